From an optimization exercise on the open Yosys and OpenROAD flow, aimed at small area and a short achievable clock period; shortcuts taken in it are not production practice. At most, simulation tests tie the RTL to the original design; equivalence was not proved. Runs are listed by start time; runs that overlapped did not see each other's results, and the first one shown may already differ from the original design. The series may have gaps, and a smaller design here may also do less where the tests do not look. Only the layout flow was run in runs 5, 16 and 20; the RTL was not checked for function there. No activity file was given, so power comes from the tool's default toggle rates.

===== flow/config.mk =====
export PLATFORM = sky130hd
export DESIGN_NAME = Controller
export DESIGN_NICKNAME = Controller
export VERILOG_FILES = /design/flow/design.v
export SDC_FILE = /design/flow/constraint.sdc
export NUM_CORES = 4
export LEC_CHECK = 0
export CAP_MARGIN = 20
export CORE_MARGIN = 2
export CORE_UTILIZATION = 30
export SLEW_MARGIN = 20

===== flow/constraint.sdc =====
create_clock -name core_clock -period 9.0 [get_ports {CLK}]
set_input_delay 1.8000 -clock core_clock [delete_from_list [all_inputs] [get_ports {CLK}]]
set_output_delay 1.8000 -clock core_clock [all_outputs]
set_load 0.01 [all_outputs]

===== flow/design.v =====
module Controller (CLK, reset, busIn, instrIn, imemAddr, out);
input CLK;
input reset;
input [31:0] busIn;
input [15:0] instrIn;
output [15:0] imemAddr;
output [106:0] out;
wire [15:0] pcNext8;
wire [15:0] instr8;
wire [155:0] next;
wire [106:0] out;
reg [48:0] processor8;
assign pcNext8 = ( processor8[48:33] + 16'b0000000000000001 );
assign instr8 = instrIn;
assign next = ( processor8[0]? ( ( instr8[15:8] == 8'b00000001 )? {{{pcNext8, ( processor8[32:1] + busIn ) }, 1'b0 }, {{{{8'b00000000, 1'b0 }, 1'b0 }, 32'b00000000000000000000000000000000 }, {{{( processor8[32:1] + busIn ), pcNext8 }, instr8 }, 1'b0 } } } : ( ( instr8[15:8] == 8'b00000011 )? {{{pcNext8, ( processor8[32:1] - busIn ) }, 1'b0 }, {{{{8'b00000000, 1'b0 }, 1'b0 }, 32'b00000000000000000000000000000000 }, {{{( processor8[32:1] - busIn ), pcNext8 }, instr8 }, 1'b0 } } } : ( ( instr8[15:8] == 8'b00000111 )? {{{pcNext8, busIn }, 1'b0 }, {{{{8'b00000000, 1'b0 }, 1'b0 }, 32'b00000000000000000000000000000000 }, {{{busIn, pcNext8 }, instr8 }, 1'b0 } } } : ( ( instr8[15:8] == 8'b00001010 )? {{{pcNext8, ( processor8[32:1] & busIn ) }, 1'b0 }, {{{{8'b00000000, 1'b0 }, 1'b0 }, 32'b00000000000000000000000000000000 }, {{{( processor8[32:1] & busIn ), pcNext8 }, instr8 }, 1'b0 } } } : ( ( instr8[15:8] == 8'b00001100 )? {{{pcNext8, ( processor8[32:1] | busIn ) }, 1'b0 }, {{{{8'b00000000, 1'b0 }, 1'b0 }, 32'b00000000000000000000000000000000 }, {{{( processor8[32:1] | busIn ), pcNext8 }, instr8 }, 1'b0 } } } : ( ( instr8[15:8] == 8'b00001110 )? {{{pcNext8, ( ( processor8[32:1] & ~busIn ) | ( ~processor8[32:1] & busIn ) ) }, 1'b0 }, {{{{8'b00000000, 1'b0 }, 1'b0 }, 32'b00000000000000000000000000000000 }, {{{( ( processor8[32:1] & ~busIn ) | ( ~processor8[32:1] & busIn ) ), pcNext8 }, instr8 }, 1'b0 } } } : {{{pcNext8, processor8[32:1] }, 1'b0 }, {{{{8'b00000000, 1'b0 }, 1'b0 }, 32'b00000000000000000000000000000000 }, {{{processor8[32:1], pcNext8 }, instr8 }, 1'b0 } } } ) ) ) ) ) ) : ( ( instr8[15:8] == 8'b00000010 )? {{{pcNext8, ( processor8[32:1] + {24'b000000000000000000000000, instr8[7:0] } ) }, 1'b0 }, {{{{8'b00000000, 1'b0 }, 1'b0 }, 32'b00000000000000000000000000000000 }, {{{( processor8[32:1] + {24'b000000000000000000000000, instr8[7:0] } ), pcNext8 }, instr8 }, 1'b0 } } } : ( ( instr8[15:8] == 8'b00000100 )? {{{pcNext8, ( processor8[32:1] - {24'b000000000000000000000000, instr8[7:0] } ) }, 1'b0 }, {{{{8'b00000000, 1'b0 }, 1'b0 }, 32'b00000000000000000000000000000000 }, {{{( processor8[32:1] - {24'b000000000000000000000000, instr8[7:0] } ), pcNext8 }, instr8 }, 1'b0 } } } : ( ( instr8[15:8] == 8'b00001000 )? {{{pcNext8, {24'b000000000000000000000000, instr8[7:0] } }, 1'b0 }, {{{{8'b00000000, 1'b0 }, 1'b0 }, 32'b00000000000000000000000000000000 }, {{{{24'b000000000000000000000000, instr8[7:0] }, pcNext8 }, instr8 }, 1'b0 } } } : ( ( instr8[15:8] == 8'b00001001 )? {{{pcNext8, processor8[32:1] }, 1'b0 }, {{{{instr8[7:0], 1'b0 }, 1'b1 }, processor8[32:1] }, {{{processor8[32:1], pcNext8 }, instr8 }, 1'b0 } } } : ( ( instr8[15:8] == 8'b00001011 )? {{{pcNext8, ( processor8[32:1] & {24'b000000000000000000000000, instr8[7:0] } ) }, 1'b0 }, {{{{8'b00000000, 1'b0 }, 1'b0 }, 32'b00000000000000000000000000000000 }, {{{( processor8[32:1] & {24'b000000000000000000000000, instr8[7:0] } ), pcNext8 }, instr8 }, 1'b0 } } } : ( ( instr8[15:8] == 8'b00001101 )? {{{pcNext8, ( processor8[32:1] | {24'b000000000000000000000000, instr8[7:0] } ) }, 1'b0 }, {{{{8'b00000000, 1'b0 }, 1'b0 }, 32'b00000000000000000000000000000000 }, {{{( processor8[32:1] | {24'b000000000000000000000000, instr8[7:0] } ), pcNext8 }, instr8 }, 1'b0 } } } : ( ( instr8[15:8] == 8'b00001111 )? {{{pcNext8, ( ( processor8[32:1] & ~{24'b000000000000000000000000, instr8[7:0] } ) | ( ~processor8[32:1] & {24'b000000000000000000000000, instr8[7:0] } ) ) }, 1'b0 }, {{{{8'b00000000, 1'b0 }, 1'b0 }, 32'b00000000000000000000000000000000 }, {{{( ( processor8[32:1] & ~{24'b000000000000000000000000, instr8[7:0] } ) | ( ~processor8[32:1] & {24'b000000000000000000000000, instr8[7:0] } ) ), pcNext8 }, instr8 }, 1'b0 } } } : ( ( instr8[15:8] == 8'b00000101 )? {{{pcNext8, ( processor8[32:1] << instr8[4:0] ) }, 1'b0 }, {{{{8'b00000000, 1'b0 }, 1'b0 }, 32'b00000000000000000000000000000000 }, {{{( processor8[32:1] << instr8[4:0] ), pcNext8 }, instr8 }, 1'b0 } } } : ( ( instr8[15:8] == 8'b00000110 )? {{{pcNext8, ( processor8[32:1] >> instr8[4:0] ) }, 1'b0 }, {{{{8'b00000000, 1'b0 }, 1'b0 }, 32'b00000000000000000000000000000000 }, {{{( processor8[32:1] >> instr8[4:0] ), pcNext8 }, instr8 }, 1'b0 } } } : ( ( instr8[15:8] == 8'b00010000 )? {{{( processor8[48:33] + ( instr8[7]? {8'b11111111, instr8[7:0] } : {8'b00000000, instr8[7:0] } ) ), processor8[32:1] }, 1'b0 }, {{{{8'b00000000, 1'b0 }, 1'b0 }, 32'b00000000000000000000000000000000 }, {{{processor8[32:1], ( processor8[48:33] + ( instr8[7]? {8'b11111111, instr8[7:0] } : {8'b00000000, instr8[7:0] } ) ) }, instr8 }, 1'b0 } } } : ( ( instr8[15:8] == 8'b00010001 )? ( ( processor8[32:1] == 32'b00000000000000000000000000000000 )? {{{( processor8[48:33] + ( instr8[7]? {8'b11111111, instr8[7:0] } : {8'b00000000, instr8[7:0] } ) ), processor8[32:1] }, 1'b0 }, {{{{8'b00000000, 1'b0 }, 1'b0 }, 32'b00000000000000000000000000000000 }, {{{processor8[32:1], ( processor8[48:33] + ( instr8[7]? {8'b11111111, instr8[7:0] } : {8'b00000000, instr8[7:0] } ) ) }, instr8 }, 1'b0 } } } : {{{pcNext8, processor8[32:1] }, 1'b0 }, {{{{8'b00000000, 1'b0 }, 1'b0 }, 32'b00000000000000000000000000000000 }, {{{processor8[32:1], pcNext8 }, instr8 }, 1'b0 } } } ) : ( ( instr8[15:8] == 8'b00010010 )? ( ( processor8[32:1] == 32'b00000000000000000000000000000000 )? {{{pcNext8, processor8[32:1] }, 1'b0 }, {{{{8'b00000000, 1'b0 }, 1'b0 }, 32'b00000000000000000000000000000000 }, {{{processor8[32:1], pcNext8 }, instr8 }, 1'b0 } } } : {{{( processor8[48:33] + ( instr8[7]? {8'b11111111, instr8[7:0] } : {8'b00000000, instr8[7:0] } ) ), processor8[32:1] }, 1'b0 }, {{{{8'b00000000, 1'b0 }, 1'b0 }, 32'b00000000000000000000000000000000 }, {{{processor8[32:1], ( processor8[48:33] + ( instr8[7]? {8'b11111111, instr8[7:0] } : {8'b00000000, instr8[7:0] } ) ) }, instr8 }, 1'b0 } } } ) : ( ( instr8[15:8] == 8'b00000001 )? {{{processor8[48:33], processor8[32:1] }, 1'b1 }, {{{{instr8[7:0], 1'b1 }, 1'b0 }, 32'b00000000000000000000000000000000 }, {{{processor8[32:1], processor8[48:33] }, instr8 }, 1'b0 } } } : ( ( instr8[15:8] == 8'b00000011 )? {{{processor8[48:33], processor8[32:1] }, 1'b1 }, {{{{instr8[7:0], 1'b1 }, 1'b0 }, 32'b00000000000000000000000000000000 }, {{{processor8[32:1], processor8[48:33] }, instr8 }, 1'b0 } } } : ( ( instr8[15:8] == 8'b00000111 )? {{{processor8[48:33], processor8[32:1] }, 1'b1 }, {{{{instr8[7:0], 1'b1 }, 1'b0 }, 32'b00000000000000000000000000000000 }, {{{processor8[32:1], processor8[48:33] }, instr8 }, 1'b0 } } } : ( ( instr8[15:8] == 8'b00001010 )? {{{processor8[48:33], processor8[32:1] }, 1'b1 }, {{{{instr8[7:0], 1'b1 }, 1'b0 }, 32'b00000000000000000000000000000000 }, {{{processor8[32:1], processor8[48:33] }, instr8 }, 1'b0 } } } : ( ( instr8[15:8] == 8'b00001100 )? {{{processor8[48:33], processor8[32:1] }, 1'b1 }, {{{{instr8[7:0], 1'b1 }, 1'b0 }, 32'b00000000000000000000000000000000 }, {{{processor8[32:1], processor8[48:33] }, instr8 }, 1'b0 } } } : ( ( instr8[15:8] == 8'b00001110 )? {{{processor8[48:33], processor8[32:1] }, 1'b1 }, {{{{instr8[7:0], 1'b1 }, 1'b0 }, 32'b00000000000000000000000000000000 }, {{{processor8[32:1], processor8[48:33] }, instr8 }, 1'b0 } } } : ( ( instr8[15:8] == 8'b00010011 )? {{{pcNext8, processor8[32:1] }, 1'b0 }, {{{{8'b00000000, 1'b0 }, 1'b0 }, 32'b00000000000000000000000000000000 }, {{{processor8[32:1], pcNext8 }, instr8 }, 1'b1 } } } : {{{pcNext8, processor8[32:1] }, 1'b0 }, {{{{8'b00000000, 1'b0 }, 1'b0 }, 32'b00000000000000000000000000000000 }, {{{processor8[32:1], pcNext8 }, instr8 }, 1'b0 } } } ) ) ) ) ) ) ) ) ) ) ) ) ) ) ) ) ) ) ) );
assign out = next[106:0];
assign imemAddr = processor8[48:33];
always @ (posedge CLK)
  if (reset)
    processor8 <= 49'b0000000000000000000000000000000000000000000000000;
  else
    processor8 <= next[155:107];
endmodule

===== flow/run.sh =====
#!/bin/bash
# synth_recipe.tcl (not shown) runs the flow's synth.tcl, then flattens the netlist and writes it again
# the make line also repeats each setting of config.mk as NAME=value (left out here)
make -C /OpenROAD-flow-scripts/flow DESIGN_CONFIG=/design/flow/config.mk WORK_HOME=/design/flow/orfs CLKGATE_MAP_FILE= SYNTH_SCRIPT=/design/flow/synth_recipe.tcl finish

==> results.tsv, run 1 <==
metric	value	unit
synth_warnings	1	
min_from	processor8[48]$_SDFFE_PP0P_	
synth.distinct_cells	90	
required	7200	ps
syn_inst	2374	
cp_common_cell	buf_4	
yosysTopAreaCellShare	10.2	%
dieArea	57700	µm²
async_reset_ff_share	0	%
fmax	121	MHz
clk-insertion-delay-late	330	ps
dominantRegCellSynth	dfxtp_1	
hold_viol	0	
tns	0	ps
final_antenna_net_count	0	
grt.total_usage	28.0	%
post_cts_buffers	0	
design.portCount	173	
fin_nets	2515	
slew_viol_final	0	
die_h	240	µm
worst-slew-pin-transition	1160	ps
worstPathMaxFanout	13	
whs_path_depth	2	
htreeDepth	2	
numCtsBuffers	5	
largest_registers	processor8 (49)	
overflow	0	
critPathKind	input port to primary output	
drtIter0Drc	2632	
reg2reg_depth	11	
grt_pass1_wl	123	mm
slew-limit-headroom	22.8	%
worstReg2RegEnd	processor8[24]$_SDFFE_PP0P_	
ys_seq_elements	49	
largest_register_ffs	49	
start_kind	input port	
finalCritPeriodShare	91.9	%
hp-class	flop to flop	
ir_worst_vdd	65.5	µV
num_vias	19814	
crit_buf_inv	5	
top_register	processor8	
cp_top_family	simple AND/OR/NAND/NOR gates	
drt_first_pass_iters	6	
cts_sinks	49	
portBuffers	172	
clockBufferDepth	2	
syn_nets	2566	
critPathCaptureType	primary output	
wl	83.6	mm
cp.arrival	6470	ps
core_region_area	55100	µm²
worstReg2RegStart	processor8[6]$_SDFFE_PP0P_	
synth_area_leaders	ha_1 (10%), mux4_2 (9.3%), dfxtp_1 (5.9%), buf_4 (5.7%), a21oi_1 (5.4%)	
drt-wirelength-per-cell	27.2	µm
synth-edff-count	0	
clock_skew	14.8	ps
initial_core_util	30.4	%
finish.utilization	33.7	%
setup_viol	0	
period_minus_slack	8270	ps
grt_pass1_vias	18588	
clk_pin_slew_worst_paths	80	ps
path_cells	clkdlybuf4s50_1, or4_1, buf_4, nor3_2, nand2_1, buf_4, o21ai_0, a21oi_1, a2111oi_0, nor4_1, buf_4, nor2b_1, clkdlybuf4s50_1	
gp_congestion	1.05	
clockRootBuffer	clkbuf_16	
min_to	processor8[48]$_SDFFE_PP0P_	
fin_total_pwr	1290	µW
ys_seq_area_share	5.86	%
synth_top_area_cell	ha_1	
drive_gt1_share	9.38	%
rsz0062_at_grt	false	
hold_buffers	0	
r2r_slack	4070	ps
synth.avg_cell_area	7.05	µm²
netlist_area	16700	µm²
drc	0	
cts_resized	0	
power_leakage	0.00707	µW
grt_start_max_net_pins	53	
die_x	240	µm
cts_tree	yes	
slowest_delay	820	ps
antenna_found_initial	1	
slowest_stage	or4_1	
num_rows	86	
cap_violations	0	
hpwl	63.8	mm
pwr_density_cell	69.7	nW/µm²
vias_per_cell	6.45	
filler_cell_count	6010	
status	timing/DRC/antenna clean	
syn_to_final_growth	10.8	%
[cells in the mapped netlist, drive strengths merged, types with 24 or more instances]
master,number
nand4,27
o211ai,30
nand3,50
mux4,69
nand2,193
a221oi,29
buf,165
ha,137
mux2i,71
nand2b,24
o22ai,27
nor3,109
xnor2,43
a211oi,29
a31oi,31
and2,46
o21ai,159
dfxtp,49
nor2,220
a21oi,182
inv,118
nor4,27
clkbuf,147
[report_power, final]
part / leakage (µW) / switching [µW] / total [µW] / internal, µW
clock: 0.0000811 / 114 / 247 / 133
combinational: 0.00659 / 491 / 793 / 302
sequential: 0.000398 / 26.1 / 253 / 227
[placed cells by master, fill, tap and decap left out, types with 26 or more instances in the layout]
cell,count
nor4_1,26
a211oi_1,28
a21oi_1,182
dfxtp_1,48
and2_1,45
a221oi_1,29
nand2_1,192
o22ai_1,27
buf_4,83
clkdlybuf4s50_1,167
nand3_1,50
inv_1,116
nor3_1,100
o211ai_1,30
mux4_2,69
xnor2_1,43
mux2i_1,71
nand4_1,27
ha_1,137
o21ai_0,157
nor2_1,217
a31oi_1,31
[layer usage]
layer	track usage, %	vias up	part of all wire [%]	wire length, µm
met1	38.6	9609	41	34500
li1	-	8652	-	-
met3	4.91	215	11	8990
met5	0	-	0	0
met4	13.1	0	5.0	4140
met2	42.3	1338	43	35900
[cell families after synthesis]
group | after synthesis | synth area share, %
compound gates | 759 | 30.9
xor+xnor | 60 | 3.14
fa+ha+maj | 142 | 10.8
buf+inv | 435 | 12.7
flops | 49 | 5.86
mux | 153 | 14.4
simple gates | 776 | 22.1
[worst reg2reg max path, stage by stage (launching register included)]
cell	delay, ps
dfxtp_1	870
inv_1	390
ha_1	580
nor2_1	130
a211o_1	310
o21a_1	210
a2111oi_1	770
nor3_1	260
or2_1	300
a221o_1	350
a2111oi_1	430
nor3_1	160
[through the flow]
step,setup WS [ps],hold slack (ps),area [µm²],cells
floorplan,1660,507,16700,2374
CTS,853,572,18500,3072
finish,732,570,18500,3073
global placement,852,530,18400,3064
detailed placement,870,558,18400,3064
global route,631,617,18500,3072
[worst max-delay path by stage]
stage,from,slack (ps),cells after the start,to
3_5_place_dp,busIn[6],870,13,out[56]
2_1_floorplan,instrIn[1],1660,17,out[64]
5_1_grt,busIn[6],630,13,out[56]
3_3_place_gp,busIn[6],850,13,out[56]
6_report,instrIn[12],730,13,out[38]
4_1_cts,busIn[6],850,13,out[56]
[layout make-up]
class / instances / area [µm²] / area share, %
repair buffers: 254 / 2330 / 12.6
clock buffers: 6 / 129 / 0.695
multi-input cells: 1890 / 13700 / 73.7
flip-flops and latches: 49 / 982 / 5.30
inverters: 123 / 462 / 2.49
diodes: 1 / 2.50 / 0.0135
clock inverters: 2 / 38.8 / 0.209
well taps: 748 / 936 / 5.05
==> run 2, diff against run 1 <==
==> flow/design.v (replaced) <==
module Controller (CLK, reset, busIn, instrIn, imemAddr, out);
input CLK;
input reset;
input [31:0] busIn;
input [15:0] instrIn;
output [15:0] imemAddr;
output [106:0] out;
reg [15:0] pc;
reg [31:0] acc;
reg mode;
wire [7:0] op  = instrIn[15:8];
wire [7:0] imm = instrIn[7:0];
wire hi0    = (op[7:5] == 3'b000);
wire grp0   = hi0 & ~op[4];            
wire grp1   = hi0 &  op[4];            
wire o_add  = grp0 & (op[3:0] == 4'h1);
wire o_addi = grp0 & (op[3:0] == 4'h2);
wire o_sub  = grp0 & (op[3:0] == 4'h3);
wire o_subi = grp0 & (op[3:0] == 4'h4);
wire o_shl  = grp0 & (op[3:0] == 4'h5);
wire o_shr  = grp0 & (op[3:0] == 4'h6);
wire o_ld   = grp0 & (op[3:0] == 4'h7);
wire o_ldi  = grp0 & (op[3:0] == 4'h8);
wire o_st   = grp0 & (op[3:0] == 4'h9);
wire o_and  = grp0 & (op[3:0] == 4'ha);
wire o_andi = grp0 & (op[3:0] == 4'hb);
wire o_or   = grp0 & (op[3:0] == 4'hc);
wire o_ori  = grp0 & (op[3:0] == 4'hd);
wire o_xor  = grp0 & (op[3:0] == 4'he);
wire o_xori = grp0 & (op[3:0] == 4'hf);
wire o_br   = grp1 & (op[3:0] == 4'h0);
wire o_brz  = grp1 & (op[3:0] == 4'h1);
wire o_brnz = grp1 & (op[3:0] == 4'h2);
wire o_exit = grp1 & (op[3:0] == 4'h3);
wire busform = o_add | o_sub | o_ld | o_and | o_or | o_xor;
wire m0 = ~mode;
wire [31:0] b = mode ? busIn : {24'b0, imm};
wire sub = mode ? op[1] : op[2];
wire [31:0] sum = acc + (b ^ {32{sub}}) + {31'b0, sub};
function [31:0] rev32(input [31:0] x);
  integer k;
  for (k = 0; k < 32; k = k + 1) rev32[k] = x[31-k];
endfunction
wire dir_l = op[0];                  
wire [31:0] sh_in = dir_l ? acc : rev32(acc);
wire [31:0] sh = sh_in << imm[4:0];
wire s_add = mode ? (o_add | o_sub) : (o_addi | o_subi);
wire s_shl = m0 & o_shl;
wire s_shr = m0 & o_shr;
wire s_ld  = mode ? o_ld  : o_ldi;
wire s_and = mode ? o_and : o_andi;
wire s_or  = mode ? o_or  : o_ori;
wire s_xor = mode ? o_xor : o_xori;
wire s_keep = ~(s_add | s_shl | s_shr | s_ld | s_and | s_or | s_xor);
wire [31:0] acc_n = ({32{s_add}} & sum)
                  | ({32{s_shl}} & sh)
                  | ({32{s_shr}} & rev32(sh))
                  | ({32{s_ld}}  & b)
                  | ({32{s_and}} & (acc & b))
                  | ({32{s_or}}  & (acc | b))
                  | ({32{s_xor}} & (acc ^ b))
                  | ({32{s_keep}} & acc);
wire zero  = (acc == 32'b0);
wire taken = m0 & (o_br | (o_brz & zero) | (o_brnz & ~zero));
wire hold  = m0 & busform;
wire [15:0] pc_inc = taken ? {{8{imm[7]}}, imm} : {15'b0, ~hold};
wire [15:0] pc_n = pc + pc_inc;
wire st = m0 & o_st;
wire rd = m0 & busform;
assign imemAddr = pc;
assign out = {(st | rd) ? imm : 8'b0, rd, st, st ? acc : 32'b0,
              acc_n, pc_n, instrIn, m0 & o_exit};
always @(posedge CLK)
  if (reset) begin
    pc   <= 16'b0;
    acc  <= 32'b0;
    mode <= 1'b0;
  end else begin
    pc   <= pc_n;
    acc  <= acc_n;
    mode <= rd;
  end
endmodule
==> results.tsv, run 2 <==
metric	value	unit	change
status	timing/DRC/antenna clean		unchanged
num_vias	13184		was 19814
placed_area	13600	µm²	was 18400 µm²
dominantRegCellSynth	dfxtp_1		unchanged
muxShareOfSynthArea	17.0	%	was 14.4%
drive_gt1_share	10.1	%	was 9.38%
setup_slack	892	ps	was 732 ps
clock_skew	13.2	ps	was 14.8 ps
fmax	123	MHz	was 121 MHz
async_reset_ff_share	0	%	unchanged
finish.utilization	36.6	%	was 33.7%
layout_commonest_cell	clkdlybuf4s50_1		was nor2_1
clockBufferDepth	2		unchanged
portBuffers	172		unchanged
yosysMostFrequentCell	nand2_1		was nor2_1
required	7200	ps	about the same
num_rows	71		was 86
die_h	200	µm	was 240 µm
hp-class	flop to flop		unchanged
drtIter0Drc	1794		was 2632
grt_start_max_net_pins	47		was 53
final_antenna_net_count	0		unchanged
slowest_delay	590	ps	was 820 ps
gp_congestion	0.977		was 1.05
cts_resized	0		unchanged
synth_warnings	1		unchanged
drc	0		unchanged
drt-wirelength-per-cell	26.8	µm	was 27.2 µm
slowest_stage	a311oi_1		was or4_1
tns	0	ps	unchanged
netlist_area	11500	µm²	was 16700 µm²
pwr_density_cell	59.6	nW/µm²	was 69.7 nW/µm²
initial_core_util	30.6	%	was 30.4%
slew-limit-headroom	22.9	%	was 22.8%
grt.total_usage	27.2	%	was 28.0%
finalCritPeriodShare	90.1	%	was 91.9%
synth_top_family_by_area	compound AO/OA/AOI/OAI gates		unchanged
hold_buffers	0		unchanged
setup_viol	0		unchanged
ys_seq_area_share	8.50	%	was 5.86%
wl	56.6	mm	was 83.6 mm
period_minus_slack	8110	ps	was 8270 ps
largest_register_ffs	32		was 49
synth_top_area_cell	ha_1		unchanged
core_region_area	37800	µm²	was 55100 µm²
post_cts_buffers	0		unchanged
antenna_found_initial	1		unchanged
dieArea	40000	µm²	was 57700 µm²
ir_worst_vdd	67.8	µV	was 65.5 µV
critPathKind	input port to primary output		unchanged
clk-insertion-delay-late	330	ps	about the same
yosys.area_share.xor_xnor	4.25	%	was 3.14%
critPathCaptureType	primary output		unchanged
design.portCount	173		unchanged
fin_nets	1766		was 2515
cts_tree	yes		unchanged
cts_sinks	49		unchanged
whs	692	ps	was 570 ps
rsz0062_at_grt	false		unchanged
grt_pass1_wl	83.2	mm	was 123 mm
yosys.area_share.simple	22.4	%	was 22.1%
final_cell_mix	clkdlybuf4s50_1 (168), nand2_1 (121), ha_1 (116)		was nor2_1 (217), nand2_1 (192), a21oi_1 (182)
synth_area_leaders	ha_1 (13%), mux4_2 (11%), dfxtp_1 (8.5%), a21oi_1 (4.7%), and2_1 (4.3%)		was ha_1 (10%), mux4_2 (9.3%), dfxtp_1 (5.9%), buf_4 (5.7%), a21oi_1 (5.4%)
yosysTopAreaCellShare	12.6	%	was 10.2%
clk_pin_slew_worst_paths	70	ps	was 80 ps
slew_viol_final	0		unchanged
diodes	0		was 1
dp_slack	901	ps	was 870 ps
overflow	0		unchanged
numCtsBuffers	5		unchanged
cp.arrival	6310	ps	was 6470 ps
top_register	acc		was processor8
ys_seq_elements	49		unchanged
vias_per_cell	6.25		was 6.45
syn_to_final_growth	19.8	%	was 10.8%
worstPathMaxFanout	19		was 13
worst-slew-pin-transition	1150	ps	was 1160 ps
cap_violations	0		unchanged
syn_nets	1683		was 2566
crit_buf_inv	5		unchanged
syn_inst	1515		was 2374
synth.avg_cell_area	7.62	µm²	was 7.05 µm²
cp_top_family	compound AO/OA/AOI/OAI gates		was simple AND/OR/NAND/NOR gates
grt_pass1_vias	12574		was 18588
fin_area	13800	µm²	was 18500 µm²
power_leakage	0.00562	µW	was 0.00707 µW
hold_viol	0		unchanged
clockRootBuffer	clkbuf_16		unchanged
synth.distinct_cells	81		was 90
start_kind	input port		unchanged
drt_first_pass_iters	6		unchanged
hpwl	43.3	mm	was 63.8 mm
synth-edff-count	0		unchanged
die_x	200	µm	was 240 µm
path_cells	clkdlybuf4s50_1, buf_4, nand2b_1, a21boi_0, buf_4, xnor2_1, inv_1, fa_1, nand3b_1, a211o_1, a311oi_1, o21ai_0, and4_1, o21ai_0, nand2_1, clkdlybuf4s50_1		was clkdlybuf4s50_1, or4_1, buf_4, nor3_2, nand2_1, buf_4, o21ai_0, a21oi_1, a2111oi_0, nor4_1, buf_4, nor2b_1, clkdlybuf4s50_1
htreeDepth	2		unchanged
largest_registers	acc (32), pc (16), mode (1)		was processor8 (49)
synth_compound_area_share	26.1	%	was 30.9%
yosys-top-cells-count	nand2_1 (121), ha_1 (116), a21oi_1 (109)		was nor2_1 (217), nand2_1 (192), a21oi_1 (182)
synth_adder_area_share	12.9	%	was 10.8%
==> run 2: cell count changes after synthesis, sizes merged, moves of 34 or more <==
cell	before	now
clkbuf	147	96
buf	165	53
nand2	193	121
and2	46	80
nor2	220	101
a21oi	182	109
o21ai	159	37
nor3	109	21
==> run 2: worst paths after layout <==
path,from,endpoint,slack (ps),depth (start not counted)
max,instrIn[10],out[57],890,16
min,pc[1]$_SDFF_PP0_,pc[1]$_SDFF_PP0_,690,3
max reg2reg,acc[17]$_SDFF_PP0_,pc[10]$_SDFF_PP0_,4310,16
min reg2reg,pc[1]$_SDFF_PP0_,pc[1]$_SDFF_PP0_,690,3
==> run 2: logic make-up after synthesis <==
group                      after synthesis
buffers and inverters                  237
muxes                                  124
adders and majority gates              118
and+or+nand+nor                        501
DFF                                     49
AOI/OAI and AO/OA                      430
xor gates and xnor gates                56
==> run 2: per-layer routing <==
metal	track usage, %	wire length (µm)	vias up
met5	0	13	-
met2	42.1	24700	836
li1	-	-	5819
met3	4.83	5620	123
met4	9.06	1890	2
met1	38.0	24400	6404
==> run 2: final cells by class <==
cell class | instances | area [µm²]
multi-input combinational | 1229 | 9580
tap | 511 | 639
sequential | 49 | 982
clock inverter | 3 | 65.1
fill | 3967 | 23900
timing repair buffer | 225 | 2100
inverter | 88 | 330
clock buffer | 5 | 125
==> run 2: per-stage QoR <==
step | instances | power (µW)
6_report | 2110 | 825
5_1_grt | 2110 | 856
4_1_cts | 2110 | 823
3_5_place_dp | 2102 | 553
3_3_place_gp | 2102 | 551
2_1_floorplan | 1515 | 432
==> run 2: power by group <==
group	internal, µW	switching, µW
logic	130	198
clock network	160	109
registers	220	7.59
total	510	314
==> run 2: worst register-to-register path, cell delays in order (launching register included) <==
cell	delay [ps]
dfxtp_1	310
buf_4	210
nor4_1	520
nand4_1	270
o21ai_0	250
nor3b_1	580
a21oi_1	150
ha_1	240
inv_1	80
fa_1	210
nor2b_1	60
o21a_1	180
o21a_1	220
o311a_1	370
or2_2	300
a21oi_1	260
mux2_2	370
==> run 3, diff against run 2 <==
--- a/flow/config.mk
+++ b/flow/config.mk
@@ -8,4 +8,5 @@
 export CAP_MARGIN = 20
 export CORE_MARGIN = 2
 export CORE_UTILIZATION = 30
+export SETUP_SLACK_MARGIN = 2
 export SLEW_MARGIN = 20
==> results.tsv, run 3 <==
metric	value	unit	change
fin_nets	1816		was 1766
synth.distinct_cells	81		unchanged
finalCritPeriodShare	79.4	%	was 90.1%
slew-limit-headroom	19.4	%	was 22.9%
cts_tree	yes		unchanged
power.internal	528	µW	was 510 µW
rsz0062_at_grt	true		was false
drive_gt1_share	18.4	%	was 10.1%
die_h	200	µm	unchanged
yosys-top-cells-count	nand2_1 (121), ha_1 (116), a21oi_1 (109)		unchanged
final_antenna_net_count	0		unchanged
num_vias	13663		was 13184
slowest_delay	560	ps	was 590 ps
setup_viol	0		unchanged
period_minus_slack	7150	ps	was 8110 ps
clockRootBuffer	clkbuf_16		unchanged
numCtsBuffers	5		unchanged
htreeDepth	2		unchanged
slowest_stage	or4_1		was a311oi_1
fmax	140	MHz	was 123 MHz
crit_buf_inv	3		was 5
min_from	pc[0]$_SDFF_PP0_		was pc[1]$_SDFF_PP0_
hp-class	flop to flop		unchanged
filler_cell_count	3858		was 3967
worstPathMaxFanout	5		was 19
synth-edff-count	0		unchanged
worstReg2RegStart	acc[6]$_SDFF_PP0_		was acc[17]$_SDFF_PP0_
p_sw_share	38.4	%	was 38.1%
reg2reg_depth	19		was 16
layout_commonest_cell	clkdlybuf4s50_1		unchanged
slew_viol_final	0		unchanged
drt_first_pass_iters	6		unchanged
power_switching	329	µW	was 314 µW
design.portCount	173		unchanged
hpwl	43.8	mm	was 43.3 mm
critPathKind	input port to primary output		unchanged
final_cells	2160		was 2110
drt-wirelength-per-cell	27.1	µm	was 26.8 µm
status	timing/DRC/antenna clean		unchanged
syn_nets	1683		unchanged
clockPowerShare	31.3	%	was 32.6%
portBuffers	172		unchanged
cp.arrival	5350	ps	was 6310 ps
whs_path_depth	2		was 3
grt_pass1_vias	12665		was 12574
clock_skew	15.7	ps	was 13.2 ps
finish.utilization	39.3	%	was 36.6%
die_x	200	µm	unchanged
largest_register_ffs	32		unchanged
required	7200	ps	about the same
cp_common_cell	clkdlybuf4s50_1		
diodes	0		unchanged
synth_warnings	1		unchanged
grt_start_max_net_pins	50		was 47
async_reset_ff_share	0	%	unchanged
clk_pin_slew_worst_paths	70	ps	about the same
tns	0	ps	unchanged
final_cell_mix	clkdlybuf4s50_1 (134), nand2_1 (121), ha_1 (107)		was clkdlybuf4s50_1 (168), nand2_1 (121), ha_1 (116)
yosysTopAreaCellShare	12.6	%	unchanged
dieArea	40000	µm²	unchanged
clockBufferDepth	2		unchanged
cp_top_family	compound AO/OA/AOI/OAI gates		unchanged
power_leakage	0.00621	µW	was 0.00562 µW
overflow	0		unchanged
hold_viol	0		unchanged
path_cells	clkdlybuf4s50_1, nand2_1, a21boi_4, inv_1, xnor2_1, ha_2, a21o_1, a221o_2, o2111ai_4, a211oi_2, or4_1, nand3_1, clkdlybuf4s50_1		was clkdlybuf4s50_1, buf_4, nand2b_1, a21boi_0, buf_4, xnor2_1, inv_1, fa_1, nand3b_1, a211o_1, a311oi_1, o21ai_0, and4_1, o21ai_0, nand2_1, clkdlybuf4s50_1
gp_congestion	1.00		was 0.977
p_comb_share	42.6	%	was 39.8%
cap_violations	0		unchanged
antenna_found_initial	0		was 1
ir_worst_vdd	107	µV	was 67.8 µV
synth.avg_cell_area	7.62	µm²	unchanged
hold_buffers	0		unchanged
fin_total_pwr	857	µW	was 825 µW
core_region_area	37800	µm²	unchanged
critPathCaptureType	primary output		unchanged
largest_registers	acc (32), pc (16), mode (1)		unchanged
worst-slew-pin-transition	1200	ps	was 1150 ps
netlist_area	11500	µm²	unchanged
grt_pass1_wl	85.5	mm	was 83.2 mm
dominantRegCellSynth	dfxtp_1		unchanged
num_rows	71		unchanged
vias_per_cell	6.33		was 6.25
syn_to_final_growth	28.5	%	was 19.8%
top_register	acc		unchanged
drtIter0Drc	2029		was 1794
pwr_density_cell	57.8	nW/µm²	was 59.6 nW/µm²
wl	58.5	mm	was 56.6 mm
pwr-share-seq	26.1	%	was 27.6%
start_kind	input port		unchanged
grt.total_usage	27.9	%	was 27.2%
cts_sinks	49		unchanged
synth_area_leaders	ha_1 (13%), mux4_2 (11%), dfxtp_1 (8.5%), a21oi_1 (4.7%), and2_1 (4.3%)		unchanged
initial_core_util	30.6	%	unchanged
whs	694	ps	was 692 ps
drc	0		unchanged
yosysMostFrequentCell	nand2_1		unchanged
synth_top_area_cell	ha_1		unchanged
clk-insertion-delay-late	330	ps	about the same
syn_inst	1515		unchanged
startpoint	busIn[4]		was instrIn[10]
ys_seq_elements	49		unchanged
place_inst	2116		was 2102
cp_num_cells	13		was 16
ys_seq_area_share	8.50	%	unchanged
run 3: final timing paths:
kind	end	slack, ps
max reg2reg	pc[10]$_SDFF_PP0_	4560
max	out[64]	1850
min reg2reg	pc[0]$_SDFF_PP0_	690
min	pc[0]$_SDFF_PP0_	690
run 3: logic make-up (layout without fill, tap and decap cells):
family	Yosys count	count (layout)	share of synthesized area [%]
flops	49	49	8.50
mux	124	124	17.0
fa+ha+maj	118	118	12.9
simple gates	501	501	22.4
buf+inv	237	371	8.76
xor+xnor	56	56	4.25
compound gates	430	430	26.1
run 3: area by class of cell:
cell class,count,area [µm²],area share (%)
timing repair buffer,275,2600,17.6
inverter,88,332,2.24
sequential,49,982,6.63
multi-input combinational,1229,10100,68.0
clock inverter,3,65.1,0.439
clock buffer,5,125,0.844
tap,511,639,4.31
run 3: repair_timing:
item,4_1_cts,5_1_grt
resized for setup,155,49
setup endpoints to repair,44,34
pin swaps,28,19
setup buffers,26,8
cloned,1,1
run 3: power groups by stage:
stage	registers [µW]	logic [µW]	clock network, µW
after floorplan	229	204	0
after global placement	228	326	0
after detailed placement	228	326	0
after CTS	223	347	274
after global routing	224	384	279
final	223	365	269
run 3: tightest hold or removal path, stage by stage, from the launching register on:
cell and delay (ps):
dfxtp_1 350, ha_2 190, nor2b_1 120
run 3: metrics by stage:
stage / worst slack [ps] / instance area, µm²
2_1_floorplan: 2050 / 11500
4_1_cts: 1830 / 14600
5_1_grt: 1720 / 14800
6_report: 1850 / 14800
3_5_place_dp: 1080 / 13700
3_3_place_gp: 1130 / 13700
run 3: layer usage:
layer,GRT usage (%),wire length (µm),share of wire [%],up-vias
met4,9.86,2260,3.9,0
met3,4.13,6120,10,127
met2,43.7,25700,44,948
li1,-,-,-,5918
met1,39.0,24500,42,6670
met5,0,0,0,-
==> run 4, diff against run 3 <==
--- a/flow/config.mk
+++ b/flow/config.mk
@@ -8,5 +8,5 @@
 export CAP_MARGIN = 20
 export CORE_MARGIN = 2
 export CORE_UTILIZATION = 30
-export SETUP_SLACK_MARGIN = 2
+export SETUP_SLACK_MARGIN = 3.5
 export SLEW_MARGIN = 20
==> results.tsv, run 4 <==
metric	value	unit	change
initial_core_util	30.6	%	unchanged
synth_top_area_cell	ha_1		unchanged
filler_cell_count	3622		was 3858
hp-class	flop to flop		unchanged
largest_register_ffs	32		unchanged
layout_commonest_cell	buf_4		was clkdlybuf4s50_1
required	7200	ps	about the same
worstPathMaxFanout	15		was 5
clk_pin_slew_worst_paths	80	ps	was 70 ps
core_region_area	37800	µm²	unchanged
setup_viol	0		unchanged
numCtsBuffers	5		unchanged
netlist_area	11500	µm²	unchanged
worstReg2RegEnd	acc[19]$_SDFF_PP0_		was pc[10]$_SDFF_PP0_
cts_tree	yes		unchanged
cts_sinks	49		unchanged
whs_path_depth	2		unchanged
slew-limit-headroom	29.8	%	was 19.4%
cp.arrival	4840	ps	was 5350 ps
drtIter0Drc	1881		was 2029
ys_seq_area_share	8.50	%	unchanged
clock_skew	10.2	ps	was 15.7 ps
clockBufferDepth	2		unchanged
portBuffers	172		unchanged
yosysMostFrequentCell	nand2_1		unchanged
reg2reg_depth	18		was 19
num_vias	14642		was 13663
synth_warnings	1		unchanged
power_leakage	0.00738	µW	was 0.00621 µW
rsz0062_at_grt	true		unchanged
finalCritPeriodShare	73.8	%	was 79.4%
status	timing/DRC/antenna clean		unchanged
start_kind	input port		unchanged
hold_buffers	0		unchanged
min_to	pc[0]$_SDFF_PP0_		unchanged
setup_slack	2360	ps	was 1850 ps
syn_inst	1515		unchanged
yosys-top-cells-count	nand2_1 (121), ha_1 (116), a21oi_1 (109)		unchanged
wl	62.8	mm	was 58.5 mm
place_inst	2096		was 2116
synth.distinct_cells	81		unchanged
design.portCount	173		unchanged
worstReg2RegStart	mode$_SDFF_PP0_		was acc[6]$_SDFF_PP0_
overflow	0		unchanged
antenna_found_initial	5		was 0
dominantRegCellSynth	dfxtp_1		unchanged
gp_congestion	0.994		was 1.00
drt_first_pass_iters	9		was 6
tns	0	ps	unchanged
hpwl	42.9	mm	was 43.8 mm
grt_start_max_net_pins	70		was 50
hold_viol	0		unchanged
syn_nets	1683		unchanged
synth-edff-count	0		unchanged
syn_to_final_growth	50.6	%	was 28.5%
yosysTopAreaCellShare	12.6	%	unchanged
async_reset_ff_share	0	%	unchanged
ir_worst_vdd	68.4	µV	was 107 µV
final_cells	2302		was 2160
cap_violations	0		unchanged
fmax	151	MHz	was 140 MHz
vias_per_cell	6.36		was 6.33
grt_pass1_vias	13891		was 12665
largest_registers	acc (32), pc (16), mode (1)		unchanged
synth.avg_cell_area	7.62	µm²	unchanged
final_cell_mix	buf_4 (167), nand2_1 (110), nor2_1 (85), ha_1 (85), a21oi_1 (82)		was clkdlybuf4s50_1 (134), nand2_1 (121), ha_1 (107)
dp_slack	919	ps	was 1080 ps
fin_nets	1953		was 1816
final_antenna_net_count	0		unchanged
num_rows	71		unchanged
htreeDepth	2		unchanged
clk-insertion-delay-late	330	ps	about the same
die_h	200	µm	unchanged
clockRootBuffer	clkbuf_16		unchanged
grt_pass1_wl	90.8	mm	was 85.5 mm
period_minus_slack	6640	ps	was 7150 ps
grt.total_usage	29.5	%	was 27.9%
drt-wirelength-per-cell	27.3	µm	was 27.1 µm
dieArea	40000	µm²	unchanged
drive_gt1_share	36.8	%	was 18.4%
slew_viol_final	0		unchanged
pwr_density_cell	54.5	nW/µm²	was 57.8 nW/µm²
critPathCaptureType	primary output		unchanged
synth_area_leaders	ha_1 (13%), mux4_2 (11%), dfxtp_1 (8.5%), a21oi_1 (4.7%), and2_1 (4.3%)		unchanged
ys_seq_elements	49		unchanged
r2r_slack	4500	ps	was 4560 ps
top_register	acc		unchanged
die_x	200	µm	unchanged
worst-slew-pin-transition	1040	ps	was 1200 ps
finish.utilization	46.0	%	was 39.3%
min_from	pc[0]$_SDFF_PP0_		unchanged
critPathKind	input port to primary output		unchanged
drc	0		unchanged
[run 4: how the worst max path moves through the flow]
stage | start | end | slack [ps] | depth (start not counted)
floorplan | instrIn[1] | out[45] | 2380 | 17
global placement | instrIn[15] | out[29] | 970 | 16
detailed placement | instrIn[15] | out[27] | 920 | 16
CTS | instrIn[13] | out[27] | 2310 | 16
global route | instrIn[14] | out[27] | 2330 | 16
finish | instrIn[14] | out[59] | 2360 | 10
[run 4: layout make-up]
| cell class | count | area [µm²] | area share [%] |
|---|---|---|---|
| well taps | 511 | 639 | 3.68 |
| repair buffers | 409 | 3950 | 22.7 |
| multi-input cells | 1232 | 11300 | 64.9 |
| flip-flops and latches | 49 | 982 | 5.65 |
| inverters | 88 | 348 | 2.00 |
| clock inverters | 3 | 46.3 | 0.266 |
| diodes | 5 | 12.5 | 0.0720 |
| clock buffers | 5 | 125 | 0.720 |
[run 4: cell families after synthesis]
family	share of synthesized area [%]
AND/OR/NAND/NOR	22.4
adder cells (fa/ha/maj)	12.9
buffers and inverters	8.76
flip-flops	8.50
multiplexers	17.0
XOR/XNOR	4.25
AO/OA/AOI/OAI	26.1
[run 4: through the flow]
stage | total power (µW) | hold WS, ps | instance area, µm²
2_1_floorplan | 456 | 718 | 12200
3_3_place_gp | 560 | 709 | 13900
3_5_place_dp | 562 | 715 | 13900
4_1_cts | 913 | 699 | 16700
5_1_grt | 972 | 734 | 17400
6_report | 946 | 698 | 17400
[run 4: power by group]
| part | switching, µW | internal, µW | leakage, µW |
|---|---|---|---|
| combinational | 255 | 217 | 0.00691 |
| clock | 115 | 133 | 0.0000800 |
| sequential | 6.14 | 220 | 0.000396 |
| total | 376 | 570 | 0.00738 |
[run 4: worst max-delay path: stages]
cell and delay (ps):
buf_8 100, or4_4 580, buf_4 170, buf_8 150
nor4_2 890, o21ai_1 210, a31oi_1 450, nor3_2 160
nand3_2 90, clkdlybuf4s15_1 240
[run 4: per-layer routing]
metal  vias to the layer above  global-route usage [%]  share of wire, %
li1                       6225                       -                 -
met1                      7106                    39.5                40
met2                      1076                    45.7                44
met3                       235                    6.51                11
met4                         0                    12.7               5.3
met5                         -                       0                 0
[run 4: what timing repair did]
action / 4_1_cts / 5_1_grt
hold endpoints to repair: 0 / 0
resized for setup: 594 / 109
setup endpoints to repair: 94 / 71
gates cloned: 14 / 1
setup buffers: 140 / 38
pin swaps: 125 / 81
==> run 5, diff against run 4 <==
--- a/flow/design.v
+++ b/flow/design.v
@@ -35,8 +35,12 @@
 wire busform = o_add | o_sub | o_ld | o_and | o_or | o_xor;
 wire m0 = ~mode;
 wire [31:0] b = mode ? busIn : {24'b0, imm};
-wire sub = mode ? op[1] : op[2];
-wire [31:0] sum = acc + (b ^ {32{sub}}) + {31'b0, sub};
+wire sub = mode ? (op[1] & op[0]) : (op[2] & ~op[0]);
+wire [31:0] bx = b ^ {32{sub}};
+wire [31:0] p0 = acc ^ bx;
+wire [31:0] g0 = acc & bx;
+wire [31:0] sum;
+add32 u_add (.a(acc), .b(bx), .cin(sub), .s(sum));
 function [31:0] rev32(input [31:0] x);
   integer k;
   for (k = 0; k < 32; k = k + 1) rev32[k] = x[31-k];
@@ -52,19 +56,25 @@
 wire s_or  = mode ? o_or  : o_ori;
 wire s_xor = mode ? o_xor : o_xori;
 wire s_keep = ~(s_add | s_shl | s_shr | s_ld | s_and | s_or | s_xor);
+wire s_g = s_and | s_or;
+wire s_p = s_xor | s_or;
 wire [31:0] acc_n = ({32{s_add}} & sum)
                   | ({32{s_shl}} & sh)
                   | ({32{s_shr}} & rev32(sh))
                   | ({32{s_ld}}  & b)
-                  | ({32{s_and}} & (acc & b))
-                  | ({32{s_or}}  & (acc | b))
-                  | ({32{s_xor}} & (acc ^ b))
+                  | ({32{s_g}}   & g0)
+                  | ({32{s_p}}   & p0)
                   | ({32{s_keep}} & acc);
-wire zero  = (acc == 32'b0);
+wire zero  = ~|acc;
 wire taken = m0 & (o_br | (o_brz & zero) | (o_brnz & ~zero));
 wire hold  = m0 & busform;
-wire [15:0] pc_inc = taken ? {{8{imm[7]}}, imm} : {15'b0, ~hold};
-wire [15:0] pc_n = pc + pc_inc;
+wire [7:0] inc_lo = taken ? imm : {7'b0, ~hold};
+wire neg = taken & imm[7];
+wire [8:0] lo = {1'b0, pc[7:0]} + {1'b0, inc_lo};
+wire [7:0] hi_p = pc[15:8] + 8'd1;
+wire [7:0] hi_m = pc[15:8] - 8'd1;
+wire [7:0] hi = (lo[8] == neg) ? pc[15:8] : (lo[8] ? hi_p : hi_m);
+wire [15:0] pc_n = {hi, lo[7:0]};
 wire st = m0 & o_st;
 wire rd = m0 & busform;
 assign imemAddr = pc;
@@ -81,3 +91,123 @@
     mode <= rd;
   end
 endmodule
+module add32(input [31:0] a, input [31:0] b, input cin, output [31:0] s);
+wire [31:0] p0 = a ^ b;
+wire [31:0] g0 = a & b;
+wire gc0 = g0[0] | (p0[0] & cin);
+wire g_0 = g0[1] | (p0[1] & gc0);
+wire g_1 = g0[3] | (p0[3] & g0[2]);
+wire p_1 = p0[3] & p0[2];
+wire g_2 = g0[5] | (p0[5] & g0[4]);
+wire p_2 = p0[5] & p0[4];
+wire g_3 = g0[7] | (p0[7] & g0[6]);
+wire p_3 = p0[7] & p0[6];
+wire g_4 = g0[9] | (p0[9] & g0[8]);
+wire p_4 = p0[9] & p0[8];
+wire g_5 = g0[11] | (p0[11] & g0[10]);
+wire p_5 = p0[11] & p0[10];
+wire g_6 = g0[13] | (p0[13] & g0[12]);
+wire p_6 = p0[13] & p0[12];
+wire g_7 = g0[15] | (p0[15] & g0[14]);
+wire p_7 = p0[15] & p0[14];
+wire g_8 = g0[17] | (p0[17] & g0[16]);
+wire p_8 = p0[17] & p0[16];
+wire g_9 = g0[19] | (p0[19] & g0[18]);
+wire p_9 = p0[19] & p0[18];
+wire g_10 = g0[21] | (p0[21] & g0[20]);
+wire p_10 = p0[21] & p0[20];
+wire g_11 = g0[23] | (p0[23] & g0[22]);
+wire p_11 = p0[23] & p0[22];
+wire g_12 = g0[25] | (p0[25] & g0[24]);
+wire p_12 = p0[25] & p0[24];
+wire g_13 = g0[27] | (p0[27] & g0[26]);
+wire p_13 = p0[27] & p0[26];
+wire g_14 = g0[29] | (p0[29] & g0[28]);
+wire p_14 = p0[29] & p0[28];
+wire g_15 = g0[31] | (p0[31] & g0[30]);
+wire p_15 = p0[31] & p0[30];
+wire g_16 = g_1 | (p_1 & g_0);
+wire g_17 = g_3 | (p_3 & g_2);
+wire p_17 = p_3 & p_2;
+wire g_18 = g_5 | (p_5 & g_4);
+wire p_18 = p_5 & p_4;
+wire g_19 = g_7 | (p_7 & g_6);
+wire p_19 = p_7 & p_6;
+wire g_20 = g_9 | (p_9 & g_8);
+wire p_20 = p_9 & p_8;
+wire g_21 = g_11 | (p_11 & g_10);
+wire p_21 = p_11 & p_10;
+wire g_22 = g_13 | (p_13 & g_12);
+wire p_22 = p_13 & p_12;
+wire g_23 = g_15 | (p_15 & g_14);
+wire p_23 = p_15 & p_14;
+wire g_24 = g_17 | (p_17 & g_16);
+wire g_25 = g_19 | (p_19 & g_18);
+wire p_25 = p_19 & p_18;
+wire g_26 = g_21 | (p_21 & g_20);
+wire p_26 = p_21 & p_20;
+wire g_27 = g_23 | (p_23 & g_22);
+wire p_27 = p_23 & p_22;
+wire g_28 = g_25 | (p_25 & g_24);
+wire g_29 = g_27 | (p_27 & g_26);
+wire p_29 = p_27 & p_26;
+wire g_30 = g_29 | (p_29 & g_28);
+wire g_31 = g_26 | (p_26 & g_28);
+wire g_32 = g_18 | (p_18 & g_24);
+wire g_33 = g_20 | (p_20 & g_28);
+wire g_34 = g_22 | (p_22 & g_31);
+wire g_35 = g_2 | (p_2 & g_16);
+wire g_36 = g_4 | (p_4 & g_24);
+wire g_37 = g_6 | (p_6 & g_32);
+wire g_38 = g_8 | (p_8 & g_28);
+wire g_39 = g_10 | (p_10 & g_33);
+wire g_40 = g_12 | (p_12 & g_31);
+wire g_41 = g_14 | (p_14 & g_34);
+wire g_42 = g0[2] | (p0[2] & g_0);
+wire g_43 = g0[4] | (p0[4] & g_16);
+wire g_44 = g0[6] | (p0[6] & g_35);
+wire g_45 = g0[8] | (p0[8] & g_24);
+wire g_46 = g0[10] | (p0[10] & g_36);
+wire g_47 = g0[12] | (p0[12] & g_32);
+wire g_48 = g0[14] | (p0[14] & g_37);
+wire g_49 = g0[16] | (p0[16] & g_28);
+wire g_50 = g0[18] | (p0[18] & g_38);
+wire g_51 = g0[20] | (p0[20] & g_33);
+wire g_52 = g0[22] | (p0[22] & g_39);
+wire g_53 = g0[24] | (p0[24] & g_31);
+wire g_54 = g0[26] | (p0[26] & g_40);
+wire g_55 = g0[28] | (p0[28] & g_34);
+wire g_56 = g0[30] | (p0[30] & g_41);
+assign s[0] = p0[0] ^ cin;
+assign s[1] = p0[1] ^ gc0;
+assign s[2] = p0[2] ^ g_0;
+assign s[3] = p0[3] ^ g_42;
+assign s[4] = p0[4] ^ g_16;
+assign s[5] = p0[5] ^ g_43;
+assign s[6] = p0[6] ^ g_35;
+assign s[7] = p0[7] ^ g_44;
+assign s[8] = p0[8] ^ g_24;
+assign s[9] = p0[9] ^ g_45;
+assign s[10] = p0[10] ^ g_36;
+assign s[11] = p0[11] ^ g_46;
+assign s[12] = p0[12] ^ g_32;
+assign s[13] = p0[13] ^ g_47;
+assign s[14] = p0[14] ^ g_37;
+assign s[15] = p0[15] ^ g_48;
+assign s[16] = p0[16] ^ g_28;
+assign s[17] = p0[17] ^ g_49;
+assign s[18] = p0[18] ^ g_38;
+assign s[19] = p0[19] ^ g_50;
+assign s[20] = p0[20] ^ g_33;
+assign s[21] = p0[21] ^ g_51;
+assign s[22] = p0[22] ^ g_39;
+assign s[23] = p0[23] ^ g_52;
+assign s[24] = p0[24] ^ g_31;
+assign s[25] = p0[25] ^ g_53;
+assign s[26] = p0[26] ^ g_40;
+assign s[27] = p0[27] ^ g_54;
+assign s[28] = p0[28] ^ g_34;
+assign s[29] = p0[29] ^ g_55;
+assign s[30] = p0[30] ^ g_41;
+assign s[31] = p0[31] ^ g_56;
+endmodule
==> flow/flow/run.sh (new file) <==
#!/bin/bash
# Own layout flow: the standard ORFS flow (standard synthesis unchanged), with every
# port still buffered but by sky130_fd_sc_hd__buf_1 instead of the delay cell buffer_ports
# picks by default; the resizer upsizes these where timing needs it.
set -euo pipefail
export BUFFER_PORTS_ARGS="-buffer_cell sky130_fd_sc_hd__buf_1"
bash standard.sh finish > standard_finish.log 2>&1
==> flow/standard.sh (new file) <==
#!/bin/bash
# synth_recipe.tcl (not shown) runs the flow's synth.tcl, then flattens the netlist and writes it again
# the make line also repeats each setting of config.mk as NAME=value (left out here)
make -C /OpenROAD-flow-scripts/flow DESIGN_CONFIG=/design/flow/config.mk WORK_HOME=/design/flow/orfs CLKGATE_MAP_FILE= SYNTH_SCRIPT=/design/flow/synth_recipe.tcl "${@:-finish}"
--- a/flow/config.mk
+++ b/flow/config.mk
@@ -8,5 +8,5 @@
 export CAP_MARGIN = 20
 export CORE_MARGIN = 2
 export CORE_UTILIZATION = 30
-export SETUP_SLACK_MARGIN = 3.5
+export SETUP_SLACK_MARGIN = 2
 export SLEW_MARGIN = 20
removed: flow/run.sh
==> results.tsv, run 5 <==
metric	value	unit	change
status	timing/DRC/antenna clean		unchanged
clockBufferDepth	2		unchanged
critPathKind	input port to primary output		unchanged
largest_register_ffs	32		unchanged
top_register	acc		unchanged
syn_nets	1194		was 1683
numCtsBuffers	5		unchanged
netlist_area	8530	µm²	was 11500 µm²
hp-class	flop to flop		unchanged
drtIter0Drc	1347		was 1881
grt.total_usage	24.3	%	was 29.5%
grt_start_max_net_pins	65		was 70
start_kind	input port		unchanged
die_h	173	µm	was 200 µm
wl	38.6	mm	was 62.8 mm
synth.distinct_cells	77		was 81
ir_worst_vdd	67.0	µV	was 68.4 µV
critPathCaptureType	primary output		unchanged
core_region_area	27900	µm²	was 37800 µm²
finalCritPeriodShare	89.1	%	was 73.8%
setup_viol	0		unchanged
slowest_delay	340	ps	was 890 ps
async_reset_ff_share	0	%	unchanged
cts_sinks	49		unchanged
layout_commonest_cell	buf_1		was buf_4
dieArea	29800	µm²	was 40000 µm²
num_rows	61		was 71
design.portCount	173		unchanged
clock_skew	9.40	ps	was 10.2 ps
gp_congestion	0.994		about the same
p_sw_share	37.0	%	was 39.7%
pwr_density_cell	66.5	nW/µm²	was 54.5 nW/µm²
htreeDepth	2		unchanged
diodes	0		was 5
drive_gt1_share	25.4	%	was 36.8%
yosys-top-cells-count	a21oi_1 (95), nor2_1 (80), nand2_1 (78)		was nand2_1 (121), ha_1 (116), a21oi_1 (109)
hold_buffers	0		unchanged
clk-insertion-delay-late	310	ps	was 330 ps
cap_violations	0		unchanged
p_comb_share	37.3	%	was 49.9%
ys_seq_elements	49		unchanged
synth-edff-count	0		unchanged
slew-limit-headroom	20.7	%	was 29.8%
hold_viol	0		unchanged
finish.utilization	39.4	%	was 46.0%
die_x	173	µm	was 200 µm
syn_inst	1080		was 1515
pwr-share-seq	30.9	%	was 23.9%
yosysMostFrequentCell	a21oi_1		was nand2_1
synth.avg_cell_area	7.89	µm²	was 7.62 µm²
cp.arrival	6220	ps	was 4840 ps
final_antenna_net_count	0		unchanged
initial_core_util	30.6	%	about the same
power.internal	460	µW	was 570 µW
clockPowerShare	31.9	%	was 26.2%
required	7200	ps	about the same
fmax	125	MHz	was 151 MHz
final_cells	1637		was 2302
clockRootBuffer	clkbuf_16		unchanged
portBuffers	172		unchanged
power_switching	270	µW	was 376 µW
slew_viol_final	0		unchanged
final_cell_mix	buf_1 (143), buf_4 (82), nor2_1 (79)		was buf_4 (167), nand2_1 (110), nor2_1 (85), ha_1 (85), a21oi_1 (82)
power_leakage	0.00427	µW	was 0.00738 µW
num_vias	10011		was 14642
synth_top_area_cell	dfxtp_1		was ha_1
grt_pass1_wl	57.3	mm	was 90.8 mm
synth_warnings	1		unchanged
worst-slew-pin-transition	1190	ps	was 1040 ps
largest_registers	acc (32), pc (16), mode (1)		unchanged
hpwl	26.9	mm	was 42.9 mm
place_inst	1549		was 2096
filler_cell_count	2806		was 3622
drt-wirelength-per-cell	23.6	µm	was 27.3 µm
antenna_found_initial	0		was 5
rsz0062_at_grt	true		unchanged
period_minus_slack	8020	ps	was 6640 ps
tns	0	ps	unchanged
cts_tree	yes		unchanged
worstPathMaxFanout	6		was 15
synth_area_leaders	dfxtp_1 (12%), mux4_2 (10%), ha_1 (6.8%), a21oi_1 (5.6%), and2_1 (5.5%)		was ha_1 (13%), mux4_2 (11%), dfxtp_1 (8.5%), a21oi_1 (4.7%), and2_1 (4.3%)
clk_pin_slew_worst_paths	70	ps	was 80 ps
overflow	0		unchanged
dominantRegCellSynth	dfxtp_1		unchanged
vias_per_cell	6.12		was 6.36
syn_to_final_growth	28.9	%	was 50.6%
grt_pass1_vias	9401		was 13891
yosysTopAreaCellShare	11.5	%	was 12.6%
drt_first_pass_iters	6		was 9
fin_nets	1372		was 1953
drc	0		unchanged
ys_seq_area_share	11.5	%	was 8.50%
slowest_stage	fa_2		was nor4_2
==> run 5: cell types whose count changed after synthesis, moves of 21 or more <==
cell,previous run,this run
inv_1,84,34
nand2_1,121,78
xnor2_1,51,20
clkbuf_1,96,61
nand4_1,32,4
nor2_1,101,80
ha_1,116,46
==> run 5: routing by layer <==
layer / track usage [%] / routed length (µm)
met3: 3.98 / 3980
met4: 11.1 / 2050
met2: 37.7 / 17000
met1: 33.1 / 15600
met5: 0 / 0
==> run 5: area by class of cell <==
type                    instances  area, µm²  area share [%]
flip-flops and latches         49        985            8.96
inverters                      37        173            1.57
repair inverters                1       8.76          0.0797
well taps                     378        473            4.30
clock buffers                   6        129            1.17
multi-input cells             887       7460            67.9
clock inverters                 2       38.8           0.353
repair buffers                277       1720            15.7
==> run 5: worst paths after layout <==
kind,endpoint,start,cells past startpoint,slack [ps]
setup / recovery,out[60],instrIn[8],25,980
hold / removal,pc[9]$_SDFF_PP0_,pc[9]$_SDFF_PP0_,2,560
setup reg to reg,acc[31]$_SDFF_PP0_,mode$_SDFF_PP0_,20,3410
hold reg to reg,pc[9]$_SDFF_PP0_,pc[9]$_SDFF_PP0_,2,560
==> run 5: cell families after synthesis <==
kind of cell	Yosys count	share of synthesized area, %
xor+xnor	31	3.27
fa+ha+maj	64	11.0
mux	111	19.6
buf+inv	144	7.78
compound gates	340	26.8
flops	49	11.5
simple gates	341	20.1
==> run 5: repair_timing <==
| item | in CTS | in global routing |
|---|---|---|
| setup buffers | 42 | 32 |
| gates resized for setup | 67 | 80 |
| cloned | 4 | 0 |
| setup endpoints to repair | 35 | 34 |
| endpoints found under the hold margin | 0 | 0 |
| pin swaps | 35 | 42 |
==> run 5: through the flow <==
step	instance area (µm²)	worst slack [ps]	power [µW]	hold WS [ps]
2_1_floorplan	8840	1450	391	559
3_3_place_gp	9570	508	448	540
3_5_place_dp	9570	459	450	549
4_1_cts	10400	1010	707	564
5_1_grt	11000	836	756	611
6_report	11000	977	731	563
==> run 5: worst max-delay path, delay by kind of cell <==
kind	cells	cell delay, ps
AO/OA/AOI/OAI	13	2470
buffers and inverters	8	990
adder cells (fa/ha/maj)	2	640
XOR/XNOR	2	310
==> run 5: power groups by stage <==
stage               Combinational (µW)  Clock (µW)  Sequential, µW
floorplan                          163           0             228
global placement                   218           0             230
detailed placement                 219           0             230
CTS                                248         233             225
global route                       290         240             226
finish                             272         233             226
==> run 6, diff against run 5 <==
--- a/flow/design.v
+++ b/flow/design.v
@@ -70,11 +70,40 @@
 wire hold  = m0 & busform;
 wire [7:0] inc_lo = taken ? imm : {7'b0, ~hold};
 wire neg = taken & imm[7];
-wire [8:0] lo = {1'b0, pc[7:0]} + {1'b0, inc_lo};
-wire [7:0] hi_p = pc[15:8] + 8'd1;
-wire [7:0] hi_m = pc[15:8] - 8'd1;
-wire [7:0] hi = (lo[8] == neg) ? pc[15:8] : (lo[8] ? hi_p : hi_m);
-wire [15:0] pc_n = {hi, lo[7:0]};
+wire [7:0] lp = pc[7:0] ^ inc_lo;
+wire [7:0] lg = pc[7:0] & inc_lo;
+wire [7:0] lc;    
+assign lc[0] = lg[0];
+assign lc[1] = lg[1] | (lp[1] & lg[0]);
+wire g32 = lg[3] | (lp[3] & lg[2]);
+wire p32 = lp[3] & lp[2];
+assign lc[2] = lg[2] | (lp[2] & lc[1]);
+assign lc[3] = g32 | (p32 & lc[1]);
+wire g54 = lg[5] | (lp[5] & lg[4]);
+wire p54 = lp[5] & lp[4];
+wire g76 = lg[7] | (lp[7] & lg[6]);
+wire p76 = lp[7] & lp[6];
+wire g74 = g76 | (p76 & g54);
+wire p74 = p76 & p54;
+assign lc[4] = lg[4] | (lp[4] & lc[3]);
+assign lc[5] = g54 | (p54 & lc[3]);
+wire g64 = lg[6] | (lp[6] & g54);
+wire p64 = lp[6] & p54;
+assign lc[6] = g64 | (p64 & lc[3]);
+assign lc[7] = g74 | (p74 & lc[3]);
+wire [7:0] lo = lp ^ {lc[6:0], 1'b0};
+wire up = lc[7] & ~neg;
+wire dn = ~lc[7] & neg;
+wire [7:0] ones, zeros;    
+assign ones[0] = 1'b1;
+assign zeros[0] = 1'b1;
+genvar gi;
+generate for (gi = 1; gi < 8; gi = gi + 1) begin : g_hi
+  assign ones[gi]  = ones[gi-1] & pc[8+gi-1];
+  assign zeros[gi] = zeros[gi-1] & ~pc[8+gi-1];
+end endgenerate
+wire [7:0] hi = pc[15:8] ^ (({8{up}} & ones) | ({8{dn}} & zeros));
+wire [15:0] pc_n = {hi, lo};
 wire st = m0 & o_st;
 wire rd = m0 & busform;
 assign imemAddr = pc;
==> flow/flow/run.sh (replaced) <==
#!/bin/bash
# Own layout flow: the standard ORFS flow with two changes.
#  - Synthesis: ADDER_MAP_FILE is left empty, so Yosys does not extract full/half adder cells
#    before ABC and ABC maps the adders' gates itself (faster, no larger). Everything else in
#    the standard synthesis, and so every register, its name and cell type, is unchanged.
#  - Placement: every port still gets a buffer, but sky130_fd_sc_hd__buf_1 instead of the delay
#    cell buffer_ports picks by default; the resizer upsizes these where timing needs it.
# Each step's full log is under orfs/logs/; make's own output goes to standard_finish.log.
set -euo pipefail
export BUFFER_PORTS_ARGS="-buffer_cell sky130_fd_sc_hd__buf_1"
bash standard.sh ADDER_MAP_FILE= finish > standard_finish.log 2>&1
--- a/flow/config.mk
+++ b/flow/config.mk
@@ -5,8 +5,8 @@
 export SDC_FILE = /design/flow/constraint.sdc
 export NUM_CORES = 4
 export LEC_CHECK = 0
+export ABC_AREA = 1
 export CAP_MARGIN = 20
 export CORE_MARGIN = 2
 export CORE_UTILIZATION = 30
-export SETUP_SLACK_MARGIN = 2
 export SLEW_MARGIN = 20
==> results.tsv, run 6 <==
metric	value	unit	change
status	timing/DRC/antenna clean		unchanged
muxShareOfSynthArea	3.37	%	was 19.6%
synth_warnings	1		unchanged
clk-insertion-delay-late	320	ps	was 310 ps
ys_seq_area_share	12.2	%	was 11.5%
final_cells	1938		was 1637
filler_cell_count	3032		was 2806
async_reset_ff_share	0	%	unchanged
yosysMostFrequentCell	nand2_1		was a21oi_1
post_cts_buffers	0		was 42
place_inst	1930		was 1549
drtIter0Drc	1505		was 1347
core_region_area	26100	µm²	was 27900 µm²
clk_pin_slew_worst_paths	80	ps	was 70 ps
hold_buffers	0		unchanged
design.portCount	173		unchanged
layout_commonest_cell	nand2_1		was buf_1
clockBufferDepth	2		unchanged
hold_viol	0		unchanged
num_vias	10602		was 10011
grt.total_usage	24.4	%	was 24.3%
wl	35.5	mm	was 38.6 mm
drt_first_pass_iters	6		unchanged
drive_gt1_share	7.61	%	was 25.4%
clockRootBuffer	clkbuf_16		unchanged
finish.utilization	33.9	%	was 39.4%
largest_registers	acc (32), pc (16), mode (1)		unchanged
drc	0		unchanged
syn_nets	1549		was 1194
synth.avg_cell_area	5.36	µm²	was 7.89 µm²
grt_pass1_wl	53.9	mm	was 57.3 mm
slew_viol_final	0		unchanged
syn_inst	1499		was 1080
initial_core_util	30.7	%	was 30.6%
synth_area_leaders	nand2_1 (22%), dfxtp_1 (12%), nor2_1 (8.1%), o21ai_0 (7.5%), inv_1 (6.6%)		was dfxtp_1 (12%), mux4_2 (10%), ha_1 (6.8%), a21oi_1 (5.6%), and2_1 (5.5%)
synth_adder_area_share	0	%	was 11.0%
tns	0	ps	unchanged
worst-slew-pin-transition	1110	ps	was 1190 ps
yosys.area_share.xor_xnor	1.71	%	was 3.27%
fmax	133	MHz	was 125 MHz
cts_resized	0		was 67
numCtsBuffers	5		unchanged
power_leakage	0.00395	µW	was 0.00427 µW
cts_tree	yes		unchanged
die_x	168	µm	was 173 µm
num_rows	59		was 61
period_minus_slack	7510	ps	was 8020 ps
overflow	0		unchanged
ir_worst_vdd	74.9	µV	was 67.0 µV
hpwl	27.3	mm	was 26.9 mm
fin_nets	1652		was 1372
cap_violations	0		unchanged
clock_skew	8.34	ps	was 9.40 ps
rsz0062_at_grt	false		was true
hp-class	flop to flop		unchanged
synth_top_family_by_area	simple AND/OR/NAND/NOR gates		was compound AO/OA/AOI/OAI gates
yosysTopAreaCellShare	21.5	%	was 11.5%
critPathCaptureType	primary output		unchanged
portBuffers	172		unchanged
fin_total_pwr	662	µW	was 731 µW
gp_congestion	0.982		was 0.994
antenna_found_initial	0		unchanged
cp.arrival	5710	ps	was 6220 ps
fin_area	8870	µm²	was 11000 µm²
placed_area	8720	µm²	was 9570 µm²
grt_pass1_vias	9476		was 9401
required	7200	ps	about the same
critPathKind	input port to primary output		unchanged
top_register	acc		unchanged
die_h	168	µm	was 173 µm
synth-edff-count	0		unchanged
cts_sinks	49		unchanged
vias_per_cell	5.47		was 6.12
yosys-top-cells-count	nand2_1 (460), nor2_1 (173), inv_1 (141)		was a21oi_1 (95), nor2_1 (80), nand2_1 (78)
dominantRegCellSynth	dfxtp_1		unchanged
final_cell_mix	nand2_1 (460), nor2_1 (173), buf_1 (169)		was buf_1 (143), buf_4 (82), nor2_1 (79)
pwr_density_cell	74.6	nW/µm²	was 66.5 nW/µm²
synth_compound_area_share	23.2	%	was 26.8%
seqCellArea	982	µm²	was 985 µm²
slew-limit-headroom	25.5	%	was 20.7%
setup_viol	0		unchanged
yosys.area_share.simple	45.6	%	was 20.1%
synth_top_area_cell	nand2_1		was dfxtp_1
htreeDepth	2		unchanged
worstPathMaxFanout	49		was 6
start_kind	input port		unchanged
final_antenna_net_count	0		unchanged
syn_to_final_growth	10.5	%	was 28.9%
largest_register_ffs	32		unchanged
multi_input_area	5930	µm²	was 7460 µm²
grt_start_max_net_pins	50		was 65
drt-wirelength-per-cell	18.3	µm	was 23.6 µm
dieArea	28100	µm²	was 29800 µm²
diodes	0		unchanged
synth.distinct_cells	56		was 77
ys_seq_elements	49		unchanged
finalCritPeriodShare	83.4	%	was 89.1%
netlist_area	8030	µm²	was 8530 µm²
[run 6: cell types whose count changed after synthesis, sizes merged, moves of 21 or more]
| cell | change |
|---|---|
| nand3 | +90 |
| a221o | -21 |
| nor2 | +100 |
| mux2 | -37 |
| a31oi | -24 |
| ha | -46 |
| mux4 | -39 |
| o21ai | +91 |
| inv | +123 |
| clkbuf | -21 |
| and2 | -76 |
| nand2 | +409 |
[run 6: area by class of cell]
class	instances	area share [%]
multi-input combinational	1195	66.9
inverter	163	6.91
clock inverter	3	0.324
timing repair buffer	188	8.67
tap	335	4.72
clock buffer	5	1.41
sequential	49	11.1
[run 6: where the power goes]
group,leakage (µW),internal [µW],total [µW],switching [µW]
logic,0.00348,58.2,214,156
clock network,0.0000767,108,225,117
registers,0.000396,219,223,3.41
[run 6: final timing paths]
path / startpoint / to / slack [ps] / depth (start not counted)
setup / recovery: instrIn[8] / out[40] / 1490 / 12
hold / removal: pc[15]$_SDFF_PP0_ / pc[15]$_SDFF_PP0_ / 530 / 2
setup reg to reg: mode$_SDFF_PP0_ / acc[31]$_SDFF_PP0_ / 5260 / 25
hold reg to reg: pc[15]$_SDFF_PP0_ / pc[15]$_SDFF_PP0_ / 530 / 2
[run 6: logic make-up (layout without fill, tap and decap cells)]
logic type      after synthesis  count (layout)
buf+inv                     255             359
mux                          27              27
simple gates                842             842
compound gates              312             312
flops                        49              49
xor+xnor                     14              14
[run 6: metal layers]
metal	vias to the layer above	track usage (%)	part of all wire, %
met5	-	0	0
met4	0	10.5	4.5
met3	87	4.42	9.2
met2	578	39.4	44
met1	4792	31.8	42
li1	5145	-	-
[run 6: per-stage QoR]
step / hold slack (ps) / setup slack, ps
global placement: 523 / 1840
detailed placement: 522 / 1660
CTS: 537 / 1670
floorplan: 539 / 3380
global route: 573 / 1130
finish: 534 / 1490
[run 6: worst max-delay path, cell delays in order]
cell,delay [ps]
clkbuf_2,750
nand2_2,260
nor2_1,200
inv_1,380
nor2_1,240
a31o_2,220
nor2_1,60
nand3_1,350
inv_2,360
a2111oi_0,640
nand2_1,230
buf_1,190
==> run 7, diff against run 6 <==
--- a/flow/config.mk
+++ b/flow/config.mk
@@ -9,4 +9,5 @@
 export CAP_MARGIN = 20
 export CORE_MARGIN = 2
 export CORE_UTILIZATION = 30
+export SETUP_SLACK_MARGIN = 1
 export SLEW_MARGIN = 20
==> results.tsv, run 7 <==
metric	value	unit	change
status	timing/DRC/antenna clean		unchanged
grt_pass1_vias	9476		unchanged
ir_worst_vdd	74.9	µV	unchanged
min_from	pc[15]$_SDFF_PP0_		unchanged
startpoint	instrIn[8]		unchanged
netlist_area	8030	µm²	unchanged
slowest_delay	750	ps	about the same
dp_slack	1660	ps	unchanged
fmax	133	MHz	unchanged
clk_pin_slew_worst_paths	80	ps	about the same
grt_pass1_wl	53.9	mm	unchanged
num_vias	10602		unchanged
die_h	168	µm	unchanged
drt-wirelength-per-cell	18.3	µm	unchanged
antenna_found_initial	0		unchanged
p_sw_share	41.7	%	unchanged
finalCritPeriodShare	83.4	%	unchanged
critPathCaptureType	primary output		unchanged
power_leakage	0.00395	µW	unchanged
hp-class	flop to flop		unchanged
worstReg2RegEnd	acc[31]$_SDFF_PP0_		unchanged
worst-slew-pin-transition	1110	ps	unchanged
synth.distinct_cells	56		unchanged
synth_warnings	1		unchanged
finish.utilization	33.9	%	unchanged
clock_skew	8.34	ps	unchanged
clockPowerShare	34.1	%	about the same
syn_nets	1549		unchanged
largest_register_ffs	32		unchanged
layout_commonest_cell	nand2_1		unchanged
synth_top_area_cell	nand2_1		unchanged
r2r_slack	5260	ps	about the same
fin_area	8870	µm²	unchanged
syn_inst	1499		unchanged
start_kind	input port		unchanged
clk-insertion-delay-late	320	ps	about the same
final_cell_mix	nand2_1 (460), nor2_1 (173), buf_1 (169)		unchanged
syn_to_final_growth	10.5	%	unchanged
cp-endpoint	out[40]		unchanged
cp_common_cell	nor2_1		unchanged
dieArea	28100	µm²	unchanged
required	7200	ps	about the same
largest_registers	acc (32), pc (16), mode (1)		unchanged
cts_resized	0		unchanged
htreeDepth	2		unchanged
worstPathMaxFanout	49		unchanged
final_antenna_net_count	0		unchanged
slew_viol_final	0		unchanged
rsz0062_at_grt	false		unchanged
reg2reg_depth	25		unchanged
tns	0	ps	unchanged
yosysMostFrequentCell	nand2_1		unchanged
top_register	acc		unchanged
filler_cell_count	3032		unchanged
cts_tree	yes		unchanged
slowest_stage	clkbuf_2		unchanged
period_minus_slack	7510	ps	unchanged
yosys-top-cells-count	nand2_1 (460), nor2_1 (173), inv_1 (141)		unchanged
placed_area	8720	µm²	unchanged
die_x	168	µm	unchanged
synth-edff-count	0		unchanged
slew-limit-headroom	25.5	%	unchanged
cap_violations	0		unchanged
cp.arrival	5710	ps	about the same
drt_first_pass_iters	6		unchanged
setup_slack	1490	ps	unchanged
critPathKind	input port to primary output		unchanged
path_cells	clkbuf_2, nand2_2, nor2_1, inv_1, nor2_1, a31o_2, nor2_1, nand3_1, inv_2, a2111oi_0, nand2_1, buf_1		unchanged
fin_total_pwr	662	µW	unchanged
hpwl	27.3	mm	unchanged
gp_congestion	0.982		unchanged
yosysTopAreaCellShare	21.5	%	unchanged
numCtsBuffers	5		unchanged
portBuffers	172		unchanged
synth.avg_cell_area	5.36	µm²	unchanged
whs_path_depth	2		unchanged
drive_gt1_share	7.61	%	unchanged
p_comb_share	32.3	%	about the same
clockRootBuffer	clkbuf_16		unchanged
grt.total_usage	24.4	%	unchanged
hold_viol	0		unchanged
clockBufferDepth	2		unchanged
vias_per_cell	5.47		unchanged
diodes	0		unchanged
worstReg2RegStart	mode$_SDFF_PP0_		unchanged
drtIter0Drc	1505		unchanged
dominantRegCellSynth	dfxtp_1		unchanged
overflow	0		unchanged
hold_buffers	0		unchanged
ys_seq_elements	49		unchanged
num_rows	59		unchanged
cts_sinks	49		unchanged
design.portCount	173		unchanged
fin_nets	1652		unchanged
power.internal	386	µW	unchanged
setup_viol	0		unchanged
ys_seq_area_share	12.2	%	unchanged
synth_area_leaders	nand2_1 (22%), dfxtp_1 (12%), nor2_1 (8.1%), o21ai_0 (7.5%), inv_1 (6.6%)		unchanged
core_region_area	26100	µm²	unchanged
pwr-share-seq	33.7	%	about the same
initial_core_util	30.7	%	unchanged
post_cts_buffers	0		unchanged
pwr_density_cell	74.6	nW/µm²	unchanged
wl	35.5	mm	unchanged
drc	0		unchanged
grt_start_max_net_pins	50		unchanged
async_reset_ff_share	0	%	unchanged
power_switching	276	µW	unchanged
-- run 7: how the worst min path moves through the flow --
stage / end / slack, ps
6_report: pc[15]$_SDFF_PP0_ / 530
5_1_grt: pc[15]$_SDFF_PP0_ / 570
4_1_cts: pc[15]$_SDFF_PP0_ / 540
3_5_place_dp: pc[15]$_SDFF_PP0_ / 520
3_3_place_gp: pc[15]$_SDFF_PP0_ / 520
2_1_floorplan: acc[29]$_SDFF_PP0_ / 540
-- run 7: critical path, delay by kind of cell --
| kind | cells | cell delay (ps) |
|---|---|---|
| and+or+nand+nor | 6 | 1340 |
| AOI/OAI and AO/OA | 2 | 860 |
| buffers and inverters | 4 | 1680 |
-- run 7: logic make-up (layout without fill, tap and decap cells) --
logic type / Yosys count / count (layout) / share of synthesized area [%]
flops: 49 / 49 / 12.2
simple gates: 842 / 842 / 45.6
compound gates: 312 / 312 / 23.2
mux: 27 / 27 / 3.37
xor+xnor: 14 / 14 / 1.71
buf+inv: 255 / 359 / 13.9
-- run 7: layer usage --
layer  up-vias  part of all wire, %  GRT usage, %
met4         0                  4.5          10.5
met3        87                  9.2          4.42
met1      4792                   42          31.8
li1       5145                    -             -
met5         -                    0             0
met2       578                   44          39.4
-- run 7: metrics by stage --
step | hold WS [ps] | cells
floorplan | 539 | 1499
finish | 534 | 1938
CTS | 537 | 1938
global route | 573 | 1938
detailed placement | 522 | 1930
global placement | 523 | 1930
-- run 7: power by group through the flow --
stage               clock (µW)  combinational (µW)  sequential (µW)
finish                     225                 214              223
global route               235                 236              223
CTS                        227                 210              223
detailed placement           0                 209              228
global placement             0                 208              228
floorplan                    0                 151              227
-- run 7: cell type report --
cell class,count,area (µm²),area share (%)
Clock buffer,5,125,1.41
Clock inverter,3,28.8,0.324
Inverter,163,613,6.91
Multi-Input combinational cell,1195,5930,66.9
Sequential cell,49,982,11.1
Tap cell,335,419,4.72
Timing Repair Buffer,188,769,8.67
==> run 8, diff against run 7 <==
--- a/flow/config.mk
+++ b/flow/config.mk
@@ -9,5 +9,5 @@
 export CAP_MARGIN = 20
 export CORE_MARGIN = 2
 export CORE_UTILIZATION = 30
-export SETUP_SLACK_MARGIN = 1
+export SETUP_SLACK_MARGIN = 3
 export SLEW_MARGIN = 20
==> results.tsv, run 8 <==
metric	value	unit	change
syn_inst	1499		unchanged
ys_seq_elements	49		unchanged
power_leakage	0.00530	µW	was 0.00395 µW
drive_gt1_share	28.7	%	was 7.61%
grt.total_usage	26.9	%	was 24.4%
cts_sinks	49		unchanged
initial_core_util	30.7	%	unchanged
drc	0		unchanged
num_vias	11999		was 10602
clk_pin_slew_worst_paths	90	ps	was 80 ps
netlist_area	8030	µm²	unchanged
synth-edff-count	0		unchanged
worst-slew-pin-transition	855	ps	was 1110 ps
drt-wirelength-per-cell	20.5	µm	was 18.3 µm
slowest_delay	360	ps	was 750 ps
slew-limit-headroom	42.5	%	was 25.5%
slew_viol_final	0		unchanged
final_cells	2089		was 1938
overflow	0		unchanged
core_region_area	26100	µm²	unchanged
diodes	0		unchanged
slowest_stage	nor3_1		was clkbuf_2
yosys-top-cells-count	nand2_1 (460), nor2_1 (173), inv_1 (141)		unchanged
period_minus_slack	6220	ps	was 7510 ps
async_reset_ff_share	0	%	unchanged
ys_seq_area_share	12.2	%	unchanged
dieArea	28100	µm²	unchanged
ir_worst_vdd	72.7	µV	was 74.9 µV
gp_congestion	0.982		unchanged
final_cell_mix	nand2_1 (399), nor2_1 (151), buf_1 (129)		was nand2_1 (460), nor2_1 (173), buf_1 (169)
design.portCount	173		unchanged
hpwl	27.3	mm	unchanged
place_inst	1930		unchanged
path_cells	clkbuf_16, nand2_8, o21ai_4, buf_4, nand2_4, buf_4, nand2_1, o21ai_1, or2_2, nand2_1, nand2_1, nor3_1, nor2_2, nand2_4, nand2_4, nand2_2, nand2_2, nand2_2, nand2_2, nand3_2, nand2_1, buf_2		was clkbuf_2, nand2_2, nor2_1, inv_1, nor2_1, a31o_2, nor2_1, nand3_1, inv_2, a2111oi_0, nand2_1, buf_1
largest_registers	acc (32), pc (16), mode (1)		unchanged
htreeDepth	2		unchanged
num_rows	59		unchanged
status	timing/DRC/antenna clean		unchanged
hold_viol	0		unchanged
hold_buffers	0		unchanged
whs_path_depth	2		unchanged
cts_tree	yes		unchanged
syn_to_final_growth	47.5	%	was 10.5%
antenna_found_initial	0		unchanged
grt_pass1_wl	59.2	mm	was 53.9 mm
layout_commonest_cell	nand2_1		unchanged
setup_viol	0		unchanged
dominantRegCellSynth	dfxtp_1		unchanged
largest_register_ffs	32		unchanged
whs	533	ps	was 534 ps
die_h	168	µm	unchanged
grt_start_max_net_pins	50		unchanged
synth.distinct_cells	56		unchanged
syn_nets	1549		unchanged
rsz0062_at_grt	true		was false
drtIter0Drc	1752		was 1505
clk-insertion-delay-late	320	ps	about the same
clock_skew	7.99	ps	was 8.34 ps
grt_pass1_vias	10275		was 9476
yosysMostFrequentCell	nand2_1		unchanged
final_antenna_net_count	0		unchanged
vias_per_cell	5.74		was 5.47
synth_top_area_cell	nand2_1		unchanged
wl	42.9	mm	was 35.5 mm
clockRootBuffer	clkbuf_16		unchanged
critPathKind	input port to primary output		unchanged
die_x	168	µm	unchanged
reg2reg_depth	37		was 25
pwr_density_cell	64.1	nW/µm²	was 74.6 nW/µm²
finalCritPeriodShare	69.1	%	was 83.4%
fin_nets	1803		was 1652
clockBufferDepth	2		unchanged
top_register	acc		unchanged
tns	0	ps	unchanged
fin_total_pwr	759	µW	was 662 µW
hp-class	flop to flop		unchanged
start_kind	input port		unchanged
yosysTopAreaCellShare	21.5	%	unchanged
synth.avg_cell_area	5.36	µm²	unchanged
drt_first_pass_iters	6		unchanged
critPathCaptureType	primary output		unchanged
cp.arrival	4420	ps	was 5710 ps
fmax	161	MHz	was 133 MHz
worstPathMaxFanout	7		was 49
required	7200	ps	about the same
synth_warnings	1		unchanged
portBuffers	172		unchanged
cap_violations	0		unchanged
synth_area_leaders	nand2_1 (22%), dfxtp_1 (12%), nor2_1 (8.1%), o21ai_0 (7.5%), inv_1 (6.6%)		unchanged
numCtsBuffers	5		unchanged
## run 8: final timing paths
path / startpoint / to / slack, ps
setup / recovery: instrIn[8] / out[64] / 2780
hold / removal: pc[15]$_SDFF_PP0_ / pc[15]$_SDFF_PP0_ / 530
setup reg to reg: mode$_SDFF_PP0_ / acc[26]$_SDFF_PP0_ / 3330
hold reg to reg: pc[15]$_SDFF_PP0_ / pc[15]$_SDFF_PP0_ / 530
## run 8: area by class of cell
type,instances,area [µm²]
sequential,49,982
clock buffer,5,125
tap,335,419
clock inverter,3,28.8
multi-input combinational,1199,7180
inverter,163,692
timing repair buffer,328,2350
timing repair inverter,7,60.1
fill,2718,14300
## run 8: metrics by stage
stage               utilization [%]  cell area, µm²  worst slack (ps)
floorplan                         -            8030              3380
finish                         45.3           11800              2780
detailed placement             33.4            8720              1660
global route                   45.3           11800              2670
global placement               33.4            8720              1840
CTS                            38.5           10100              2930
## run 8: what timing repair did
item | in CTS | in global routing
endpoints found under the setup margin | 56 | 49
resized for setup | 151 | 309
pin swaps | 29 | 98
setup buffers | 62 | 69
cloned | 12 | 8
## run 8: logic make-up after synthesis
kind of cell    count (synthesis)  share of synthesized area, %
flops                          49                          12.2
simple gates                  842                          45.6
xor+xnor                       14                          1.71
mux                            27                          3.37
buf+inv                       255                          13.9
compound gates                312                          23.2
## run 8: power breakdown
part	internal, µW	leakage (µW)	switching (µW)
registers	220	0.000396	3.93
logic	109	0.00482	199
clock network	108	0.0000767	119
total	437	0.00530	322
## run 8: routing by layer
layer / vias to the layer above / part of all wire (%) / GRT usage [%]
li1: 5451 / - / -
met1: 5483 / 38 / 34.4
met2: 848 / 44 / 42.6
met3: 217 / 11 / 5.89
met4: 0 / 7.0 / 14.1
met5: - / 0 / 0
## run 8: worst max-delay path: cells and delay by family
kind | cells | cell delay [ps]
buf+inv | 4 | 610
simple gates | 16 | 1760
compound gates | 2 | 210
==> run 9, diff against run 8 <==
--- a/flow/config.mk
+++ b/flow/config.mk
@@ -9,5 +9,5 @@
 export CAP_MARGIN = 20
 export CORE_MARGIN = 2
 export CORE_UTILIZATION = 30
-export SETUP_SLACK_MARGIN = 3
+export SETUP_SLACK_MARGIN = 2
 export SLEW_MARGIN = 20
==> results.tsv, run 9 <==
metric	value	unit	change
status	timing/DRC/antenna clean		unchanged
cts_sinks	49		unchanged
pwr_density_cell	74.2	nW/µm²	was 64.1 nW/µm²
clockBufferDepth	2		unchanged
tns	0	ps	unchanged
grt_start_max_net_pins	50		unchanged
synth_area_leaders	nand2_1 (22%), dfxtp_1 (12%), nor2_1 (8.1%), o21ai_0 (7.5%), inv_1 (6.6%)		unchanged
hold_buffers	0		unchanged
die_h	168	µm	unchanged
ys_seq_area_share	12.2	%	unchanged
power.internal	387	µW	was 437 µW
cap_violations	0		unchanged
rsz0062_at_grt	true		unchanged
synth_warnings	1		unchanged
slew_viol_final	0		unchanged
p_sw_share	41.7	%	was 42.5%
grt.total_usage	24.6	%	was 26.9%
dominantRegCellSynth	dfxtp_1		unchanged
pwr-share-seq	33.6	%	was 29.4%
yosysMostFrequentCell	nand2_1		unchanged
yosys-top-cells-count	nand2_1 (460), nor2_1 (173), inv_1 (141)		unchanged
hp-class	flop to flop		unchanged
final_antenna_net_count	0		unchanged
drive_gt1_share	8.34	%	was 28.7%
drt-wirelength-per-cell	18.4	µm	was 20.5 µm
cts_tree	yes		unchanged
period_minus_slack	6740	ps	was 6220 ps
slowest_stage	a2111oi_0		was nor3_1
cp.arrival	4940	ps	was 4420 ps
filler_cell_count	3035		was 2718
diodes	0		unchanged
wl	35.7	mm	was 42.9 mm
hold_viol	0		unchanged
start_kind	input port		unchanged
core_region_area	26100	µm²	unchanged
synth.distinct_cells	56		unchanged
largest_register_ffs	32		unchanged
die_x	168	µm	unchanged
dieArea	28100	µm²	unchanged
num_vias	10547		was 11999
drt_first_pass_iters	6		unchanged
hpwl	27.3	mm	unchanged
layout_commonest_cell	nand2_1		unchanged
worst-slew-pin-transition	1120	ps	was 855 ps
grt_pass1_wl	54.2	mm	was 59.2 mm
setup_viol	0		unchanged
drc	0		unchanged
path_cells	buf_1, buf_4, inv_1, buf_4, mux2i_1, o21ai_0, inv_1, nand2_1, o21ai_0, o21ai_0, a21oi_1, nor2_1, a2111oi_0, nand2_1, buf_1		was clkbuf_16, nand2_8, o21ai_4, buf_4, nand2_4, buf_4, nand2_1, o21ai_1, or2_2, nand2_1, nand2_1, nor3_1, nor2_2, nand2_4, nand2_4, nand2_2, nand2_2, nand2_2, nand2_2, nand3_2, nand2_1, buf_2
dp_slack	1660	ps	unchanged
power_leakage	0.00397	µW	was 0.00530 µW
whs	534	ps	was 533 ps
ir_worst_vdd	75.2	µV	was 72.7 µV
initial_core_util	30.7	%	unchanged
synth.avg_cell_area	5.36	µm²	unchanged
gp_congestion	0.982		unchanged
numCtsBuffers	5		unchanged
finalCritPeriodShare	74.9	%	was 69.1%
setup_slack	2260	ps	was 2780 ps
slowest_delay	490	ps	was 360 ps
clk-insertion-delay-late	320	ps	about the same
worstPathMaxFanout	28		was 7
fmax	148	MHz	was 161 MHz
portBuffers	172		unchanged
power_switching	277	µW	was 322 µW
clk_pin_slew_worst_paths	80	ps	was 90 ps
async_reset_ff_share	0	%	unchanged
synth_top_area_cell	nand2_1		unchanged
clockPowerShare	33.9	%	was 29.9%
fin_nets	1656		was 1803
grt_pass1_vias	9482		was 10275
antenna_found_initial	0		unchanged
drtIter0Drc	1345		was 1752
ys_seq_elements	49		unchanged
p_comb_share	32.5	%	was 40.6%
critPathCaptureType	primary output		unchanged
overflow	0		unchanged
synth-edff-count	0		unchanged
required	7200	ps	about the same
htreeDepth	2		unchanged
finish.utilization	34.3	%	was 45.3%
syn_nets	1549		unchanged
cp_common_cell	o21ai_0		
top_register	acc		unchanged
final_cell_mix	nand2_1 (460), nor2_1 (172), buf_1 (168)		was nand2_1 (399), nor2_1 (151), buf_1 (129)
slew-limit-headroom	25.2	%	was 42.5%
largest_registers	acc (32), pc (16), mode (1)		unchanged
syn_to_final_growth	11.6	%	was 47.5%
syn_inst	1499		unchanged
num_rows	59		unchanged
netlist_area	8030	µm²	unchanged
clock_skew	9.00	ps	was 7.99 ps
design.portCount	173		unchanged
clockRootBuffer	clkbuf_16		unchanged
critPathKind	input port to primary output		unchanged
yosysTopAreaCellShare	21.5	%	unchanged
vias_per_cell	5.43		was 5.74
run 9: cell families after synthesis:
group / share of synthesized area (%)
and+or+nand+nor: 45.6
muxes: 3.37
AOI/OAI and AO/OA: 23.2
DFF: 12.2
buffers and inverters: 13.9
xor gates and xnor gates: 1.71
run 9: worst paths after layout:
kind	slack [ps]	endpoint	startpoint	cells past startpoint
max	2260	out[45]	instrIn[0]	15
min	530	pc[15]$_SDFF_PP0_	pc[15]$_SDFF_PP0_	2
max reg2reg	5270	acc[31]$_SDFF_PP0_	mode$_SDFF_PP0_	25
min reg2reg	530	pc[15]$_SDFF_PP0_	pc[15]$_SDFF_PP0_	2
run 9: worst max-delay path: cells and delay by family:
family / cells / cell delay [ps]
AOI/OAI and AO/OA: 5 / 1330
buffers and inverters: 6 / 1210
and+or+nand+nor: 3 / 230
muxes: 1 / 340
run 9: layout make-up:
| class | instances | area [µm²] | share of cell area, % |
|---|---|---|---|
| clock inverter | 3 | 28.8 | 0.321 |
| timing repair inverter | 2 | 10.0 | 0.112 |
| tap | 335 | 419 | 4.68 |
| sequential | 49 | 982 | 11.0 |
| multi-input combinational | 1195 | 5970 | 66.7 |
| timing repair buffer | 190 | 795 | 8.87 |
| inverter | 163 | 627 | 7.00 |
| clock buffer | 5 | 125 | 1.40 |
run 9: stage by stage:
step / power, µW / instance area (µm²) / instances
global route: 697 / 8960 / 1942
CTS: 660 / 8910 / 1940
global placement: 435 / 8720 / 1930
detailed placement: 437 / 8720 / 1930
finish: 664 / 8960 / 1942
floorplan: 378 / 8030 / 1499
run 9: what timing repair did:
| item | in CTS | in global routing |
|---|---|---|
| buffers inserted | 0 | 2 |
| setup endpoints to repair | 35 | 35 |
| gates cloned | 2 | 0 |
| hold endpoints to repair | 0 | 0 |
| resized for setup | 12 | 17 |
run 9: power groups by stage:
stage                     logic (µW)  registers, µW  clock network [µW]
after floorplan                  151            227                   0
after global placement           208            228                   0
after detailed placement         209            228                   0
after CTS                        211            223                 227
after global routing             239            223                 235
final                            216            223                 226
run 9: layer usage:
metal	part of all wire, %	global-route usage (%)	up-vias
met5	0	0	-
met4	4.5	10.3	0
met3	8.9	4.42	84
met2	44	39.5	535
met1	42	32.4	4780
li1	-	-	5148
==> run 10, diff against run 9 <==
--- a/flow/config.mk
+++ b/flow/config.mk
@@ -8,6 +8,6 @@
 export ABC_AREA = 1
 export CAP_MARGIN = 20
 export CORE_MARGIN = 2
-export CORE_UTILIZATION = 30
-export SETUP_SLACK_MARGIN = 2
+export CORE_UTILIZATION = 45
+export SETUP_SLACK_MARGIN = 2.5
 export SLEW_MARGIN = 20
==> results.tsv, run 10 <==
metric	value	unit	change
status	timing/DRC/antenna clean		unchanged
worstReg2RegStart	mode$_SDFF_PP0_		unchanged
power_leakage	0.00409	µW	was 0.00397 µW
synth.avg_cell_area	5.36	µm²	unchanged
grt_start_max_net_pins	50		unchanged
wl	33.0	mm	was 35.7 mm
synth_adder_area_share	0	%	unchanged
clockBufferDepth	2		unchanged
grt_pass1_vias	9376		was 9482
largest_registers	acc (32), pc (16), mode (1)		unchanged
die_h	138	µm	was 168 µm
clk-insertion-delay-late	320	ps	about the same
clockRootBuffer	clkbuf_16		unchanged
num_vias	10537		was 10547
clk_pin_slew_worst_paths	80	ps	about the same
r2r_slack	5240	ps	was 5270 ps
placed_area	8550	µm²	was 8720 µm²
fin_area	9080	µm²	was 8960 µm²
pwr_density_cell	72.0	nW/µm²	was 74.2 nW/µm²
min_to	pc[15]$_SDFF_PP0_		unchanged
ir_worst_vdd	76.5	µV	was 75.2 µV
rsz0062_at_grt	true		unchanged
fmax	157	MHz	was 148 MHz
antenna_found_initial	0		unchanged
top_register	acc		unchanged
fin_nets	1671		was 1656
period_minus_slack	6390	ps	was 6740 ps
synth_top_area_cell	nand2_1		unchanged
hpwl	24.5	mm	was 27.3 mm
critPathCaptureType	primary output		unchanged
initial_core_util	46.3	%	was 30.7%
yosys-top-cells-count	nand2_1 (460), nor2_1 (173), inv_1 (141)		unchanged
die_x	138	µm	was 168 µm
synth_compound_area_share	23.2	%	unchanged
reg2reg_depth	25		unchanged
yosysTopAreaCellShare	21.5	%	unchanged
tns	0	ps	unchanged
worstPathMaxFanout	22		was 28
synth_area_leaders	nand2_1 (22%), dfxtp_1 (12%), nor2_1 (8.1%), o21ai_0 (7.5%), inv_1 (6.6%)		unchanged
critPathKind	input port to primary output		unchanged
yosys.area_share.simple	45.6	%	unchanged
design.portCount	173		unchanged
clock_skew	16.0	ps	was 9.00 ps
drt_first_pass_iters	7		was 6
async_reset_ff_share	0	%	unchanged
layout_commonest_cell	nand2_1		unchanged
syn_to_final_growth	13.1	%	was 11.6%
drtIter0Drc	981		was 1345
hp-class	flop to flop		unchanged
whs_path_depth	2		unchanged
ys_seq_elements	49		unchanged
worst-slew-pin-transition	711	ps	was 1120 ps
gp_congestion	1.01		was 0.982
seqCellArea	982	µm²	unchanged
synth_top_family_by_area	simple AND/OR/NAND/NOR gates		unchanged
setup_viol	0		unchanged
htreeDepth	2		unchanged
hold_viol	0		unchanged
cts_sinks	49		unchanged
overflow	0		unchanged
largest_register_ffs	32		unchanged
final_antenna_net_count	0		unchanged
grt.total_usage	34.3	%	was 24.6%
diodes	0		unchanged
finalCritPeriodShare	71.0	%	was 74.9%
dominantRegCellSynth	dfxtp_1		unchanged
vias_per_cell	5.70		was 5.43
slew-limit-headroom	52.5	%	was 25.2%
core_region_area	17400	µm²	was 26100 µm²
syn_inst	1499		unchanged
cts_tree	yes		unchanged
grt_pass1_wl	49.9	mm	was 54.2 mm
ys_seq_area_share	12.2	%	unchanged
cap_violations	0		unchanged
drt-wirelength-per-cell	17.9	µm	was 18.4 µm
muxShareOfSynthArea	3.37	%	unchanged
worstReg2RegEnd	acc[31]$_SDFF_PP0_		unchanged
start_kind	input port		unchanged
filler_cell_count	1946		was 3035
drive_gt1_share	10.0	%	was 8.34%
netlist_area	8030	µm²	unchanged
finish.utilization	52.3	%	was 34.3%
startpoint	instrIn[14]		was instrIn[0]
numCtsBuffers	5		unchanged
synth.distinct_cells	56		unchanged
yosysMostFrequentCell	nand2_1		unchanged
required	7200	ps	about the same
num_rows	48		was 59
cp.arrival	4590	ps	was 4940 ps
final_cell_mix	nand2_1 (460), nor2_1 (171), buf_1 (166)		was nand2_1 (460), nor2_1 (172), buf_1 (168)
dieArea	18900	µm²	was 28100 µm²
syn_nets	1549		unchanged
slew_viol_final	0		unchanged
multi_input_area	6080	µm²	was 5970 µm²
synth-edff-count	0		unchanged
yosys.area_share.xor_xnor	1.71	%	unchanged
min_from	pc[15]$_SDFF_PP0_		unchanged
drc	0		unchanged
synth_warnings	1		unchanged
portBuffers	172		unchanged
## run 10: cell counts after synthesis
No cell type changed its count.
## run 10: worst max-delay path by stage
stage | endpoint | slack (ps) | cells past startpoint
2_1_floorplan | out[61] | 3380 | 15
3_3_place_gp | out[64] | 1660 | 26
3_5_place_dp | out[53] | 1840 | 16
4_1_cts | out[62] | 2520 | 12
5_1_grt | out[64] | 2410 | 27
6_report | out[52] | 2610 | 14
## run 10: layer usage
layer  GRT usage, %  share of wire (%)
met4           22.0                6.1
met2           54.9                 45
met1           42.3                 40
met3           5.96                9.2
met5              0                  0
## run 10: logic make-up (layout without fill, tap and decap cells)
group,count (synthesis),in the layout
multiplexers,27,27
XOR/XNOR,14,14
AO/OA/AOI/OAI,312,312
AND/OR/NAND/NOR,842,843
buffers and inverters,255,377
flip-flops,49,49
## run 10: repair_timing
| item | 4_1_cts | 5_1_grt |
|---|---|---|
| gates resized for setup | 24 | 45 |
| gates cloned | 2 | 1 |
| hold buffers | 0 | 0 |
| endpoints found under the setup margin | 44 | 39 |
| setup buffers | 6 | 14 |
| pin swaps | 1 | 4 |
## run 10: layout make-up
class	instances	area share (%)
multi-input combinational	1196	67.0
sequential	49	10.8
timing repair buffer	204	10.4
inverter	163	7.06
tap	225	3.10
clock buffer	7	1.46
timing repair inverter	2	0.110
clock inverter	1	0.0827
## run 10: critical path, stage by stage
cell and delay, ps:
buf_1 90, nor3_2 200, nand2_1 140, nor3_2 220
nand2_1 80, buf_4 240, o21ai_1 190, buf_6 210
inv_1 100, nand3_4 200, inv_4 180, a2111oi_0 660
nand2_1 100, buf_1 160
## run 10: power by group
| part | total, µW | internal [µW] | leakage, µW | switching [µW] |
|---|---|---|---|---|
| registers | 223 | 219 | 0.000396 | 3.61 |
| clock network | 207 | 104 | 0.0000641 | 103 |
| logic | 223 | 67.1 | 0.00363 | 156 |
## run 10: through the flow
| step | setup slack, ps | std cells | total power (µW) | hold WS (ps) |
|---|---|---|---|---|
| 6_report | 2610 | 1847 | 654 | 530 |
| 5_1_grt | 2410 | 1847 | 686 | 559 |
| 4_1_cts | 2520 | 1832 | 638 | 530 |
| 3_5_place_dp | 1840 | 1816 | 430 | 519 |
| 3_3_place_gp | 1660 | 1816 | 429 | 524 |
| 2_1_floorplan | 3380 | 1499 | 378 | 539 |
==> run 11, diff against run 10 <==
--- a/flow/design.v
+++ b/flow/design.v
@@ -10,29 +10,15 @@
 reg mode;
 wire [7:0] op  = instrIn[15:8];
 wire [7:0] imm = instrIn[7:0];
-wire hi0    = (op[7:5] == 3'b000);
-wire grp0   = hi0 & ~op[4];            
-wire grp1   = hi0 &  op[4];            
-wire o_add  = grp0 & (op[3:0] == 4'h1);
-wire o_addi = grp0 & (op[3:0] == 4'h2);
-wire o_sub  = grp0 & (op[3:0] == 4'h3);
-wire o_subi = grp0 & (op[3:0] == 4'h4);
-wire o_shl  = grp0 & (op[3:0] == 4'h5);
-wire o_shr  = grp0 & (op[3:0] == 4'h6);
-wire o_ld   = grp0 & (op[3:0] == 4'h7);
-wire o_ldi  = grp0 & (op[3:0] == 4'h8);
-wire o_st   = grp0 & (op[3:0] == 4'h9);
-wire o_and  = grp0 & (op[3:0] == 4'ha);
-wire o_andi = grp0 & (op[3:0] == 4'hb);
-wire o_or   = grp0 & (op[3:0] == 4'hc);
-wire o_ori  = grp0 & (op[3:0] == 4'hd);
-wire o_xor  = grp0 & (op[3:0] == 4'he);
-wire o_xori = grp0 & (op[3:0] == 4'hf);
-wire o_br   = grp1 & (op[3:0] == 4'h0);
-wire o_brz  = grp1 & (op[3:0] == 4'h1);
-wire o_brnz = grp1 & (op[3:0] == 4'h2);
-wire o_exit = grp1 & (op[3:0] == 4'h3);
-wire busform = o_add | o_sub | o_ld | o_and | o_or | o_xor;
+wire lo_ok  = (op[7:4] == 4'h0);       
+wire hi_ok  = (op[7:4] == 4'h1);       
+wire [3:0] o = op[3:0];
+wire o_br   = hi_ok & (o == 4'h0);
+wire o_brz  = hi_ok & (o == 4'h1);
+wire o_brnz = hi_ok & (o == 4'h2);
+wire o_exit = hi_ok & (o == 4'h3);
+wire o_st   = lo_ok & (o == 4'h9);
+wire busform = lo_ok & ((o == 4'h1) | (o == 4'h3) | (o == 4'h7) | (o == 4'ha) | (o == 4'hc) | (o == 4'he));
 wire m0 = ~mode;
 wire [31:0] b = mode ? busIn : {24'b0, imm};
 wire sub = mode ? (op[1] & op[0]) : (op[2] & ~op[0]);
@@ -47,20 +33,44 @@
 endfunction
 wire dir_l = op[0];                  
 wire [31:0] sh_in = dir_l ? acc : rev32(acc);
-wire [31:0] sh = sh_in << imm[4:0];
-wire s_add = mode ? (o_add | o_sub) : (o_addi | o_subi);
-wire s_shl = m0 & o_shl;
-wire s_shr = m0 & o_shr;
-wire s_ld  = mode ? o_ld  : o_ldi;
-wire s_and = mode ? o_and : o_andi;
-wire s_or  = mode ? o_or  : o_ori;
-wire s_xor = mode ? o_xor : o_xori;
-wire s_keep = ~(s_add | s_shl | s_shr | s_ld | s_and | s_or | s_xor);
-wire s_g = s_and | s_or;
-wire s_p = s_xor | s_or;
+wire [31:0] x4 = sh_in << imm[3:0];
+wire n4 = imm[4];
+reg f_add, f_shl, f_shr, f_ld, f_g, f_p, f_keep;
+always @* begin
+  {f_add, f_shl, f_shr, f_ld, f_g, f_p, f_keep} = 7'b0;
+  if (mode)
+    case (o)
+      4'h1, 4'h3: f_add = 1'b1;
+      4'h7: f_ld = 1'b1;
+      4'ha: f_g = 1'b1;
+      4'hc: begin f_g = 1'b1; f_p = 1'b1; end
+      4'he: f_p = 1'b1;
+      default: f_keep = 1'b1;
+    endcase
+  else
+    case (o)
+      4'h2, 4'h4: f_add = 1'b1;
+      4'h5: f_shl = 1'b1;
+      4'h6: f_shr = 1'b1;
+      4'h8: f_ld = 1'b1;
+      4'hb: f_g = 1'b1;
+      4'hd: begin f_g = 1'b1; f_p = 1'b1; end
+      4'hf: f_p = 1'b1;
+      default: f_keep = 1'b1;
+    endcase
+end
+wire s_add  = lo_ok & f_add;
+wire s_shl  = lo_ok & f_shl;
+wire s_shr  = lo_ok & f_shr;
+wire s_ld   = lo_ok & f_ld;
+wire s_g    = lo_ok & f_g;
+wire s_p    = lo_ok & f_p;
+wire s_keep = ~lo_ok | f_keep;
 wire [31:0] acc_n = ({32{s_add}} & sum)
-                  | ({32{s_shl}} & sh)
-                  | ({32{s_shr}} & rev32(sh))
+                  | ({32{s_shl & ~n4}} & x4)
+                  | ({32{s_shl &  n4}} & {x4[15:0], 16'b0})
+                  | ({32{s_shr & ~n4}} & rev32(x4))
+                  | ({32{s_shr &  n4}} & {16'b0, rev32({x4[15:0], 16'b0})} )
                   | ({32{s_ld}}  & b)
                   | ({32{s_g}}   & g0)
                   | ({32{s_p}}   & p0)
--- a/flow/config.mk
+++ b/flow/config.mk
@@ -9,5 +9,5 @@
 export CAP_MARGIN = 20
 export CORE_MARGIN = 2
 export CORE_UTILIZATION = 45
-export SETUP_SLACK_MARGIN = 2.5
+export SETUP_SLACK_MARGIN = 2.8
 export SLEW_MARGIN = 20
==> results.tsv, run 11 <==
metric	value	unit	change
syn_inst	1487		was 1499
vias_per_cell	6.04		was 5.70
place_inst	1820		was 1816
core_region_area	17200	µm²	was 17400 µm²
drtIter0Drc	1643		was 981
worstReg2RegStart	mode$_SDFF_PP0_		unchanged
rsz0062_at_grt	true		unchanged
final_cell_mix	nand2_1 (432), buf_1 (158), inv_1 (157)		was nand2_1 (460), nor2_1 (171), buf_1 (166)
largest_registers	acc (32), pc (16), mode (1)		unchanged
clk-insertion-delay-late	320	ps	about the same
worstReg2RegEnd	acc[29]$_SDFF_PP0_		was acc[31]$_SDFF_PP0_
yosysMostFrequentCell	nand2_1		unchanged
netlist_area	7880	µm²	was 8030 µm²
slew-limit-headroom	26.5	%	was 52.5%
setup_slack	2780	ps	was 2610 ps
initial_core_util	45.7	%	was 46.3%
hold_viol	0		unchanged
synth_warnings	1		unchanged
drive_gt1_share	13.4	%	was 10.0%
dp_slack	1910	ps	was 1840 ps
cp.arrival	4420	ps	was 4590 ps
hp-class	flop to flop		unchanged
hold_buffers	0		unchanged
htreeDepth	2		unchanged
hpwl	28.7	mm	was 24.5 mm
drt_first_pass_iters	9		was 7
numCtsBuffers	5		unchanged
worstPathMaxFanout	27		was 22
finalCritPeriodShare	69.1	%	was 71.0%
p_sw_share	41.0	%	was 40.2%
grt.total_usage	38.5	%	was 34.3%
worst-slew-pin-transition	1090	ps	was 711 ps
layout_commonest_cell	nand2_1		unchanged
grt_pass1_wl	54.1	mm	was 49.9 mm
drt-wirelength-per-cell	20.5	µm	was 17.9 µm
r2r_slack	5420	ps	was 5240 ps
critPathCaptureType	primary output		unchanged
antenna_found_initial	0		unchanged
async_reset_ff_share	0	%	unchanged
cts_sinks	49		unchanged
filler_cell_count	1831		was 1946
die_x	136	µm	was 138 µm
pwr-share-seq	32.3	%	was 34.1%
final_cells	1863		was 1847
clock_skew	11.3	ps	was 16.0 ps
clk_pin_slew_worst_paths	70	ps	was 80 ps
num_rows	48		unchanged
syn_nets	1537		was 1549
largest_register_ffs	32		unchanged
final_antenna_net_count	0		unchanged
synth-edff-count	0		unchanged
yosysTopAreaCellShare	21.8	%	was 21.5%
critPathKind	input port to primary output		unchanged
dominantRegCellSynth	dfxtp_1		unchanged
cts_tree	yes		unchanged
portBuffers	172		unchanged
clockRootBuffer	clkbuf_16		unchanged
synth.distinct_cells	53		was 56
cap_violations	0		unchanged
power.internal	409	µW	was 391 µW
required	7200	ps	about the same
ys_seq_elements	49		unchanged
synth.avg_cell_area	5.30	µm²	was 5.36 µm²
multi_input_area	6310	µm²	was 6080 µm²
whs_path_depth	2		unchanged
synth_top_area_cell	nand2_1		unchanged
seqCellArea	982	µm²	unchanged
syn_to_final_growth	21.8	%	was 13.1%
power_switching	285	µW	was 263 µW
synth_area_leaders	nand2_1 (22%), dfxtp_1 (12%), nor2_1 (8.3%), inv_1 (7.8%), o21ai_0 (7.5%)		was nand2_1 (22%), dfxtp_1 (12%), nor2_1 (8.1%), o21ai_0 (7.5%), inv_1 (6.6%)
tns	0	ps	unchanged
finish.utilization	55.7	%	was 52.3%
fmax	161	MHz	was 157 MHz
reg2reg_depth	21		was 25
status	timing/DRC/antenna clean		unchanged
power_leakage	0.00440	µW	was 0.00409 µW
gp_congestion	1.24		was 1.01
clockPowerShare	29.9	%	was 31.7%
min_from	pc[10]$_SDFF_PP0_		was pc[15]$_SDFF_PP0_
start_kind	input port		unchanged
fin_nets	1687		was 1671
min_to	pc[10]$_SDFF_PP0_		was pc[15]$_SDFF_PP0_
pwr_density_cell	72.2	nW/µm²	was 72.0 nW/µm²
period_minus_slack	6220	ps	was 6390 ps
die_h	136	µm	was 138 µm
grt_start_max_net_pins	48		was 50
p_comb_share	37.8	%	was 34.2%
overflow	0		unchanged
slew_viol_final	0		unchanged
top_register	acc		unchanged
wl	38.2	mm	was 33.0 mm
grt_pass1_vias	9438		was 9376
setup_viol	0		unchanged
dieArea	18600	µm²	was 18900 µm²
drc	0		unchanged
clockBufferDepth	2		unchanged
num_vias	11248		was 10537
yosys-top-cells-count	nand2_1 (458), nor2_1 (174), inv_1 (163)		was nand2_1 (460), nor2_1 (173), inv_1 (141)
ys_seq_area_share	12.4	%	was 12.2%
design.portCount	173		unchanged
ir_worst_vdd	65.4	µV	was 76.5 µV
-- run 11: cell type report --
cell class / count / share of cell area (%)
Multi-Input combinational cell: 1179 / 65.7
Timing Repair Buffer: 220 / 12.1
Sequential cell: 49 / 10.2
Inverter: 182 / 7.44
Tap cell: 225 / 2.93
Clock buffer: 7 / 1.49
Antenna cell: 1 / 0.0261
-- run 11: cells by family (layout without fill, tap and decap cells) --
| kind of cell | Yosys count | count (layout) | share of synthesized area (%) |
|---|---|---|---|
| and+or+nand+nor | 810 | 813 | 43.1 |
| AOI/OAI and AO/OA | 324 | 324 | 25.1 |
| DFF | 49 | 49 | 12.4 |
| other | 0 | 1 | 0 |
| muxes | 35 | 35 | 4.44 |
| xor gates and xnor gates | 7 | 7 | 0.778 |
| buffers and inverters | 262 | 409 | 14.1 |
-- run 11: stage by stage --
| stage | power (µW) | cell area, µm² | hold slack [ps] |
|---|---|---|---|
| 3_3_place_gp | 440 | 8510 | 514 |
| 5_1_grt | 718 | 9600 | 553 |
| 4_1_cts | 657 | 8880 | 532 |
| 2_1_floorplan | 375 | 7880 | 540 |
| 3_5_place_dp | 441 | 8530 | 522 |
| 6_report | 694 | 9600 | 534 |
-- run 11: how the worst max path moves through the flow --
stage | from | to | depth (start not counted)
floorplan | instrIn[8] | out[62] | 21
global placement | instrIn[8] | out[37] | 13
detailed placement | instrIn[8] | out[37] | 13
CTS | instrIn[8] | out[37] | 15
global route | instrIn[8] | out[64] | 27
finish | instrIn[8] | out[51] | 14
-- run 11: worst max-delay path, stage by stage --
cell	delay (ps)
clkbuf_16	180
buf_6	190
nand2_1	130
o21ai_0	210
mux2i_1	240
buf_4	150
mux2i_1	100
o21ai_1	290
nand2_1	90
nand2_1	290
inv_1	100
a2111oi_2	390
nand2_1	110
buf_1	140
-- run 11: what timing repair did --
action,CTS,global route
gates cloned,2,4
resized for setup,47,130
endpoints found under the setup margin,44,42
endpoints found under the hold margin,0,0
pin swaps,3,30
setup buffers,2,26
-- run 11: power groups by stage --
stage / clock [µW] / combinational [µW] / sequential [µW]
global placement: 0 / 211 / 229
CTS: 211 / 222 / 224
finish: 208 / 262 / 224
detailed placement: 0 / 212 / 229
floorplan: 0 / 147 / 228
global route: 215 / 278 / 224
-- run 11: layer usage --
layer	global-route usage (%)	part of all wire, %	wire [µm]
met1	50.3	40	15300
met2	57.6	41	15700
met3	11.2	12	4710
met4	18.7	6.7	2550
met5	0	0	0
==> run 12, diff against run 11 <==
==> flow/flow/run.sh (replaced) <==
#!/bin/bash
# Own layout flow: the standard ORFS flow (standard.sh) with these changes.
#  - Synthesis: ADDER_MAP_FILE is left empty, so Yosys does not extract full/half adder cells
#    before ABC, and ABC maps the combinational logic with flow/abc.script (an area-oriented
#    mapping) through flow/abc_wrap.tcl, which otherwise runs synth_recipe.tcl unchanged. The
#    registers, their names and cell types are those of the standard synthesis.
#  - Placement: every port still gets a buffer, but sky130_fd_sc_hd__buf_1 instead of the delay
#    cell buffer_ports picks by default; the resizer upsizes these where timing needs it.
# Each step's full log is under orfs/logs/; make's own output goes to standard_finish.log.
set -euo pipefail
here=$(pwd)
export BUFFER_PORTS_ARGS="-buffer_cell sky130_fd_sc_hd__buf_1"
export MY_ABC_SCRIPT="$here/flow/abc.script"
export FLOW_SYNTH_TCL="$here/synth_recipe.tcl"
bash standard.sh ADDER_MAP_FILE= SYNTH_SCRIPT="$here/flow/abc_wrap.tcl" finish > standard_finish.log 2>&1
==> flow/flow/abc.script (new file) <==
&get -n
&st
&dch
&nf -R 1000
&put
topo
stime -c
buffer -c
upsize -c
dnsize -c
==> flow/flow/abc_wrap.tcl (new file) <==
# The standard flow's synthesis (synth_recipe.tcl, unchanged) with one change: the ABC call that maps the
# combinational logic uses flow/abc.script instead of ORFS's abc_area.script. Every other
# argument of that call, and every other step, is as in the standard synthesis.
proc abc {args} {
  set i [lsearch -exact $args -script]
  if {$i >= 0} { lset args [expr {$i + 1}] $::env(MY_ABC_SCRIPT) }
  yosys abc {*}$args
}
source $::env(FLOW_SYNTH_TCL)
--- a/flow/config.mk
+++ b/flow/config.mk
@@ -9,5 +9,5 @@
 export CAP_MARGIN = 20
 export CORE_MARGIN = 2
 export CORE_UTILIZATION = 45
-export SETUP_SLACK_MARGIN = 2.8
+export SETUP_SLACK_MARGIN = 2.5
 export SLEW_MARGIN = 20
==> results.tsv, run 12 <==
metric	value	unit	change
status	timing/DRC/antenna clean		unchanged
crit_buf_inv	4		was 5
setup_slack	1670	ps	was 2780 ps
whs_path_depth	2		unchanged
yosys.area_share.simple	31.7	%	was 43.1%
netlist_area	7290	µm²	was 7880 µm²
vias_per_cell	5.97		was 6.04
largest_register_ffs	32		unchanged
power_switching	261	µW	was 285 µW
num_vias	8847		was 11248
cp_num_cells	23		was 14
fin_nets	1316		was 1687
synth_top_area_cell	dfxtp_1		was nand2_1
fmax	136	MHz	was 161 MHz
period_minus_slack	7330	ps	was 6220 ps
yosys-top-cells-count	nand2_1 (149), nor2_1 (124), o21ai_0 (83)		was nand2_1 (458), nor2_1 (174), inv_1 (163)
synth_top_family_by_area	simple AND/OR/NAND/NOR gates		unchanged
diodes	0		was 1
fin_area	9490	µm²	was 9600 µm²
placed_area	7960	µm²	was 8530 µm²
antenna_found_initial	0		unchanged
grt.total_usage	32.3	%	was 38.5%
largest_registers	acc (32), pc (16), mode (1)		unchanged
power.internal	454	µW	was 409 µW
cp_common_cell	o21ai_4		was nand2_1
syn_nets	1148		was 1537
drtIter0Drc	965		was 1643
synth.avg_cell_area	6.64	µm²	was 5.30 µm²
htreeDepth	2		unchanged
pwr-share-seq	31.7	%	was 32.3%
cts_sinks	49		unchanged
cap_violations	0		unchanged
grt_start_max_net_pins	62		was 48
finalCritPeriodShare	81.5	%	was 69.1%
required	7200	ps	about the same
reg2reg_depth	22		was 21
cp.arrival	5530	ps	was 4420 ps
hold_viol	0		unchanged
cp_top_family	simple AND/OR/NAND/NOR gates		was compound AO/OA/AOI/OAI gates
drt_first_pass_iters	5		was 9
final_cell_mix	nand2_1 (140), buf_1 (132), nor2_1 (116)		was nand2_1 (432), buf_1 (158), inv_1 (157)
clockBufferDepth	2		unchanged
setup_viol	0		unchanged
ys_seq_area_share	13.4	%	was 12.4%
synth.distinct_cells	77		was 53
grt_pass1_wl	44.1	mm	was 54.1 mm
ys_seq_elements	49		unchanged
rsz0062_at_grt	true		unchanged
die_h	131	µm	was 136 µm
dieArea	17200	µm²	was 18600 µm²
slowest_stage	or3_4		was a2111oi_2
drive_gt1_share	23.8	%	was 13.4%
overflow	0		unchanged
drt-wirelength-per-cell	20.1	µm	was 20.5 µm
synth_compound_area_share	26.0	%	was 25.1%
slew_viol_final	0		unchanged
power_leakage	0.00365	µW	was 0.00440 µW
numCtsBuffers	5		unchanged
hp-class	flop to flop		unchanged
syn_inst	1098		was 1487
top_layer	met4		unchanged
grt_pass1_vias	7878		was 9438
synth_warnings	1		unchanged
tns	0	ps	unchanged
wl	29.8	mm	was 38.2 mm
yosysTopAreaCellShare	13.4	%	was 21.8%
ir_worst_vdd	79.6	µV	was 65.4 µV
async_reset_ff_share	0	%	unchanged
final_antenna_net_count	0		unchanged
critPathKind	input port to primary output		unchanged
multi_input_area	6450	µm²	was 6310 µm²
synth_adder_area_share	0.463	%	was 0%
slowest_delay	340	ps	was 390 ps
worst-slew-pin-transition	1120	ps	was 1090 ps
fin_total_pwr	714	µW	was 694 µW
yosys.area_share.xor_xnor	11.0	%	was 0.778%
portBuffers	172		unchanged
path_cells	buf_12, inv_4, o21ai_4, nand2_8, xor2_4, xnor2_2, or2_4, nand2_4, maj3_4, a21oi_4, or3_4, nand3b_1, o21ai_4, o31ai_4, nand4_2, nand3_2, buf_6, nand2b_4, a32o_1, a221o_1, nor4_2, nand2_1, clkbuf_2		was clkbuf_16, buf_6, nand2_1, o21ai_0, mux2i_1, buf_4, mux2i_1, o21ai_1, nand2_1, nand2_1, inv_1, a2111oi_2, nand2_1, buf_1
design.portCount	173		unchanged
dominantRegCellSynth	dfxtp_1		unchanged
synth_area_leaders	dfxtp_1 (13%), nand2_1 (7.7%), nor2_1 (6.4%), mux2i_1 (6.2%), xor2_1 (6.0%)		was nand2_1 (22%), dfxtp_1 (12%), nor2_1 (8.3%), inv_1 (7.8%), o21ai_0 (7.5%)
num_rows	46		was 48
hpwl	20.8	mm	was 28.7 mm
clk-insertion-delay-late	320	ps	about the same
seqCellArea	982	µm²	unchanged
start_kind	input port		unchanged
gp_congestion	0.957		was 1.24
initial_core_util	45.9	%	was 45.7%
synth-edff-count	0		unchanged
clock_skew	15.4	ps	was 11.3 ps
p_comb_share	35.6	%	was 37.8%
critPathCaptureType	primary output		unchanged
wl_met3	3.06	mm	was 4.71 mm
core_region_area	15900	µm²	was 17200 µm²
clockPowerShare	32.7	%	was 29.9%
place_inst	1401		was 1820
die_x	131	µm	was 136 µm
drc	0		unchanged
top_register	acc		unchanged
clockRootBuffer	clkbuf_16		unchanged
p_sw_share	36.5	%	was 41.0%
drt-met1-wl	12.3	mm	was 15.3 mm
final_cells	1483		was 1863
muxShareOfSynthArea	10.2	%	was 4.44%
dp_slack	1030	ps	was 1910 ps
syn_to_final_growth	30.2	%	was 21.8%
worstPathMaxFanout	4		was 27
layout_commonest_cell	nand2_1		unchanged
route.met2.wl	13.2	mm	was 15.7 mm
cts_tree	yes		unchanged
yosysMostFrequentCell	nand2_1		unchanged
slew-limit-headroom	25.0	%	was 26.5%
pwr_density_cell	75.2	nW/µm²	was 72.2 nW/µm²
hold_buffers	0		unchanged
clk_pin_slew_worst_paths	70	ps	about the same
filler_cell_count	1575		was 1831
==> run 12: cell count changes in the layout (fill, tap and decap cells not counted), moves of 27 or more <==
cell / previous run / this run
and2_1: 2 / 45
nor2b_1: 3 / 47
inv_1: 157 / 10
nor2_1: 155 / 116
buf_6: 2 / 35
nand3_1: 87 / 15
o21ai_0: 103 / 65
xor2_1: 5 / 40
nand2_1: 432 / 140
buf_2: 1 / 28
==> run 12: final timing paths <==
check / slack, ps / start / to
worst min register to register: 600 / pc[15]$_SDFF_PP0_ / pc[15]$_SDFF_PP0_
worst min-delay path: 600 / pc[15]$_SDFF_PP0_ / pc[15]$_SDFF_PP0_
worst max-delay path: 1670 / instrIn[10] / out[57]
worst max register to register: 4090 / acc[2]$_SDFF_PP0_ / pc[15]$_SDFF_PP0_
==> run 12: per-layer routing <==
layer	up-vias	track usage, %
li1	4187	-
met1	4032	44.1
met2	533	51.8
met3	95	4.51
met4	0	12.2
met5	-	0
==> run 12: power groups by stage <==
stage	Combinational (µW)	Clock (µW)	Sequential, µW
5_1_grt	272	245	227
2_1_floorplan	148	0	229
3_3_place_gp	193	0	230
3_5_place_dp	194	0	230
4_1_cts	226	236	225
6_report	254	234	226
==> run 12: cells by family (layout without fill, tap and decap cells) <==
| family | Yosys count | in the layout |
|---|---|---|
| flip-flops | 49 | 49 |
| AND/OR/NAND/NOR | 476 | 476 |
| AO/OA/AOI/OAI | 295 | 295 |
| multiplexers | 71 | 71 |
| buffers and inverters | 113 | 282 |
| XOR/XNOR | 91 | 91 |
| adder cells (fa/ha/maj) | 3 | 3 |
==> run 12: repair_timing <==
action                                  in CTS  in global routing
endpoints found under the setup margin      41                 41
pin swaps                                   45                 51
buffers inserted                            56                 18
resized for setup                          126                 85
==> run 12: per-stage QoR <==
step,util [%],hold slack [ps]
global placement,50.1,577
floorplan,-,520
detailed placement,50.1,577
CTS,56.8,592
finish,59.8,598
global route,59.8,625
==> run 12: tightest hold or removal path: cells and delay by family (launching register included) <==
kind | cells | cell delay (ps)
flip-flops | 1 | 350
AND/OR/NAND/NOR | 1 | 120
XOR/XNOR | 1 | 80
==> run 12: area by class of cell <==
| class | count | area share [%] |
|---|---|---|
| Clock inverter | 3 | 0.461 |
| Multi-Input combinational cell | 936 | 67.9 |
| Sequential cell | 49 | 10.3 |
| Clock buffer | 5 | 1.32 |
| Tap cell | 216 | 2.85 |
| Inverter | 11 | 0.461 |
| Timing Repair Buffer | 263 | 16.7 |
==> run 13, diff against run 12 <==
==> flow/flow/abc.script (replaced) <==
strash
dch
amap
topo
stime -c
buffer -c
upsize -c
dnsize -c
==> results.tsv, run 13 <==
metric	value	unit	change
antenna_found_initial	0		unchanged
largest_register_ffs	32		unchanged
critPathKind	input port to primary output		unchanged
tns	0	ps	unchanged
yosys-top-cells-count	nor2_1 (291), nand2_1 (91), o22ai_1 (87)		was nand2_1 (149), nor2_1 (124), o21ai_0 (83)
clk-insertion-delay-late	320	ps	about the same
design.portCount	173		unchanged
gp_congestion	0.986		was 0.957
synth.distinct_cells	55		was 77
wl	32.6	mm	was 29.8 mm
numCtsBuffers	5		unchanged
multi_input_area	5870	µm²	was 6450 µm²
syn_inst	1141		was 1098
filler_cell_count	1400		was 1575
vias_per_cell	6.51		was 5.97
cts_tree	yes		unchanged
worst-slew-pin-transition	1020	ps	was 1120 ps
largest_registers	acc (32), pc (16), mode (1)		unchanged
start_kind	input port		unchanged
yosysMostFrequentCell	nor2_1		was nand2_1
grt_start_max_net_pins	50		was 62
syn_nets	1191		was 1148
layout_commonest_cell	nor2_1		was nand2_1
slowest_stage	o21ai_4		was or3_4
synth_area_leaders	nor2_1 (16%), dfxtp_1 (14%), o22a_1 (8.5%), o22ai_1 (8.0%), o221ai_1 (5.9%)		was dfxtp_1 (13%), nand2_1 (7.7%), nor2_1 (6.4%), mux2i_1 (6.2%), xor2_1 (6.0%)
drtIter0Drc	1233		was 965
final_cell_mix	nor2_1 (268), buf_1 (140), buf_4 (99)		was nand2_1 (140), buf_1 (132), nor2_1 (116)
portBuffers	172		unchanged
critPathCaptureType	primary output		unchanged
slew_viol_final	0		unchanged
drt-wirelength-per-cell	21.4	µm	was 20.1 µm
drc	0		unchanged
required	7200	ps	about the same
die_h	127	µm	was 131 µm
clockRootBuffer	clkbuf_16		unchanged
syn_to_final_growth	38.1	%	was 30.2%
grt_pass1_wl	46.7	mm	was 44.1 mm
dieArea	16100	µm²	was 17200 µm²
clockBufferDepth	2		unchanged
hp-class	flop to flop		unchanged
slew-limit-headroom	32.0	%	was 25.0%
diodes	0		unchanged
hold_viol	0		unchanged
synth-edff-count	0		unchanged
grt_pass1_vias	8503		was 7878
grt.total_usage	36.7	%	was 32.3%
ys_seq_area_share	14.5	%	was 13.4%
synth.avg_cell_area	5.94	µm²	was 6.64 µm²
fin_nets	1391		was 1316
slowest_delay	330	ps	was 340 ps
synth_top_area_cell	nor2_1		was dfxtp_1
period_minus_slack	8150	ps	was 7330 ps
worstPathMaxFanout	6		was 4
dominantRegCellSynth	dfxtp_1		unchanged
netlist_area	6780	µm²	was 7290 µm²
num_vias	9941		was 8847
dp_slack	816	ps	was 1030 ps
cts_sinks	49		unchanged
pwr_density_cell	77.5	nW/µm²	was 75.2 nW/µm²
top_register	acc		unchanged
status	timing/DRC/antenna clean		unchanged
cap_violations	0		unchanged
clock_skew	17.4	ps	was 15.4 ps
setup_slack	849	ps	was 1670 ps
hpwl	21.1	mm	was 20.8 mm
setup_viol	0		unchanged
overflow	0		unchanged
yosysTopAreaCellShare	16.1	%	was 13.4%
drt_first_pass_iters	7		was 5
ys_seq_elements	49		unchanged
num_rows	44		was 46
rsz0062_at_grt	true		unchanged
clk_pin_slew_worst_paths	70	ps	about the same
initial_core_util	46.3	%	was 45.9%
synth_warnings	1		unchanged
htreeDepth	2		unchanged
ir_worst_vdd	70.7	µV	was 79.6 µV
final_antenna_net_count	0		unchanged
fmax	123	MHz	was 136 MHz
seqCellArea	982	µm²	unchanged
die_x	127	µm	was 131 µm
drive_gt1_share	26.4	%	was 23.8%
async_reset_ff_share	0	%	unchanged
cp.arrival	6350	ps	was 5530 ps
core_region_area	14600	µm²	was 15900 µm²
finalCritPeriodShare	90.6	%	was 81.5%
power_leakage	0.00345	µW	was 0.00365 µW
run 13: cell types whose count changed in the layout (fill, tap and decap cells not counted), moves of 44 or more:
cell | before | now
o22ai_1 | 22 | 79
o22a_1 | 2 | 66
nor2_1 | 116 | 268
inv_1 | 10 | 65
nand2_1 | 140 | 85
and2_1 | 45 | 1
run 13: worst paths after layout:
path | from | to | slack [ps] | cells past startpoint
setup / recovery | instrIn[10] | out[63] | 850 | 32
hold / removal | pc[0]$_SDFF_PP0_ | pc[0]$_SDFF_PP0_ | 580 | 2
setup reg to reg | mode$_SDFF_PP0_ | acc[30]$_SDFF_PP0_ | 3040 | 28
hold reg to reg | pc[0]$_SDFF_PP0_ | pc[0]$_SDFF_PP0_ | 580 | 2
run 13: final cells by class:
class	count	share of cell area, %
multi-input combinational	912	62.6
timing repair buffer	292	19.3
sequential	49	10.5
inverter	80	3.41
tap	184	2.46
clock buffer	5	1.34
clock inverter	3	0.307
timing repair inverter	1	0.0801
run 13: metrics by stage:
step / cell area, µm² / hold WS [ps] / total power, µW / utilization, % / cells
6_report: 9370 / 577 / 726 / 64.0 / 1526
5_1_grt: 9370 / 637 / 748 / 64.0 / 1526
4_1_cts: 8500 / 558 / 692 / 58.0 / 1481
3_5_place_dp: 7430 / 538 / 442 / 50.7 / 1414
3_3_place_gp: 7430 / 517 / 443 / 50.7 / 1414
2_1_floorplan: 6860 / 564 / 382 / - / 1141
run 13: cells by family after synthesis:
logic type      after synthesis  share of synthesized area (%)
compound gates              402                           41.5
flops                        49                           14.5
buf+inv                     180                           11.4
simple gates                510                           32.6
run 13: repair_timing:
action	CTS	global route
pin swaps	33	59
setup endpoints to repair	41	44
setup buffers	56	44
cloned	3	0
hold buffers	0	0
gates resized for setup	111	148
run 13: worst max-delay path, delay by kind of cell:
kind,cells,cell delay [ps]
compound gates,13,2450
buf+inv,10,1100
simple gates,9,1010
run 13: per-layer routing:
| metal | vias to the layer above | share of wire, % | track usage, % |
|---|---|---|---|
| li1 | 4542 | - | - |
| met2 | 748 | 43 | 56.6 |
| met4 | 0 | 6.5 | 19.2 |
| met3 | 175 | 11 | 8.77 |
| met1 | 4476 | 39 | 47.7 |
| met5 | - | 0 | 0 |
run 13: power by group:
| group | leakage, µW | switching, µW | internal, µW |
|---|---|---|---|
| registers | 0.000396 | 5.45 | 220 |
| logic | 0.00298 | 180 | 105 |
| clock network | 0.0000763 | 109 | 107 |
| total | 0.00345 | 294 | 432 |
==> run 14, diff against run 13 <==
==> flow/flow/run.sh (replaced) <==
#!/bin/bash
# Own layout flow: the standard ORFS flow with two changes.
#  - Synthesis: ADDER_MAP_FILE is left empty, so Yosys does not extract full/half adder cells
#    before ABC and ABC maps the adders' gates itself (faster, no larger). Everything else in
#    the standard synthesis, and so every register, its name and cell type, is unchanged.
#  - Placement: every port still gets a buffer, but sky130_fd_sc_hd__buf_1 instead of the delay
#    cell buffer_ports picks by default; the resizer upsizes these where timing needs it.
# Each step's full log is under orfs/logs/; make's own output goes to standard_finish.log.
set -euo pipefail
export BUFFER_PORTS_ARGS="-buffer_cell sky130_fd_sc_hd__buf_1"
bash standard.sh ADDER_MAP_FILE= finish > standard_finish.log 2>&1
removed: flow/flow/abc.script
removed: flow/flow/abc_wrap.tcl
==> results.tsv, run 14 <==
metric	value	unit	change
final_cell_mix	nand2_1 (454), nor2_1 (171), buf_1 (167)		was nor2_1 (268), buf_1 (140), buf_4 (99)
power_leakage	0.00408	µW	was 0.00345 µW
cp_common_cell	nand2_1		
cp_num_cells	14		was 32
final_cells	1830		was 1526
r2r_slack	5290	ps	was 3040 ps
clockBufferDepth	2		unchanged
pwr_density_cell	74.4	nW/µm²	was 77.5 nW/µm²
cp.arrival	4660	ps	was 6350 ps
synth_area_leaders	nand2_1 (22%), dfxtp_1 (12%), nor2_1 (8.3%), inv_1 (7.8%), o21ai_0 (7.5%)		was nor2_1 (16%), dfxtp_1 (14%), o22a_1 (8.5%), o22ai_1 (8.0%), o221ai_1 (5.9%)
drive_gt1_share	6.79	%	was 26.4%
numCtsBuffers	5		unchanged
grt.total_usage	37.8	%	was 36.7%
clk-insertion-delay-late	310	ps	was 320 ps
hp-class	flop to flop		unchanged
place_inst	1820		was 1414
grt_pass1_wl	53.3	mm	was 46.7 mm
diodes	0		unchanged
finish.utilization	51.7	%	was 64.0%
syn_inst	1487		was 1141
ys_seq_area_share	12.4	%	was 14.5%
period_minus_slack	6460	ps	was 8150 ps
grt_pass1_vias	9345		was 8503
gp_congestion	1.24		was 0.986
vias_per_cell	5.93		was 6.51
start_kind	input port		unchanged
drc	0		unchanged
top_register	acc		unchanged
dominantRegCellSynth	dfxtp_1		unchanged
synth_warnings	1		unchanged
largest_registers	acc (32), pc (16), mode (1)		unchanged
whs	534	ps	was 577 ps
htreeDepth	2		unchanged
setup_viol	0		unchanged
critPathCaptureType	primary output		unchanged
slew-limit-headroom	29.7	%	was 32.0%
num_rows	48		was 44
synth.avg_cell_area	5.30	µm²	was 5.94 µm²
cp_top_family	compound AO/OA/AOI/OAI gates		unchanged
die_h	136	µm	was 127 µm
dieArea	18600	µm²	was 16100 µm²
overflow	0		unchanged
synth-edff-count	0		unchanged
cap_violations	0		unchanged
syn_nets	1537		was 1191
hold_viol	0		unchanged
die_x	136	µm	was 127 µm
design.portCount	173		unchanged
netlist_area	7880	µm²	was 6780 µm²
async_reset_ff_share	0	%	unchanged
required	7200	ps	about the same
yosysTopAreaCellShare	21.8	%	was 16.1%
worstPathMaxFanout	33		was 6
finalCritPeriodShare	71.8	%	was 90.6%
drtIter0Drc	1547		was 1233
filler_cell_count	1913		was 1400
ir_worst_vdd	63.5	µV	was 70.7 µV
clk_pin_slew_worst_paths	70	ps	about the same
grt_start_max_net_pins	48		was 50
slowest_stage	a2111oi_1		was o21ai_4
drt_first_pass_iters	9		was 7
cts_tree	yes		unchanged
synth.distinct_cells	53		was 55
final_antenna_net_count	0		unchanged
fmax	155	MHz	was 123 MHz
tns	0	ps	unchanged
syn_to_final_growth	13.0	%	was 38.1%
layout_commonest_cell	nand2_1		was nor2_1
initial_core_util	45.7	%	was 46.3%
path_cells	buf_12, buf_4, nand2_1, o21ai_0, mux2i_1, nand2_1, o21ai_0, nor2_1, a31oi_1, o21a_1, o22ai_1, a2111oi_1, nand2_1, buf_1		
cts_sinks	49		unchanged
portBuffers	172		unchanged
antenna_found_initial	0		unchanged
clock_skew	10.1	ps	was 17.4 ps
core_region_area	17200	µm²	was 14600 µm²
num_vias	10859		was 9941
rsz0062_at_grt	true		unchanged
reg2reg_depth	11		was 28
drt-wirelength-per-cell	20.0	µm	was 21.4 µm
whs_path_depth	2		unchanged
hpwl	28.7	mm	was 21.1 mm
slowest_delay	530	ps	was 330 ps
yosys-top-cells-count	nand2_1 (458), nor2_1 (174), inv_1 (163)		was nor2_1 (291), nand2_1 (91), o22ai_1 (87)
clockRootBuffer	clkbuf_16		unchanged
wl	36.7	mm	was 32.6 mm
slew_viol_final	0		unchanged
synth_top_area_cell	nand2_1		was nor2_1
fin_nets	1655		was 1391
critPathKind	input port to primary output		unchanged
worst-slew-pin-transition	1050	ps	was 1020 ps
crit_buf_inv	3		was 10
largest_register_ffs	32		unchanged
yosysMostFrequentCell	nand2_1		was nor2_1
status	timing/DRC/antenna clean		unchanged
ys_seq_elements	49		unchanged
==> run 14: through the flow <==
step | total power [µW] | setup slack, ps | instance area (µm²)
after detailed placement | 441 | 1910 | 8530
after CTS | 650 | 2480 | 8730
after floorplan | 375 | 3350 | 7880
after global placement | 440 | 1930 | 8510
final | 663 | 2540 | 8910
after global routing | 688 | 2440 | 8910
==> run 14: worst paths after layout <==
path	startpoint	to
worst min-delay path	pc[10]$_SDFF_PP0_	pc[10]$_SDFF_PP0_
worst min register to register	pc[10]$_SDFF_PP0_	pc[10]$_SDFF_PP0_
worst max register to register	mode$_SDFF_PP0_	acc[25]$_SDFF_PP0_
worst max-delay path	instrIn[8]	out[60]
==> run 14: cell type report <==
cell class / instances / area, µm² / share of cell area [%]
clock buffers: 7 / 143 / 1.60
multi-input cells: 1177 / 5950 / 66.8
repair buffers: 190 / 845 / 9.48
flip-flops and latches: 49 / 982 / 11.0
well taps: 225 / 282 / 3.16
inverters: 182 / 703 / 7.90
==> run 14: power breakdown <==
| part | internal [µW] | total, µW | leakage [µW] | switching, µW |
|---|---|---|---|---|
| sequential | 220 | 224 | 0.000396 | 4.30 |
| clock | 110 | 207 | 0.0000700 | 96.9 |
| combinational | 64.3 | 232 | 0.00362 | 168 |
==> run 14: routing by layer <==
metal	share of wire (%)	wire, µm	vias up	GRT usage, %
met1	41	15000	4871	49.9
met4	5.4	1970	0	17.2
li1	-	-	5159	-
met3	12	4430	140	10.4
met5	0	0	-	0
met2	42	15300	689	56.9
==> run 14: timing repair <==
action	in CTS	in global routing
resized for setup	15	42
gates cloned	0	1
setup endpoints to repair	41	33
hold buffers	0	0
pin swaps	1	3
setup buffers	0	2
==> run 14: cells by family (layout without fill, tap and decap cells) <==
logic type             after synthesis  count (layout)  synth area share, %
XOR/XNOR                             7               7                0.778
AND/OR/NAND/NOR                    810             811                 43.1
buffers and inverters              262             379                 14.1
flip-flops                          49              49                 12.4
AO/OA/AOI/OAI                      324             324                 25.1
multiplexers                        35              35                 4.44
==> run 14: worst min-delay path: cells and delay by family, from the launching register on <==
family / cells / cell delay (ps)
AOI/OAI and AO/OA: 1 / 60
DFF: 1 / 330
and+or+nand+nor: 1 / 100
==> run 15, diff against run 14 <==
--- a/flow/config.mk
+++ b/flow/config.mk
@@ -8,6 +8,6 @@
 export ABC_AREA = 1
 export CAP_MARGIN = 20
 export CORE_MARGIN = 2
-export CORE_UTILIZATION = 45
+export CORE_UTILIZATION = 60
 export SETUP_SLACK_MARGIN = 2.5
 export SLEW_MARGIN = 20
==> results.tsv, run 15 <==
metric	value	unit	change
status	timing/DRC/antenna clean		unchanged
crit_buf_inv	2		was 3
drtIter0Drc	2348		was 1547
final_cells	1776		was 1830
slew-limit-headroom	25.7	%	was 29.7%
cp.arrival	4660	ps	about the same
syn_nets	1537		unchanged
top_register	acc		unchanged
required	7200	ps	about the same
grt.total_usage	48.0	%	was 37.8%
synth.avg_cell_area	5.30	µm²	unchanged
cp_top_family	compound AO/OA/AOI/OAI gates		unchanged
drive_gt1_share	6.61	%	was 6.79%
synth.distinct_cells	53		unchanged
cts_tree	yes		unchanged
final_cell_mix	nand2_1 (454), nor2_1 (172), buf_1 (167)		was nand2_1 (454), nor2_1 (171), buf_1 (167)
clock_skew	10.6	ps	was 10.1 ps
synth_warnings	1		unchanged
ys_seq_area_share	12.4	%	unchanged
gp_congestion	1.16		was 1.24
initial_core_util	62.0	%	was 45.7%
finalCritPeriodShare	71.8	%	about the same
cts_sinks	49		unchanged
pwr_density_cell	78.2	nW/µm²	was 74.4 nW/µm²
numCtsBuffers	5		unchanged
fin_total_pwr	692	µW	was 663 µW
slew_viol_final	0		unchanged
clk_pin_slew_worst_paths	80	ps	was 70 ps
min_from	pc[10]$_SDFF_PP0_		unchanged
clockBufferDepth	2		unchanged
largest_registers	acc (32), pc (16), mode (1)		unchanged
worstReg2RegStart	mode$_SDFF_PP0_		unchanged
clk-insertion-delay-late	320	ps	was 310 ps
syn_to_final_growth	12.3	%	was 13.0%
die_x	119	µm	was 136 µm
dominantRegCellSynth	dfxtp_1		unchanged
slowest_stage	o21ai_0		was a2111oi_1
drt_first_pass_iters	10		was 9
path_cells	buf_8, o21ai_0, o21ai_0, mux2i_1, o21ai_0, o21ai_0, a221oi_1, nand2_1, buf_1		was buf_12, buf_4, nand2_1, o21ai_0, mux2i_1, nand2_1, o21ai_0, nor2_1, a31oi_1, o21a_1, o22ai_1, a2111oi_1, nand2_1, buf_1
rsz0062_at_grt	true		unchanged
syn_inst	1487		unchanged
hold_viol	0		unchanged
antenna_found_initial	2		was 0
power_leakage	0.00409	µW	was 0.00408 µW
yosysMostFrequentCell	nand2_1		unchanged
final_antenna_net_count	0		unchanged
whs_path_depth	2		unchanged
wl	35.6	mm	was 36.7 mm
worstPathMaxFanout	30		was 33
cap_violations	0		unchanged
dieArea	14100	µm²	was 18600 µm²
hp-class	flop to flop		unchanged
synth_area_leaders	nand2_1 (22%), dfxtp_1 (12%), nor2_1 (8.3%), inv_1 (7.8%), o21ai_0 (7.5%)		unchanged
ys_seq_elements	49		unchanged
drt-wirelength-per-cell	20.0	µm	about the same
period_minus_slack	6460	ps	about the same
yosys-top-cells-count	nand2_1 (458), nor2_1 (174), inv_1 (163)		unchanged
fmax	155	MHz	about the same
place_inst	1763		was 1820
start_kind	input port		unchanged
critPathKind	input port to primary output		unchanged
worst-slew-pin-transition	1110	ps	was 1050 ps
portBuffers	172		unchanged
netlist_area	7880	µm²	unchanged
grt_start_max_net_pins	50		was 48
overflow	0		unchanged
largest_register_ffs	32		unchanged
layout_commonest_cell	nand2_1		unchanged
grt_pass1_vias	9763		was 9345
worstReg2RegEnd	acc[25]$_SDFF_PP0_		unchanged
cp_common_cell	o21ai_0		was nand2_1
tns	0	ps	unchanged
drc	0		unchanged
async_reset_ff_share	0	%	unchanged
startpoint	instrIn[8]		unchanged
design.portCount	173		unchanged
yosysTopAreaCellShare	21.8	%	unchanged
finish.utilization	69.6	%	was 51.7%
die_h	119	µm	was 136 µm
num_rows	41		was 48
synth_top_area_cell	nand2_1		unchanged
synth-edff-count	0		unchanged
hpwl	26.5	mm	was 28.7 mm
slowest_delay	660	ps	was 530 ps
core_region_area	12700	µm²	was 17200 µm²
setup_viol	0		unchanged
fin_nets	1653		was 1655
htreeDepth	2		unchanged
r2r_slack	5140	ps	was 5290 ps
min_to	pc[10]$_SDFF_PP0_		unchanged
critPathCaptureType	primary output		unchanged
vias_per_cell	6.39		was 5.93
grt_pass1_wl	53.2	mm	was 53.3 mm
reg2reg_depth	11		unchanged
ir_worst_vdd	77.7	µV	was 63.5 µV
num_vias	11343		was 10859
clockRootBuffer	clkbuf_16		unchanged
run 15: cell counts after synthesis:
No cell type changed its count.
run 15: worst reg2reg max path, stage by stage (launching register included):
cell and delay (ps):
dfxtp_2 320, buf_4 470, inv_2 350, nand2_1 310
nand2_1 80, nand3_1 80, buf_4 320, clkinv_1 540
a31oi_1 530, o211ai_1 160, a221oi_2 410, a21oi_1 120
run 15: logic make-up after synthesis:
family / share of synthesized area [%]
AOI/OAI and AO/OA: 25.1
xor gates and xnor gates: 0.778
buffers and inverters: 14.1
DFF: 12.4
muxes: 4.44
and+or+nand+nor: 43.1
run 15: final cells by class:
class,instances,area (µm²)
Antenna cell,1,2.50
Clock buffer,5,125
Clock inverter,2,38.8
Fill cell,1201,3870
Inverter,182,701
Multi-Input combinational cell,1177,5950
Sequential cell,49,982
Tap cell,172,215
Timing Repair Buffer,188,841
run 15: repair_timing:
item	in CTS	in global routing
buffers inserted	0	3
hold buffers	0	0
setup endpoints to repair	37	35
gates cloned	0	1
pin swaps	0	4
resized for setup	14	44
run 15: per-stage QoR:
stage	worst slack, ps	cell area (µm²)	hold slack, ps
2_1_floorplan	3350	7880	540
3_3_place_gp	2090	8420	510
3_5_place_dp	2050	8420	525
4_1_cts	2470	8630	537
5_1_grt	2430	8850	570
6_report	2540	8860	539
run 15: per-layer routing:
metal / GRT usage, % / wire [µm]
met3: 14.3 / 5630
met2: 70.0 / 14300
met4: 26.6 / 2560
met5: 0 / 0
met1: 62.7 / 13100
run 15: report_power, final:
| part | leakage (µW) | internal [µW] | switching (µW) | total, µW |
|---|---|---|---|---|
| sequential | 0.000396 | 220 | 3.98 | 224 |
| combinational | 0.00362 | 63.0 | 168 | 231 |
| clock | 0.0000803 | 131 | 106 | 238 |
run 15: how the worst max path moves through the flow:
stage               to  slack [ps]  cells after the start
2_1_floorplan  out[62]        3350                     21
3_3_place_gp   out[64]        2090                     26
3_5_place_dp   out[54]        2050                     15
4_1_cts        out[60]        2470                     13
5_1_grt        out[62]        2430                     13
6_report       out[39]        2540                      9
==> run 16, diff against run 15 <==
--- a/flow/design.v
+++ b/flow/design.v
@@ -26,7 +26,8 @@
 wire [31:0] p0 = acc ^ bx;
 wire [31:0] g0 = acc & bx;
 wire [31:0] sum;
-add32 u_add (.a(acc), .b(bx), .cin(sub), .s(sum));
+wire [31:0] cin_v;    
+add32 u_add (.a(acc), .b(bx), .cin(sub), .s(sum), .c(cin_v));
 function [31:0] rev32(input [31:0] x);
   integer k;
   for (k = 0; k < 32; k = k + 1) rev32[k] = x[31-k];
@@ -35,46 +36,42 @@
 wire [31:0] sh_in = dir_l ? acc : rev32(acc);
 wire [31:0] x4 = sh_in << imm[3:0];
 wire n4 = imm[4];
-reg f_add, f_shl, f_shr, f_ld, f_g, f_p, f_keep;
+reg f_add, f_shl, f_shr;
+reg [3:0] f_t;
 always @* begin
-  {f_add, f_shl, f_shr, f_ld, f_g, f_p, f_keep} = 7'b0;
+  {f_add, f_shl, f_shr} = 3'b0;
+  f_t = 4'b1100;                                   
   if (mode)
     case (o)
-      4'h1, 4'h3: f_add = 1'b1;
-      4'h7: f_ld = 1'b1;
-      4'ha: f_g = 1'b1;
-      4'hc: begin f_g = 1'b1; f_p = 1'b1; end
-      4'he: f_p = 1'b1;
-      default: f_keep = 1'b1;
+      4'h1, 4'h3: begin f_add = 1'b1; f_t = 4'b0110; end    
+      4'h7: f_t = 4'b0101;                         
+      4'ha: f_t = 4'b1000;                         
+      4'hc: f_t = 4'b1110;                         
+      4'he: f_t = 4'b0110;                         
+      default: ;
     endcase
   else
     case (o)
-      4'h2, 4'h4: f_add = 1'b1;
-      4'h5: f_shl = 1'b1;
-      4'h6: f_shr = 1'b1;
-      4'h8: f_ld = 1'b1;
-      4'hb: f_g = 1'b1;
-      4'hd: begin f_g = 1'b1; f_p = 1'b1; end
-      4'hf: f_p = 1'b1;
-      default: f_keep = 1'b1;
+      4'h2, 4'h4: begin f_add = 1'b1; f_t = 4'b0110; end
+      4'h5: begin f_shl = 1'b1; f_t = 4'b0000; end
+      4'h6: begin f_shr = 1'b1; f_t = 4'b0000; end
+      4'h8: f_t = 4'b1010;                         
+      4'hb: f_t = 4'b1000;
+      4'hd: f_t = 4'b1110;
+      4'hf: f_t = 4'b0110;
+      default: ;
     endcase
 end
 wire s_add  = lo_ok & f_add;
 wire s_shl  = lo_ok & f_shl;
 wire s_shr  = lo_ok & f_shr;
-wire s_ld   = lo_ok & f_ld;
-wire s_g    = lo_ok & f_g;
-wire s_p    = lo_ok & f_p;
-wire s_keep = ~lo_ok | f_keep;
-wire [31:0] acc_n = ({32{s_add}} & sum)
+wire [3:0] t = lo_ok ? f_t : 4'b1100;
+wire [31:0] lut = (~acc & ~bx & {32{t[0]}}) | (~acc & bx & {32{t[1]}}) | (acc & ~bx & {32{t[2]}}) | (acc & bx & {32{t[3]}});
+wire [31:0] acc_n = (lut ^ ({32{s_add}} & cin_v))
                   | ({32{s_shl & ~n4}} & x4)
                   | ({32{s_shl &  n4}} & {x4[15:0], 16'b0})
                   | ({32{s_shr & ~n4}} & rev32(x4))
-                  | ({32{s_shr &  n4}} & {16'b0, rev32({x4[15:0], 16'b0})} )
-                  | ({32{s_ld}}  & b)
-                  | ({32{s_g}}   & g0)
-                  | ({32{s_p}}   & p0)
-                  | ({32{s_keep}} & acc);
+                  | ({32{s_shr &  n4}} & {16'b0, rev32({x4[15:0], 16'b0})} );
 wire zero  = ~|acc;
 wire taken = m0 & (o_br | (o_brz & zero) | (o_brnz & ~zero));
 wire hold  = m0 & busform;
@@ -130,7 +127,7 @@
     mode <= rd;
   end
 endmodule
-module add32(input [31:0] a, input [31:0] b, input cin, output [31:0] s);
+module add32(input [31:0] a, input [31:0] b, input cin, output [31:0] s, output [31:0] c);
 wire [31:0] p0 = a ^ b;
 wire [31:0] g0 = a & b;
 wire gc0 = g0[0] | (p0[0] & cin);
@@ -218,35 +215,67 @@
 wire g_55 = g0[28] | (p0[28] & g_34);
 wire g_56 = g0[30] | (p0[30] & g_41);
 assign s[0] = p0[0] ^ cin;
+assign c[0] = cin;
 assign s[1] = p0[1] ^ gc0;
+assign c[1] = gc0;
 assign s[2] = p0[2] ^ g_0;
+assign c[2] = g_0;
 assign s[3] = p0[3] ^ g_42;
+assign c[3] = g_42;
 assign s[4] = p0[4] ^ g_16;
+assign c[4] = g_16;
 assign s[5] = p0[5] ^ g_43;
+assign c[5] = g_43;
 assign s[6] = p0[6] ^ g_35;
+assign c[6] = g_35;
 assign s[7] = p0[7] ^ g_44;
+assign c[7] = g_44;
 assign s[8] = p0[8] ^ g_24;
+assign c[8] = g_24;
 assign s[9] = p0[9] ^ g_45;
+assign c[9] = g_45;
 assign s[10] = p0[10] ^ g_36;
+assign c[10] = g_36;
 assign s[11] = p0[11] ^ g_46;
+assign c[11] = g_46;
 assign s[12] = p0[12] ^ g_32;
+assign c[12] = g_32;
 assign s[13] = p0[13] ^ g_47;
+assign c[13] = g_47;
 assign s[14] = p0[14] ^ g_37;
+assign c[14] = g_37;
 assign s[15] = p0[15] ^ g_48;
+assign c[15] = g_48;
 assign s[16] = p0[16] ^ g_28;
+assign c[16] = g_28;
 assign s[17] = p0[17] ^ g_49;
+assign c[17] = g_49;
 assign s[18] = p0[18] ^ g_38;
+assign c[18] = g_38;
 assign s[19] = p0[19] ^ g_50;
+assign c[19] = g_50;
 assign s[20] = p0[20] ^ g_33;
+assign c[20] = g_33;
 assign s[21] = p0[21] ^ g_51;
+assign c[21] = g_51;
 assign s[22] = p0[22] ^ g_39;
+assign c[22] = g_39;
 assign s[23] = p0[23] ^ g_52;
+assign c[23] = g_52;
 assign s[24] = p0[24] ^ g_31;
+assign c[24] = g_31;
 assign s[25] = p0[25] ^ g_53;
+assign c[25] = g_53;
 assign s[26] = p0[26] ^ g_40;
+assign c[26] = g_40;
 assign s[27] = p0[27] ^ g_54;
+assign c[27] = g_54;
 assign s[28] = p0[28] ^ g_34;
+assign c[28] = g_34;
 assign s[29] = p0[29] ^ g_55;
+assign c[29] = g_55;
 assign s[30] = p0[30] ^ g_41;
+assign c[30] = g_41;
 assign s[31] = p0[31] ^ g_56;
+assign c[31] = g_56;
 endmodule
--- a/flow/config.mk
+++ b/flow/config.mk
@@ -8,6 +8,6 @@
 export ABC_AREA = 1
 export CAP_MARGIN = 20
 export CORE_MARGIN = 2
-export CORE_UTILIZATION = 60
+export CORE_UTILIZATION = 45
 export SETUP_SLACK_MARGIN = 2.5
 export SLEW_MARGIN = 20
==> results.tsv, run 16 <==
metric	value	unit	change
status	timing/DRC/antenna clean		unchanged
synth_top_area_cell	nand2_1		unchanged
design.portCount	173		unchanged
numCtsBuffers	5		unchanged
power_switching	304	µW	was 278 µW
drt-wirelength-per-cell	18.7	µm	was 20.0 µm
worst-slew-pin-transition	1110	ps	about the same
worstPathMaxFanout	65		was 30
crit_buf_inv	3		was 2
cts_tree	yes		unchanged
period_minus_slack	6470	ps	was 6460 ps
die_h	139	µm	was 119 µm
grt_pass1_vias	9447		was 9763
p_sw_share	39.8	%	was 40.2%
slowest_delay	390	ps	was 660 ps
clockPowerShare	35.7	%	was 34.3%
pwr-share-seq	30.2	%	was 32.3%
wl	35.2	mm	was 35.6 mm
synth_area_leaders	nand2_1 (21%), dfxtp_1 (12%), inv_1 (8.2%), nor2_1 (7.4%), o21ai_0 (7.4%)		was nand2_1 (22%), dfxtp_1 (12%), nor2_1 (8.3%), inv_1 (7.8%), o21ai_0 (7.5%)
dieArea	19300	µm²	was 14100 µm²
setup_viol	0		unchanged
yosys-top-cells-count	nand2_1 (458), inv_1 (180), nor2_1 (162)		was nand2_1 (458), nor2_1 (174), inv_1 (163)
core_region_area	17900	µm²	was 12700 µm²
finalCritPeriodShare	71.8	%	about the same
final_cells	1881		was 1776
yosysMostFrequentCell	nand2_1		unchanged
portBuffers	172		unchanged
yosysTopAreaCellShare	21.0	%	was 21.8%
syn_inst	1527		was 1487
grt_pass1_wl	52.4	mm	was 53.2 mm
place_inst	1853		was 1763
critPathCaptureType	primary output		unchanged
fmax	155	MHz	about the same
power_leakage	0.00428	µW	was 0.00409 µW
cp.arrival	4670	ps	was 4660 ps
synth_warnings	1		unchanged
ir_worst_vdd	81.0	µV	was 77.7 µV
tns	0	ps	unchanged
grt.total_usage	34.1	%	was 48.0%
final_antenna_net_count	0		unchanged
drt_first_pass_iters	8		was 10
critPathKind	input port to primary output		unchanged
cap_violations	0		unchanged
path_cells	buf_2, buf_12, o21ai_0, mux2i_1, mux2i_1, o21ai_0, nor2_1, a31oi_1, o22ai_1, a21oi_1, o221ai_1, buf_1		was buf_8, o21ai_0, o21ai_0, mux2i_1, o21ai_0, o21ai_0, a221oi_1, nand2_1, buf_1
synth.distinct_cells	60		was 53
hp-class	flop to flop		unchanged
fin_nets	1700		was 1653
slowest_stage	a31oi_1		was o21ai_0
hold_buffers	0		unchanged
syn_nets	1577		was 1537
ys_seq_area_share	12.0	%	was 12.4%
synth-edff-count	0		unchanged
clock_skew	22.5	ps	was 10.6 ps
start_kind	input port		unchanged
cts_sinks	49		unchanged
async_reset_ff_share	0	%	unchanged
clk_pin_slew_worst_paths	80	ps	about the same
layout_commonest_cell	nand2_1		unchanged
fin_total_pwr	763	µW	was 692 µW
final_cell_mix	nand2_1 (458), inv_1 (177), buf_1 (169)		was nand2_1 (454), nor2_1 (172), buf_1 (167)
largest_registers	acc (32), pc (16), mode (1)		unchanged
gp_congestion	1.07		was 1.16
die_x	139	µm	was 119 µm
hpwl	26.2	mm	was 26.5 mm
drtIter0Drc	1178		was 2348
clockRootBuffer	clkbuf_16		unchanged
num_rows	49		was 41
hold_viol	0		unchanged
clk-insertion-delay-late	330	ps	was 320 ps
antenna_found_initial	1		was 2
syn_to_final_growth	12.4	%	was 12.3%
power.internal	460	µW	was 414 µW
slew_viol_final	0		unchanged
clockBufferDepth	2		unchanged
slew-limit-headroom	25.7	%	about the same
grt_start_max_net_pins	66		was 50
dominantRegCellSynth	dfxtp_1		unchanged
vias_per_cell	5.74		was 6.39
drive_gt1_share	8.24	%	was 6.61%
num_vias	10792		was 11343
cp_top_family	compound AO/OA/AOI/OAI gates		unchanged
p_comb_share	34.1	%	was 33.4%
overflow	0		unchanged
top_register	acc		unchanged
ys_seq_elements	49		unchanged
finish.utilization	51.5	%	was 69.6%
synth.avg_cell_area	5.37	µm²	was 5.30 µm²
netlist_area	8200	µm²	was 7880 µm²
htreeDepth	2		unchanged
rsz0062_at_grt	true		unchanged
initial_core_util	45.8	%	was 62.0%
pwr_density_cell	82.8	nW/µm²	was 78.2 nW/µm²
largest_register_ffs	32		unchanged
required	7200	ps	about the same
drc	0		unchanged
==> run 16: changes by cell type in the layout (fill, tap and decap cells not counted), moves of 6 or more <==
cell      delta
nor2_1      -12
o21ai_0      +6
buf_4        +9
a31oi_1     +17
nor4_1       -8
o211ai_1    +10
o221ai_1    -10
xor2_1       +7
inv_1       +16
a221oi_1     -7
nor3_1       -9
==> run 16: cell families (layout without fill, tap and decap cells) <==
family / Yosys count / after routing / share of synthesized area (%)
AND/OR/NAND/NOR: 810 / 811 / 42.3
AO/OA/AOI/OAI: 327 / 327 / 23.7
buffers and inverters: 284 / 407 / 15.2
flip-flops: 49 / 49 / 12.0
multiplexers: 37 / 37 / 4.52
XOR/XNOR: 19 / 19 / 2.21
adder cells (fa/ha/maj): 1 / 1 / 0.122
other: 0 / 1 / 0
==> run 16: what timing repair did <==
action | 4_1_cts | 5_1_grt
setup endpoints to repair | 30 | 33
gates resized for setup | 6 | 33
hold endpoints to repair | 0 | 0
pin swaps | 0 | 2
buffers inserted | 0 | 14
cloned | 1 | 3
==> run 16: worst register-to-register path: cells and delay by family (launching register included) <==
family,cells,cell delay (ps)
simple gates,19,1940
buf+inv,3,550
flops,1,960
compound gates,2,150
==> run 16: per-layer routing <==
metal	part of all wire [%]	track usage (%)
met1	41	44.3
met2	45	55.8
met5	0.15	0
met3	9.9	5.01
met4	4.6	15.9
==> run 16: path summary, 6_finish.rpt <==
| path | from | end | slack (ps) | cells after the start |
|---|---|---|---|---|
| setup reg to reg | mode$_SDFF_PP0_ | acc[30]$_SDFF_PP0_ | 5270 | 24 |
| hold / removal | pc[15]$_SDFF_PP0_ | pc[15]$_SDFF_PP0_ | 540 | 2 |
| hold reg to reg | pc[15]$_SDFF_PP0_ | pc[15]$_SDFF_PP0_ | 540 | 2 |
| setup / recovery | instrIn[8] | out[37] | 2530 | 12 |
==> run 16: area by class of cell <==
| class | instances | area, µm² |
|---|---|---|
| Antenna cell | 1 | 2.50 |
| Clock inverter | 3 | 68.8 |
| Multi-Input combinational cell | 1195 | 6060 |
| Timing Repair Buffer | 198 | 905 |
| Fill cell | 2019 | 8680 |
| Clock buffer | 5 | 125 |
| Timing Repair inverter | 3 | 17.5 |
| Inverter | 198 | 773 |
| Sequential cell | 49 | 982 |
| Tap cell | 229 | 287 |
==> run 16: power groups by stage <==
stage,clock network [µW],registers (µW),logic [µW]
floorplan,0,232,175
global placement,0,235,241
detailed placement,0,235,241
CTS,275,230,243
global route,279,231,283
finish,272,230,261
==> run 16: per-stage QoR <==
stage	instance area, µm²	hold WS (ps)	setup slack [ps]
5_1_grt	9220	573	2440
3_3_place_gp	8720	515	2260
6_report	9220	540	2530
3_5_place_dp	8720	529	2240
4_1_cts	8940	541	2490
2_1_floorplan	8200	541	3540
==> run 17, diff against run 16 <==
==> flow/design.v: back to that of run 11 <==
--- a/flow/config.mk
+++ b/flow/config.mk
@@ -9,5 +9,5 @@
 export CAP_MARGIN = 20
 export CORE_MARGIN = 2
 export CORE_UTILIZATION = 45
-export SETUP_SLACK_MARGIN = 2.5
+export SETUP_SLACK_MARGIN = 2.3
 export SLEW_MARGIN = 20
==> results.tsv, run 17 <==
metric	value	unit	change
ys_seq_elements	49		unchanged
slowest_delay	780	ps	was 390 ps
cp_top_family	compound AO/OA/AOI/OAI gates		unchanged
hpwl	28.7	mm	was 26.2 mm
ys_seq_area_share	12.4	%	was 12.0%
min_to	pc[15]$_SDFF_PP0_		unchanged
rsz0062_at_grt	false		was true
syn_nets	1537		was 1577
synth.distinct_cells	53		was 60
vias_per_cell	5.91		was 5.74
clockRootBuffer	clkbuf_16		unchanged
design.portCount	173		unchanged
synth_area_leaders	nand2_1 (22%), dfxtp_1 (12%), nor2_1 (8.3%), inv_1 (7.8%), o21ai_0 (7.5%)		was nand2_1 (21%), dfxtp_1 (12%), inv_1 (8.2%), nor2_1 (7.4%), o21ai_0 (7.4%)
slowest_stage	a2111oi_1		was a31oi_1
largest_registers	acc (32), pc (16), mode (1)		unchanged
layout_commonest_cell	nand2_1		unchanged
tns	0	ps	unchanged
finish.utilization	50.9	%	was 51.5%
worstReg2RegStart	mode$_SDFF_PP0_		unchanged
slew_viol_final	0		unchanged
async_reset_ff_share	0	%	unchanged
ir_worst_vdd	64.0	µV	was 81.0 µV
critPathCaptureType	primary output		unchanged
status	timing/DRC/antenna clean		unchanged
synth-edff-count	0		unchanged
netlist_area	7880	µm²	was 8200 µm²
place_inst	1820		was 1853
setup_viol	0		unchanged
critPathKind	input port to primary output		unchanged
clock_skew	11.6	ps	was 22.5 ps
fmax	151	MHz	was 155 MHz
num_vias	10802		was 10792
reg2reg_depth	11		was 24
dieArea	18600	µm²	was 19300 µm²
grt_pass1_vias	9352		was 9447
cp.arrival	4810	ps	was 4670 ps
synth.avg_cell_area	5.30	µm²	was 5.37 µm²
cp_common_cell	o21ai_0		
largest_register_ffs	32		unchanged
hold_viol	0		unchanged
core_region_area	17200	µm²	was 17900 µm²
fin_nets	1652		was 1700
clk_pin_slew_worst_paths	70	ps	was 80 ps
final_cell_mix	nand2_1 (457), nor2_1 (173), buf_1 (167)		was nand2_1 (458), inv_1 (177), buf_1 (169)
drc	0		unchanged
r2r_slack	5220	ps	was 5270 ps
slew-limit-headroom	32.7	%	was 25.7%
wl	36.2	mm	was 35.2 mm
clockBufferDepth	2		unchanged
yosys-top-cells-count	nand2_1 (458), nor2_1 (174), inv_1 (163)		was nand2_1 (458), inv_1 (180), nor2_1 (162)
antenna_found_initial	0		was 1
cts_tree	yes		unchanged
grt.total_usage	37.8	%	was 34.1%
worstPathMaxFanout	33		was 65
worstReg2RegEnd	acc[13]$_SDFF_PP0_		was acc[30]$_SDFF_PP0_
final_cells	1827		was 1881
numCtsBuffers	5		unchanged
required	7200	ps	about the same
overflow	0		unchanged
top_register	acc		unchanged
syn_to_final_growth	11.2	%	was 12.4%
die_h	136	µm	was 139 µm
crit_buf_inv	5		was 3
min_from	pc[15]$_SDFF_PP0_		unchanged
cap_violations	0		unchanged
syn_inst	1487		was 1527
final_antenna_net_count	0		unchanged
filler_cell_count	1924		was 2019
cts_sinks	49		unchanged
drt-wirelength-per-cell	19.8	µm	was 18.7 µm
grt_start_max_net_pins	48		was 66
worst-slew-pin-transition	1000	ps	was 1110 ps
gp_congestion	1.24		was 1.07
post_cts_buffers	0		unchanged
hold_buffers	0		unchanged
finalCritPeriodShare	73.5	%	was 71.8%
period_minus_slack	6610	ps	was 6470 ps
yosysTopAreaCellShare	21.8	%	was 21.0%
startpoint	instrIn[8]		unchanged
portBuffers	172		unchanged
drtIter0Drc	1435		was 1178
dominantRegCellSynth	dfxtp_1		unchanged
yosysMostFrequentCell	nand2_1		unchanged
num_rows	48		was 49
clk-insertion-delay-late	320	ps	was 330 ps
pwr_density_cell	75.0	nW/µm²	was 82.8 nW/µm²
drive_gt1_share	5.74	%	was 8.24%
diodes	0		was 1
synth_top_area_cell	nand2_1		unchanged
die_x	136	µm	was 139 µm
power_leakage	0.00404	µW	was 0.00428 µW
initial_core_util	45.7	%	was 45.8%
whs_path_depth	2		unchanged
path_cells	buf_8, buf_4, nand2_1, o21ai_0, mux2i_1, inv_1, nand2_1, o21ai_0, o21ai_0, nor2_1, inv_1, o21ai_0, a2111oi_1, nand2_1, buf_1		was buf_2, buf_12, o21ai_0, mux2i_1, mux2i_1, o21ai_0, nor2_1, a31oi_1, o22ai_1, a21oi_1, o221ai_1, buf_1
htreeDepth	2		unchanged
synth_warnings	1		unchanged
drt_first_pass_iters	9		was 8
hp-class	flop to flop		unchanged
start_kind	input port		unchanged
grt_pass1_wl	53.3	mm	was 52.4 mm
-- run 17: cell type report --
class	instances	area (µm²)	share of cell area [%]
timing repair buffer	188	802	9.15
tap	225	282	3.21
sequential	49	982	11.2
multi-input combinational	1176	5860	66.9
clock buffer	7	143	1.63
inverter	182	694	7.92
-- run 17: cells by family after synthesis --
logic type                after synthesis  synth area share [%]
AOI/OAI and AO/OA                     324                  25.1
muxes                                  35                  4.44
xor gates and xnor gates                7                 0.778
buffers and inverters                 262                  14.1
and+or+nand+nor                       810                  43.1
DFF                                    49                  12.4
-- run 17: how the worst max path moves through the flow --
stage	to	slack, ps	depth (start not counted)
after global routing	out[64]	2310	26
final	out[37]	2390	15
after CTS	out[64]	2320	26
after detailed placement	out[37]	1910	13
after floorplan	out[62]	3350	21
after global placement	out[37]	1930	13
-- run 17: timing repair --
item                                    4_1_cts  5_1_grt
hold endpoints to repair                      0        0
resized for setup                             7       20
endpoints found under the setup margin       27       33
-- run 17: power by group --
group / internal [µW] / switching [µW]
Clock: 110 / 98.0
Sequential: 220 / 4.28
Combinational: 61.0 / 164
-- run 17: worst reg2reg max path, cell delays in order (launching register included) --
cell and delay [ps]:
dfxtp_2 310, buf_4 460, inv_2 320, nand2_1 300, nand2_1 80, nand3_1 90, buf_4 310, clkinv_1 530
nand2_1 200, o221ai_1 170, nor4_1 740, a21oi_1 150
-- run 17: metrics by stage --
step           hold slack (ps)  worst slack, ps  cell area (µm²)  total power (µW)
6_report                   534             2390             8770               657
5_1_grt                    553             2310             8770               682
3_3_place_gp               514             1930             8510               440
3_5_place_dp               522             1910             8530               441
2_1_floorplan              540             3350             7880               375
4_1_cts                    532             2320             8700               648
-- run 17: layer usage --
layer  wire length [µm]  vias up  track usage [%]
met4               1850        0             17.2
met3               4500      144             10.4
met2              15000      680             56.9
li1                   -     5143                -
met5                  0        -                0
met1              14900     4835             49.9
==> run 18, diff against run 17 <==
--- a/flow/config.mk
+++ b/flow/config.mk
@@ -9,5 +9,6 @@
 export CAP_MARGIN = 20
 export CORE_MARGIN = 2
 export CORE_UTILIZATION = 45
-export SETUP_SLACK_MARGIN = 2.3
+export CTS_BUF_LIST = sky130_fd_sc_hd__clkbuf_8
+export SETUP_SLACK_MARGIN = 2.5
 export SLEW_MARGIN = 20
==> results.tsv, run 18 <==
metric	value	unit	change
grt_pass1_wl	53.4	mm	was 53.3 mm
required	7200	ps	about the same
clk-insertion-delay-late	340	ps	was 320 ps
yosys.area_share.simple	43.1	%	unchanged
clockBufferDepth	2		unchanged
yosys.area_share.xor_xnor	0.778	%	unchanged
hpwl	28.7	mm	unchanged
yosys-top-cells-count	nand2_1 (458), nor2_1 (174), inv_1 (163)		unchanged
clockPowerShare	25.2	%	was 31.6%
status	timing/DRC/antenna clean		unchanged
syn_inst	1487		unchanged
clk_pin_slew_worst_paths	100	ps	was 70 ps
num_vias	10949		was 10802
cts_sinks	49		unchanged
die_h	136	µm	unchanged
syn_to_final_growth	12.2	%	was 11.2%
synth.avg_cell_area	5.30	µm²	unchanged
largest_register_ffs	32		unchanged
period_minus_slack	6510	ps	was 6610 ps
drive_gt1_share	6.79	%	was 5.74%
cts_tree	yes		unchanged
synth-edff-count	0		unchanged
core_region_area	17200	µm²	unchanged
htreeDepth	2		unchanged
wl	36.9	mm	was 36.2 mm
top_register	acc		unchanged
clock_skew	9.72	ps	was 11.6 ps
gp_congestion	1.24		unchanged
hp-class	flop to flop		unchanged
rsz0062_at_grt	true		was false
synth_adder_area_share	0	%	unchanged
drt-wirelength-per-cell	20.1	µm	was 19.8 µm
finish.utilization	51.3	%	was 50.9%
antenna_found_initial	0		unchanged
dieArea	18600	µm²	unchanged
power.internal	344	µW	was 391 µW
clockRootBuffer	clkbuf_8		was clkbuf_16
fmax	154	MHz	was 151 MHz
largest_registers	acc (32), pc (16), mode (1)		unchanged
vias_per_cell	5.98		was 5.91
yosysTopAreaCellShare	21.8	%	unchanged
pwr-share-seq	36.7	%	was 34.1%
diodes	0		unchanged
synth_compound_area_share	25.1	%	unchanged
r2r_slack	5320	ps	was 5220 ps
drc	0		unchanged
slew-limit-headroom	30.5	%	was 32.7%
die_x	136	µm	unchanged
netlist_area	7880	µm²	unchanged
ys_seq_elements	49		unchanged
design.portCount	173		unchanged
cp.arrival	4710	ps	was 4810 ps
portBuffers	172		unchanged
dominantRegCellSynth	dfxtp_1		unchanged
critPathCaptureType	primary output		unchanged
power_leakage	0.00406	µW	was 0.00404 µW
numCtsBuffers	5		unchanged
p_sw_share	43.6	%	was 40.6%
pwr_density_cell	69.1	nW/µm²	was 75.0 nW/µm²
worstPathMaxFanout	33		unchanged
ys_seq_area_share	12.4	%	unchanged
start_kind	input port		unchanged
tns	0	ps	unchanged
whs_path_depth	2		unchanged
ir_worst_vdd	55.1	µV	was 64.0 µV
final_cell_mix	nand2_1 (454), nor2_1 (171), buf_1 (167)		was nand2_1 (457), nor2_1 (173), buf_1 (167)
drt_first_pass_iters	8		was 9
muxShareOfSynthArea	4.44	%	unchanged
finalCritPeriodShare	72.3	%	was 73.5%
cap_violations	0		unchanged
slew_viol_final	0		unchanged
setup_viol	0		unchanged
synth_top_family_by_area	simple AND/OR/NAND/NOR gates		unchanged
whs	537	ps	was 534 ps
grt_pass1_vias	9376		was 9352
yosysMostFrequentCell	nand2_1		unchanged
critPathKind	input port to primary output		unchanged
overflow	0		unchanged
synth.distinct_cells	53		unchanged
async_reset_ff_share	0	%	unchanged
layout_commonest_cell	nand2_1		unchanged
reg2reg_depth	11		unchanged
grt.total_usage	37.8	%	about the same
final_antenna_net_count	0		unchanged
hold_viol	0		unchanged
drtIter0Drc	1531		was 1435
worst-slew-pin-transition	1040	ps	was 1000 ps
fin_nets	1655		was 1652
hold_buffers	0		unchanged
seqCellArea	982	µm²	unchanged
initial_core_util	45.7	%	unchanged
synth_top_area_cell	nand2_1		unchanged
synth_area_leaders	nand2_1 (22%), dfxtp_1 (12%), nor2_1 (8.3%), inv_1 (7.8%), o21ai_0 (7.5%)		unchanged
syn_nets	1537		unchanged
grt_start_max_net_pins	48		unchanged
synth_warnings	1		unchanged
filler_cell_count	1919		was 1924
p_comb_share	38.1	%	was 34.3%
multi_input_area	5940	µm²	was 5860 µm²
num_rows	48		unchanged
power_switching	267	µW	about the same
run 18: kinds of logic (layout without fill, tap and decap cells):
logic type	Yosys count	after routing
flops	49	49
simple gates	810	811
xor+xnor	7	7
mux	35	35
compound gates	324	324
buf+inv	262	379
run 18: metal layers:
metal  global-route usage [%]  routed length (µm)  vias up
met5                        0                   0        -
met4                     17.4                2060        0
met3                     9.66                4460      165
met2                     56.7               15200      746
met1                     50.5               15100     4890
li1                         -                   -     5148
run 18: path summary, 6_finish.rpt:
| check | start | endpoint |
|---|---|---|
| min | pc[15]$_SDFF_PP0_ | pc[15]$_SDFF_PP0_ |
| max | instrIn[8] | out[60] |
| max reg2reg | mode$_SDFF_PP0_ | acc[25]$_SDFF_PP0_ |
| min reg2reg | pc[15]$_SDFF_PP0_ | pc[15]$_SDFF_PP0_ |
run 18: power by group through the flow:
stage / combinational, µW / clock, µW / sequential (µW)
2_1_floorplan: 147 / 0 / 228
6_report: 233 / 154 / 224
3_5_place_dp: 212 / 0 / 229
4_1_cts: 215 / 158 / 224
3_3_place_gp: 211 / 0 / 229
5_1_grt: 250 / 161 / 224
run 18: final cells by class:
| class | count | share of cell area [%] |
|---|---|---|
| well taps | 225 | 3.18 |
| multi-input cells | 1177 | 67.2 |
| inverters | 182 | 7.95 |
| flip-flops and latches | 49 | 11.1 |
| repair buffers | 190 | 9.55 |
| clock buffers | 6 | 0.934 |
| clock inverters | 1 | 0.0425 |
run 18: metrics by stage:
| step | total power, µW | worst slack [ps] | instances | cell area [µm²] |
|---|---|---|---|---|
| final | 611 | 2490 | 1830 | 8840 |
| after global routing | 635 | 2440 | 1830 | 8840 |
| after CTS | 597 | 2480 | 1827 | 8680 |
| after detailed placement | 441 | 1910 | 1820 | 8530 |
| after global placement | 440 | 1930 | 1819 | 8510 |
| after floorplan | 375 | 3350 | 1487 | 7880 |
run 18: critical path, cell delays in order:
cell,delay [ps]
buf_12,150
buf_4,230
nand2_1,140
o21ai_0,210
mux2i_1,280
nand2_1,80
o21ai_0,130
nor2_1,70
a31oi_1,250
o21a_1,410
o22ai_1,150
a2111oi_1,520
nand2_1,100
buf_1,140
run 18: timing repair:
action                     4_1_cts  5_1_grt
pin swaps                        1        3
setup endpoints to repair       41       33
resized for setup               15       42
gates cloned                     0        1
setup buffers                    0        2
==> run 19, diff against run 18 <==
==> flow/design.v (replaced) <==
module Controller (CLK, reset, busIn, instrIn, imemAddr, out);
input CLK;
input reset;
input [31:0] busIn;
input [15:0] instrIn;
output [15:0] imemAddr;
output [106:0] out;
reg [15:0] pc;
reg [31:0] acc;
reg mode;
wire [7:0] op  = instrIn[15:8];
wire [7:0] imm = instrIn[7:0];
wire lo_ok  = (op[7:4] == 4'h0);       
wire hi_ok  = (op[7:4] == 4'h1);       
wire [3:0] o = op[3:0];
wire o_br   = hi_ok & (o == 4'h0);
wire o_brz  = hi_ok & (o == 4'h1);
wire o_brnz = hi_ok & (o == 4'h2);
wire o_exit = hi_ok & (o == 4'h3);
wire o_st   = lo_ok & (o == 4'h9);
wire busform = lo_ok & ((o == 4'h1) | (o == 4'h3) | (o == 4'h7) | (o == 4'ha) | (o == 4'hc) | (o == 4'he));
wire m0 = ~mode;
wire [31:0] b = mode ? busIn : {24'b0, imm};
wire sub = mode ? (op[1] & op[0]) : (op[2] & ~op[0]);
wire [31:0] bx = b ^ {32{sub}};
wire [31:0] p0 = acc ^ bx;
wire [31:0] g0 = acc & bx;
wire [31:0] sum;
wire [31:0] ad_p0 = acc ^ bx;
wire [31:0] ad_g0 = acc & bx;
wire ad_gc0 = ad_g0[0] | (ad_p0[0] & sub);
wire ad_g_0 = ad_g0[1] | (ad_p0[1] & ad_gc0);
wire ad_g_1 = ad_g0[3] | (ad_p0[3] & ad_g0[2]);
wire ad_p_1 = ad_p0[3] & ad_p0[2];
wire ad_g_2 = ad_g0[5] | (ad_p0[5] & ad_g0[4]);
wire ad_p_2 = ad_p0[5] & ad_p0[4];
wire ad_g_3 = ad_g0[7] | (ad_p0[7] & ad_g0[6]);
wire ad_p_3 = ad_p0[7] & ad_p0[6];
wire ad_g_4 = ad_g0[9] | (ad_p0[9] & ad_g0[8]);
wire ad_p_4 = ad_p0[9] & ad_p0[8];
wire ad_g_5 = ad_g0[11] | (ad_p0[11] & ad_g0[10]);
wire ad_p_5 = ad_p0[11] & ad_p0[10];
wire ad_g_6 = ad_g0[13] | (ad_p0[13] & ad_g0[12]);
wire ad_p_6 = ad_p0[13] & ad_p0[12];
wire ad_g_7 = ad_g0[15] | (ad_p0[15] & ad_g0[14]);
wire ad_p_7 = ad_p0[15] & ad_p0[14];
wire ad_g_8 = ad_g0[17] | (ad_p0[17] & ad_g0[16]);
wire ad_p_8 = ad_p0[17] & ad_p0[16];
wire ad_g_9 = ad_g0[19] | (ad_p0[19] & ad_g0[18]);
wire ad_p_9 = ad_p0[19] & ad_p0[18];
wire ad_g_10 = ad_g0[21] | (ad_p0[21] & ad_g0[20]);
wire ad_p_10 = ad_p0[21] & ad_p0[20];
wire ad_g_11 = ad_g0[23] | (ad_p0[23] & ad_g0[22]);
wire ad_p_11 = ad_p0[23] & ad_p0[22];
wire ad_g_12 = ad_g0[25] | (ad_p0[25] & ad_g0[24]);
wire ad_p_12 = ad_p0[25] & ad_p0[24];
wire ad_g_13 = ad_g0[27] | (ad_p0[27] & ad_g0[26]);
wire ad_p_13 = ad_p0[27] & ad_p0[26];
wire ad_g_14 = ad_g0[29] | (ad_p0[29] & ad_g0[28]);
wire ad_p_14 = ad_p0[29] & ad_p0[28];
wire ad_g_15 = ad_g0[31] | (ad_p0[31] & ad_g0[30]);
wire ad_p_15 = ad_p0[31] & ad_p0[30];
wire ad_g_16 = ad_g_1 | (ad_p_1 & ad_g_0);
wire ad_g_17 = ad_g_3 | (ad_p_3 & ad_g_2);
wire ad_p_17 = ad_p_3 & ad_p_2;
wire ad_g_18 = ad_g_5 | (ad_p_5 & ad_g_4);
wire ad_p_18 = ad_p_5 & ad_p_4;
wire ad_g_19 = ad_g_7 | (ad_p_7 & ad_g_6);
wire ad_p_19 = ad_p_7 & ad_p_6;
wire ad_g_20 = ad_g_9 | (ad_p_9 & ad_g_8);
wire ad_p_20 = ad_p_9 & ad_p_8;
wire ad_g_21 = ad_g_11 | (ad_p_11 & ad_g_10);
wire ad_p_21 = ad_p_11 & ad_p_10;
wire ad_g_22 = ad_g_13 | (ad_p_13 & ad_g_12);
wire ad_p_22 = ad_p_13 & ad_p_12;
wire ad_g_23 = ad_g_15 | (ad_p_15 & ad_g_14);
wire ad_p_23 = ad_p_15 & ad_p_14;
wire ad_g_24 = ad_g_17 | (ad_p_17 & ad_g_16);
wire ad_g_25 = ad_g_19 | (ad_p_19 & ad_g_18);
wire ad_p_25 = ad_p_19 & ad_p_18;
wire ad_g_26 = ad_g_21 | (ad_p_21 & ad_g_20);
wire ad_p_26 = ad_p_21 & ad_p_20;
wire ad_g_27 = ad_g_23 | (ad_p_23 & ad_g_22);
wire ad_p_27 = ad_p_23 & ad_p_22;
wire ad_g_28 = ad_g_25 | (ad_p_25 & ad_g_24);
wire ad_g_29 = ad_g_27 | (ad_p_27 & ad_g_26);
wire ad_p_29 = ad_p_27 & ad_p_26;
wire ad_g_30 = ad_g_29 | (ad_p_29 & ad_g_28);
wire ad_g_31 = ad_g_26 | (ad_p_26 & ad_g_28);
wire ad_g_32 = ad_g_18 | (ad_p_18 & ad_g_24);
wire ad_g_33 = ad_g_20 | (ad_p_20 & ad_g_28);
wire ad_g_34 = ad_g_22 | (ad_p_22 & ad_g_31);
wire ad_g_35 = ad_g_2 | (ad_p_2 & ad_g_16);
wire ad_g_36 = ad_g_4 | (ad_p_4 & ad_g_24);
wire ad_g_37 = ad_g_6 | (ad_p_6 & ad_g_32);
wire ad_g_38 = ad_g_8 | (ad_p_8 & ad_g_28);
wire ad_g_39 = ad_g_10 | (ad_p_10 & ad_g_33);
wire ad_g_40 = ad_g_12 | (ad_p_12 & ad_g_31);
wire ad_g_41 = ad_g_14 | (ad_p_14 & ad_g_34);
wire ad_g_42 = ad_g0[2] | (ad_p0[2] & ad_g_0);
wire ad_g_43 = ad_g0[4] | (ad_p0[4] & ad_g_16);
wire ad_g_44 = ad_g0[6] | (ad_p0[6] & ad_g_35);
wire ad_g_45 = ad_g0[8] | (ad_p0[8] & ad_g_24);
wire ad_g_46 = ad_g0[10] | (ad_p0[10] & ad_g_36);
wire ad_g_47 = ad_g0[12] | (ad_p0[12] & ad_g_32);
wire ad_g_48 = ad_g0[14] | (ad_p0[14] & ad_g_37);
wire ad_g_49 = ad_g0[16] | (ad_p0[16] & ad_g_28);
wire ad_g_50 = ad_g0[18] | (ad_p0[18] & ad_g_38);
wire ad_g_51 = ad_g0[20] | (ad_p0[20] & ad_g_33);
wire ad_g_52 = ad_g0[22] | (ad_p0[22] & ad_g_39);
wire ad_g_53 = ad_g0[24] | (ad_p0[24] & ad_g_31);
wire ad_g_54 = ad_g0[26] | (ad_p0[26] & ad_g_40);
wire ad_g_55 = ad_g0[28] | (ad_p0[28] & ad_g_34);
wire ad_g_56 = ad_g0[30] | (ad_p0[30] & ad_g_41);
assign sum[0] = ad_p0[0] ^ sub;
assign sum[1] = ad_p0[1] ^ ad_gc0;
assign sum[2] = ad_p0[2] ^ ad_g_0;
assign sum[3] = ad_p0[3] ^ ad_g_42;
assign sum[4] = ad_p0[4] ^ ad_g_16;
assign sum[5] = ad_p0[5] ^ ad_g_43;
assign sum[6] = ad_p0[6] ^ ad_g_35;
assign sum[7] = ad_p0[7] ^ ad_g_44;
assign sum[8] = ad_p0[8] ^ ad_g_24;
assign sum[9] = ad_p0[9] ^ ad_g_45;
assign sum[10] = ad_p0[10] ^ ad_g_36;
assign sum[11] = ad_p0[11] ^ ad_g_46;
assign sum[12] = ad_p0[12] ^ ad_g_32;
assign sum[13] = ad_p0[13] ^ ad_g_47;
assign sum[14] = ad_p0[14] ^ ad_g_37;
assign sum[15] = ad_p0[15] ^ ad_g_48;
assign sum[16] = ad_p0[16] ^ ad_g_28;
assign sum[17] = ad_p0[17] ^ ad_g_49;
assign sum[18] = ad_p0[18] ^ ad_g_38;
assign sum[19] = ad_p0[19] ^ ad_g_50;
assign sum[20] = ad_p0[20] ^ ad_g_33;
assign sum[21] = ad_p0[21] ^ ad_g_51;
assign sum[22] = ad_p0[22] ^ ad_g_39;
assign sum[23] = ad_p0[23] ^ ad_g_52;
assign sum[24] = ad_p0[24] ^ ad_g_31;
assign sum[25] = ad_p0[25] ^ ad_g_53;
assign sum[26] = ad_p0[26] ^ ad_g_40;
assign sum[27] = ad_p0[27] ^ ad_g_54;
assign sum[28] = ad_p0[28] ^ ad_g_34;
assign sum[29] = ad_p0[29] ^ ad_g_55;
assign sum[30] = ad_p0[30] ^ ad_g_41;
assign sum[31] = ad_p0[31] ^ ad_g_56;
function [31:0] rev32(input [31:0] x);
  integer k;
  for (k = 0; k < 32; k = k + 1) rev32[k] = x[31-k];
endfunction
wire dir_l = op[0];                  
wire [31:0] sh_in = dir_l ? acc : rev32(acc);
wire [31:0] x4 = sh_in << imm[3:0];
wire n4 = imm[4];
reg f_add, f_shl, f_shr, f_ld, f_g, f_p, f_keep;
always @* begin
  {f_add, f_shl, f_shr, f_ld, f_g, f_p, f_keep} = 7'b0;
  if (mode)
    case (o)
      4'h1, 4'h3: f_add = 1'b1;
      4'h7: f_ld = 1'b1;
      4'ha: f_g = 1'b1;
      4'hc: begin f_g = 1'b1; f_p = 1'b1; end
      4'he: f_p = 1'b1;
      default: f_keep = 1'b1;
    endcase
  else
    case (o)
      4'h2, 4'h4: f_add = 1'b1;
      4'h5: f_shl = 1'b1;
      4'h6: f_shr = 1'b1;
      4'h8: f_ld = 1'b1;
      4'hb: f_g = 1'b1;
      4'hd: begin f_g = 1'b1; f_p = 1'b1; end
      4'hf: f_p = 1'b1;
      default: f_keep = 1'b1;
    endcase
end
wire s_add  = lo_ok & f_add;
wire s_shl  = lo_ok & f_shl;
wire s_shr  = lo_ok & f_shr;
wire s_ld   = lo_ok & f_ld;
wire s_g    = lo_ok & f_g;
wire s_p    = lo_ok & f_p;
wire s_keep = ~lo_ok | f_keep;
wire [31:0] n_add = ~({32{s_add}} & sum);
wire [31:0] n_sh  = ~(({32{s_shl & ~n4}} & x4)
                    | ({32{s_shl &  n4}} & {x4[15:0], 16'b0})
                    | ({32{s_shr & ~n4}} & rev32(x4))
                    | ({32{s_shr &  n4}} & {16'b0, rev32({x4[15:0], 16'b0})}));
wire [31:0] n_lg  = ~(({32{s_ld}}  & b)
                    | ({32{s_g}}   & g0)
                    | ({32{s_p}}   & p0)
                    | ({32{s_keep}} & acc));
wire [31:0] acc_n;
nand3x32 u_fin (.a(n_add), .b(n_sh), .c(n_lg), .y(acc_n));
wire zero  = ~|acc;
wire taken = m0 & (o_br | (o_brz & zero) | (o_brnz & ~zero));
wire hold  = m0 & busform;
wire [7:0] inc_lo = taken ? imm : {7'b0, ~hold};
wire neg = taken & imm[7];
wire [7:0] lp = pc[7:0] ^ inc_lo;
wire [7:0] lg = pc[7:0] & inc_lo;
wire [7:0] lc;    
assign lc[0] = lg[0];
assign lc[1] = lg[1] | (lp[1] & lg[0]);
wire g32 = lg[3] | (lp[3] & lg[2]);
wire p32 = lp[3] & lp[2];
assign lc[2] = lg[2] | (lp[2] & lc[1]);
assign lc[3] = g32 | (p32 & lc[1]);
wire g54 = lg[5] | (lp[5] & lg[4]);
wire p54 = lp[5] & lp[4];
wire g76 = lg[7] | (lp[7] & lg[6]);
wire p76 = lp[7] & lp[6];
wire g74 = g76 | (p76 & g54);
wire p74 = p76 & p54;
assign lc[4] = lg[4] | (lp[4] & lc[3]);
assign lc[5] = g54 | (p54 & lc[3]);
wire g64 = lg[6] | (lp[6] & g54);
wire p64 = lp[6] & p54;
assign lc[6] = g64 | (p64 & lc[3]);
assign lc[7] = g74 | (p74 & lc[3]);
wire [7:0] lo = lp ^ {lc[6:0], 1'b0};
wire up = lc[7] & ~neg;
wire dn = ~lc[7] & neg;
wire [7:0] ones, zeros;    
assign ones[0] = 1'b1;
assign zeros[0] = 1'b1;
genvar gi;
generate for (gi = 1; gi < 8; gi = gi + 1) begin : g_hi
  assign ones[gi]  = ones[gi-1] & pc[8+gi-1];
  assign zeros[gi] = zeros[gi-1] & ~pc[8+gi-1];
end endgenerate
wire [7:0] hi = pc[15:8] ^ (({8{up}} & ones) | ({8{dn}} & zeros));
wire [15:0] pc_n = {hi, lo};
wire st = m0 & o_st;
wire rd = m0 & busform;
assign imemAddr = pc;
assign out = {(st | rd) ? imm : 8'b0, rd, st, st ? acc : 32'b0,
              acc_n, pc_n, instrIn, m0 & o_exit};
always @(posedge CLK)
  if (reset) begin
    pc   <= 16'b0;
    acc  <= 32'b0;
    mode <= 1'b0;
  end else begin
    pc   <= pc_n;
    acc  <= acc_n;
    mode <= rd;
  end
endmodule
module nand3x32(input [31:0] a, input [31:0] b, input [31:0] c, output [31:0] y);
assign y = ~(a & b & c);
endmodule
--- a/flow/config.mk
+++ b/flow/config.mk
@@ -9,6 +9,6 @@
 export CAP_MARGIN = 20
 export CORE_MARGIN = 2
 export CORE_UTILIZATION = 45
-export CTS_BUF_LIST = sky130_fd_sc_hd__clkbuf_8
-export SETUP_SLACK_MARGIN = 2.5
+export SETUP_SLACK_MARGIN = 2.8
 export SLEW_MARGIN = 20
+export SYNTH_HIERARCHICAL = 1
==> results.tsv, run 19 <==
metric	value	unit	change
reg2reg_depth	21		was 11
cts_sinks	49		unchanged
die_x	137	µm	was 136 µm
hold_viol	0		unchanged
power_leakage	0.00445	µW	was 0.00406 µW
cp.arrival	4340	ps	was 4710 ps
drive_gt1_share	15.8	%	was 6.79%
hp-class	flop to flop		unchanged
antenna_found_initial	0		unchanged
required	7200	ps	about the same
status	timing/DRC/antenna clean		unchanged
top_register	acc		unchanged
numCtsBuffers	5		unchanged
hpwl	25.2	mm	was 28.7 mm
dieArea	18700	µm²	was 18600 µm²
synth.avg_cell_area	5.41	µm²	was 5.30 µm²
clock_skew	6.06	ps	was 9.72 ps
synth-edff-count	0		unchanged
synth_top_area_cell	nand2_1		unchanged
drc	0		unchanged
htreeDepth	2		unchanged
fin_nets	1669		was 1655
yosysMostFrequentCell	nand2_1		unchanged
clockBufferDepth	2		unchanged
largest_registers	acc (32), pc (16), mode (1)		unchanged
cap_violations	0		unchanged
clockRootBuffer	clkbuf_16		was clkbuf_8
critPathCaptureType	primary output		unchanged
synth_area_leaders	nand2_1 (17%), dfxtp_1 (12%), inv_1 (8.9%), nor2_1 (8.3%), nand3_1 (8.1%)		was nand2_1 (22%), dfxtp_1 (12%), nor2_1 (8.3%), inv_1 (7.8%), o21ai_0 (7.5%)
initial_core_util	45.9	%	was 45.7%
r2r_slack	4950	ps	was 5320 ps
grt.total_usage	34.5	%	was 37.8%
cts_tree	yes		unchanged
drt_first_pass_iters	7		was 8
filler_cell_count	1846		was 1919
period_minus_slack	6140	ps	was 6510 ps
final_antenna_net_count	0		unchanged
startpoint	instrIn[8]		unchanged
dominantRegCellSynth	dfxtp_1		unchanged
drtIter0Drc	1168		was 1531
final_cell_mix	nand2_1 (355), inv_1 (181), nor2_1 (168)		was nand2_1 (454), nor2_1 (171), buf_1 (167)
syn_to_final_growth	20.6	%	was 12.2%
drt-wirelength-per-cell	18.9	µm	was 20.1 µm
wl	34.9	mm	was 36.9 mm
grt_pass1_wl	49.9	mm	was 53.4 mm
clk-insertion-delay-late	320	ps	was 340 ps
rsz0062_at_grt	true		unchanged
largest_register_ffs	32		unchanged
gp_congestion	0.996		was 1.24
critPathKind	input port to primary output		unchanged
ys_seq_elements	49		unchanged
die_h	137	µm	was 136 µm
diodes	0		unchanged
layout_commonest_cell	nand2_1		unchanged
worstReg2RegStart	mode$_SDFF_PP0_		unchanged
async_reset_ff_share	0	%	unchanged
fmax	163	MHz	was 154 MHz
design.portCount	173		unchanged
hold_buffers	0		unchanged
ys_seq_area_share	12.4	%	about the same
num_rows	48		unchanged
finalCritPeriodShare	68.3	%	was 72.3%
worstPathMaxFanout	10		was 33
worst-slew-pin-transition	1260	ps	was 1040 ps
cp-endpoint	out[60]		unchanged
worstReg2RegEnd	acc[26]$_SDFF_PP0_		was acc[25]$_SDFF_PP0_
overflow	0		unchanged
min_from	pc[15]$_SDFF_PP0_		unchanged
core_region_area	17300	µm²	was 17200 µm²
pwr_density_cell	70.4	nW/µm²	was 69.1 nW/µm²
syn_nets	1516		was 1537
synth_warnings	7		was 1
tns	0	ps	unchanged
num_vias	10647		was 10949
finish.utilization	55.3	%	was 51.3%
grt_pass1_vias	9069		was 9376
setup_viol	0		unchanged
slew-limit-headroom	15.7	%	was 30.5%
clk_pin_slew_worst_paths	80	ps	was 100 ps
start_kind	input port		unchanged
grt_start_max_net_pins	63		was 48
portBuffers	172		unchanged
syn_inst	1466		was 1487
yosys-top-cells-count	nand2_1 (369), inv_1 (188), nor2_1 (176)		was nand2_1 (458), nor2_1 (174), inv_1 (163)
vias_per_cell	5.77		was 5.98
slew_viol_final	0		unchanged
netlist_area	7940	µm²	was 7880 µm²
synth.distinct_cells	52		was 53
ir_worst_vdd	74.8	µV	was 55.1 µV
yosysTopAreaCellShare	17.4	%	was 21.8%
## run 19: cell types whose count changed in the layout (fill, tap and decap cells not counted), sizes merged, moves of 18 or more
cell / delta
o221ai: -22
a21oi: -59
o21ai: -18
o22ai: +37
nand3: +40
inv: +37
a221oi: +20
buf: +33
nand2: -60
## run 19: cell type report
type | count | area, µm² | area share (%)
multi-input cells | 1116 | 6090 | 63.7
repair buffers | 228 | 1200 | 12.6
flip-flops and latches | 49 | 982 | 10.3
inverters | 216 | 843 | 8.81
well taps | 225 | 282 | 2.94
clock buffers | 5 | 125 | 1.31
clock inverters | 3 | 21.3 | 0.222
repair inverters | 3 | 20.0 | 0.209
## run 19: layer usage
layer	track usage, %	share of wire (%)	vias to the layer above
li1	-	-	5124
met1	43.8	39	4790
met2	55.8	45	624
met3	5.93	10	109
met4	18.3	5.4	0
met5	0	0	-
## run 19: kinds of logic after synthesis
logic type	count (synthesis)	share of synthesized area [%]
AND/OR/NAND/NOR	783	43.4
buffers and inverters	306	16.4
AO/OA/AOI/OAI	280	21.9
flip-flops	49	12.4
multiplexers	43	5.42
XOR/XNOR	5	0.552
## run 19: report_power, final
part | internal (µW) | total, µW | switching [µW]
clock network | 105 | 217 | 112
logic | 76.5 | 233 | 157
registers | 219 | 224 | 4.16
## run 19: Yosys stat by module (local to each module, per instance)
module / times used / cells
Controller: 1 / 1434
nand3x32: 1 / 32
## run 19: how the worst min path moves through the flow
stage / endpoint / slack [ps] / depth (start not counted)
after floorplan: pc[15]$_SDFF_PP0_ / 550 / 3
after global placement: pc[15]$_SDFF_PP0_ / 520 / 3
after detailed placement: pc[11]$_SDFF_PP0_ / 540 / 3
after CTS: pc[11]$_SDFF_PP0_ / 560 / 3
after global routing: pc[13]$_SDFF_PP0_ / 590 / 3
final: pc[15]$_SDFF_PP0_ / 550 / 3
## run 19: metrics by stage
step | setup WS, ps | total power [µW] | cells | cell area (µm²) | hold slack [ps]
6_report | 2860 | 674 | 1845 | 9570 | 555
5_1_grt | 2680 | 703 | 1845 | 9570 | 594
4_1_cts | 2800 | 638 | 1797 | 8800 | 561
3_5_place_dp | 2090 | 419 | 1786 | 8500 | 542
3_3_place_gp | 2100 | 419 | 1786 | 8500 | 525
2_1_floorplan | 3400 | 373 | 1466 | 7940 | 547
## run 19: critical path: stages
cell and delay (ps):
buf_16 130, clkinvlp_4 120, nand3_4 180, buf_12 190, nand2_8 120, nand2_2 90
nand2_2 80, nand2_2 60, nand2_2 80, nand2_1 110, nor2_2 110, nand2_2 80
nand2_2 100, nand2_2 80, nand2_4 90, nand2_4 60, nand2_4 70, nand2_2 80
a21oi_2 160, nand2_2 80, nand2_1 70, nand2_1 60, nand3_2 70, nand3_4 100
buf_6 150
## run 19: timing repair
action	in CTS	in global routing
pin swaps	1	30
endpoints found under the hold margin	0	0
setup endpoints to repair	40	65
setup buffers	1	41
cloned	2	7
gates resized for setup	35	99
==> run 20, diff against run 19 <==
--- a/flow/design.v
+++ b/flow/design.v
@@ -152,42 +152,15 @@
 wire [31:0] sh_in = dir_l ? acc : rev32(acc);
 wire [31:0] x4 = sh_in << imm[3:0];
 wire n4 = imm[4];
-reg f_add, f_shl, f_shr, f_ld, f_g, f_p, f_keep;
-always @* begin
-  {f_add, f_shl, f_shr, f_ld, f_g, f_p, f_keep} = 7'b0;
-  if (mode)
-    case (o)
-      4'h1, 4'h3: f_add = 1'b1;
-      4'h7: f_ld = 1'b1;
-      4'ha: f_g = 1'b1;
-      4'hc: begin f_g = 1'b1; f_p = 1'b1; end
-      4'he: f_p = 1'b1;
-      default: f_keep = 1'b1;
-    endcase
-  else
-    case (o)
-      4'h2, 4'h4: f_add = 1'b1;
-      4'h5: f_shl = 1'b1;
-      4'h6: f_shr = 1'b1;
-      4'h8: f_ld = 1'b1;
-      4'hb: f_g = 1'b1;
-      4'hd: begin f_g = 1'b1; f_p = 1'b1; end
-      4'hf: f_p = 1'b1;
-      default: f_keep = 1'b1;
-    endcase
-end
-wire s_add  = lo_ok & f_add;
-wire s_shl  = lo_ok & f_shl;
-wire s_shr  = lo_ok & f_shr;
-wire s_ld   = lo_ok & f_ld;
-wire s_g    = lo_ok & f_g;
-wire s_p    = lo_ok & f_p;
-wire s_keep = ~lo_ok | f_keep;
+wire s_add, s_shl_lo, s_shl_hi, s_shr_lo, s_shr_hi, s_ld, s_g, s_p, s_keep;
+acc_dec u_dec (.mode(mode), .op(op), .n4(n4), .s_add(s_add), .s_shl_lo(s_shl_lo),
+               .s_shl_hi(s_shl_hi), .s_shr_lo(s_shr_lo), .s_shr_hi(s_shr_hi), .s_ld(s_ld),
+               .s_g(s_g), .s_p(s_p), .s_keep(s_keep));
 wire [31:0] n_add = ~({32{s_add}} & sum);
-wire [31:0] n_sh  = ~(({32{s_shl & ~n4}} & x4)
-                    | ({32{s_shl &  n4}} & {x4[15:0], 16'b0})
-                    | ({32{s_shr & ~n4}} & rev32(x4))
-                    | ({32{s_shr &  n4}} & {16'b0, rev32({x4[15:0], 16'b0})}));
+wire [31:0] n_sh  = ~(({32{s_shl_lo}} & x4)
+                    | ({32{s_shl_hi}} & {x4[15:0], 16'b0})
+                    | ({32{s_shr_lo}} & rev32(x4))
+                    | ({32{s_shr_hi}} & {16'b0, rev32({x4[15:0], 16'b0})}));
 wire [31:0] n_lg  = ~(({32{s_ld}}  & b)
                     | ({32{s_g}}   & g0)
                     | ({32{s_p}}   & p0)
@@ -252,3 +225,19 @@
 module nand3x32(input [31:0] a, input [31:0] b, input [31:0] c, output [31:0] y);
 assign y = ~(a & b & c);
 endmodule
+module acc_dec(input mode, input [7:0] op, input n4, output s_add, output s_shl_lo,
+               output s_shl_hi, output s_shr_lo, output s_shr_hi, output s_ld, output s_g,
+               output s_p, output s_keep);
+wire lo_ok = (op[7:4] == 4'h0);
+wire [3:0] o = op[3:0];
+wire m1 = mode, m0 = ~mode;
+assign s_add    = lo_ok & ((m1 & ((o == 4'h1) | (o == 4'h3))) | (m0 & ((o == 4'h2) | (o == 4'h4))));
+assign s_shl_lo = lo_ok & m0 & (o == 4'h5) & ~n4;
+assign s_shl_hi = lo_ok & m0 & (o == 4'h5) &  n4;
+assign s_shr_lo = lo_ok & m0 & (o == 4'h6) & ~n4;
+assign s_shr_hi = lo_ok & m0 & (o == 4'h6) &  n4;
+assign s_ld     = lo_ok & ((m1 & (o == 4'h7)) | (m0 & (o == 4'h8)));
+assign s_g      = lo_ok & ((m1 & ((o == 4'ha) | (o == 4'hc))) | (m0 & ((o == 4'hb) | (o == 4'hd))));
+assign s_p      = lo_ok & ((m1 & ((o == 4'he) | (o == 4'hc))) | (m0 & ((o == 4'hf) | (o == 4'hd))));
+assign s_keep   = ~(s_add | s_shl_lo | s_shl_hi | s_shr_lo | s_shr_hi | s_ld | s_g | s_p);
+endmodule
--- a/flow/config.mk
+++ b/flow/config.mk
@@ -9,6 +9,6 @@
 export CAP_MARGIN = 20
 export CORE_MARGIN = 2
 export CORE_UTILIZATION = 45
-export SETUP_SLACK_MARGIN = 2.8
+export SETUP_SLACK_MARGIN = 2.5
 export SLEW_MARGIN = 20
 export SYNTH_HIERARCHICAL = 1
==> results.tsv, run 20 <==
metric	value	unit	change
worstReg2RegEnd	acc[31]$_SDFF_PP0_		was acc[26]$_SDFF_PP0_
synth_top_family_by_area	simple AND/OR/NAND/NOR gates		unchanged
largest_register_ffs	32		unchanged
slew-limit-headroom	46.6	%	was 15.7%
critPathKind	input port to primary output		unchanged
dieArea	18900	µm²	was 18700 µm²
synth_warnings	7		unchanged
ir_worst_vdd	77.0	µV	was 74.8 µV
cts_tree	yes		unchanged
syn_nets	1558		was 1516
cts_sinks	49		unchanged
portBuffers	172		unchanged
htreeDepth	2		unchanged
power_leakage	0.00424	µW	was 0.00445 µW
filler_cell_count	1968		was 1846
fmax	159	MHz	was 163 MHz
core_region_area	17400	µm²	was 17300 µm²
synth-edff-count	0		unchanged
synth_top_area_cell	nand2_1		unchanged
r2r_slack	5480	ps	was 4950 ps
die_x	138	µm	was 137 µm
final_cell_mix	nand2_1 (383), inv_1 (190), nor2_1 (177)		was nand2_1 (355), inv_1 (181), nor2_1 (168)
hold_viol	0		unchanged
ys_seq_elements	49		unchanged
fin_nets	1673		was 1669
diodes	0		unchanged
setup_viol	0		unchanged
cap_violations	0		unchanged
async_reset_ff_share	0	%	unchanged
drc	0		unchanged
cp.arrival	4510	ps	was 4340 ps
dp_slack	1870	ps	was 2090 ps
num_rows	48		unchanged
drt_first_pass_iters	6		was 7
grt_pass1_wl	48.5	mm	was 49.9 mm
netlist_area	8040	µm²	was 7940 µm²
drive_gt1_share	8.31	%	was 15.8%
yosys.area_share.xor_xnor	1.09	%	was 0.552%
finish.utilization	52.5	%	was 55.3%
numCtsBuffers	5		unchanged
min_to	pc[15]$_SDFF_PP0_		unchanged
worstReg2RegStart	mode$_SDFF_PP0_		unchanged
grt_start_max_net_pins	54		was 63
clockRootBuffer	clkbuf_16		unchanged
slew_viol_final	0		unchanged
whs_path_depth	3		unchanged
reg2reg_depth	28		was 21
pwr_density_cell	72.0	nW/µm²	was 70.4 nW/µm²
worstPathMaxFanout	30		was 10
design.portCount	173		unchanged
grt_pass1_vias	9144		was 9069
top_register	acc		unchanged
synth_area_leaders	nand2_1 (18%), dfxtp_1 (12%), nand3_1 (9.3%), inv_1 (8.9%), nor2_1 (8.4%)		was nand2_1 (17%), dfxtp_1 (12%), inv_1 (8.9%), nor2_1 (8.3%), nand3_1 (8.1%)
dominantRegCellSynth	dfxtp_1		unchanged
clock_skew	7.38	ps	was 6.06 ps
vias_per_cell	5.78		was 5.77
yosys.area_share.simple	42.4	%	was 43.4%
gp_congestion	1.04		was 0.996
yosysTopAreaCellShare	18.0	%	was 17.4%
drtIter0Drc	1349		was 1168
whs	554	ps	was 555 ps
required	7200	ps	about the same
initial_core_util	46.3	%	was 45.9%
rsz0062_at_grt	true		unchanged
grt.total_usage	33.3	%	was 34.5%
hpwl	24.3	mm	was 25.2 mm
overflow	0		unchanged
ys_seq_area_share	12.2	%	was 12.4%
synth.avg_cell_area	5.33	µm²	was 5.41 µm²
finalCritPeriodShare	70.1	%	was 68.3%
syn_inst	1508		was 1466
hp-class	flop to flop		unchanged
final_antenna_net_count	0		unchanged
wl	33.0	mm	was 34.9 mm
yosysMostFrequentCell	nand2_1		unchanged
tns	0	ps	unchanged
hold_buffers	0		unchanged
yosys-top-cells-count	nand2_1 (386), inv_1 (190), nor2_1 (179)		was nand2_1 (369), inv_1 (188), nor2_1 (176)
synth.distinct_cells	51		was 52
die_h	138	µm	was 137 µm
period_minus_slack	6310	ps	was 6140 ps
clockBufferDepth	2		unchanged
status	timing/DRC/antenna clean		unchanged
synth_compound_area_share	24.1	%	was 21.9%
drt-wirelength-per-cell	17.8	µm	was 18.9 µm
critPathCaptureType	primary output		unchanged
largest_registers	acc (32), pc (16), mode (1)		unchanged
antenna_found_initial	0		unchanged
min_from	pc[15]$_SDFF_PP0_		unchanged
synth_adder_area_share	0	%	unchanged
setup_slack	2690	ps	was 2860 ps
layout_commonest_cell	nand2_1		unchanged
worst-slew-pin-transition	793	ps	was 1260 ps
start_kind	input port		unchanged
syn_to_final_growth	13.4	%	was 20.6%
num_vias	10690		was 10647
muxShareOfSynthArea	4.48	%	was 5.42%
clk_pin_slew_worst_paths	80	ps	about the same
clk-insertion-delay-late	320	ps	about the same
fin_total_pwr	656	µW	was 674 µW
==> run 20: cell count changes in the layout (fill, tap and decap cells not counted), sizes merged, moves of 6 or more <==
cell      change
mux2i         -7
clkinvlp      -8
nand4         -7
xor2          +6
nand3        +18
buf          -36
inv           +6
a31oi         +8
nand2         -9
o21ai        +23
==> run 20: worst max path at each step <==
stage                      from       to  slack, ps  cells after the start
global placement     instrIn[0]  out[64]       1920                     24
CTS                  instrIn[8]  out[64]       2530                     24
finish               instrIn[1]  out[63]       2690                     13
global route         instrIn[2]  out[64]       2460                     29
detailed placement   instrIn[8]  out[64]       1870                     24
floorplan           instrIn[15]  out[24]       3490                     16
==> run 20: kinds of logic after synthesis <==
kind of cell / after synthesis
flops: 49
xor+xnor: 10
compound gates: 313
mux: 36
simple gates: 792
buf+inv: 308
==> run 20: per-layer routing <==
layer,vias to the layer above,part of all wire (%),GRT usage (%)
met2,576,41,49.3
met5,-,0,0
met3,53,13,8.39
met1,4841,43,47.8
li1,5220,-,-
met4,0,2.5,8.42
==> run 20: critical path, stage by stage <==
cell and delay, ps:
buf_1 200, buf_4 320, inv_1 60, buf_4 240, o21ai_0 360, nand2_1 80, o21ai_0 80, inv_1 150
o21ai_1 340, o22ai_1 120, a31oi_1 390, nand3_1 180, buf_1 170
==> run 20: layout make-up <==
| class | instances | area [µm²] | share of cell area (%) |
|---|---|---|---|
| multi-input cells | 1153 | 5910 | 64.9 |
| clock inverters | 3 | 28.8 | 0.316 |
| inverters | 220 | 837 | 9.18 |
| well taps | 225 | 282 | 3.09 |
| clock buffers | 5 | 125 | 1.37 |
| flip-flops and latches | 49 | 982 | 10.8 |
| repair buffers | 194 | 946 | 10.4 |
==> run 20: report_power, final <==
| part | switching, µW | internal (µW) | total, µW |
|---|---|---|---|
| sequential | 3.31 | 220 | 223 |
| clock | 109 | 107 | 216 |
| combinational | 151 | 66.3 | 217 |
==> run 20: timing repair <==
item,CTS,global route
hold endpoints to repair,0,0
gates cloned,0,5
pin swaps,0,1
setup endpoints to repair,32,21
resized for setup,12,35
buffers inserted,0,3
==> run 20: modules after synthesis (local to each module, per instance) <==
module / cells / times used
nand3x32: 32 / 1
acc_dec: 62 / 1
Controller: 1414 / 1
==> run 20: metrics by stage <==
step / instance area [µm²] / std cells
detailed placement: 8670 / 1833
floorplan: 8040 / 1508
finish: 9110 / 1849
CTS: 8860 / 1841
global placement: 8670 / 1833
global route: 9110 / 1849
==> run 21, diff against run 20 <==
==> flow/design.v: back to that of run 19 <==
==> results.tsv, run 21 <==
metric	value	unit	change
status	timing/DRC/antenna clean		unchanged
largest_register_ffs	32		unchanged
path_cells	buf_6, buf_8, o21ai_0, o21ai_0, nor2_1, a31oi_1, nand2_1, o21ai_0, inv_1, o21ai_1, o22ai_1, a31oi_1, nand3_1, buf_1		was buf_1, buf_4, inv_1, buf_4, o21ai_0, nand2_1, o21ai_0, inv_1, o21ai_1, o22ai_1, a31oi_1, nand3_1, buf_1
top_register	acc		unchanged
hold_viol	0		unchanged
start_kind	input port		unchanged
drc	0		unchanged
finalCritPeriodShare	70.4	%	was 70.1%
drive_gt1_share	10.2	%	was 8.31%
fin_total_pwr	645	µW	was 656 µW
synth.distinct_cells	52		was 51
hold_buffers	0		unchanged
fin_area	8900	µm²	was 9110 µm²
portBuffers	172		unchanged
slew-limit-headroom	25.6	%	was 46.6%
tns	0	ps	unchanged
fin_nets	1630		was 1673
yosysTopAreaCellShare	17.4	%	was 18.0%
drt_first_pass_iters	6		unchanged
worstPathMaxFanout	62		was 30
numCtsBuffers	5		unchanged
async_reset_ff_share	0	%	unchanged
clockRootBuffer	clkbuf_16		unchanged
gp_congestion	0.996		was 1.04
clk_pin_slew_worst_paths	80	ps	about the same
synth_warnings	7		unchanged
final_antenna_net_count	0		unchanged
drt-wirelength-per-cell	18.6	µm	was 17.8 µm
layout_commonest_cell	nand2_1		unchanged
num_vias	10330		was 10690
initial_core_util	45.9	%	was 46.3%
cts_tree	yes		unchanged
slowest_stage	o21ai_1		was a31oi_1
dominantRegCellSynth	dfxtp_1		unchanged
hp-class	flop to flop		unchanged
clock_skew	3.89	ps	was 7.38 ps
dieArea	18700	µm²	was 18900 µm²
syn_nets	1516		was 1558
slew_viol_final	0		unchanged
drtIter0Drc	1077		was 1349
die_x	137	µm	was 138 µm
yosysMostFrequentCell	nand2_1		unchanged
grt.total_usage	34.1	%	was 33.3%
htreeDepth	2		unchanged
yosys-top-cells-count	nand2_1 (369), inv_1 (188), nor2_1 (176)		was nand2_1 (386), inv_1 (190), nor2_1 (179)
ys_seq_elements	49		unchanged
ys_seq_area_share	12.4	%	was 12.2%
final_cell_mix	nand2_1 (369), inv_1 (183), nor2_1 (176)		was nand2_1 (383), inv_1 (190), nor2_1 (177)
cp_common_cell	o21ai_0		
clk-insertion-delay-late	320	ps	about the same
syn_to_final_growth	12.1	%	was 13.4%
rsz0062_at_grt	false		was true
placed_area	8500	µm²	was 8670 µm²
overflow	0		unchanged
period_minus_slack	6340	ps	was 6310 ps
num_rows	48		unchanged
cp.arrival	4540	ps	was 4510 ps
synth-edff-count	0		unchanged
whs_path_depth	3		unchanged
final_cells	1806		was 1849
ir_worst_vdd	71.0	µV	was 77.0 µV
setup_viol	0		unchanged
largest_registers	acc (32), pc (16), mode (1)		unchanged
grt_start_max_net_pins	63		was 54
netlist_area	7940	µm²	was 8040 µm²
vias_per_cell	5.72		was 5.78
diodes	0		unchanged
cap_violations	0		unchanged
pwr_density_cell	72.5	nW/µm²	was 72.0 nW/µm²
fmax	158	MHz	was 159 MHz
required	7200	ps	about the same
grt_pass1_wl	49.4	mm	was 48.5 mm
setup_slack	2660	ps	was 2690 ps
worst-slew-pin-transition	1120	ps	was 793 ps
synth_top_area_cell	nand2_1		unchanged
place_inst	1786		was 1833
wl	33.6	mm	was 33.0 mm
critPathCaptureType	primary output		unchanged
clockBufferDepth	2		unchanged
cts_sinks	49		unchanged
hpwl	25.2	mm	was 24.3 mm
die_h	137	µm	was 138 µm
dp_slack	2090	ps	was 1870 ps
reg2reg_depth	20		was 28
slowest_delay	420	ps	was 390 ps
design.portCount	173		unchanged
syn_inst	1466		was 1508
power_leakage	0.00407	µW	was 0.00424 µW
synth.avg_cell_area	5.41	µm²	was 5.33 µm²
grt_pass1_vias	9024		was 9144
critPathKind	input port to primary output		unchanged
core_region_area	17300	µm²	was 17400 µm²
synth_area_leaders	nand2_1 (17%), dfxtp_1 (12%), inv_1 (8.9%), nor2_1 (8.3%), nand3_1 (8.1%)		was nand2_1 (18%), dfxtp_1 (12%), nand3_1 (9.3%), inv_1 (8.9%), nor2_1 (8.4%)
antenna_found_initial	0		unchanged
[run 21: changes by cell type after synthesis, sizes merged, moves of 4 or more]
cell | previous run | this run
nand4 | 13 | 20
nand2 | 407 | 414
o21ai | 144 | 121
a31oi | 25 | 17
nor2 | 188 | 184
mux2i | 36 | 43
nand3 | 155 | 137
xor2 | 8 | 2
[run 21: cell type report]
| type | count | area (µm²) |
|---|---|---|
| Clock buffer | 5 | 125 |
| Clock inverter | 3 | 21.3 |
| Fill cell | 1911 | 8400 |
| Inverter | 216 | 838 |
| Multi-Input combinational cell | 1112 | 5790 |
| Sequential cell | 49 | 982 |
| Tap cell | 225 | 282 |
| Timing Repair Buffer | 193 | 840 |
| Timing Repair inverter | 3 | 20.0 |
[run 21: per-module statistics from Yosys (local to each module, per instance)]
module | cells | copies in the design | flip-flops and latches | cell area [µm²]
nand3x32 | 32 | 1 | 0 | 160
Controller | 1434 | 1 | 49 | 7780
[run 21: worst max-delay path: cells and delay by family]
family | cells | cell delay, ps
compound gates | 7 | 1580
buf+inv | 4 | 780
simple gates | 3 | 350
[run 21: layer usage]
| metal | global-route usage [%] | part of all wire (%) | up-vias |
|---|---|---|---|
| li1 | - | - | 5052 |
| met1 | 43.5 | 41 | 4603 |
| met2 | 54.6 | 44 | 577 |
| met3 | 5.44 | 8.9 | 98 |
| met4 | 19.5 | 5.8 | 0 |
| met5 | 0 | 0 | - |
[run 21: final timing paths]
path	startpoint	endpoint	slack [ps]
worst min-delay path	pc[15]$_SDFF_PP0_	pc[15]$_SDFF_PP0_	550
worst max-delay path	instrIn[8]	out[50]	2660
worst min register to register	pc[15]$_SDFF_PP0_	pc[15]$_SDFF_PP0_	550
worst max register to register	mode$_SDFF_PP0_	acc[26]$_SDFF_PP0_	5250
[run 21: logic make-up (layout without fill, tap and decap cells)]
family | after synthesis | in the layout | share of synthesized area, %
AND/OR/NAND/NOR | 783 | 784 | 43.4
XOR/XNOR | 5 | 5 | 0.552
flip-flops | 49 | 49 | 12.4
buffers and inverters | 306 | 420 | 16.4
AO/OA/AOI/OAI | 280 | 280 | 21.9
multiplexers | 43 | 43 | 5.42
[run 21: power breakdown]
part / leakage (µW) / internal (µW) / switching, µW
Clock: 0.0000702 / 104 / 110
Combinational: 0.00360 / 61.5 / 146
Sequential: 0.000396 / 219 / 4.05
Total: 0.00407 / 385 / 260
[run 21: stage by stage]
stage               utilization [%]  hold slack, ps
global placement               49.1             525
global route                   51.5             594
floorplan                         -             547
detailed placement             49.1             542
CTS                            50.2             561
finish                         51.5             554
[run 21: what timing repair did]
item,in CTS,in global routing
pin swaps,0,2
cloned,0,4
resized for setup,12,32
setup endpoints to repair,31,40
buffers inserted,0,8
endpoints found under the hold margin,0,0
==> run 22, diff against run 21 <==
--- a/flow/config.mk
+++ b/flow/config.mk
@@ -9,6 +9,7 @@
 export CAP_MARGIN = 20
 export CORE_MARGIN = 2
 export CORE_UTILIZATION = 45
-export SETUP_SLACK_MARGIN = 2.5
+export CTS_BUF_LIST = sky130_fd_sc_hd__clkbuf_8
+export SETUP_SLACK_MARGIN = 2.6
 export SLEW_MARGIN = 20
 export SYNTH_HIERARCHICAL = 1
==> results.tsv, run 22 <==
metric	value	unit	change
cp.arrival	4460	ps	was 4540 ps
drc	0		unchanged
clock_skew	11.5	ps	was 3.89 ps
place_inst	1786		unchanged
ys_seq_area_share	12.4	%	unchanged
min_from	pc[15]$_SDFF_PP0_		unchanged
slew_viol_final	0		unchanged
dp_slack	2090	ps	unchanged
die_x	137	µm	unchanged
overflow	0		unchanged
final_cell_mix	nand2_1 (368), inv_1 (183), nor2_1 (174)		was nand2_1 (369), inv_1 (183), nor2_1 (176)
layout_commonest_cell	nand2_1		unchanged
portBuffers	172		unchanged
setup_slack	2740	ps	was 2660 ps
synth_area_leaders	nand2_1 (17%), dfxtp_1 (12%), inv_1 (8.9%), nor2_1 (8.3%), nand3_1 (8.1%)		unchanged
core_region_area	17300	µm²	unchanged
synth_top_area_cell	nand2_1		unchanged
ys_seq_elements	49		unchanged
synth-edff-count	0		unchanged
clk_pin_slew_worst_paths	110	ps	was 80 ps
setup_viol	0		unchanged
synth.distinct_cells	52		unchanged
final_cells	1813		was 1806
r2r_slack	5140	ps	was 5250 ps
tns	0	ps	unchanged
min_to	pc[15]$_SDFF_PP0_		unchanged
cts_sinks	49		unchanged
whs_path_depth	3		unchanged
critPathKind	input port to primary output		unchanged
die_h	137	µm	unchanged
yosysMostFrequentCell	nand2_1		unchanged
grt_start_max_net_pins	63		unchanged
grt.total_usage	34.1	%	about the same
drive_gt1_share	11.3	%	was 10.2%
design.portCount	173		unchanged
start_kind	input port		unchanged
hold_buffers	0		unchanged
htreeDepth	2		unchanged
cts_tree	yes		unchanged
drt-wirelength-per-cell	18.8	µm	was 18.6 µm
clockBufferDepth	2		unchanged
filler_cell_count	1916		was 1911
worstReg2RegStart	mode$_SDFF_PP0_		unchanged
drt_first_pass_iters	7		was 6
synth.avg_cell_area	5.41	µm²	unchanged
slew-limit-headroom	21.0	%	was 25.6%
top_register	acc		unchanged
power_leakage	0.00409	µW	was 0.00407 µW
worstReg2RegEnd	acc[26]$_SDFF_PP0_		unchanged
period_minus_slack	6260	ps	was 6340 ps
largest_registers	acc (32), pc (16), mode (1)		unchanged
hpwl	25.2	mm	unchanged
pwr_density_cell	66.6	nW/µm²	was 72.5 nW/µm²
clk-insertion-delay-late	350	ps	was 320 ps
worst-slew-pin-transition	1190	ps	was 1120 ps
largest_register_ffs	32		unchanged
netlist_area	7940	µm²	unchanged
syn_nets	1516		unchanged
hold_viol	0		unchanged
clockRootBuffer	clkbuf_8		was clkbuf_16
syn_to_final_growth	13.1	%	was 12.1%
yosys-top-cells-count	nand2_1 (369), inv_1 (188), nor2_1 (176)		unchanged
reg2reg_depth	22		was 20
critPathCaptureType	primary output		unchanged
initial_core_util	45.9	%	unchanged
syn_inst	1466		unchanged
final_antenna_net_count	0		unchanged
fin_nets	1637		was 1630
rsz0062_at_grt	true		was false
finalCritPeriodShare	69.6	%	was 70.4%
worstPathMaxFanout	62		unchanged
gp_congestion	0.996		unchanged
hp-class	flop to flop		unchanged
dominantRegCellSynth	dfxtp_1		unchanged
antenna_found_initial	0		unchanged
fmax	160	MHz	was 158 MHz
status	timing/DRC/antenna clean		unchanged
wl	34.1	mm	was 33.6 mm
dieArea	18700	µm²	unchanged
synth_warnings	7		unchanged
drtIter0Drc	1126		was 1077
numCtsBuffers	5		unchanged
grt_pass1_vias	8993		was 9024
fin_total_pwr	598	µW	was 645 µW
num_rows	48		unchanged
required	7200	ps	about the same
ir_worst_vdd	51.6	µV	was 71.0 µV
grt_pass1_wl	49.4	mm	about the same
vias_per_cell	5.76		was 5.72
diodes	0		unchanged
yosysTopAreaCellShare	17.4	%	unchanged
async_reset_ff_share	0	%	unchanged
num_vias	10436		was 10330
cap_violations	0		unchanged
==> run 22: cell count changes in the layout (fill, tap and decap cells not counted), sizes merged <==
cell	change
buf	+1
clkbuf	+3
nand2	+3
==> run 22: how the worst max path moves through the flow <==
stage                     from  endpoint  slack [ps]
finish              instrIn[8]   out[41]        2740
global route        instrIn[8]   out[31]        2550
CTS                 instrIn[8]   out[46]        2640
detailed placement  instrIn[0]   out[60]        2090
global placement    instrIn[9]   out[64]        2100
floorplan           instrIn[8]   out[64]        3400
==> run 22: metrics by stage <==
stage               hold slack [ps]  instance area [µm²]  util [%]
floorplan                       547                 7940         -
global placement                525                 8500      49.1
detailed placement              542                 8500      49.1
CTS                             568                 8660      50.1
global route                    603                 8980      51.9
finish                          561                 8980      51.9
==> run 22: metal layers <==
layer / track usage (%) / part of all wire [%] / routed length (µm) / vias up
met4: 16.9 / 5.3 / 1820 / 0
met2: 55.6 / 44 / 15100 / 641
li1: - / - / - / 5070
met3: 5.56 / 10 / 3490 / 102
met1: 43.5 / 40 / 13600 / 4623
met5: 0 / 0 / 0 / -
==> run 22: power by group <==
part,switching (µW),internal [µW],total [µW]
clock network,104,55.8,159
logic,150,64.7,215
registers,4.11,220,224
==> run 22: critical path: stages <==
cell and delay, ps:
buf_8 160, buf_12 250, o21ai_0 230, o21ai_0 360, o21ai_0 130, inv_1 120
o21ai_0 190, o21ai_0 360, nor2_1 70, nor2_1 390, nand3_1 200, buf_1 170
==> run 22: cell families after synthesis <==
logic type | Yosys count | share of synthesized area (%)
XOR/XNOR | 5 | 0.552
AO/OA/AOI/OAI | 280 | 21.9
flip-flops | 49 | 12.4
multiplexers | 43 | 5.42
buffers and inverters | 306 | 16.4
AND/OR/NAND/NOR | 783 | 43.4
==> run 22: Yosys stat by module (local to each module, per instance) <==
module / cells / area [µm²]
nand3x32: 32 / 160
Controller: 1434 / 7780
==> run 22: repair_timing <==
item | CTS | global route
gates resized for setup | 17 | 41
pin swaps | 0 | 4
buffers inserted | 0 | 12
setup endpoints to repair | 32 | 41
gates cloned | 0 | 7
==> run 22: cell type report <==
| type | instances | area [µm²] | share of cell area, % |
|---|---|---|---|
| clock buffers | 5 | 68.8 | 0.767 |
| repair inverters | 3 | 20.0 | 0.223 |
| well taps | 225 | 282 | 3.14 |
| flip-flops and latches | 49 | 982 | 10.9 |
| multi-input cells | 1115 | 5880 | 65.5 |
| repair buffers | 197 | 885 | 9.86 |
| inverters | 216 | 838 | 9.34 |
| clock inverters | 3 | 21.3 | 0.237 |
==> run 23, diff against run 22 <==
--- a/flow/config.mk
+++ b/flow/config.mk
@@ -9,7 +9,6 @@
 export CAP_MARGIN = 20
 export CORE_MARGIN = 2
 export CORE_UTILIZATION = 45
-export CTS_BUF_LIST = sky130_fd_sc_hd__clkbuf_8
 export SETUP_SLACK_MARGIN = 2.6
 export SLEW_MARGIN = 20
 export SYNTH_HIERARCHICAL = 1
==> results.tsv, run 23 <==
metric	value	unit	change
status	timing/DRC/antenna clean		unchanged
htreeDepth	2		unchanged
drc	0		unchanged
worstPathMaxFanout	62		unchanged
drtIter0Drc	1273		was 1126
diodes	0		unchanged
slowest_delay	560	ps	was 390 ps
largest_registers	acc (32), pc (16), mode (1)		unchanged
largest_register_ffs	32		unchanged
overflow	0		unchanged
cap_violations	0		unchanged
power_leakage	0.00411	µW	was 0.00409 µW
syn_to_final_growth	13.6	%	was 13.1%
synth_area_leaders	nand2_1 (17%), dfxtp_1 (12%), inv_1 (8.9%), nor2_1 (8.3%), nand3_1 (8.1%)		unchanged
worst-slew-pin-transition	1200	ps	was 1190 ps
fin_total_pwr	654	µW	was 598 µW
design.portCount	173		unchanged
clk-insertion-delay-late	320	ps	was 350 ps
fin_area	9020	µm²	was 8980 µm²
slew_viol_final	0		unchanged
clockRootBuffer	clkbuf_16		was clkbuf_8
antenna_found_initial	0		unchanged
drive_gt1_share	11.0	%	was 11.3%
syn_nets	1516		unchanged
cp_common_cell	o21ai_0		unchanged
pwr_density_cell	72.5	nW/µm²	was 66.6 nW/µm²
hold_buffers	0		unchanged
required	7200	ps	about the same
synth-edff-count	0		unchanged
dominantRegCellSynth	dfxtp_1		unchanged
top_register	acc		unchanged
async_reset_ff_share	0	%	unchanged
initial_core_util	45.9	%	unchanged
start_kind	input port		unchanged
placed_area	8500	µm²	unchanged
clock_skew	3.86	ps	was 11.5 ps
hpwl	25.2	mm	unchanged
setup_viol	0		unchanged
fin_nets	1635		was 1637
synth_warnings	7		unchanged
worstReg2RegStart	mode$_SDFF_PP0_		unchanged
yosysMostFrequentCell	nand2_1		unchanged
clockBufferDepth	2		unchanged
clk_pin_slew_worst_paths	80	ps	was 110 ps
dieArea	18700	µm²	unchanged
cp.arrival	4510	ps	was 4460 ps
whs_path_depth	3		unchanged
die_x	137	µm	unchanged
grt_start_max_net_pins	63		unchanged
tns	0	ps	unchanged
whs	554	ps	was 561 ps
syn_inst	1466		unchanged
die_h	137	µm	unchanged
r2r_slack	5170	ps	was 5140 ps
cts_sinks	49		unchanged
ys_seq_elements	49		unchanged
grt_pass1_wl	49.4	mm	about the same
min_to	pc[15]$_SDFF_PP0_		unchanged
wl	34.1	mm	about the same
reg2reg_depth	20		was 22
final_cell_mix	nand2_1 (368), inv_1 (183), nor2_1 (175)		was nand2_1 (368), inv_1 (183), nor2_1 (174)
path_cells	buf_8, buf_12, o21ai_0, nand2_1, o21ai_0, nand2_1, o21ai_0, o21ai_0, mux2i_1, a21oi_1, nand3_1, buf_1		was buf_8, buf_12, o21ai_0, o21ai_0, o21ai_0, inv_1, o21ai_0, o21ai_0, nor2_1, nor2_1, nand3_1, buf_1
cp_top_family	compound AO/OA/AOI/OAI gates		unchanged
hp-class	flop to flop		unchanged
grt.total_usage	34.2	%	was 34.1%
cts_tree	yes		unchanged
worstReg2RegEnd	acc[26]$_SDFF_PP0_		unchanged
layout_commonest_cell	nand2_1		unchanged
gp_congestion	0.996		unchanged
period_minus_slack	6310	ps	was 6260 ps
core_region_area	17300	µm²	unchanged
critPathKind	input port to primary output		unchanged
numCtsBuffers	5		unchanged
synth.avg_cell_area	5.41	µm²	unchanged
synth.distinct_cells	52		unchanged
drt_first_pass_iters	6		was 7
hold_viol	0		unchanged
yosysTopAreaCellShare	17.4	%	unchanged
fmax	159	MHz	was 160 MHz
ys_seq_area_share	12.4	%	unchanged
min_from	pc[15]$_SDFF_PP0_		unchanged
slew-limit-headroom	19.8	%	was 21.0%
portBuffers	172		unchanged
vias_per_cell	5.76		about the same
crit_buf_inv	3		was 4
grt_pass1_vias	9004		was 8993
num_rows	48		unchanged
synth_top_area_cell	nand2_1		unchanged
slowest_stage	mux2i_1		was nor2_1
drt-wirelength-per-cell	18.9	µm	was 18.8 µm
num_vias	10438		was 10436
critPathCaptureType	primary output		unchanged
ir_worst_vdd	71.2	µV	was 51.6 µV
yosys-top-cells-count	nand2_1 (369), inv_1 (188), nor2_1 (176)		unchanged
netlist_area	7940	µm²	unchanged
rsz0062_at_grt	true		unchanged
finalCritPeriodShare	70.1	%	was 69.6%
finish.utilization	52.1	%	was 51.9%
final_antenna_net_count	0		unchanged
filler_cell_count	1898		was 1916
-- run 23: layout make-up --
class	instances	area [µm²]	area share (%)
flip-flops and latches	49	982	10.9
clock buffers	5	125	1.39
repair buffers	196	890	9.87
well taps	225	282	3.12
repair inverters	3	20.0	0.222
clock inverters	3	21.3	0.236
inverters	216	838	9.30
multi-input cells	1114	5860	65.0
-- run 23: power breakdown --
part           switching [µW]  internal, µW  total (µW)
Sequential               4.14           219         224
Combinational             149          65.2         214
Clock                     111           105         216
-- run 23: worst reg2reg max path, stage by stage, from the launching register on --
cell     delay (ps)
dfxtp_2        1140
inv_2           260
nand2_2         310
nand2_8         170
nand2_2         120
nand3_2         110
nand2_1         140
nor2_1           70
nand2_1         110
inv_1            60
a21oi_2         200
nand2_4         100
nand2_2          80
nand2_2          60
nand2_2          90
a21oi_2          60
or2_1           220
nand3_1          70
nand3_1         180
inv_1           120
nor2_1           50
-- run 23: kinds of logic after synthesis --
group                     count (synthesis)  share of synthesized area, %
xor gates and xnor gates                  5                         0.552
DFF                                      49                          12.4
buffers and inverters                   306                          16.4
muxes                                    43                          5.42
and+or+nand+nor                         783                          43.4
AOI/OAI and AO/OA                       280                          21.9
-- run 23: layer usage --
layer  vias up  share of wire, %  wire, µm  track usage [%]
li1       5065                 -         -                -
met1      4625                41     13900             43.9
met2       642                44     15000             54.9
met3       106               9.7      3310             4.96
met4         0               5.8      1990             18.7
met5         -                 0         0                0
-- run 23: stage by stage --
| stage | setup slack, ps | std cells |
|---|---|---|
| 4_1_cts | 2640 | 1794 |
| 3_5_place_dp | 2090 | 1786 |
| 2_1_floorplan | 3400 | 1466 |
| 6_report | 2690 | 1811 |
| 5_1_grt | 2570 | 1811 |
| 3_3_place_gp | 2100 | 1786 |
-- run 23: Yosys stat by module (local to each module, per instance) --
module | cell area [µm²] | cells | copies in the design
nand3x32 | 160 | 32 | 1
Controller | 7780 | 1434 | 1
-- run 23: worst max-delay path by stage --
stage,startpoint,to,slack (ps),cells after the start
2_1_floorplan,instrIn[8],out[64],3400,23
3_3_place_gp,instrIn[9],out[64],2100,24
3_5_place_dp,instrIn[0],out[60],2090,22
4_1_cts,instrIn[8],out[46],2640,12
5_1_grt,instrIn[8],out[31],2570,22
6_report,instrIn[8],out[49],2690,12
-- run 23: repair_timing --
action / 4_1_cts / 5_1_grt
setup endpoints to repair: 32 / 41
gates resized for setup: 17 / 39
pin swaps: 0 / 5
gates cloned: 0 / 6
setup buffers: 0 / 11
==> run 24, diff against run 23 <==
--- a/flow/config.mk
+++ b/flow/config.mk
@@ -9,6 +9,7 @@
 export CAP_MARGIN = 20
 export CORE_MARGIN = 2
 export CORE_UTILIZATION = 45
-export SETUP_SLACK_MARGIN = 2.6
+export CTS_BUF_LIST = sky130_fd_sc_hd__clkbuf_8
+export SETUP_SLACK_MARGIN = 2.5
 export SLEW_MARGIN = 20
 export SYNTH_HIERARCHICAL = 1
==> results.tsv, run 24 <==
metric	value	unit	change
whs_path_depth	3		unchanged
die_x	137	µm	unchanged
htreeDepth	2		unchanged
ir_worst_vdd	52.1	µV	was 71.2 µV
synth.avg_cell_area	5.41	µm²	unchanged
async_reset_ff_share	0	%	unchanged
dieArea	18700	µm²	unchanged
cts_tree	yes		unchanged
synth_warnings	7		unchanged
drt-wirelength-per-cell	18.4	µm	was 18.9 µm
synth_top_family_by_area	simple AND/OR/NAND/NOR gates		unchanged
hold_viol	0		unchanged
finalCritPeriodShare	70.8	%	was 70.1%
drtIter0Drc	1160		was 1273
yosysTopAreaCellShare	17.4	%	unchanged
cp_top_family	compound AO/OA/AOI/OAI gates		unchanged
syn_nets	1516		unchanged
yosysMostFrequentCell	nand2_1		unchanged
diodes	0		unchanged
design.portCount	173		unchanged
yosys-top-cells-count	nand2_1 (369), inv_1 (188), nor2_1 (176)		unchanged
clk-insertion-delay-late	350	ps	was 320 ps
clock_skew	11.5	ps	was 3.86 ps
min_to	pc[15]$_SDFF_PP0_		unchanged
netlist_area	7940	µm²	unchanged
setup_slack	2630	ps	was 2690 ps
slew-limit-headroom	25.5	%	was 19.8%
worstReg2RegEnd	acc[3]$_SDFF_PP0_		was acc[26]$_SDFF_PP0_
vias_per_cell	5.71		was 5.76
drc	0		unchanged
slowest_delay	390	ps	was 560 ps
rsz0062_at_grt	true		unchanged
setup_viol	0		unchanged
antenna_found_initial	0		unchanged
fmax	157	MHz	was 159 MHz
synth_compound_area_share	21.9	%	unchanged
ys_seq_elements	49		unchanged
top_register	acc		unchanged
gp_congestion	0.996		unchanged
muxShareOfSynthArea	5.42	%	unchanged
layout_commonest_cell	nand2_1		unchanged
worstPathMaxFanout	62		unchanged
num_vias	10296		was 10438
period_minus_slack	6370	ps	was 6310 ps
synth_area_leaders	nand2_1 (17%), dfxtp_1 (12%), inv_1 (8.9%), nor2_1 (8.3%), nand3_1 (8.1%)		unchanged
largest_registers	acc (32), pc (16), mode (1)		unchanged
slew_viol_final	0		unchanged
ys_seq_area_share	12.4	%	unchanged
syn_to_final_growth	10.9	%	was 13.6%
tns	0	ps	unchanged
cap_violations	0		unchanged
dominantRegCellSynth	dfxtp_1		unchanged
reg2reg_depth	12		was 20
placed_area	8500	µm²	unchanged
initial_core_util	45.9	%	unchanged
num_rows	48		unchanged
final_cell_mix	nand2_1 (369), inv_1 (185), nor2_1 (176)		was nand2_1 (368), inv_1 (183), nor2_1 (175)
crit_buf_inv	4		was 3
overflow	0		unchanged
wl	33.2	mm	was 34.1 mm
power_leakage	0.00404	µW	was 0.00411 µW
clockRootBuffer	clkbuf_8		was clkbuf_16
yosys.area_share.simple	43.4	%	unchanged
critPathKind	input port to primary output		unchanged
grt_start_max_net_pins	63		unchanged
path_cells	buf_6, buf_8, o21ai_0, mux2i_1, inv_1, o21ai_0, nand2_1, o21ai_0, nand2_1, o21ai_0, o22ai_1, a31oi_1, nand3_1, buf_1		was buf_8, buf_12, o21ai_0, nand2_1, o21ai_0, nand2_1, o21ai_0, o21ai_0, mux2i_1, a21oi_1, nand3_1, buf_1
synth_top_area_cell	nand2_1		unchanged
synth_adder_area_share	0	%	unchanged
synth.distinct_cells	52		unchanged
fin_nets	1628		was 1635
worstReg2RegStart	mode$_SDFF_PP0_		unchanged
grt_pass1_vias	9007		was 9004
core_region_area	17300	µm²	unchanged
hp-class	flop to flop		unchanged
numCtsBuffers	5		unchanged
slowest_stage	a31oi_1		was mux2i_1
die_h	137	µm	unchanged
fin_area	8800	µm²	was 9020 µm²
cts_sinks	49		unchanged
status	timing/DRC/antenna clean		unchanged
cp.arrival	4570	ps	was 4510 ps
drt_first_pass_iters	7		was 6
synth-edff-count	0		unchanged
r2r_slack	5260	ps	was 5170 ps
clk_pin_slew_worst_paths	110	ps	was 80 ps
filler_cell_count	1928		was 1898
dp_slack	2090	ps	unchanged
cp_common_cell	o21ai_0		unchanged
worst-slew-pin-transition	1120	ps	was 1200 ps
clockBufferDepth	2		unchanged
portBuffers	172		unchanged
grt_pass1_wl	49.4	mm	about the same
yosys.area_share.xor_xnor	0.552	%	unchanged
critPathCaptureType	primary output		unchanged
min_from	pc[15]$_SDFF_PP0_		unchanged
drive_gt1_share	9.94	%	was 11.0%
largest_register_ffs	32		unchanged
start_kind	input port		unchanged
syn_inst	1466		unchanged
pwr_density_cell	66.8	nW/µm²	was 72.5 nW/µm²
required	7200	ps	about the same
grt.total_usage	34.1	%	was 34.2%
final_antenna_net_count	0		unchanged
hpwl	25.2	mm	unchanged
[run 24: cell count changes in the layout (fill, tap and decap cells not counted), moves of 2 or more]
cell / previous run / this run
buf_12: 3 / 1
buf_4: 21 / 18
clkbuf_16: 5 / 0
clkbuf_4: 3 / 1
clkbuf_8: 0 / 5
clkinvlp_4: 7 / 4
inv_1: 183 / 185
nand2_4: 6 / 4
nand3_2: 6 / 8
nand3_4: 3 / 1
o21ai_1: 19 / 21
o21ai_2: 5 / 3
[run 24: kinds of logic (layout without fill, tap and decap cells)]
group	Yosys count	in the layout
AOI/OAI and AO/OA	280	280
and+or+nand+nor	783	784
buffers and inverters	306	418
xor gates and xnor gates	5	5
DFF	49	49
muxes	43	43
[run 24: worst reg2reg max path, delay by kind of cell, from the launching register on]
family / cells / cell delay [ps]
buffers and inverters: 5 / 1150
flip-flops: 1 / 1090
AO/OA/AOI/OAI: 2 / 750
AND/OR/NAND/NOR: 5 / 640
[run 24: area by class of cell]
class	count	area, µm²	share of cell area [%]
clock inverters	3	21.3	0.242
multi-input cells	1112	5780	65.6
well taps	225	282	3.20
flip-flops and latches	49	982	11.2
repair buffers	192	832	9.45
clock buffers	5	68.8	0.782
repair inverters	2	12.5	0.142
inverters	216	828	9.41
[run 24: through the flow]
| step | cells | hold WS [ps] | power (µW) | utilization, % |
|---|---|---|---|---|
| floorplan | 1466 | 547 | 373 | - |
| global placement | 1786 | 525 | 419 | 49.1 |
| detailed placement | 1786 | 542 | 419 | 49.1 |
| CTS | 1794 | 568 | 580 | 49.9 |
| global route | 1804 | 603 | 620 | 50.9 |
| finish | 1804 | 561 | 588 | 50.9 |
[run 24: how the worst max path moves through the flow]
stage / start / end / slack [ps] / depth (start not counted)
3_5_place_dp: instrIn[0] / out[60] / 2090 / 22
5_1_grt: instrIn[15] / out[44] / 2450 / 17
3_3_place_gp: instrIn[9] / out[64] / 2100 / 24
4_1_cts: instrIn[8] / out[46] / 2510 / 12
6_report: instrIn[8] / out[58] / 2630 / 14
2_1_floorplan: instrIn[8] / out[64] / 3400 / 23
[run 24: per-layer routing]
metal / wire length (µm) / global-route usage, %
met2: 14700 / 55.6
met4: 1820 / 16.8
met1: 13600 / 43.4
met3: 3030 / 5.81
met5: 0 / 0
[run 24: power by group]
group	switching, µW	internal (µW)
clock	104	55.8
combinational	144	60.7
sequential	4.07	220
total	252	336
[run 24: per-module statistics from Yosys (local to each module, per instance)]
module / copies in the design / cells
Controller: 1 / 1434
nand3x32: 1 / 32
[run 24: what timing repair did]
| action | CTS | global route |
|---|---|---|
| gates cloned | 0 | 3 |
| resized for setup | 12 | 25 |
| setup endpoints to repair | 31 | 40 |
| hold buffers | 0 | 0 |
| setup buffers | 0 | 7 |
| pin swaps | 0 | 2 |
==> run 25, diff against run 24 <==
--- a/flow/config.mk
+++ b/flow/config.mk
@@ -10,6 +10,6 @@
 export CORE_MARGIN = 2
 export CORE_UTILIZATION = 45
 export CTS_BUF_LIST = sky130_fd_sc_hd__clkbuf_8
-export SETUP_SLACK_MARGIN = 2.5
+export SETUP_SLACK_MARGIN = 2.4
 export SLEW_MARGIN = 20
 export SYNTH_HIERARCHICAL = 1
==> results.tsv, run 25 <==
metric	value	unit	change
cts_tree	yes		unchanged
yosysMostFrequentCell	nand2_1		unchanged
diodes	0		unchanged
num_vias	10238		was 10296
status	timing/DRC/antenna clean		unchanged
start_kind	input port		unchanged
final_antenna_net_count	0		unchanged
syn_inst	1466		unchanged
synth_area_leaders	nand2_1 (17%), dfxtp_1 (12%), inv_1 (8.9%), nor2_1 (8.3%), nand3_1 (8.1%)		unchanged
synth_compound_area_share	21.9	%	unchanged
drt-wirelength-per-cell	18.2	µm	was 18.4 µm
num_rows	48		unchanged
drc	0		unchanged
yosys.area_share.xor_xnor	0.552	%	unchanged
numCtsBuffers	5		unchanged
grt.total_usage	34.0	%	was 34.1%
drive_gt1_share	9.05	%	was 9.94%
whs_path_depth	3		unchanged
initial_core_util	45.9	%	unchanged
setup_viol	0		unchanged
worst-slew-pin-transition	1120	ps	about the same
synth.distinct_cells	52		unchanged
largest_registers	acc (32), pc (16), mode (1)		unchanged
crit_buf_inv	4		unchanged
gp_congestion	0.996		unchanged
clk_pin_slew_worst_paths	110	ps	about the same
tns	0	ps	unchanged
post_cts_buffers	0		unchanged
syn_nets	1516		unchanged
layout_commonest_cell	nand2_1		unchanged
worstReg2RegStart	mode$_SDFF_PP0_		unchanged
filler_cell_count	1935		was 1928
drt_first_pass_iters	6		was 7
synth-edff-count	0		unchanged
required	7200	ps	about the same
yosysTopAreaCellShare	17.4	%	unchanged
overflow	0		unchanged
setup_slack	2540	ps	was 2630 ps
drtIter0Drc	1120		was 1160
ys_seq_area_share	12.4	%	unchanged
antenna_found_initial	0		unchanged
clock_skew	13.8	ps	was 11.5 ps
largest_register_ffs	32		unchanged
cts_sinks	49		unchanged
ys_seq_elements	49		unchanged
cp_common_cell	o21ai_0		unchanged
grt_pass1_wl	49.3	mm	was 49.4 mm
hp-class	flop to flop		unchanged
clockBufferDepth	2		unchanged
reg2reg_depth	24		was 12
critPathCaptureType	primary output		unchanged
top_register	acc		unchanged
grt_pass1_vias	8991		was 9007
die_h	137	µm	unchanged
muxShareOfSynthArea	5.42	%	unchanged
pwr_density_cell	67.1	nW/µm²	was 66.8 nW/µm²
dp_slack	2090	ps	unchanged
finalCritPeriodShare	71.7	%	was 70.8%
synth_warnings	7		unchanged
hpwl	25.2	mm	unchanged
wl	32.7	mm	was 33.2 mm
slew_viol_final	0		unchanged
clockRootBuffer	clkbuf_8		unchanged
critPathKind	input port to primary output		unchanged
cp.arrival	4660	ps	was 4570 ps
hold_viol	0		unchanged
netlist_area	7940	µm²	unchanged
cp_top_family	compound AO/OA/AOI/OAI gates		unchanged
dieArea	18700	µm²	unchanged
rsz0062_at_grt	true		unchanged
slowest_stage	a31oi_1		unchanged
period_minus_slack	6460	ps	was 6370 ps
dominantRegCellSynth	dfxtp_1		unchanged
synth_adder_area_share	0	%	unchanged
min_to	pc[15]$_SDFF_PP0_		unchanged
synth.avg_cell_area	5.41	µm²	unchanged
htreeDepth	2		unchanged
yosys.area_share.simple	43.4	%	unchanged
r2r_slack	5220	ps	was 5260 ps
grt_start_max_net_pins	63		unchanged
final_cell_mix	nand2_1 (369), inv_1 (188), nor2_1 (176)		was nand2_1 (369), inv_1 (185), nor2_1 (176)
core_region_area	17300	µm²	unchanged
hold_buffers	0		unchanged
yosys-top-cells-count	nand2_1 (369), inv_1 (188), nor2_1 (176)		unchanged
syn_to_final_growth	9.38	%	was 10.9%
power_leakage	0.00400	µW	was 0.00404 µW
fin_nets	1618		was 1628
min_from	pc[15]$_SDFF_PP0_		unchanged
clk-insertion-delay-late	350	ps	about the same
synth_top_family_by_area	simple AND/OR/NAND/NOR gates		unchanged
worstPathMaxFanout	62		unchanged
slew-limit-headroom	25.1	%	was 25.5%
vias_per_cell	5.71		about the same
portBuffers	172		unchanged
slowest_delay	390	ps	about the same
worstReg2RegEnd	acc[27]$_SDFF_PP0_		was acc[3]$_SDFF_PP0_
path_cells	clkbuf_4, buf_8, o21ai_0, mux2i_1, inv_1, o21ai_0, nand2_1, o21ai_0, nand2_1, o21ai_0, o22ai_1, a31oi_1, nand3_1, buf_1		was buf_6, buf_8, o21ai_0, mux2i_1, inv_1, o21ai_0, nand2_1, o21ai_0, nand2_1, o21ai_0, o22ai_1, a31oi_1, nand3_1, buf_1
die_x	137	µm	unchanged
synth_top_area_cell	nand2_1		unchanged
async_reset_ff_share	0	%	unchanged
design.portCount	173		unchanged
cap_violations	0		unchanged
ir_worst_vdd	50.1	µV	was 52.1 µV
fmax	155	MHz	was 157 MHz
[run 25: cell families (layout without fill, tap and decap cells)]
family,count (synthesis),in the layout
XOR/XNOR,5,5
flip-flops,49,49
AO/OA/AOI/OAI,280,280
AND/OR/NAND/NOR,783,783
multiplexers,43,43
buffers and inverters,306,409
[run 25: report_power, final]
part | total [µW] | switching [µW] | internal (µW)
clock | 160 | 104 | 55.8
combinational | 199 | 141 | 57.7
sequential | 224 | 4.07 | 220
total | 582 | 249 | 333
[run 25: layout make-up]
cell class              count  area [µm²]  area share (%)
multi-input cells        1111        5750            66.2
repair buffers            185         761            8.76
clock inverters             3        21.3           0.245
flip-flops and latches     49         982            11.3
clock buffers               5        68.8           0.793
well taps                 225         282            3.24
inverters                 216         818            9.42
[run 25: timing repair]
action	4_1_cts	5_1_grt
gates resized for setup	4	22
setup endpoints to repair	23	40
endpoints found under the hold margin	0	0
[run 25: worst max-delay path by stage]
stage,slack (ps),cells past startpoint,to,from
3_5_place_dp,2090,22,out[60],instrIn[0]
5_1_grt,2340,14,out[64],instrIn[15]
2_1_floorplan,3400,23,out[64],instrIn[8]
3_3_place_gp,2100,24,out[64],instrIn[9]
6_report,2540,14,out[58],instrIn[8]
4_1_cts,2300,23,out[64],instrIn[8]
[run 25: per-layer routing]
| metal | global-route usage [%] | share of wire (%) |
|---|---|---|
| met1 | 43.3 | 41 |
| met3 | 5.67 | 9.1 |
| met4 | 17.7 | 5.4 |
| met5 | 0 | 0 |
| met2 | 55.2 | 45 |
[run 25: Yosys stat by module (local to each module, per instance)]
module	flops+latches	copies in the design
nand3x32	0	1
Controller	49	1
[run 25: worst reg2reg max path, cell delays in order, from the launching register on]
cell	delay, ps
dfxtp_2	1100
inv_2	230
nand3_2	210
nand2_8	150
or2_1	280
nand2_1	90
nand2_1	50
nand2_1	110
nand2_1	80
nor2_1	90
nand2_1	100
nand2_2	100
nand2_2	70
nand2_4	80
nand2_2	70
nand2_2	80
nand2_2	70
a21oi_2	130
nand2_1	90
nand2_1	60
nand2_1	40
nand3_1	60
nand3_1	170
inv_1	100
nor2_1	40
[run 25: metrics by stage]
stage          util (%)  hold WS [ps]  power [µW]  instance area [µm²]  cells
3_5_place_dp       49.1           542         419                 8500   1786
6_report           50.2           561         582                 8680   1794
5_1_grt            50.2           603         613                 8680   1794
4_1_cts            49.7           568         578                 8590   1794
3_3_place_gp       49.1           525         419                 8500   1786
2_1_floorplan         -           547         373                 7940   1466

==> what the ideal ports hide <==
The results above use ideal ports. As a check the final layouts listed here were re-extracted and re-timed, cells and wires unchanged. Step 1 sets driving cells, clkbuf_16 on the clock port and buf_2 on the other inputs (assumed; they add their load-dependent delay and slew). Step 2 adds t to the input delays and takes it off the output delays; t is the mean of the earliest and latest rising clock arrival at the registers after step 1. Input paths then give back, and output paths get back, about the clock's delay inside the block. a / b / c = no drivers / after step 1 / after step 2; a / b = the first two.
run	t, ns	setup slack, ns	hold slack, ns	worst data-port slew with drivers (ns)	pins driven straight from the clock port
run 1	0.379	0.732 / 0.707 / 0.707	0.570 / 0.570 / 0.570	0.07	1
run 2	0.367	0.892 / 0.857 / 0.857	0.692 / 0.692 / 0.692	0.06	1
run 3	0.367	1.852 / 1.827 / 1.827	0.694 / 0.694 / 0.694	0.06	1
run 4	0.367	2.357 / 2.312 / 2.312	0.698 / 0.698 / 0.698	0.24	1
run 5	0.348	0.977 / 0.938 / 0.938	0.563 / 0.563 / 0.563	0.07	1
run 6	0.358	1.490 / 1.469 / 1.469	0.534 / 0.534 / 0.534	0.06	1
run 7	0.358	1.490 / 1.469 / 1.469	0.534 / 0.534 / 0.534	0.06	1
run 8	0.360	2.782 / 2.531 / 2.443	0.533 / 0.533 / 0.533	0.24	1
run 9	0.358	2.263 / 2.243 / 2.243	0.534 / 0.534 / 0.534	0.06	1
run 10	0.359	2.612 / 2.588 / 2.588	0.530 / 0.530 / 0.530	0.06	1
run 11	0.357	2.784 / 2.647 / 2.647	0.534 / 0.534 / 0.534	0.14	1
run 12	0.351	1.668 / 1.605 / 1.605	0.598 / 0.598 / 0.598	0.06	1
run 13	0.354	0.849 / 0.810 / 0.810	0.577 / 0.577 / 0.577	0.06	1
run 14	0.355	2.535 / 2.486 / 2.486	0.534 / 0.534 / 0.534	0.06	1
run 15	0.359	2.541 / 2.482 / 2.482	0.539 / 0.539 / 0.539	0.08	1
run 16	0.365	2.534 / 2.512 / 2.512	0.540 / 0.540 / 0.540	0.04	1
run 17	0.357	2.387 / 2.346 / 2.346	0.534 / 0.534 / 0.534	0.05	1
run 18	0.379	2.491 / 2.443 / 2.443	0.537 / 0.537 / 0.537	0.06	1
run 19	0.363	2.856 / 2.727 / 2.727	0.555 / 0.555 / 0.555	0.14	1
run 20	0.357	2.693 / 2.542 / 2.542	0.554 / 0.554 / 0.554	0.18	1
run 21	0.359	2.664 / 2.627 / 2.627	0.554 / 0.554 / 0.554	0.07	1
run 22	0.381	2.738 / 2.690 / 2.690	0.561 / 0.561 / 0.561	0.07	1
run 23	0.360	2.693 / 2.656 / 2.656	0.554 / 0.554 / 0.554	0.07	1
run 24	0.381	2.631 / 2.594 / 2.594	0.561 / 0.561 / 0.561	0.07	1
run 25	0.381	2.543 / 2.521 / 2.521	0.561 / 0.561 / 0.561	0.07	1
After both steps setup and hold are still met in every run listed. For run 8, which loses most, drivers alone change the setup slack by -0.251 ns; drivers and shift together by -0.339 ns.
